Background: an optimization exercise with open tools, aiming at small area, a short achievable clock period and few clock cycles per item. Do not read the settings as production practice. At most, simulation tests tie the RTL to the original design; equivalence was not proved. Order is by start time. A run may have started before the one above it ended, and the first run may already hold edits. Not every run is shown, and edits may drop behaviour that the tests do not exercise. Function not checked in runs 3 to 6, 11, 20 and 22: the RTL went through the layout flow alone.

==> flow/design.v <==
`timescale 1ns/1ps
module SBGCDCtrl (
  input      [31:0]   io_sb_SBaddress,
  input               io_sb_SBvalid,
  input      [31:0]   io_sb_SBwdata,
  input               io_sb_SBwrite,
  input      [3:0]    io_sb_SBsize,
  output              io_sb_SBready,
  output     [31:0]   io_sb_SBrdata,
  input               io_sel,
  output              io_irq,
  input               clk,
  input               reset
);
  wire                gcdCtrl_1_io_ready;
  wire       [31:0]   gcdCtrl_1_io_res;
  wire                busCtrl_io_ready;
  wire       [0:0]    _zz_sbDataOutputReg;
  reg        [31:0]   regA;
  reg        [31:0]   regB;
  reg        [31:0]   regResBuf;
  reg                 regValid;
  reg                 regReadyBuf;
  reg        [31:0]   sbDataOutputReg;
  wire                mmioRegLogic_read;
  wire                mmioRegLogic_write;
  wire       [7:0]    mmioRegLogic_addr;
  wire                when_SBGCDCtrl_l31;
  wire                when_SBGCDCtrl_l34;
  wire                when_SBGCDCtrl_l37;
  wire                when_SBGCDCtrl_l39;
  wire                when_SBGCDCtrl_l41;
  wire                when_SBGCDCtrl_l46;
  wire                when_SBGCDCtrl_l48;
  wire                when_SBGCDCtrl_l50;
  wire                when_SBGCDCtrl_l54;
  assign _zz_sbDataOutputReg = regReadyBuf;
  GCDTop gcdCtrl_1 (
    .io_valid (regValid              ),  
    .io_ready (gcdCtrl_1_io_ready    ),  
    .io_a     (regA[31:0]            ),  
    .io_b     (regB[31:0]            ),  
    .io_res   (gcdCtrl_1_io_res[31:0]),  
    .clk      (clk                   ),  
    .reset    (reset                 )   
  );
  SimpleBusSlaveController busCtrl (
    .io_valid  (io_sb_SBvalid   ),  
    .io_ready  (busCtrl_io_ready),  
    .io_select (io_sel          ),  
    .clk       (clk             ),  
    .reset     (reset           )   
  );
  assign mmioRegLogic_read = ((io_sb_SBvalid && io_sel) && (! io_sb_SBwrite));
  assign mmioRegLogic_write = ((io_sb_SBvalid && io_sel) && io_sb_SBwrite);
  assign mmioRegLogic_addr = io_sb_SBaddress[7 : 0];
  assign when_SBGCDCtrl_l31 = (mmioRegLogic_addr == 8'h00);
  assign when_SBGCDCtrl_l34 = (mmioRegLogic_addr == 8'h04);
  assign when_SBGCDCtrl_l37 = (mmioRegLogic_addr == 8'h08);
  assign when_SBGCDCtrl_l39 = (mmioRegLogic_addr == 8'h0c);
  assign when_SBGCDCtrl_l41 = (mmioRegLogic_addr == 8'h10);
  assign when_SBGCDCtrl_l46 = (mmioRegLogic_addr == 8'h00);
  assign when_SBGCDCtrl_l48 = (mmioRegLogic_addr == 8'h04);
  assign when_SBGCDCtrl_l50 = (mmioRegLogic_addr == 8'h08);
  assign when_SBGCDCtrl_l54 = (mmioRegLogic_addr == 8'h0c);
  assign io_sb_SBready = busCtrl_io_ready;
  assign io_sb_SBrdata = sbDataOutputReg;
  assign io_irq = regReadyBuf;
  always @(posedge clk or posedge reset) begin
    if(reset) begin
      regA <= 32'h00000000;
      regB <= 32'h00000000;
      regResBuf <= 32'h00000000;
      regValid <= 1'b0;
      regReadyBuf <= 1'b0;
      sbDataOutputReg <= 32'h00000000;
    end else begin
      if(gcdCtrl_1_io_ready) begin
        regResBuf <= gcdCtrl_1_io_res;
      end
      regValid <= 1'b0;
      if(gcdCtrl_1_io_ready) begin
        regReadyBuf <= gcdCtrl_1_io_ready;
      end
      sbDataOutputReg <= 32'h00000000;
      if(mmioRegLogic_write) begin
        if(when_SBGCDCtrl_l31) begin
          regA <= io_sb_SBwdata;
          regResBuf <= 32'h00000000;
        end else begin
          if(when_SBGCDCtrl_l34) begin
            regB <= io_sb_SBwdata;
            regResBuf <= 32'h00000000;
          end else begin
            if(!when_SBGCDCtrl_l37) begin
              if(!when_SBGCDCtrl_l39) begin
                if(when_SBGCDCtrl_l41) begin
                  regValid <= (io_sb_SBwdata == 32'h00000001);
                  regResBuf <= 32'h00000000;
                end
              end
            end
          end
        end
      end else begin
        if(mmioRegLogic_read) begin
          if(when_SBGCDCtrl_l46) begin
            sbDataOutputReg <= regA;
          end else begin
            if(when_SBGCDCtrl_l48) begin
              sbDataOutputReg <= regB;
            end else begin
              if(when_SBGCDCtrl_l50) begin
                sbDataOutputReg <= regResBuf;
                regReadyBuf <= 1'b0;
              end else begin
                if(when_SBGCDCtrl_l54) begin
                  sbDataOutputReg <= {31'd0, _zz_sbDataOutputReg};
                end
              end
            end
          end
        end
      end
    end
  end
endmodule
module SimpleBusSlaveController (
  input               io_valid,
  output              io_ready,
  input               io_select,
  input               clk,
  input               reset
);
  localparam busStateMachine_enumDef_BOOT = 2'd0;
  localparam busStateMachine_enumDef_idle = 2'd1;
  localparam busStateMachine_enumDef_handleRequest = 2'd2;
  wire                busStateMachine_wantExit;
  reg                 busStateMachine_wantStart;
  wire                busStateMachine_wantKill;
  reg                 busStateMachine_readyFlag;
  reg        [1:0]    busStateMachine_stateReg;
  reg        [1:0]    busStateMachine_stateNext;
  reg                 io_valid_regNext;
  wire                when_SimpleBusSlaveController_l22;
  assign busStateMachine_wantExit = 1'b0;
  always @(*) begin
    busStateMachine_wantStart = 1'b0;
    case(busStateMachine_stateReg)
      busStateMachine_enumDef_idle : begin
      end
      busStateMachine_enumDef_handleRequest : begin
      end
      default : begin
        busStateMachine_wantStart = 1'b1;
      end
    endcase
  end
  assign busStateMachine_wantKill = 1'b0;
  assign io_ready = busStateMachine_readyFlag;
  always @(*) begin
    busStateMachine_stateNext = busStateMachine_stateReg;
    case(busStateMachine_stateReg)
      busStateMachine_enumDef_idle : begin
        if(when_SimpleBusSlaveController_l22) begin
          busStateMachine_stateNext = busStateMachine_enumDef_handleRequest;
        end
      end
      busStateMachine_enumDef_handleRequest : begin
        busStateMachine_stateNext = busStateMachine_enumDef_idle;
      end
      default : begin
      end
    endcase
    if(busStateMachine_wantStart) begin
      busStateMachine_stateNext = busStateMachine_enumDef_idle;
    end
    if(busStateMachine_wantKill) begin
      busStateMachine_stateNext = busStateMachine_enumDef_BOOT;
    end
  end
  assign when_SimpleBusSlaveController_l22 = (io_select && (io_valid && (! io_valid_regNext)));
  always @(posedge clk or posedge reset) begin
    if(reset) begin
      busStateMachine_readyFlag <= 1'b0;
      busStateMachine_stateReg <= busStateMachine_enumDef_BOOT;
    end else begin
      busStateMachine_stateReg <= busStateMachine_stateNext;
      case(busStateMachine_stateReg)
        busStateMachine_enumDef_idle : begin
          if(when_SimpleBusSlaveController_l22) begin
            busStateMachine_readyFlag <= 1'b1;
          end
        end
        busStateMachine_enumDef_handleRequest : begin
          busStateMachine_readyFlag <= 1'b0;
        end
        default : begin
        end
      endcase
    end
  end
  always @(posedge clk) begin
    io_valid_regNext <= io_valid;
  end
endmodule
module GCDTop (
  input               io_valid,
  output              io_ready,
  input      [31:0]   io_a,
  input      [31:0]   io_b,
  output     [31:0]   io_res,
  input               clk,
  input               reset
);
  wire                gcdCtr_io_ready;
  wire                gcdCtr_io_dataCtrl_loadA;
  wire                gcdCtr_io_dataCtrl_loadB;
  wire                gcdCtr_io_dataCtrl_selL;
  wire                gcdCtr_io_dataCtrl_selR;
  wire                gcdCtr_io_dataCtrl_init;
  wire       [31:0]   gcdDat_io_res;
  wire                gcdDat_io_dataCtrl_cmpAgtB;
  wire                gcdDat_io_dataCtrl_cmpAltB;
  GCDCtrl gcdCtr (
    .io_valid            (io_valid                  ),  
    .io_ready            (gcdCtr_io_ready           ),  
    .io_dataCtrl_cmpAgtB (gcdDat_io_dataCtrl_cmpAgtB),  
    .io_dataCtrl_cmpAltB (gcdDat_io_dataCtrl_cmpAltB),  
    .io_dataCtrl_loadA   (gcdCtr_io_dataCtrl_loadA  ),  
    .io_dataCtrl_loadB   (gcdCtr_io_dataCtrl_loadB  ),  
    .io_dataCtrl_init    (gcdCtr_io_dataCtrl_init   ),  
    .io_dataCtrl_selL    (gcdCtr_io_dataCtrl_selL   ),  
    .io_dataCtrl_selR    (gcdCtr_io_dataCtrl_selR   ),  
    .clk                 (clk                       ),  
    .reset               (reset                     )   
  );
  GCDData gcdDat (
    .io_a                (io_a[31:0]                ),  
    .io_b                (io_b[31:0]                ),  
    .io_res              (gcdDat_io_res[31:0]       ),  
    .io_dataCtrl_cmpAgtB (gcdDat_io_dataCtrl_cmpAgtB),  
    .io_dataCtrl_cmpAltB (gcdDat_io_dataCtrl_cmpAltB),  
    .io_dataCtrl_loadA   (gcdCtr_io_dataCtrl_loadA  ),  
    .io_dataCtrl_loadB   (gcdCtr_io_dataCtrl_loadB  ),  
    .io_dataCtrl_init    (gcdCtr_io_dataCtrl_init   ),  
    .io_dataCtrl_selL    (gcdCtr_io_dataCtrl_selL   ),  
    .io_dataCtrl_selR    (gcdCtr_io_dataCtrl_selR   ),  
    .clk                 (clk                       ),  
    .reset               (reset                     )   
  );
  assign io_ready = gcdCtr_io_ready;
  assign io_res = gcdDat_io_res;
endmodule
module GCDData (
  input      [31:0]   io_a,
  input      [31:0]   io_b,
  output     [31:0]   io_res,
  output              io_dataCtrl_cmpAgtB,
  output              io_dataCtrl_cmpAltB,
  input               io_dataCtrl_loadA,
  input               io_dataCtrl_loadB,
  input               io_dataCtrl_init,
  input               io_dataCtrl_selL,
  input               io_dataCtrl_selR,
  input               clk,
  input               reset
);
  reg        [31:0]   regA;
  reg        [31:0]   regB;
  wire                xGTy;
  wire                xLTy;
  wire       [31:0]   chX;
  wire       [31:0]   chY;
  wire       [31:0]   subXY;
  assign xGTy = (regB < regA);
  assign xLTy = (regA < regB);
  assign chX = (io_dataCtrl_selL ? regB : regA);
  assign chY = (io_dataCtrl_selR ? regB : regA);
  assign subXY = (chX - chY);
  assign io_dataCtrl_cmpAgtB = xGTy;
  assign io_dataCtrl_cmpAltB = xLTy;
  assign io_res = regA;
  always @(posedge clk or posedge reset) begin
    if(reset) begin
      regA <= 32'h00000000;
      regB <= 32'h00000000;
    end else begin
      if(io_dataCtrl_init) begin
        regA <= io_a;
        regB <= io_b;
      end
      if(io_dataCtrl_loadA) begin
        regA <= subXY;
      end
      if(io_dataCtrl_loadB) begin
        regB <= subXY;
      end
    end
  end
endmodule
module GCDCtrl (
  input               io_valid,
  output reg          io_ready,
  input               io_dataCtrl_cmpAgtB,
  input               io_dataCtrl_cmpAltB,
  output reg          io_dataCtrl_loadA,
  output reg          io_dataCtrl_loadB,
  output reg          io_dataCtrl_init,
  output reg          io_dataCtrl_selL,
  output reg          io_dataCtrl_selR,
  input               clk,
  input               reset
);
  localparam fsm_enumDef_BOOT = 3'd0;
  localparam fsm_enumDef_idle = 3'd1;
  localparam fsm_enumDef_calculate = 3'd2;
  localparam fsm_enumDef_calcA = 3'd3;
  localparam fsm_enumDef_calcB = 3'd4;
  localparam fsm_enumDef_calcDone = 3'd5;
  wire                fsm_wantExit;
  reg                 fsm_wantStart;
  wire                fsm_wantKill;
  reg        [2:0]    fsm_stateReg;
  reg        [2:0]    fsm_stateNext;
  wire                when_GCDCtrl_l37;
  assign fsm_wantExit = 1'b0;
  always @(*) begin
    fsm_wantStart = 1'b0;
    case(fsm_stateReg)
      fsm_enumDef_idle : begin
      end
      fsm_enumDef_calculate : begin
      end
      fsm_enumDef_calcA : begin
      end
      fsm_enumDef_calcB : begin
      end
      fsm_enumDef_calcDone : begin
      end
      default : begin
        fsm_wantStart = 1'b1;
      end
    endcase
  end
  assign fsm_wantKill = 1'b0;
  always @(*) begin
    io_dataCtrl_loadA = 1'b0;
    case(fsm_stateReg)
      fsm_enumDef_idle : begin
      end
      fsm_enumDef_calculate : begin
      end
      fsm_enumDef_calcA : begin
        io_dataCtrl_loadA = 1'b1;
      end
      fsm_enumDef_calcB : begin
      end
      fsm_enumDef_calcDone : begin
      end
      default : begin
      end
    endcase
  end
  always @(*) begin
    io_dataCtrl_loadB = 1'b0;
    case(fsm_stateReg)
      fsm_enumDef_idle : begin
      end
      fsm_enumDef_calculate : begin
      end
      fsm_enumDef_calcA : begin
      end
      fsm_enumDef_calcB : begin
        io_dataCtrl_loadB = 1'b1;
      end
      fsm_enumDef_calcDone : begin
      end
      default : begin
      end
    endcase
  end
  always @(*) begin
    io_dataCtrl_init = 1'b0;
    case(fsm_stateReg)
      fsm_enumDef_idle : begin
        if(io_valid) begin
          io_dataCtrl_init = 1'b1;
        end
      end
      fsm_enumDef_calculate : begin
      end
      fsm_enumDef_calcA : begin
      end
      fsm_enumDef_calcB : begin
      end
      fsm_enumDef_calcDone : begin
      end
      default : begin
      end
    endcase
  end
  always @(*) begin
    io_dataCtrl_selL = 1'b0;
    case(fsm_stateReg)
      fsm_enumDef_idle : begin
      end
      fsm_enumDef_calculate : begin
      end
      fsm_enumDef_calcA : begin
      end
      fsm_enumDef_calcB : begin
        io_dataCtrl_selL = 1'b1;
      end
      fsm_enumDef_calcDone : begin
      end
      default : begin
      end
    endcase
  end
  always @(*) begin
    io_dataCtrl_selR = 1'b0;
    case(fsm_stateReg)
      fsm_enumDef_idle : begin
      end
      fsm_enumDef_calculate : begin
      end
      fsm_enumDef_calcA : begin
        io_dataCtrl_selR = 1'b1;
      end
      fsm_enumDef_calcB : begin
      end
      fsm_enumDef_calcDone : begin
      end
      default : begin
      end
    endcase
  end
  always @(*) begin
    io_ready = 1'b0;
    case(fsm_stateReg)
      fsm_enumDef_idle : begin
      end
      fsm_enumDef_calculate : begin
      end
      fsm_enumDef_calcA : begin
      end
      fsm_enumDef_calcB : begin
      end
      fsm_enumDef_calcDone : begin
        io_ready = 1'b1;
      end
      default : begin
      end
    endcase
  end
  always @(*) begin
    fsm_stateNext = fsm_stateReg;
    case(fsm_stateReg)
      fsm_enumDef_idle : begin
        if(io_valid) begin
          fsm_stateNext = fsm_enumDef_calculate;
        end
      end
      fsm_enumDef_calculate : begin
        if(io_dataCtrl_cmpAgtB) begin
          fsm_stateNext = fsm_enumDef_calcA;
        end else begin
          if(io_dataCtrl_cmpAltB) begin
            fsm_stateNext = fsm_enumDef_calcB;
          end else begin
            if(when_GCDCtrl_l37) begin
              fsm_stateNext = fsm_enumDef_calcDone;
            end
          end
        end
      end
      fsm_enumDef_calcA : begin
        fsm_stateNext = fsm_enumDef_calculate;
      end
      fsm_enumDef_calcB : begin
        fsm_stateNext = fsm_enumDef_calculate;
      end
      fsm_enumDef_calcDone : begin
        fsm_stateNext = fsm_enumDef_idle;
      end
      default : begin
      end
    endcase
    if(fsm_wantStart) begin
      fsm_stateNext = fsm_enumDef_idle;
    end
    if(fsm_wantKill) begin
      fsm_stateNext = fsm_enumDef_BOOT;
    end
  end
  assign when_GCDCtrl_l37 = ((! io_dataCtrl_cmpAgtB) && (! io_dataCtrl_cmpAgtB));
  always @(posedge clk or posedge reset) begin
    if(reset) begin
      fsm_stateReg <= fsm_enumDef_BOOT;
    end else begin
      fsm_stateReg <= fsm_stateNext;
    end
  end
endmodule
==> flow/run.sh <==
#!/bin/bash
# synth_recipe.tcl (not shown) runs the flow's synth.tcl, then flattens the netlist and writes it again
# the make line also repeats each setting of config.mk as NAME=value (left out here)
make -C /OpenROAD-flow-scripts/flow DESIGN_CONFIG=/design/flow/config.mk WORK_HOME=/design/flow/orfs CLKGATE_MAP_FILE= SYNTH_SCRIPT=/design/flow/synth_recipe.tcl finish
==> flow/config.mk <==
export PLATFORM = sky130hd
export DESIGN_NAME = SBGCDCtrl
export DESIGN_NICKNAME = SBGCDCtrl
export VERILOG_FILES = /design/flow/design.v
export SDC_FILE = /design/flow/constraint.sdc
export NUM_CORES = 4
export LEC_CHECK = 0
export CAP_MARGIN = 20
export CORE_MARGIN = 2
export CORE_UTILIZATION = 40
export SLEW_MARGIN = 20
==> flow/constraint.sdc <==
create_clock -name core_clock -period 10.0 [get_ports {clk}]
set_input_delay 2.0000 -clock core_clock [delete_from_list [all_inputs] [get_ports {clk}]]
set_output_delay 2.0000 -clock core_clock [all_outputs]
set_load 0.01 [all_outputs]
==> results.cfg, run 1 <==
[status]
status = timing/DRC/antenna clean

[hold_path]
hold_path.class = reg2reg
min_path_cells = 1
hold_path_end = busCtrl.busStateMachine_stateReg[0]
min_from = busCtrl.busStateMachine_stateReg[0]

[worst_setup_path]
reg2reg_slack_ps = 5330
arrival_ps = 5020
crit_path_cell_trace = inv_1, nor2_1, nand2_1, o21ai_0, ha_1, inv_1, fa_1, a211oi_2, o21ai_2, o2111a_2, o21ai_2, o21ai_2, a211oi_2, o31a_1, xor2_1, o21ai_1
critPathKind = reg2reg
critical_path_buf_inv_count = 2
crit_slowest_cell = nand2_1
crit_family = compound AO/OA/AOI/OAI gates
rr_worst_depth = 16
r2r-start = gcdCtrl_1.gcdCtr.fsm_stateReg[1]
endpoint_kind = register
crit_top_cell = o21ai_2
regToRegEndpoint = gcdCtrl_1.gcdDat.regA[24]
required_ps = 10360
cpPeakStageDelay_ps = 690
start_kind = register
cp_max_fo = 22

[synthesis]
synth_area_um2 = 11200
yosysSeqAreaShare = 0.447
synth_edf_count = 0
netlist_instances = 1219
ys_types = 56
synth_seq_cells = 201
async_reset_ff_frac = 0.995
synth_ff_type = dfrtp_1
synthesis.nets = 1356
syn_area_per_cell_um2 = 9.22
synth_warnings = 4

[clocking]
numCtsBuffers = 23
ctsHoldBuffers = 0
cts.clk_slew.worst_paths_ps = 60
clk_path_buf_depth = 3
worstSkewPairLatency_ps = 510
cts_tree = yes
cts.sinks = 201
cts_max_level = 1
cts_setup_buffers = 0
cts_root_buffer = clkbuf_16
cts_resized = 0

[cells_and_area]
nNetsFinal = 1403
area_growth_pct = 16.7
drive_gt1_frac = 0.106
final_common_cell = dfrtp_1
antennaDiodeCount = 0
fillers = 2648
layout_common_cells = dfrtp_1, nand2_1, a21oi_1, nor2_1, clkdlybuf4s50_1

[sta]
slew_headroom = 0.242
post-route-min-period_ps = 4670
worst_slew_pin_slew_ps = 1130
drv_slew = 0
rsz0062_at_grt = false
final.setup.tns_ps = 0
clock_skew_ps = 12.8
fmax_mhz = 214
hold_violations = 0
fin_crit_sh = 0.467
setup_viol = 0

[placed_design]
dpl.hpwl_um = 20400
gp_congestion = 0.869
port_buffers = 78

[global_route]
grt_pass1_vias = 8843
antenna_found_initial = 0
grt_pass1_wl_um = 48600
grt_remaining_overflow = 0
grt_util_all_layers = 0.209
grt_max_degree = 129

[die]
num_rows = 61
die_w_um = 172
initial_utilization = 0.406
die_area_um2 = 29400
io_pins = 107
core_um2 = 27700
die_y_um = 172

[route]
wl_um = 30400
dr.pass1.iters = 5
viasPerCell = 5.47
drcViolationCount = 0
vias = 9081
drt_iter0_drc = 603
wl_per_cell_um = 18.3
drtAntennaViolNets = 0

[run]
drv_cap = 0
## layer usage
metal	global-route usage	share of wire	vias to the layer above
li1	-	-	4414
met1	0.298	0.48	4421
met2	0.341	0.45	201
met3	0.0214	0.046	45
met4	0.0553	0.022	0
met5	0	0	-
## Yosys cell counts (all sizes together) (7+ instances only)
cell type / number / area share
nand4: 11 / 0.0061
nor4: 7 / 0.0039
nor2: 116 / 0.039
a21oi: 136 / 0.061
ha: 63 / 0.070
inv: 47 / 0.016
nand3: 16 / 0.0071
nor2b: 9 / 0.0050
o211ai: 9 / 0.0074
mux2i: 33 / 0.029
mux2: 64 / 0.064
clkbuf: 55 / 0.018
nor3: 12 / 0.0053
o21ai: 89 / 0.041
a21o: 13 / 0.0087
nand2: 173 / 0.058
dfrtp: 200 / 0.45
buf: 15 / 0.0057
xor2: 13 / 0.010
a22oi: 53 / 0.035
xnor2: 16 / 0.012
## stage by stage
step	instances	worst slack, ps	hold slack, ps	area, um2	utilization
floorplan	1219	2550	436	11200	-
detailed placement	1619	5330	476	12300	0.446
CTS	1660	5380	486	13100	0.473
global placement	1619	5350	457	12300	0.446
global route	1660	5020	527	13100	0.473
finish	1660	5330	484	13100	0.473
## cell type report
cell class	count	area, um2	share of cell area
clock buffer	34	667	0.0509
clock inverter	7	96.3	0.00735
inverter	47	184	0.0140
multi-input combinational	901	5780	0.441
sequential	201	5020	0.383
tap	378	473	0.0361
timing repair buffer	92	881	0.0672
## logic make-up (layout without fill, tap and decap cells)
logic type,after synthesis,in the layout,share of synthesized area
AOI/OAI and AO/OA,342,342,0.185
xor gates and xnor gates,29,29,0.0226
adders and majority gates,64,64,0.0719
buffers and inverters,117,180,0.0398
DFF,201,201,0.447
muxes,97,97,0.0936
and+or+nand+nor,369,369,0.140
## flip-flops by register name, summed over array words and instances, names as in the netlist
signal / flops
busCtrl.io_valid_regNext: 1
busCtrl.busStateMachine_stateReg: 2
sbDataOutputReg: 32
busCtrl.busStateMachine_readyFlag: 1
regResBuf: 32
gcdCtrl_1.gcdCtr.fsm_stateReg: 3
gcdCtrl_1.gcdDat.regB: 32
gcdCtrl_1.gcdDat.regA: 32
regReadyBuf: 1
regA: 32
regB: 32
regValid: 1
## how the worst max path moves through the flow
stage	start	to	cells past startpoint	slack (ps)
2_1_floorplan	reset	busCtrl.busStateMachine_readyFlag	1	2550
3_3_place_gp	io_sb_SBaddress[7]	regResBuf[19]	7	5350
3_5_place_dp	io_sb_SBaddress[7]	regResBuf[13]	7	5330
4_1_cts	gcdCtrl_1.gcdCtr.fsm_stateReg[1]	gcdCtrl_1.gcdDat.regA[24]	16	5380
5_1_grt	gcdCtrl_1.gcdCtr.fsm_stateReg[1]	gcdCtrl_1.gcdDat.regA[24]	16	5020
6_report	gcdCtrl_1.gcdCtr.fsm_stateReg[1]	gcdCtrl_1.gcdDat.regA[24]	16	5330
Testbench counts, summed over its fixed seeds: cycles 212,358, items 2,400.
Power of run 1 is not shown: the default activity estimate is doubtful for this run.
==> run 2: changes to the inputs <==
==> flow/design.v (replaced) <==
`timescale 1ns/1ps
module SBGCDCtrl (
  input      [31:0]   io_sb_SBaddress,
  input               io_sb_SBvalid,
  input      [31:0]   io_sb_SBwdata,
  input               io_sb_SBwrite,
  input      [3:0]    io_sb_SBsize,
  output              io_sb_SBready,
  output     [31:0]   io_sb_SBrdata,
  input               io_sel,
  output              io_irq,
  input               clk,
  input               reset
);
  wire        acc   = io_sb_SBvalid && io_sel;
  wire [7:0]  addr  = io_sb_SBaddress[7:0];
  wire        wr    = acc && io_sb_SBwrite;
  wire        rd    = acc && !io_sb_SBwrite;
  wire        wrA   = wr && (addr == 8'h00);
  wire        wrB   = wr && (addr == 8'h04);
  wire        wrGo  = wr && (addr == 8'h10);
  wire        start = wrGo && (io_sb_SBwdata == 32'h00000001);
  wire        rdRes = rd && (addr == 8'h08);
  reg  [31:0] regA;
  reg  [31:0] regB;
  reg         readyReg;
  reg         irqReg;
  reg         busy;      
  reg         resValid;  
  reg         reload;    
  reg         irqPrev;   
  reg         selA, selB, selR, selS;
  wire [31:0] nextA = wrA ? io_sb_SBwdata : regA;
  wire [31:0] nextB = wrB ? io_sb_SBwdata : regB;
  wire        load  = wrA || wrB || reload;
  reg  [31:0] x;
  reg  [31:0] y;
  function [4:0] ctz;
    input [31:0] v;
    integer i;
    begin
      ctz = 5'd0;
      for (i = 31; i >= 0; i = i - 1)
        if (v[i]) ctz = i;
    end
  endfunction
  wire        done  = (x == y);
  wire [31:0] xd    = x ^ y;
  wire [31:0] xy    = x | y;
  wire [31:0] low   = xy & (~xy + 32'd1);            
  wire        evenX = !(|(x & low));
  wire        evenY = !(|(y & low));
  wire [32:0] diff  = {1'b0, x} - {1'b0, y};
  wire        neg   = diff[32];
  wire [31:0] t     = evenX ? x : (evenY ? y : xd);
  wire [4:0]  kz    = ctz(t) - ctz(xy);
  wire [2:0]  k     = (kz > 5'd7) ? 3'd7 : kz[2:0];
  wire [31:0] above = ~(xd ^ (xd - 32'd1));
  wire [31:0] w     = evenX ? x : (evenY ? y : (diff[31:0] ^ ({32{neg}} & above)));
  wire [31:0] r     = w >> k;
  wire        updX  = !done && (evenX || (!evenY && !neg));
  wire        updY  = !done && !evenX && (evenY || neg);
  always @(posedge clk) begin
    if (load) begin
      x <= nextA;
      y <= nextB;
    end else begin
      if (updX) x <= r;
      if (updY) y <= r;
    end
  end
  always @(posedge clk or posedge reset) begin
    if (reset) begin
      regA     <= 32'h00000000;
      regB     <= 32'h00000000;
      readyReg <= 1'b0;
      irqReg   <= 1'b0;
      busy     <= 1'b0;
      resValid <= 1'b0;
      reload   <= 1'b1;
      irqPrev  <= 1'b0;
      selA     <= 1'b0;
      selB     <= 1'b0;
      selR     <= 1'b0;
      selS     <= 1'b0;
    end else begin
      regA     <= nextA;
      regB     <= nextB;
      reload   <= 1'b0;
      readyReg <= acc;
      irqPrev  <= irqReg;
      selA     <= rd && (addr == 8'h00);
      selB     <= rd && (addr == 8'h04);
      selR     <= rdRes && resValid;
      selS     <= rd && (addr == 8'h0c);
      if (start)
        busy <= 1'b1;
      else if (done)
        busy <= 1'b0;
      if (rdRes)
        irqReg <= 1'b0;
      else if (busy && done)
        irqReg <= 1'b1;
      if (wrA || wrB || wrGo)
        resValid <= 1'b0;
      else if (busy && done)
        resValid <= 1'b1;
    end
  end
  assign io_sb_SBready = readyReg;
  assign io_irq        = irqReg;
  assign io_sb_SBrdata = ({32{selA}} & regA) | ({32{selB}} & regB) |
                         ({32{selR}} & x) | {31'd0, selS & irqPrev};
endmodule
==> results.cfg, run 2 <==
[synthesis]
synth_top_cell_area_share = 0.137
synth_commonest_cells = nand2_1, inv_1, nor2_1, a21oi_1, clkbuf_1
synth_area_um2 = 14000
yosysTopAreaCell = edfxtp_1
synth_edf_count = 64
yosys-top-cells-area = edfxtp_1, dfrtp_1, ha_1
synth.most_common_cell = nand2_1
synthesis.nets = 1855
netlist_instances = 1712
synth_warnings = 1
yosysSeqAreaShare = 0.270
synth_ff_type = dfrtp_1
synth_seq_cells = 138
syn_area_per_cell_um2 = 8.17
async_reset_ff_frac = 0.536
ys_types = 97

[route]
wl_per_cell_um = 25.4
vias = 14800
drt_iter0_drc = 1828
wl_um = 56200
dr.pass1.iters = 6
viasPerCell = 6.66
drcViolationCount = 0
drtAntennaViolNets = 0

[global_route]
met2_usage = 0.496
grt_pass1_vias = 13700
grt_remaining_overflow = 0
use_met3 = 0.0430
grt_max_degree = 75
grt_pass1_wl_um = 84900
top_usage_layer = met2
grt_use_met1 = 0.432
grt_util_all_layers = 0.306
antenna_found_initial = 0

[hold_path]
min_from = irqReg
hold_path.class = reg2reg

[clocking]
cts_resized = 0
cts_tree = yes
numCtsBuffers = 17
clk_path_buf_depth = 2
cts.clk_slew.worst_paths_ps = 70
cts_setup_buffers = 0
ctsHoldBuffers = 0
worstSkewPairLatency_ps = 430
cts.sinks = 138
cts_max_level = 4
cts_root_buffer = clkbuf_16

[sta]
fin_crit_sh = 0.881
post-route-min-period_ps = 8810
slew_headroom = 0.324
hold_violations = 0
final.setup.tns_ps = 0
fmax_mhz = 113
worst_slew_pin_slew_ps = 1010
drv_slew = 0
clock_skew_ps = 13.9
rsz0062_at_grt = false
setup_viol = 0

[run]
drv_cap = 0

[worst_setup_path]
start_kind = register
crit_slowest_cell = or4_1
endpoint_kind = register
critPathKind = reg2reg
reg2reg_slack_ps = 1190
worstSetupStartpoint = x[20]
r2r-start = x[20]
required_ps = 10140
cp-endpoint = y[23]
regToRegEndpoint = y[23]
cpPeakStageDelay_ps = 670
cp_max_fo = 25
arrival_ps = 8950
rr_worst_depth = 28

[die]
core_um2 = 34500
die_y_um = 191
die_w_um = 191
initial_utilization = 0.406
io_pins = 107
num_rows = 68
die_area_um2 = 36500

[cells_and_area]
drive_gt1_frac = 0.113
final_common_cell = nand2_1
nNetsFinal = 1890
area_growth_pct = 13.0
antennaDiodeCount = 0
layout_common_cells = nand2_1, inv_1, nor2_1, a21oi_1, clkdlybuf4s50_1

[placed_design]
dpl.hpwl_um = 44100
port_buffers = 78
gp_congestion = 0.979

[status]
status = timing/DRC/antenna clean
[run 2: worst min path at each step]
stage	to	slack [ps]	depth (start not counted)
finish	irqPrev	480	0
floorplan	irqPrev	440	0
global placement	selR	470	1
global route	irqPrev	500	0
CTS	selR	490	1
detailed placement	selR	480	1
[run 2: kinds of logic (layout without fill, tap and decap cells)]
family,Yosys count,count (layout),share of synthesized area
AND/OR/NAND/NOR,604,604,0.223
multiplexers,117,117,0.0912
other,1,1,0.000268
AO/OA/AOI/OAI,508,508,0.262
buffers and inverters,244,292,0.0710
XOR/XNOR,30,30,0.0188
flip-flops,138,138,0.270
adder cells (fa/ha/maj),70,70,0.0637
[run 2: worst max-delay path, delay by kind of cell (launching register included)]
family | cells | cell delay (ps)
and+or+nand+nor | 10 | 3260
AOI/OAI and AO/OA | 10 | 2770
adders and majority gates | 2 | 650
DFF | 1 | 530
muxes | 2 | 520
buffers and inverters | 3 | 510
xor gates and xnor gates | 1 | 300
[run 2: final cells by class]
type                       instances  area [um2]
sequential                       138        3770
tap                              455         569
multi-input combinational       1330        9280
clock buffer                      19         464
inverter                         139         522
timing repair buffer             121        1100
fill                            3409       18700
clock inverter                    13        95.1
[run 2: layer usage]
metal  share of wire  vias to the layer above  wire [um]
met5               0                        -          0
met4           0.018                        0       1010
met3           0.086                       72       4810
met2            0.46                      768      25800
met1            0.44                     7314      24700
li1                -                     6598          -
[run 2: stage by stage]
stage	worst slack, ps	hold WS, ps	instances	util	area (um2)
2_1_floorplan	3230	435	1712	-	14000
3_3_place_gp	1480	469	2183	0.442	15200
3_5_place_dp	1470	477	2183	0.442	15200
4_1_cts	1410	490	2215	0.459	15800
5_1_grt	802	505	2215	0.459	15800
6_report	1190	479	2215	0.459	15800
Testbench counts for the RTL of run 2, summed over its fixed seeds: cycles 34,242, items 2,400.
Power of run 2 is not shown: default switching activity piles up to over one toggle a cycle in this logic, so the estimate is an artifact.
==> run 3: changes to the inputs <==
--- a/flow/design.v
+++ b/flow/design.v
@@ -37,34 +37,62 @@
   reg  [31:0] y;
-  function [4:0] ctz;
-    input [31:0] v;
-    integer i;
-    begin
-      ctz = 5'd0;
-      for (i = 31; i >= 0; i = i - 1)
-        if (v[i]) ctz = i;
+  reg  [4:0]  c;         
+  reg         fin;       
+  wire [31:0] xd = x ^ y;
+  wire        eq = ~|xd;
+  wire        ce = eq || fin;
+  wire        done = ce && (c == 5'd0);
+  wire        ex = ~x[0];
+  wire        ey = ~y[0];
+  wire [31:0] p = ~xd;
+  wire [31:0] g = x & ~y;
+  reg  [32:0] gc;
+  reg  [32:0] pc;
+  reg  [32:0] gt, pt;
+  integer i, s;
+  always @(*) begin
+    gt = {g, 1'b0};
+    pt = {p, 1'b1};
+    for (s = 1; s < 33; s = s * 2) begin
+      for (i = 32; i >= s; i = i - 1) begin
+        gt[i] = gt[i] | (pt[i] & gt[i - s]);
+        pt[i] = pt[i] & pt[i - s];
+      end
     end
-  endfunction
-  wire        done  = (x == y);
-  wire [31:0] xd    = x ^ y;
-  wire [31:0] xy    = x | y;
-  wire [31:0] low   = xy & (~xy + 32'd1);            
-  wire        evenX = !(|(x & low));
-  wire        evenY = !(|(y & low));
-  wire [32:0] diff  = {1'b0, x} - {1'b0, y};
-  wire        neg   = diff[32];
-  wire [31:0] t     = evenX ? x : (evenY ? y : xd);
-  wire [4:0]  kz    = ctz(t) - ctz(xy);
-  wire [2:0]  k     = (kz > 5'd7) ? 3'd7 : kz[2:0];
-  wire [31:0] above = ~(xd ^ (xd - 32'd1));
-  wire [31:0] w     = evenX ? x : (evenY ? y : (diff[31:0] ^ ({32{neg}} & above)));
-  wire [31:0] r     = w >> k;
-  wire        updX  = !done && (evenX || (!evenY && !neg));
-  wire        updY  = !done && !evenX && (evenY || neg);
+    gc = gt;
+    pc = pt;
+  end
+  wire [32:0] c1  = gc | pc;
+  wire        neg = ~c1[32];
+  wire [31:0] ad  = neg ? ~(p ^ gc[31:0]) : (p ^ c1[31:0]);
+  wire [31:0] t = ex ? x : (ey ? y : xd);
+  wire [2:0]  kz = t[1] ? 3'd1 : t[2] ? 3'd2 : t[3] ? 3'd3 : t[4] ? 3'd4 :
+                   t[5] ? 3'd5 : t[6] ? 3'd6 : 3'd7;
+  wire        both = ex && ey;
+  wire [2:0]  k = both ? 3'd1 : kz;
+  wire [31:0] w = ex ? x : (ey ? y : ad);
+  wire [31:0] r = w >> k;
+  wire        updX = !ce && (ex || (!ey && !neg));
+  wire        updY = !ce && !ex && (ey || neg);
+  wire        halfY = !ce && both;
+  wire        dblX = ce && (c != 5'd0);
   always @(posedge clk) begin
     if (load) begin
-      x <= nextA;
-      y <= nextB;
+      x   <= nextA;
+      y   <= nextB;
+      c   <= 5'd0;
+      fin <= 1'b0;
     end else begin
-      if (updX) x <= r;
-      if (updY) y <= r;
+      if (dblX) begin
+        x   <= {x[30:0], 1'b0};
+        c   <= c - 5'd1;
+        fin <= 1'b1;
+      end else if (updX) begin
+        x <= r;
+      end
+      if (halfY) begin
+        y <= {1'b0, y[31:1]};
+        c <= c + 5'd1;
+      end else if (updY) begin
+        y <= r;
+      end
     end
--- a/flow/config.mk
+++ b/flow/config.mk
@@ -10,2 +10,3 @@
 export CORE_UTILIZATION = 40
+export SETUP_SLACK_MARGIN = 5
 export SLEW_MARGIN = 20
==> results.cfg, run 3 <==
[synthesis]
yosysTopAreaCell = edfxtp_1
yosysSeqAreaShare = 0.315
synth_area_um2 = 12400
synth.most_common_cell = nand2_1
synth_edf_count = 64
yosys-top-cells-area = edfxtp_1, dfrtp_1, nand2_1
async_reset_ff_frac = 0.514
synth_top_cell_area_share = 0.156
ys_types = 106
netlist_instances = 1551
synth_commonest_cells = nand2_1, a21oi_1, nor2_1, o21ai_0, inv_1
syn_area_per_cell_um2 = 7.97
synth_ff_type = dfrtp_1
synth_seq_cells = 144
synthesis.nets = 1663
synth_warnings = 1

[clocking]
worstSkewPairLatency_ps = 430
cts.sinks = 144
cts_max_level = 4
cts.clk_slew.worst_paths_ps = 50
cts_tree = yes
cts_root_buffer = clkbuf_16
clk_path_buf_depth = 2
numCtsBuffers = 17

[die]
num_rows = 64
die_y_um = 180
core_um2 = 30500
io_pins = 107
die_w_um = 180
die_area_um2 = 32300
initial_utilization = 0.405

[worst_setup_path]
arrival_ps = 5060
endpoint_kind = register
start_kind = input pin
cp_max_fo = 55
required_ps = 10170
critPathKind = in2reg

[sta]
final.setup.tns_ps = 0
setup_viol = 0
worst_slew_pin_slew_ps = 1110
fin_crit_sh = 0.489
post-route-min-period_ps = 4890
rsz0062_at_grt = true
drv_slew = 0
slew_headroom = 0.259
hold_violations = 0
clock_skew_ps = 9.88
fmax_mhz = 205

[placed_design]
port_buffers = 78
dpl.hpwl_um = 33900
gp_congestion = 0.951
post-place-cells = 1934

[route]
drtAntennaViolNets = 0
wl_per_cell_um = 23.0
viasPerCell = 6.42
wl_um = 45300
vias = 12700
drcViolationCount = 0
drt_iter0_drc = 1501
dr.pass1.iters = 6

[cells_and_area]
drive_gt1_frac = 0.107
final_common_cell = nand2_1
fin_cells = 1970
layout_common_cells = nand2_1, a21oi_1, nor2_1, o21ai_0, inv_1
area_growth_pct = 12.8
antennaDiodeCount = 0
nNetsFinal = 1673

[status]
status = timing/DRC/antenna clean

[global_route]
grt_max_degree = 75
grt_pass1_vias = 11800
grt_remaining_overflow = 0
antenna_found_initial = 0
grt_util_all_layers = 0.272
grt_pass1_wl_um = 69800

[run]
drv_cap = 0

[hold_path]
hold_path.class = reg2reg
[run 3: cell count changes after synthesis, moves of 18 or more]
cell,change
ha_1,-31
inv_1,-57
o22a_1,-18
xnor2_1,-21
mux2_2,-34
nand2b_1,-18
nand2_1,+81
o21ai_0,+30
a31oi_1,-27
nand3_1,-21
a21oi_1,+37
nor4_1,-27
[run 3: cells by family after synthesis]
group                      after synthesis  share of synthesized area
AOI/OAI and AO/OA                      527                      0.294
xor gates and xnor gates                14                    0.00993
adders and majority gates               39                     0.0407
buffers and inverters                  198                     0.0689
DFF                                    144                      0.315
muxes                                   64                     0.0569
other                                    1                   0.000304
and+or+nand+nor                        564                      0.214
[run 3: critical path, cell delays in order]
cell             delay [ps]
clkdlybuf4s50_1         590
nor3_1                  120
nand2_1                  80
buf_4                   420
nand2_1                 190
nor2_4                  480
buf_6                   410
nand2_1                 350
o221a_1                 350
[run 3: timing repair]
| item | CTS | global route |
|---|---|---|
| hold buffers | 0 | 0 |
| resized for setup | 9 | 13 |
| cloned | 0 | 0 |
| pin swaps | 0 | 2 |
| setup buffers | 0 | 4 |
| endpoints found under the setup margin | 124 | 90 |
[run 3: final timing paths]
| path | startpoint | endpoint | slack, ps | cells after the start |
|---|---|---|---|---|
| setup / recovery | io_sb_SBaddress[3] | x[23] | 5110 | 9 |
| hold / removal | irqReg | irqPrev | 430 | 0 |
| setup reg to reg | y[0] | x[21] | 5220 | 18 |
| hold reg to reg | irqReg | irqPrev | 430 | 0 |
| max in group asynchronous | reset | selB | 7190 | 3 |
| min in group asynchronous | reset | regB[31] | 2170 | 3 |
[run 3: layout make-up]
cell class / instances / area (um2)
clock buffer: 26 / 489
clock inverter: 6 / 33.8
fill: 2967 / 16600
inverter: 82 / 308
multi-input combinational: 1209 / 7680
sequential: 144 / 3890
tap: 396 / 495
timing repair buffer: 107 / 1030
[run 3: per-stage QoR]
| stage | instance area [um2] | utilization | hold WS [ps] | worst slack, ps |
|---|---|---|---|---|
| 2_1_floorplan | 12400 | - | 435 | 5400 |
| 3_3_place_gp | 13300 | 0.436 | 398 | 4370 |
| 3_5_place_dp | 13300 | 0.436 | 406 | 4350 |
| 4_1_cts | 13800 | 0.454 | 422 | 4990 |
| 5_1_grt | 13900 | 0.457 | 429 | 4930 |
| 6_report | 13900 | 0.457 | 429 | 5110 |
[run 3: layer usage]
metal	routed length [um]	track usage	up-vias
li1	-	-	5789
met1	21100	0.412	6144
met2	19400	0.406	662
met3	3520	0.0286	57
met4	1250	0.0849	0
met5	0	0	-
Power of run 3 is not shown: the default activity estimate is doubtful for this run.
==> run 4: changes to the inputs <==
--- a/flow/config.mk
+++ b/flow/config.mk
@@ -10,3 +10,2 @@
 export CORE_UTILIZATION = 40
-export SETUP_SLACK_MARGIN = 5
 export SLEW_MARGIN = 20
==> results.cfg, run 4 <==
[sta]
drv_slew = 0
fin_crit_sh = 0.546
rsz0062_at_grt = false
fmax_mhz = 183
slew_headroom = 0.265
post-route-min-period_ps = 5460
clock_skew_ps = 11.8
worst_slew_pin_slew_ps = 1100
setup_viol = 0
hold_violations = 0
final.setup.tns_ps = 0

[placed_design]
port_buffers = 78
dpl.hpwl_um = 35000
gp_congestion = 0.994

[synthesis]
synthesis.nets = 1663
synth_top_cell_area_share = 0.156
synth_area_um2 = 12400
netlist_instances = 1551
synth_warnings = 1
synth_seq_cells = 144
synth_edf_count = 64
yosysSeqAreaShare = 0.315
synth_commonest_cells = nand2_1, a21oi_1, nor2_1, o21ai_0, inv_1
synth.most_common_cell = nand2_1
synth_ff_type = dfrtp_1
ys_types = 106
yosys-top-cells-area = edfxtp_1, dfrtp_1, nand2_1
yosysTopAreaCell = edfxtp_1
async_reset_ff_frac = 0.514
syn_area_per_cell_um2 = 7.97

[route]
drtAntennaViolNets = 0
viasPerCell = 6.53
drcViolationCount = 0
vias = 12800
drt_iter0_drc = 1726
wl_per_cell_um = 24.3
dr.pass1.iters = 8
wl_um = 47700

[die]
initial_utilization = 0.405
die_y_um = 180
die_area_um2 = 32300
core_um2 = 30500
num_rows = 64
die_w_um = 180
io_pins = 107

[hold_path]
hold_path.class = reg2reg
min_path_cells = 0

[worst_setup_path]
regToRegEndpoint = y[17]
reg2reg_slack_ps = 4540
crit_path_cell_trace = inv_1, buf_4, ha_1, inv_1, fa_1, nand3b_1, a21oi_2, o211a_4, o21ai_4, nand2_1, o41a_1, a32o_1, o21ai_1, o22ai_1, nor3_1, a21oi_1
arrival_ps = 5640
rr_worst_depth = 16
start_kind = register
cpPeakStageDelay_ps = 680
worstSetupStartpoint = y[0]
required_ps = 10180
crit_top_cell = inv_1
r2r-start = y[0]
cp_max_fo = 34
critPathKind = reg2reg
endpoint_kind = register
cp-endpoint = y[17]
crit_slowest_cell = o21ai_4

[clocking]
cts_max_level = 4
cts.sinks = 144
cts_tree = yes
cts_setup_buffers = 0
clk_path_buf_depth = 2
cts_resized = 0
cts.clk_slew.worst_paths_ps = 70
numCtsBuffers = 17
ctsHoldBuffers = 0
cts_root_buffer = clkbuf_16
worstSkewPairLatency_ps = 440

[run]
drv_cap = 0

[cells_and_area]
final_common_cell = nand2_1
fillers = 3017
nNetsFinal = 1668
layout_common_cells = nand2_1, a21oi_1, nor2_1, o21ai_0, inv_1
drive_gt1_frac = 0.101
antennaDiodeCount = 0
area_growth_pct = 12.4

[global_route]
grt_max_degree = 79
grt_pass1_vias = 12000
grt_remaining_overflow = 0
grt_util_all_layers = 0.288
grt_pass1_wl_um = 72800
antenna_found_initial = 0

[status]
status = timing/DRC/antenna clean
run 4: logic make-up after synthesis:
| group | Yosys count | share of synthesized area |
|---|---|---|
| AOI/OAI and AO/OA | 527 | 0.294 |
| other | 1 | 0.000304 |
| buffers and inverters | 198 | 0.0689 |
| adders and majority gates | 39 | 0.0407 |
| xor gates and xnor gates | 14 | 0.00993 |
| DFF | 144 | 0.315 |
| muxes | 64 | 0.0569 |
| and+or+nand+nor | 564 | 0.214 |
run 4: layer usage:
layer / part of all wire / vias up / GRT usage
met5: 0 / - / 0
met4: 0.035 / 0 / 0.106
met3: 0.098 / 89 / 0.0432
met2: 0.43 / 761 / 0.434
met1: 0.43 / 6199 / 0.418
li1: - / 5779 / -
run 4: final cells by class:
class	instances	area, um2	share of cell area
Timing Repair Buffer	102	961	0.0692
Multi-Input combinational cell	1209	7630	0.549
Sequential cell	144	3890	0.280
Clock inverter	10	135	0.00973
Inverter	82	308	0.0222
Clock buffer	22	465	0.0335
Tap cell	396	495	0.0357
run 4: worst min-delay path by stage:
stage	slack [ps]	startpoint	end
after floorplan	440	irqReg	irqPrev
final	430	irqReg	irqPrev
after detailed placement	410	irqReg	irqPrev
after CTS	430	irqReg	irqPrev
after global routing	460	irqReg	irqPrev
after global placement	410	irqReg	irqPrev
run 4: critical path, delay by kind of cell (launching register included):
kind	cells	cell delay, ps
buf+inv	3	420
flops	1	480
fa+ha+maj	2	600
simple gates	3	1170
compound gates	8	2530
run 4: per-stage QoR:
step	cell area [um2]	utilization	worst slack, ps	instances	hold slack [ps]
after floorplan	12400	-	4000	1551	435
after global placement	13300	0.435	4600	1933	412
after detailed placement	13300	0.435	4560	1933	407
after CTS	13900	0.455	4620	1965	433
after global routing	13900	0.455	4250	1965	459
final	13900	0.455	4540	1965	427
Power of run 4 is not shown: the default activity estimate is doubtful for this run.
==> run 5: changes to the inputs <==
==> flow/flow/run.sh (new file) <==
#!/bin/bash
set -euo pipefail
export SETUP_SLACK_MARGIN=6
bash standard.sh > standard.log 2>&1
==> flow/standard.sh (new file) <==
#!/bin/bash
# synth_recipe.tcl (not shown) runs the flow's synth.tcl, then flattens the netlist and writes it again
# the make line also repeats each setting of config.mk as NAME=value (left out here)
make -C /OpenROAD-flow-scripts/flow DESIGN_CONFIG=/design/flow/config.mk WORK_HOME=/design/flow/orfs CLKGATE_MAP_FILE= SYNTH_SCRIPT=/design/flow/synth_recipe.tcl "${@:-finish}"
removed: flow/run.sh
==> results.cfg, run 5 <==
[cells_and_area]
layout_common_cells = nand2_1, nor2_1, a21oi_1, buf_4, o21ai_0
fin_cells = 2088
area_growth_pct = 34.4
nNetsFinal = 1791
final_common_cell = nand2_1
drive_gt1_frac = 0.267
antennaDiodeCount = 0

[sta]
post-route-min-period_ps = 4060
hold_violations = 0
setup_viol = 0
slew_headroom = 0.253
clock_skew_ps = 9.70
final.setup.tns_ps = 0
rsz0062_at_grt = true
fin_crit_sh = 0.406
fmax_mhz = 247
worst_slew_pin_slew_ps = 1110
drv_slew = 0
fin_ws_ps = 5940

[synthesis]
syn_area_per_cell_um2 = 7.97
synthesis.nets = 1663
synth_ff_type = dfrtp_1
synth_area_um2 = 12400
ys_types = 106
netlist_instances = 1551
yosys-top-cells-area = edfxtp_1, dfrtp_1, nand2_1
async_reset_ff_frac = 0.514
yosysTopAreaCell = edfxtp_1
yosysSeqAreaShare = 0.315
synth_seq_cells = 144
synth_top_cell_area_share = 0.156
synth_edf_count = 64
synth_commonest_cells = nand2_1, a21oi_1, nor2_1, o21ai_0, inv_1
synth_warnings = 1
synth.most_common_cell = nand2_1

[hold_path]
hold_path.class = reg2reg
hold_path_end = irqPrev
min_from = irqReg
min_path_cells = 0

[worst_setup_path]
arrival_ps = 4240
cp_max_fo = 5
endpoint_kind = register
critPathKind = reg2reg
required_ps = 10180
r2r-start = y[0]
reg2reg_slack_ps = 5940
start_kind = register
rr_worst_depth = 19
regToRegEndpoint = y[24]

[clocking]
cts_max_level = 4
cts_root_buffer = clkbuf_16
worstSkewPairLatency_ps = 430
cts.sinks = 144
ctsHoldBuffers = 0
cts.clk_slew.worst_paths_ps = 60
clk_path_buf_depth = 2
numCtsBuffers = 17
cts_tree = yes

[placed_design]
dpl.hpwl_um = 34500
port_buffers = 78
pre_cts_ws_ps = 4450
post-place-cells = 1934
gp_congestion = 0.984

[route]
vias = 13700
drtAntennaViolNets = 0
drcViolationCount = 0
dr.pass1.iters = 10
wl_per_cell_um = 25.5
drt_iter0_drc = 1740
wl_um = 53200
viasPerCell = 6.58

[status]
status = timing/DRC/antenna clean

[die]
num_rows = 64
die_w_um = 180
die_area_um2 = 32300
die_y_um = 180
io_pins = 107
core_um2 = 30500
initial_utilization = 0.405

[global_route]
grt_util_all_layers = 0.310
grt_pass1_wl_um = 77700
grt_remaining_overflow = 0
grt_max_degree = 80
grt_pass1_vias = 12600
antenna_found_initial = 0

[run]
drv_cap = 0
run 5: final cells by class:
class                           count  area (um2)
Clock buffer                       21         450
Clock inverter                     11         210
Fill cell                        2735       13900
Inverter                           82         328
Multi-Input combinational cell   1213        8790
Sequential cell                   144        3900
Tap cell                          396         495
Timing Repair Buffer              220        2420
Timing Repair inverter              1        8.76
run 5: repair_timing:
action | 4_1_cts | 5_1_grt
hold endpoints to repair | 0 | 0
setup buffers | 56 | 49
gates cloned | 16 | 1
pin swaps | 53 | 99
resized for setup | 144 | 177
endpoints found under the setup margin | 165 | 145
run 5: how the worst max path moves through the flow:
stage / from / end / slack [ps]
final: y[0] / y[24] / 5940
after global routing: y[0] / y[24] / 5850
after CTS: y[0] / x[22] / 5930
after detailed placement: io_sb_SBvalid / x[10] / 4450
after global placement: io_sb_SBvalid / x[10] / 4480
after floorplan: y[0] / x[22] / 6000
run 5: cell families (layout without fill, tap and decap cells):
logic type | count (synthesis) | count (layout) | synth area share
buffers and inverters | 198 | 335 | 0.0689
muxes | 64 | 64 | 0.0569
adders and majority gates | 39 | 39 | 0.0407
AOI/OAI and AO/OA | 527 | 528 | 0.294
other | 1 | 1 | 0.000304
and+or+nand+nor | 564 | 567 | 0.214
xor gates and xnor gates | 14 | 14 | 0.00993
DFF | 144 | 144 | 0.315
run 5: per-stage QoR:
| stage | hold slack (ps) | area [um2] | util |
|---|---|---|---|
| after global routing | 446 | 16600 | 0.544 |
| after global placement | 411 | 13300 | 0.437 |
| after detailed placement | 409 | 13300 | 0.437 |
| final | 431 | 16600 | 0.544 |
| after floorplan | 435 | 12400 | - |
| after CTS | 420 | 15400 | 0.506 |
run 5: worst max-delay path: stages (launching register included):
cell	delay, ps
edfxtp_1	430
buf_12	170
inv_16	50
ha_4	130
inv_2	30
fa_2	350
nand3b_1	210
a21oi_2	210
o211a_4	220
o21a_4	210
nor2_4	80
buf_6	120
buf_12	130
o311a_4	310
nor3_4	220
nand2_2	80
a32o_2	300
o211ai_2	150
o21ai_2	100
o221a_1	270
run 5: routing by layer:
metal | wire, um | track usage | vias up
met1 | 21900 | 0.431 | 6736
met4 | 1930 | 0.115 | 0
met5 | 0 | 0 | -
met2 | 24200 | 0.494 | 849
met3 | 5140 | 0.0399 | 114
li1 | - | - | 6038
Power of run 5 is not shown: the default activity estimate is doubtful for this run.
==> run 6: changes to the inputs <==
==> flow/flow/run.sh (replaced) <==
#!/bin/bash
set -euo pipefail
export SETUP_SLACK_MARGIN=7
bash standard.sh > standard.log 2>&1
==> results.cfg, run 6 <==
[sta]
clock_skew_ps = 13.6
rsz0062_at_grt = true
slew_headroom = 0.487
post-route-min-period_ps = 4340
setup_viol = 0
fin_crit_sh = 0.434
drv_slew = 0
final.setup.tns_ps = 0
hold_violations = 0
worst_slew_pin_slew_ps = 751
fmax_mhz = 230

[cells_and_area]
antennaDiodeCount = 0
drive_gt1_frac = 0.416
nNetsFinal = 1919
fillers = 2491
area_growth_pct = 52.3
layout_common_cells = nand2_1, buf_4, nor2_1, a21oi_1
final_common_cell = nand2_1

[worst_setup_path]
crit_slowest_cell = edfxtp_1
rr_worst_depth = 16
cpPeakStageDelay_ps = 440
crit_path_cell_trace = bufinv_16, ha_4, inv_2, fa_2, nand3b_1, a21oi_4, o211a_4, o21ai_4, buf_6, a221o_1, nand4_1, nor3b_4, a21oi_2, a32o_2, a211oi_1, o21ai_1
regToRegEndpoint = x[27]
arrival_ps = 4510
start_kind = register
r2r-start = y[0]
crit_family = compound AO/OA/AOI/OAI gates
worstSetupStartpoint = y[0]
cp_max_fo = 5
reg2reg_slack_ps = 5660
critical_path_buf_inv_count = 3
critPathKind = reg2reg
endpoint_kind = register
required_ps = 10160

[global_route]
grt_max_degree = 75
grt_remaining_overflow = 0
grt_pass1_wl_um = 92300
grt_pass1_vias = 14100
antenna_found_initial = 0
grt_util_all_layers = 0.378

[synthesis]
synth.most_common_cell = nand2_1
yosys-top-cells-area = edfxtp_1, dfrtp_1, nand2_1
synth_area_um2 = 12400
synth_top_cell_area_share = 0.156
async_reset_ff_frac = 0.514
synthesis.nets = 1663
synth_seq_cells = 144
netlist_instances = 1551
synth_warnings = 1
ys_types = 106
syn_area_per_cell_um2 = 7.97
synth_edf_count = 64
yosysTopAreaCell = edfxtp_1
yosysSeqAreaShare = 0.315
synth_ff_type = dfrtp_1
synth_commonest_cells = nand2_1, a21oi_1, nor2_1, o21ai_0, inv_1

[hold_path]
hold_path_end = regB[30]
hold_path.class = reg2reg
min_from = regB[30]
min_path_cells = 2

[route]
wl_per_cell_um = 29.1
dr.pass1.iters = 8
drtAntennaViolNets = 0
wl_um = 64400
vias = 15000
drt_iter0_drc = 2297
drcViolationCount = 0
viasPerCell = 6.77

[clocking]
clk_path_buf_depth = 2
worstSkewPairLatency_ps = 440
cts.clk_slew.worst_paths_ps = 60
cts_max_level = 4
numCtsBuffers = 17
cts_root_buffer = clkbuf_16
cts.sinks = 144
cts_tree = yes

[placed_design]
gp_congestion = 0.950
port_buffers = 78
dpl.hpwl_um = 37500

[status]
status = timing/DRC/antenna clean

[die]
num_rows = 64
io_pins = 107
core_um2 = 30500
die_area_um2 = 32300
initial_utilization = 0.405
die_y_um = 180
die_w_um = 180

[run]
drv_cap = 0
-- run 6: changes by cell type in the layout (fill, tap and decap cells not counted), sizes merged, moves of 4 or more --
cell / before / now
buf: 131 / 293
bufbuf: 9 / 5
bufinv: 6 / 2
clkdlybuf4s15: 0 / 7
clkdlybuf4s50: 52 / 10
dlymetal6s2s: 16 / 3
-- run 6: cell families after synthesis --
kind of cell / count (synthesis) / share of synthesized area
other: 1 / 0.000304
xor gates and xnor gates: 14 / 0.00993
DFF: 144 / 0.315
and+or+nand+nor: 564 / 0.214
AOI/OAI and AO/OA: 527 / 0.294
buffers and inverters: 198 / 0.0689
muxes: 64 / 0.0569
adders and majority gates: 39 / 0.0407
-- run 6: cell type report --
type,instances,area [um2],area share
clock buffer,20,467,0.0248
clock inverter,12,105,0.00559
inverter,82,354,0.0188
multi-input combinational,1224,9930,0.528
sequential,144,3900,0.207
tap,396,495,0.0263
timing repair buffer,337,3560,0.189
timing repair inverter,1,8.76,0.000465
-- run 6: what timing repair did --
action                     4_1_cts  5_1_grt
setup endpoints to repair      239      308
cloned                          30        2
hold buffers                     0        0
pin swaps                      150      125
setup buffers                  163       59
resized for setup              564      188
-- run 6: worst max path at each step --
stage	end	slack, ps	depth (start not counted)
3_3_place_gp	x[23]	4430	9
5_1_grt	x[27]	5600	16
3_5_place_dp	x[23]	4390	9
2_1_floorplan	x[6]	6080	21
4_1_cts	y[24]	5910	16
6_report	x[27]	5660	16
-- run 6: worst register-to-register path: stages, from the launching register on --
cell	delay, ps
edfxtp_1	440
bufinv_16	230
ha_4	130
inv_2	30
fa_2	380
nand3b_1	260
a21oi_4	210
o211a_4	240
o21ai_4	130
buf_6	160
a221o_1	430
nand4_1	140
nor3b_4	320
a21oi_2	110
a32o_2	300
a211oi_1	400
o21ai_1	160
-- run 6: metrics by stage --
stage          hold slack, ps  setup WS, ps  cells  instance area (um2)   util
2_1_floorplan             435          6080   1551                12900      -
3_3_place_gp              424          4430   1930                13600  0.444
3_5_place_dp              421          4390   1930                13600  0.444
4_1_cts                   508          5910   2155                17500  0.574
5_1_grt                   525          5600   2216                18800  0.617
6_report                  505          5660   2216                18800  0.617
-- run 6: per-layer routing --
metal | up-vias | GRT usage | part of all wire | routed length [um]
met5 | - | 0 | 0 | 0
met4 | 0 | 0.204 | 0.068 | 4360
met3 | 270 | 0.0756 | 0.11 | 7340
met2 | 1112 | 0.573 | 0.43 | 27800
met1 | 7310 | 0.507 | 0.39 | 24900
li1 | 6311 | - | - | -
Power of run 6 is not shown: the default activity estimate is doubtful for this run.
==> run 7: changes to the inputs <==
--- a/flow/design.v
+++ b/flow/design.v
@@ -45,2 +45,4 @@
   wire        ey = ~y[0];
+  wire        fresh  = busy && done;
+  wire        irqNow = irqReg || fresh;
   wire [31:0] p = ~xd;
@@ -55,3 +57,9 @@
     for (s = 1; s < 33; s = s * 2) begin
-      for (i = 32; i >= s; i = i - 1) begin
+      for (i = 2 * s - 1; i < 33; i = i + 2 * s) begin
+        gt[i] = gt[i] | (pt[i] & gt[i - s]);
+        pt[i] = pt[i] & pt[i - s];
+      end
+    end
+    for (s = 16; s >= 1; s = s / 2) begin
+      for (i = 3 * s - 1; i < 33; i = i + 2 * s) begin
         gt[i] = gt[i] | (pt[i] & gt[i - s]);
@@ -118,6 +126,6 @@
       readyReg <= acc;
-      irqPrev  <= irqReg;
+      irqPrev  <= irqNow;
       selA     <= rd && (addr == 8'h00);
       selB     <= rd && (addr == 8'h04);
-      selR     <= rdRes && resValid;
+      selR     <= rdRes && (resValid || fresh);
       selS     <= rd && (addr == 8'h0c);
@@ -129,3 +137,3 @@
         irqReg <= 1'b0;
-      else if (busy && done)
+      else if (fresh)
         irqReg <= 1'b1;
@@ -133,3 +141,3 @@
         resValid <= 1'b0;
-      else if (busy && done)
+      else if (fresh)
         resValid <= 1'b1;
@@ -138,3 +146,3 @@
   assign io_sb_SBready = readyReg;
-  assign io_irq        = irqReg;
+  assign io_irq        = irqNow;
   assign io_sb_SBrdata = ({32{selA}} & regA) | ({32{selB}} & regB) |
==> flow/run.sh (new file) <==
#!/bin/bash
# synth_recipe.tcl (not shown) runs the flow's synth.tcl, then flattens the netlist and writes it again
# the make line also repeats each setting of config.mk as NAME=value (left out here)
make -C /OpenROAD-flow-scripts/flow DESIGN_CONFIG=/design/flow/config.mk WORK_HOME=/design/flow/orfs CLKGATE_MAP_FILE= SYNTH_SCRIPT=/design/flow/synth_recipe.tcl finish
--- a/flow/config.mk
+++ b/flow/config.mk
@@ -10,2 +10,3 @@
 export CORE_UTILIZATION = 40
+export SETUP_SLACK_MARGIN = 5
 export SLEW_MARGIN = 20
removed: flow/flow/run.sh
removed: flow/standard.sh
==> results.cfg, run 7 <==
[run]
drv_cap = 0

[clocking]
cts_tree = yes
cts.clk_slew.worst_paths_ps = 60
cts_max_level = 4
worstSkewPairLatency_ps = 430
cts_root_buffer = clkbuf_16
numCtsBuffers = 17
clk_path_buf_depth = 2
cts.sinks = 144

[synthesis]
synth_commonest_cells = nand2_1, a21oi_1, inv_1, nor2_1, clkbuf_1
synth_top_cell_area_share = 0.166
synth_seq_cells = 144
synth_area_um2 = 11600
yosys-top-cells-area = edfxtp_1, dfrtp_1, mux2_2
netlist_instances = 1304
yosysSeqAreaShare = 0.337
syn_area_per_cell_um2 = 8.86
yosysTopAreaCell = edfxtp_1
synthesis.nets = 1431
synth.most_common_cell = nand2_1
synth_edf_count = 64
synth_ff_type = dfrtp_1
ys_types = 88
synth_warnings = 1
async_reset_ff_frac = 0.514

[placed_design]
gp_congestion = 0.954
placed_area_um2 = 12700
dpl.hpwl_um = 30900
post-place-cells = 1705
port_buffers = 78

[route]
dr.pass1.iters = 9
drcViolationCount = 0
drtAntennaViolNets = 0
drt_iter0_drc = 1415
wl_per_cell_um = 24.8
viasPerCell = 6.49
vias = 11700
wl_um = 44600

[global_route]
grt_pass1_wl_um = 66700
grt_util_all_layers = 0.284
grt_max_degree = 75
grt_pass1_vias = 11000
antenna_found_initial = 0
grt_remaining_overflow = 0

[sta]
fin_crit_sh = 0.497
clock_skew_ps = 7.76
final.setup.tns_ps = 0
post-route-min-period_ps = 4970
worst_slew_pin_slew_ps = 1040
fmax_mhz = 201
slew_headroom = 0.292
setup_viol = 0
rsz0062_at_grt = true
drv_slew = 0
hold_violations = 0

[die]
num_rows = 62
die_y_um = 174
core_um2 = 28500
die_area_um2 = 30300
io_pins = 107
initial_utilization = 0.405
die_w_um = 174

[worst_setup_path]
endpoint_kind = primary output
arrival_ps = 2970
start_kind = register
critPathKind = reg2out
cpPeakStageDelay_ps = 430
crit_slowest_cell = or3_4
cp_max_fo = 5
crit_family = simple AND/OR/NAND/NOR gates
crit_path_cell_trace = buf_6, clkinvlp_4, buf_12, ha_4, nand3b_1, or3_4, nor3_4, nor2_4, nor2_4, a21o_1, buf_6
required_ps = 8000
critical_path_buf_inv_count = 4

[cells_and_area]
fin_cells = 1800
drive_gt1_frac = 0.225
finalInstanceArea_um2 = 14500
area_growth_pct = 25.2
nNetsFinal = 1530
layout_common_cells = nand2_1, a21oi_1, inv_1, buf_4, clkdlybuf4s50_1
antennaDiodeCount = 0
utilization = 0.507
final_common_cell = nand2_1

[hold_path]
hold_path.class = reg2reg

[status]
status = timing/DRC/antenna clean
==> run 7: layout make-up <==
| class | count | area (um2) |
|---|---|---|
| clock buffer | 19 | 433 |
| clock inverter | 13 | 193 |
| fill | 2676 | 14100 |
| inverter | 86 | 333 |
| multi-input combinational | 985 | 7520 |
| sequential | 144 | 3890 |
| tap | 384 | 480 |
| timing repair buffer | 169 | 1610 |
==> run 7: worst paths after layout <==
check / endpoint / depth (start not counted) / slack, ps / from
worst max-delay path: io_irq / 11 / 5030 / y[0]
worst min-delay path: irqPrev / 1 / 490 / irqReg
worst max register to register: y[5] / 21 / 5040 / y[0]
worst min register to register: irqPrev / 1 / 490 / irqReg
max in group asynchronous: regB[14] / 3 / 7160 / reset
min in group asynchronous: selR / 3 / 2180 / reset
==> run 7: cell families (layout without fill, tap and decap cells) <==
kind of cell             Yosys count  after routing  synth area share
AO/OA/AOI/OAI                    417            417             0.252
XOR/XNOR                          14             14            0.0106
adder cells (fa/ha/maj)           54             54            0.0695
buffers and inverters            176            287            0.0591
flip-flops                       144            144             0.337
multiplexers                     112            112             0.105
other                              1              1          0.000324
AND/OR/NAND/NOR                  386            387             0.167
==> run 7: metrics by stage <==
step	hold WS, ps	worst slack, ps
floorplan	464	5070
global route	515	4940
finish	488	5030
CTS	473	4970
global placement	449	3230
detailed placement	459	3230
==> run 7: routing by layer <==
layer | track usage | routed length (um) | vias up
met5 | 0 | 0 | -
met1 | 0.403 | 19000 | 5696
met2 | 0.428 | 19500 | 744
met4 | 0.111 | 1640 | 0
li1 | - | - | 5144
met3 | 0.0525 | 4430 | 97
==> run 7: timing repair <==
action / 4_1_cts / 5_1_grt
setup buffers: 29 / 28
hold endpoints to repair: 0 / 0
cloned: 5 / 1
resized for setup: 69 / 72
setup endpoints to repair: 135 / 93
hold buffers: 0 / 0
pin swaps: 10 / 15
==> run 7: worst reg2reg max path, cell delays in order, from the launching register on <==
cell        delay [ps]
edfxtp_1           340
buf_6              140
clkinvlp_4         110
buf_12             150
ha_1               250
a211oi_2           320
o211ai_1           230
and3_4             250
o21ai_4            180
and2_4             190
o21ai_1            100
fa_2               450
clkinv_2           170
o31ai_4            160
buf_6              200
mux2i_1            180
xnor2_1             90
a211o_1            330
a22o_1             240
o21ai_2            360
a22oi_1            160
a2bb2oi_1          180
Testbench counts for the RTL of run 7, summed over its fixed seeds: cycles 35,714, items 2,400.
Power of run 7 is not shown: the default activity estimate is doubtful for this run.
==> run 8: changes to the inputs <==
--- a/flow/config.mk
+++ b/flow/config.mk
@@ -9,3 +9,3 @@
 export CORE_MARGIN = 2
-export CORE_UTILIZATION = 40
+export CORE_UTILIZATION = 60
 export SETUP_SLACK_MARGIN = 5
==> results.cfg, run 8 <==
[status]
status = timing/DRC/antenna clean

[route]
dr.pass1.iters = 7
drcViolationCount = 0
drtAntennaViolNets = 0
wl_per_cell_um = 26.3
drt_iter0_drc = 2008
vias = 12100
viasPerCell = 7.27
wl_um = 43900

[synthesis]
synth_edf_count = 64
synth_warnings = 1
synthesis.nets = 1431
synth.most_common_cell = nand2_1
ys_types = 88
syn_area_per_cell_um2 = 8.86
netlist_instances = 1304
synth_commonest_cells = nand2_1, a21oi_1, inv_1, nor2_1, clkbuf_1
synth_top_cell_area_share = 0.166
yosysTopAreaCell = edfxtp_1
yosys-top-cells-area = edfxtp_1, dfrtp_1, mux2_2
async_reset_ff_frac = 0.514
synth_ff_type = dfrtp_1
yosysSeqAreaShare = 0.337
synth_area_um2 = 11600
synth_seq_cells = 144

[die]
die_y_um = 143
num_rows = 50
die_w_um = 143
core_um2 = 18800
io_pins = 107
die_area_um2 = 20400
initial_utilization = 0.614

[worst_setup_path]
critical_path_buf_inv_count = 2
cp_max_fo = 7
endpoint_kind = register
start_kind = register
crit_path_cell_trace = inv_1, ha_1, and4_1, a211o_2, nor2_4, inv_1, a21oi_1, o21ai_0, fa_1, nand2b_1, nor4_2, a31oi_1, a31oi_1, o21ai_0, a21boi_2, mux2_2, a221oi_1, o31ai_1
rr_worst_depth = 18
reg2reg_slack_ps = 4960
critPathKind = reg2reg
crit_family = compound AO/OA/AOI/OAI gates
required_ps = 10150
arrival_ps = 5190
crit_slowest_cell = fa_1
r2r-start = y[13]
cpPeakStageDelay_ps = 460
regToRegEndpoint = y[19]

[sta]
setup_viol = 0
hold_violations = 0
fmax_mhz = 198
final.setup.tns_ps = 0
drv_slew = 0
clock_skew_ps = 19.7
fin_crit_sh = 0.504
worst_slew_pin_slew_ps = 1060
rsz0062_at_grt = true
slew_headroom = 0.287
post-route-min-period_ps = 5040

[hold_path]
hold_path.class = reg2reg
min_from = irqReg
min_path_cells = 1
hold_path_end = irqPrev

[clocking]
numCtsBuffers = 17
cts.sinks = 144
worstSkewPairLatency_ps = 440
clk_path_buf_depth = 2
cts_tree = yes
cts_max_level = 4
cts_root_buffer = clkbuf_16
cts.clk_slew.worst_paths_ps = 70
ctsHoldBuffers = 0

[cells_and_area]
layout_common_cells = nand2_1, a21oi_1, inv_1, clkdlybuf4s50_1, nor2_1
antennaDiodeCount = 0
nNetsFinal = 1524
drive_gt1_frac = 0.210
final_common_cell = nand2_1
area_growth_pct = 22.7
fin_cells = 1670

[placed_design]
post-place-cells = 1580
port_buffers = 78
gp_congestion = 0.984
dpl.hpwl_um = 29000

[run]
drv_cap = 0

[global_route]
antenna_found_initial = 0
grt_util_all_layers = 0.431
grt_max_degree = 75
grt_remaining_overflow = 0
grt_pass1_vias = 11400
grt_pass1_wl_um = 66300
## run 8: worst max-delay path by stage
| stage | start | endpoint | slack, ps | cells after the start |
|---|---|---|---|---|
| after detailed placement | y[0] | y[24] | 3200 | 19 |
| after CTS | x[0] | y[19] | 4950 | 20 |
| after floorplan | x[0] | io_irq | 5070 | 12 |
| after global routing | y[11] | y[19] | 4870 | 18 |
| final | y[13] | y[19] | 4960 | 18 |
| after global placement | y[0] | x[21] | 3180 | 19 |
## run 8: cell type report
type	count	area, um2
timing repair buffer	162	1620
clock inverter	12	145
fill	1388	4650
tap	260	325
clock buffer	20	479
multi-input combinational	986	7380
inverter	86	329
sequential	144	3890
## run 8: what timing repair did
item                                    4_1_cts  5_1_grt
setup buffers                                28       22
gates cloned                                  6        1
pin swaps                                    11       10
endpoints found under the setup margin      135       95
resized for setup                            67       44
## run 8: metrics by stage
stage | area [um2] | hold WS [ps] | setup WS, ps | util
finish | 14200 | 492 | 4960 | 0.753
global route | 14200 | 510 | 4870 | 0.753
CTS | 13800 | 493 | 4950 | 0.734
detailed placement | 12600 | 483 | 3200 | 0.667
global placement | 12600 | 473 | 3180 | 0.667
floorplan | 11600 | 464 | 5070 | -
## run 8: cell families after synthesis
logic type      after synthesis  synth area share
compound gates              417             0.252
xor+xnor                     14            0.0106
fa+ha+maj                    54            0.0695
buf+inv                     176            0.0591
flops                       144             0.337
mux                         112             0.105
other cells                   1          0.000324
simple gates                386             0.167
## run 8: per-layer routing
metal,routed length [um],vias to the layer above,part of all wire,track usage
met3,6690,183,0.15,0.137
li1,-,5145,-,-
met5,0,-,0,0
met2,18500,1025,0.42,0.624
met4,2170,0,0.049,0.200
met1,16600,5788,0.38,0.590
Power of run 8 is not shown: the default activity estimate is doubtful for this run.
==> run 9: changes to the inputs <==
--- a/flow/design.v
+++ b/flow/design.v
@@ -57,9 +57,3 @@
     for (s = 1; s < 33; s = s * 2) begin
-      for (i = 2 * s - 1; i < 33; i = i + 2 * s) begin
-        gt[i] = gt[i] | (pt[i] & gt[i - s]);
-        pt[i] = pt[i] & pt[i - s];
-      end
-    end
-    for (s = 16; s >= 1; s = s / 2) begin
-      for (i = 3 * s - 1; i < 33; i = i + 2 * s) begin
+      for (i = 32; i >= s; i = i - 1) begin
         gt[i] = gt[i] | (pt[i] & gt[i - s]);
--- a/flow/config.mk
+++ b/flow/config.mk
@@ -9,3 +9,3 @@
 export CORE_MARGIN = 2
-export CORE_UTILIZATION = 60
+export CORE_UTILIZATION = 40
 export SETUP_SLACK_MARGIN = 5
==> results.cfg, run 9 <==
[route]
drcViolationCount = 0
viasPerCell = 6.64
vias = 13600
wl_per_cell_um = 24.9
drt_iter0_drc = 1939
wl_um = 51000
drtAntennaViolNets = 0
dr.pass1.iters = 9

[clocking]
clk_path_buf_depth = 2
ctsHoldBuffers = 0
cts.clk_slew.worst_paths_ps = 60
cts_max_level = 4
worstSkewPairLatency_ps = 420
cts_root_buffer = clkbuf_16
numCtsBuffers = 17
cts.sinks = 144
cts_tree = yes

[synthesis]
yosys-top-cells-area = edfxtp_1, dfrtp_1, nand2_1
ys_types = 92
syn_area_per_cell_um2 = 7.70
synth.most_common_cell = nand2_1
async_reset_ff_frac = 0.514
synth_warnings = 1
synth_top_cell_area_share = 0.155
synthesis.nets = 1723
synth_area_um2 = 12400
yosysSeqAreaShare = 0.314
synth_ff_type = dfrtp_1
yosysTopAreaCell = edfxtp_1
synth_seq_cells = 144
synth_commonest_cells = nand2_1, nor2_1, a21oi_1, o21ai_0, inv_1
netlist_instances = 1611
synth_edf_count = 64

[worst_setup_path]
rr_worst_depth = 18
crit_slowest_cell = edfxtp_1
regToRegEndpoint = x[23]
critPathKind = reg2out
cp_max_fo = 9
crit_family = simple AND/OR/NAND/NOR gates
reg2reg_slack_ps = 4990
start_kind = register
endpoint_kind = primary output
critical_path_buf_inv_count = 3
r2r-start = y[0]
required_ps = 8000
arrival_ps = 3070
worstSetupStartpoint = x[17]
cpPeakStageDelay_ps = 530
crit_path_cell_trace = ha_2, nand4_1, nor4_4, buf_4, a21oi_4, nor3_2, buf_4, a21o_1, clkdlybuf4s15_2
crit_top_cell = buf_4

[global_route]
grt_pass1_wl_um = 77300
grt_remaining_overflow = 0
antenna_found_initial = 0
met2_usage = 0.463
grt_use_met1 = 0.437
grt_util_all_layers = 0.305
grt_pass1_vias = 12600
top_usage_layer = met2
use_met3 = 0.0424
grt_max_degree = 75

[sta]
fin_crit_sh = 0.507
post-route-min-period_ps = 5070
clock_skew_ps = 9.07
setup_viol = 0
hold_violations = 0
worst_slew_pin_slew_ps = 1060
rsz0062_at_grt = true
drv_slew = 0
final.setup.tns_ps = 0
whs_ps = 485
slew_headroom = 0.290
fmax_mhz = 197

[cells_and_area]
fin_cells = 2047
nNetsFinal = 1750
area_growth_pct = 17.2
fillers = 3070
final_common_cell = nand2_1
antennaDiodeCount = 0
drive_gt1_frac = 0.108
utilization = 0.475
layout_common_cells = nand2_1, nor2_1, a21oi_1, o21ai_0

[hold_path]
min_from = irqReg
min_path_cells = 1
hold_path_end = irqPrev
hold_path.class = reg2reg

[die]
die_w_um = 180
die_y_um = 180
die_area_um2 = 32400
io_pins = 107
core_um2 = 30600
num_rows = 64
initial_utilization = 0.406

[placed_design]
port_buffers = 78
post-place-cells = 1991
dpl.hpwl_um = 36800
gp_congestion = 0.957

[status]
status = timing/DRC/antenna clean

[run]
drv_cap = 0
==> run 9: changes by cell type after synthesis, sizes merged, moves of 15 or more <==
cell   change
nand2    +205
nor2      +47
buf       +38
o21ai     +31
mux2      -61
mux2i     -27
a21oi     +18
fa        -15
==> run 9: worst reg2reg max path, stage by stage, from the launching register on <==
cell,delay [ps]
edfxtp_1,430
buf_12,190
clkinvlp_4,100
buf_12,180
ha_1,230
inv_1,80
fa_2,390
nand3b_1,220
a21oi_1,300
o211a_1,220
o21ai_2,80
buf_4,270
a221oi_1,450
a21oi_1,90
o211ai_1,550
o22ai_1,250
a22oi_1,310
a21boi_0,300
o221a_2,240
==> run 9: logic make-up after synthesis <==
group                    after synthesis  share of synthesized area
AND/OR/NAND/NOR                      649                      0.238
AO/OA/AOI/OAI                        544                      0.312
buffers and inverters                200                     0.0666
flip-flops                           144                      0.314
adder cells (fa/ha/maj)               39                     0.0405
multiplexers                          25                     0.0222
XOR/XNOR                               9                    0.00636
other                                  1                   0.000302
==> run 9: worst max-delay path by stage <==
stage	cells past startpoint	slack, ps	end
after global routing	11	4830	io_irq
after detailed placement	11	3620	y[12]
final	9	4930	io_irq
after global placement	11	3640	y[16]
after CTS	8	4790	io_irq
after floorplan	11	4940	io_irq
==> run 9: metal layers <==
metal | up-vias | share of wire
li1 | 6073 | -
met1 | 6556 | 0.43
met2 | 836 | 0.43
met3 | 120 | 0.10
met4 | 0 | 0.041
met5 | - | 0
==> run 9: repair_timing <==
item	in CTS	in global routing
pin swaps	4	8
resized for setup	38	34
setup endpoints to repair	128	76
setup buffers	10	11
gates cloned	3	0
==> run 9: per-stage QoR <==
stage          setup WS [ps]  cell area (um2)
5_1_grt                 4830            14500
4_1_cts                 4790            14300
6_report                4930            14500
3_5_place_dp            3620            13400
2_1_floorplan           4940            12400
3_3_place_gp            3640            13400
==> run 9: area by class of cell <==
type / instances / area (um2) / area share
clock buffer: 19 / 433 / 0.0298
clock inverter: 13 / 169 / 0.0116
inverter: 79 / 300 / 0.0207
multi-input combinational: 1267 / 7950 / 0.547
sequential: 144 / 3890 / 0.268
tap: 396 / 495 / 0.0341
timing repair buffer: 129 / 1300 / 0.0894
Testbench counts for the RTL of run 9, summed over its fixed seeds: cycles 35,714, items 2,400.
Power of run 9 is not shown: the default activity estimate is doubtful for this run.
==> run 10: changes to the inputs <==
==> flow/flow/run.sh (new file) <==
#!/bin/bash
# The standard layout (standard.sh, standard synthesis included), with
# the port buffers made from sky130_fd_sc_hd__buf_1 instead of the buffer that
# buffer_ports picks by default (a slow, large delay buffer). Every port still
# gets its own buffer.
set -euo pipefail
export BUFFER_PORTS_ARGS="-buffer_cell sky130_fd_sc_hd__buf_1"
bash standard.sh > standard.log 2>&1
==> flow/standard.sh (new file) <==
#!/bin/bash
# synth_recipe.tcl (not shown) runs the flow's synth.tcl, then flattens the netlist and writes it again
# the make line also repeats each setting of config.mk as NAME=value (left out here)
make -C /OpenROAD-flow-scripts/flow DESIGN_CONFIG=/design/flow/config.mk WORK_HOME=/design/flow/orfs CLKGATE_MAP_FILE= SYNTH_SCRIPT=/design/flow/synth_recipe.tcl "${@:-finish}"
removed: flow/run.sh
==> results.cfg, run 10 <==
[synthesis]
synth_commonest_cells = nand2_1, nor2_1, a21oi_1, o21ai_0, inv_1
synth_edf_count = 64
synth_warnings = 1
yosysTopAreaCell = edfxtp_1
synth_ff_type = dfrtp_1
yosys-top-cells-area = edfxtp_1, dfrtp_1, nand2_1
synthesis.nets = 1723
synth.most_common_cell = nand2_1
yosysSeqAreaShare = 0.314
syn_area_per_cell_um2 = 7.70
netlist_instances = 1611
ys_types = 92
synth_seq_cells = 144
synth_area_um2 = 12400
async_reset_ff_frac = 0.514
synth_top_cell_area_share = 0.155

[sta]
final.setup.tns_ps = 0
post-route-min-period_ps = 5000
fin_crit_sh = 0.500
slew_headroom = 0.354
clock_skew_ps = 4.93
whs_ps = 475
drv_slew = 0
rsz0062_at_grt = true
worst_slew_pin_slew_ps = 969
fmax_mhz = 200
hold_violations = 0
setup_viol = 0

[global_route]
grt_util_all_layers = 0.293
antenna_found_initial = 0
grt_pass1_wl_um = 74800
grt_pass1_vias = 12500
grt_max_degree = 75
grt_remaining_overflow = 0

[status]
status = timing/DRC/antenna clean

[clocking]
cts_tree = yes
cts.sinks = 144
cts_root_buffer = clkbuf_16
worstSkewPairLatency_ps = 420
clk_path_buf_depth = 2
cts.clk_slew.worst_paths_ps = 60
cts_max_level = 4
numCtsBuffers = 17

[worst_setup_path]
worstSetupStartpoint = x[12]
critPathKind = reg2out
crit_slowest_cell = ha_2
crit_family = simple AND/OR/NAND/NOR gates
r2r-start = y[0]
arrival_ps = 3000
endpoint_kind = primary output
cpPeakStageDelay_ps = 530
crit_cells = 7
cp_max_fo = 10
start_kind = register
required_ps = 8000
rr_worst_depth = 18
critical_path_buf_inv_count = 1
crit_path_cell_trace = ha_2, nand4_1, nor4_4, a21oi_4, nor3_4, a21o_1, buf_1

[hold_path]
hold_path.class = reg2reg
min_from = irqReg
min_path_cells = 1

[route]
dr.pass1.iters = 6
drtAntennaViolNets = 0
vias = 13400
drt_iter0_drc = 1681
drcViolationCount = 0
viasPerCell = 6.56
wl_per_cell_um = 24.1
wl_um = 49300

[die]
die_area_um2 = 32400
core_um2 = 30600
die_w_um = 180
num_rows = 64
die_y_um = 180
initial_utilization = 0.406
io_pins = 107

[placed_design]
dpl.hpwl_um = 35900
port_buffers = 78
gp_congestion = 0.974

[cells_and_area]
layout_common_cells = nand2_1, nor2_1, a21oi_1, o21ai_0, buf_1
fillers = 3123
utilization = 0.456
drive_gt1_frac = 0.0999
nNetsFinal = 1750
final_common_cell = nand2_1
antennaDiodeCount = 0
multi_input_area_um2 = 7900
seqCellArea_um2 = 3890
area_growth_pct = 12.5

[run]
drv_cap = 0
run 10: cell counts after synthesis:
Identical to the previous run, type by type.
run 10: area by class of cell:
type,count,share of cell area
Multi-Input combinational cell,1267,0.566
Sequential cell,144,0.279
Clock buffer,25,0.0393
Inverter,79,0.0215
Clock inverter,7,0.00475
Timing Repair Buffer,129,0.0542
Tap cell,396,0.0355
run 10: kinds of logic (layout without fill, tap and decap cells):
logic type / Yosys count / in the layout / synth area share
AOI/OAI and AO/OA: 544 / 544 / 0.312
xor gates and xnor gates: 9 / 9 / 0.00636
adders and majority gates: 39 / 39 / 0.0405
buffers and inverters: 200 / 240 / 0.0666
DFF: 144 / 144 / 0.314
muxes: 25 / 25 / 0.0222
other: 1 / 1 / 0.000302
and+or+nand+nor: 649 / 649 / 0.238
run 10: what timing repair did:
item | in CTS | in global routing
pin swaps | 4 | 7
cloned | 1 | 1
gates resized for setup | 15 | 38
hold buffers | 0 | 0
buffers inserted | 10 | 9
hold endpoints to repair | 0 | 0
setup endpoints to repair | 79 | 51
run 10: worst paths after layout:
kind	endpoint	slack [ps]
max	io_irq	5000
min	irqPrev	480
max reg2reg	x[7]	5130
min reg2reg	irqPrev	480
max in group asynchronous	regB[27]	7510
min in group asynchronous	regA[19]	1840
run 10: metal layers:
metal  vias up  global-route usage  routed length [um]  part of all wire
met3       120              0.0451                5140              0.10
met5         -                   0                   0                 0
met2       824               0.441               21100              0.43
met4         0               0.113                2230             0.045
met1      6420               0.424               20800              0.42
li1       6070                   -                   -                 -
run 10: metrics by stage:
| stage | cells | instance area (um2) | worst slack (ps) |
|---|---|---|---|
| floorplan | 1611 | 12400 | 4940 |
| global placement | 1994 | 12900 | 4040 |
| detailed placement | 1994 | 12900 | 4060 |
| CTS | 2037 | 13700 | 4950 |
| global route | 2047 | 14000 | 4910 |
| finish | 2047 | 14000 | 5000 |
Power of run 10 is not shown: the default activity estimate is doubtful for this run.
==> run 11: changes to the inputs <==
--- a/flow/design.v
+++ b/flow/design.v
@@ -45,4 +45,2 @@
   wire        ey = ~y[0];
-  wire        fresh  = busy && done;
-  wire        irqNow = irqReg || fresh;
   wire [31:0] p = ~xd;
@@ -120,6 +118,6 @@
       readyReg <= acc;
-      irqPrev  <= irqNow;
+      irqPrev  <= irqReg;
       selA     <= rd && (addr == 8'h00);
       selB     <= rd && (addr == 8'h04);
-      selR     <= rdRes && (resValid || fresh);
+      selR     <= rdRes && resValid;
       selS     <= rd && (addr == 8'h0c);
@@ -131,3 +129,3 @@
         irqReg <= 1'b0;
-      else if (fresh)
+      else if (busy && done)
         irqReg <= 1'b1;
@@ -135,3 +133,3 @@
         resValid <= 1'b0;
-      else if (fresh)
+      else if (busy && done)
         resValid <= 1'b1;
@@ -140,3 +138,3 @@
   assign io_sb_SBready = readyReg;
-  assign io_irq        = irqNow;
+  assign io_irq        = irqReg;
   assign io_sb_SBrdata = ({32{selA}} & regA) | ({32{selB}} & regB) |
==> results.cfg, run 11 <==
[sta]
slew_headroom = 0.252
worst_slew_pin_slew_ps = 1120
clock_skew_ps = 13.2
fin_ws_ps = 5160
fmax_mhz = 207
setup_viol = 0
rsz0062_at_grt = false
drv_slew = 0
hold_violations = 0
final.setup.tns_ps = 0
whs_ps = 415
fin_crit_sh = 0.484
post-route-min-period_ps = 4840

[worst_setup_path]
required_ps = 10120
endpoint_kind = register
arrival_ps = 4960
start_kind = register
critPathKind = reg2reg
cp_max_fo = 66

[synthesis]
synth.area.mux_share = 0.0569
synth_seq_cells = 144
yosysSeqAreaShare = 0.315
synth_top_family_by_area = compound AO/OA/AOI/OAI gates
yosys.area_share.simple = 0.214
syn_area_per_cell_um2 = 7.97
ys_types = 106
synth_xor_area_frac = 0.00993
netlist_instances = 1551
synth_area_um2 = 12400
synth_ff_type = dfrtp_1
yosys-top-cells-area = edfxtp_1, dfrtp_1, nand2_1
synth_edf_count = 64
async_reset_ff_frac = 0.514
yosysTopAreaCell = edfxtp_1
synth_compound_area_frac = 0.294
synth_warnings = 1
synth_commonest_cells = nand2_1, a21oi_1, nor2_1, o21ai_0, inv_1
synth.most_common_cell = nand2_1
synthesis.nets = 1663
synth_adder_area_share = 0.0407
synth_top_cell_area_share = 0.156

[global_route]
grt_pass1_wl_um = 70300
grt_remaining_overflow = 0
grt_util_all_layers = 0.275
antenna_found_initial = 0
grt_max_degree = 79
grt_pass1_vias = 11900

[hold_path]
hold_path.class = reg2reg

[clocking]
cts_root_buffer = clkbuf_16
ctsHoldBuffers = 0
cts.clk_slew.worst_paths_ps = 60
cts_tree = yes
cts.sinks = 144
worstSkewPairLatency_ps = 430
clk_path_buf_depth = 2
numCtsBuffers = 17
cts_max_level = 4

[die]
die_area_um2 = 32300
initial_utilization = 0.405
die_y_um = 180
num_rows = 64
io_pins = 107
die_w_um = 180
core_um2 = 30500

[placed_design]
pre_cts_ws_ps = 4070
dpl.hpwl_um = 33500
port_buffers = 78
placed_area_um2 = 12800
gp_congestion = 0.947

[cells_and_area]
drive_gt1_frac = 0.114
layout_common_cells = nand2_1, a21oi_1, nor2_1, o21ai_0, inv_1
nNetsFinal = 1680
fillers = 3083
finalInstanceArea_um2 = 13600
final_common_cell = nand2_1
antennaDiodeCount = 0
area_growth_pct = 10.2

[route]
viasPerCell = 6.41
wl_per_cell_um = 23.3
drtAntennaViolNets = 0
drcViolationCount = 0
drt_iter0_drc = 1364
wl_um = 46100
vias = 12700
dr.pass1.iters = 8

[run]
drv_cap = 0

[status]
status = timing/DRC/antenna clean
run 11: through the flow:
| stage | instances | utilization |
|---|---|---|
| floorplan | 1551 | - |
| global placement | 1932 | 0.419 |
| detailed placement | 1932 | 0.419 |
| CTS | 1966 | 0.439 |
| global route | 1977 | 0.446 |
| finish | 1977 | 0.446 |
run 11: final cells by class:
class	instances	area, um2	area share
multi-input cells	1210	7720	0.567
flip-flops and latches	144	3890	0.286
repair buffers	113	638	0.0469
well taps	396	495	0.0364
clock buffers	19	443	0.0325
inverters	82	317	0.0232
clock inverters	13	111	0.00818
run 11: cells by family (layout without fill, tap and decap cells):
family / Yosys count / count (layout)
and+or+nand+nor: 564 / 564
AOI/OAI and AO/OA: 527 / 528
buffers and inverters: 198 / 227
DFF: 144 / 144
muxes: 64 / 64
adders and majority gates: 39 / 39
xor gates and xnor gates: 14 / 14
other: 1 / 1
run 11: path summary, 6_finish.rpt:
check | start | to | slack (ps) | cells past startpoint
max | y[0] | y[8] | 5160 | 18
min | irqReg | irqPrev | 420 | 0
max reg2reg | y[0] | y[8] | 5160 | 18
min reg2reg | irqReg | irqPrev | 420 | 0
max in group asynchronous | reset | regB[1] | 7500 | 3
min in group asynchronous | reset | regB[30] | 1820 | 3
run 11: what timing repair did:
action                                 4_1_cts  5_1_grt
pin swaps                                    2        4
setup endpoints to repair                  124       56
endpoints found under the hold margin        0        0
gates resized for setup                      8       21
cloned                                       1        1
setup buffers                                1       10
run 11: routing by layer:
layer  wire [um]  global-route usage  part of all wire
met5           0                   0                 0
met2       20300               0.419              0.44
met3        4060              0.0361             0.088
met1       20600               0.406              0.45
met4        1070              0.0797             0.023
run 11: critical path, stage by stage (launching register included):
cell,delay (ps)
edfxtp_1,370
clkbuf_16,310
clkinvlp_4,180
buf_12,180
ha_1,230
inv_1,80
fa_2,280
nand3b_1,230
a21oi_4,90
o211a_4,280
o21a_4,260
buf_4,210
or4b_1,520
o211ai_1,150
a21oi_1,170
a22oi_1,290
mux2i_1,150
o21ai_0,390
a21oi_1,120
Power of run 11 is not shown: the default activity estimate is doubtful for this run.
==> run 12: changes to the inputs <==
--- a/flow/design.v
+++ b/flow/design.v
@@ -45,2 +45,4 @@
   wire        ey = ~y[0];
+  wire        fresh  = busy && done;
+  wire        irqNow = irqReg || fresh;
   wire [31:0] p = ~xd;
@@ -118,6 +120,6 @@
       readyReg <= acc;
-      irqPrev  <= irqReg;
+      irqPrev  <= irqNow;
       selA     <= rd && (addr == 8'h00);
       selB     <= rd && (addr == 8'h04);
-      selR     <= rdRes && resValid;
+      selR     <= rdRes && (resValid || fresh);
       selS     <= rd && (addr == 8'h0c);
@@ -129,3 +131,3 @@
         irqReg <= 1'b0;
-      else if (busy && done)
+      else if (fresh)
         irqReg <= 1'b1;
@@ -133,3 +135,3 @@
         resValid <= 1'b0;
-      else if (busy && done)
+      else if (fresh)
         resValid <= 1'b1;
@@ -138,3 +140,3 @@
   assign io_sb_SBready = readyReg;
-  assign io_irq        = irqReg;
+  assign io_irq        = irqNow;
   assign io_sb_SBrdata = ({32{selA}} & regA) | ({32{selB}} & regB) |
==> flow/flow/run.sh (replaced) <==
#!/bin/bash
# The standard layout (standard.sh, standard synthesis included), with
# the port buffers made from sky130_fd_sc_hd__buf_1 instead of the buffer that
# buffer_ports picks by default (a slow, large delay buffer), and timing repair
# aiming at 6 ns of setup slack. Every port still gets its own buffer.
set -euo pipefail
export BUFFER_PORTS_ARGS="-buffer_cell sky130_fd_sc_hd__buf_1"
export SETUP_SLACK_MARGIN=6
bash standard.sh > standard.log 2>&1
--- a/flow/config.mk
+++ b/flow/config.mk
@@ -10,3 +10,2 @@
 export CORE_UTILIZATION = 40
-export SETUP_SLACK_MARGIN = 5
 export SLEW_MARGIN = 20
==> results.cfg, run 12 <==
[status]
status = timing/DRC/antenna clean

[sta]
worst_slew_pin_slew_ps = 1030
drv_slew = 0
rsz0062_at_grt = true
hold_violations = 0
fin_crit_sh = 0.462
fmax_mhz = 216
final.setup.tns_ps = 0
setup_viol = 0
post-route-min-period_ps = 4620
clock_skew_ps = 10.4
slew_headroom = 0.312

[worst_setup_path]
start_kind = register
arrival_ps = 2620
critical_path_buf_inv_count = 3
crit_family = simple AND/OR/NAND/NOR gates
crit_path_cell_trace = inv_1, ha_4, nand4_1, nor4_4, a21oi_4, nor3_4, buf_6, a21o_1, buf_2
endpoint_kind = primary output
crit_slowest_cell = edfxtp_1
required_ps = 8000
cpPeakStageDelay_ps = 460
critPathKind = reg2out
cp_max_fo = 3

[synthesis]
yosysSeqAreaShare = 0.314
synth_commonest_cells = nand2_1, nor2_1, a21oi_1, o21ai_0, inv_1
synthesis.nets = 1723
synth_seq_cells = 144
syn_area_per_cell_um2 = 7.70
synth_area_um2 = 12400
synth.most_common_cell = nand2_1
synth_ff_type = dfrtp_1
synth_warnings = 1
async_reset_ff_frac = 0.514
synth_edf_count = 64
synth_top_cell_area_share = 0.155
yosys-top-cells-area = edfxtp_1, dfrtp_1, nand2_1
ys_types = 92
yosysTopAreaCell = edfxtp_1
netlist_instances = 1611

[global_route]
grt_pass1_vias = 13600
grt_remaining_overflow = 0
grt_max_degree = 75
antenna_found_initial = 1
grt_pass1_wl_um = 86000
grt_util_all_layers = 0.345

[route]
dr.pass1.iters = 8
drcViolationCount = 0
viasPerCell = 6.78
wl_um = 60800
vias = 15100
wl_per_cell_um = 27.4
drtAntennaViolNets = 0
drt_iter0_drc = 2468

[die]
core_um2 = 30600
initial_utilization = 0.406
die_y_um = 180
num_rows = 64
die_w_um = 180
die_area_um2 = 32400
io_pins = 107

[clocking]
cts_root_buffer = clkbuf_16
cts_max_level = 4
clk_path_buf_depth = 2
numCtsBuffers = 17
cts_tree = yes
cts.clk_slew.worst_paths_ps = 60
ctsHoldBuffers = 0
cts.sinks = 144
worstSkewPairLatency_ps = 430

[cells_and_area]
final_common_cell = nand2_1
fillers = 2743
utilization = 0.562
area_growth_pct = 38.6
layout_common_cells = nand2_1, buf_4, nor2_1, a21oi_1, buf_1
fin_cells = 2221
antennaDiodeCount = 0
drive_gt1_frac = 0.277
finalInstanceArea_um2 = 17200
nNetsFinal = 1924

[hold_path]
hold_path.class = reg2reg

[placed_design]
placed_area_um2 = 13000
dpl.hpwl_um = 37100
port_buffers = 78
post-place-cells = 1990
gp_congestion = 0.978

[run]
drv_cap = 0
## run 12: changes by cell type after synthesis, moves of 9 or more
cell and delta:
nor2b_1 +12, mux2_2 -30, o21ai_0 -13, o22ai_1 +12
and3_1 -9, mux2i_1 -9, nand3_1 -13, buf_2 +11
a21oi_1 -21, nand2_1 +72, a31oi_1 +16
## run 12: path summary, 6_finish.rpt
| kind | start | to | slack, ps | cells past startpoint |
|---|---|---|---|---|
| hold / removal | resValid | selR | 490 | 2 |
| hold reg to reg | resValid | selR | 490 | 2 |
| setup / recovery | y[31] | io_irq | 5380 | 9 |
| min in group asynchronous | reset | regA[15] | 1830 | 3 |
| setup reg to reg | x[0] | x[13] | 5400 | 17 |
| max in group asynchronous | reset | selR | 7500 | 3 |
## run 12: repair_timing
| action | in CTS | in global routing |
|---|---|---|
| gates cloned | 9 | 9 |
| setup endpoints to repair | 135 | 114 |
| gates resized for setup | 196 | 193 |
| buffers inserted | 116 | 65 |
| pin swaps | 67 | 118 |
## run 12: cells by family (layout without fill, tap and decap cells)
logic type / count (synthesis) / in the layout / share of synthesized area
fa+ha+maj: 39 / 39 / 0.0405
simple gates: 649 / 653 / 0.238
mux: 25 / 25 / 0.0222
buf+inv: 200 / 410 / 0.0666
other cells: 1 / 1 / 0.000302
xor+xnor: 9 / 9 / 0.00636
compound gates: 544 / 544 / 0.312
flops: 144 / 144 / 0.314
## run 12: cell type report
type	count	area (um2)	share of cell area
multi-input combinational	1271	9500	0.553
timing repair inverter	3	22.5	0.00131
inverter	79	345	0.0201
tap	396	495	0.0288
clock buffer	30	504	0.0293
sequential	144	3890	0.227
timing repair buffer	296	2420	0.141
clock inverter	2	10.0	0.000582
## run 12: tightest hold or removal path, stage by stage (launching register included)
cell,delay [ps]
dfrtp_1,320
a21oi_1,50
nor2_1,80
## run 12: metrics by stage
stage	setup slack (ps)	hold WS (ps)
3_5_place_dp	3980	472
4_1_cts	5410	487
3_3_place_gp	3980	459
5_1_grt	5340	512
6_report	5380	486
2_1_floorplan	5620	449
## run 12: per-layer routing
| metal | GRT usage | vias up | wire length (um) |
|---|---|---|---|
| met5 | 0 | - | 0 |
| met1 | 0.484 | 7204 | 23900 |
| met2 | 0.524 | 1197 | 26000 |
| met3 | 0.0509 | 231 | 7270 |
| li1 | - | 6428 | - |
| met4 | 0.156 | 0 | 3630 |
Testbench counts for the RTL of run 12, summed over its fixed seeds: cycles 35,714, items 2,400.
Power of run 12 is not shown: default switching activity piles up to over one toggle a cycle in this logic, so the estimate is an artifact.
==> run 13: changes to the inputs <==
--- a/flow/design.v
+++ b/flow/design.v
@@ -57,3 +57,9 @@
     for (s = 1; s < 33; s = s * 2) begin
-      for (i = 32; i >= s; i = i - 1) begin
+      for (i = 2 * s - 1; i < 33; i = i + 2 * s) begin
+        gt[i] = gt[i] | (pt[i] & gt[i - s]);
+        pt[i] = pt[i] & pt[i - s];
+      end
+    end
+    for (s = 16; s >= 1; s = s / 2) begin
+      for (i = 3 * s - 1; i < 33; i = i + 2 * s) begin
         gt[i] = gt[i] | (pt[i] & gt[i - s]);
==> flow/flow/run.sh (replaced) <==
#!/bin/bash
# The standard layout (standard.sh, standard synthesis included), with
# the port buffers made from sky130_fd_sc_hd__buf_1 instead of the buffer that
# buffer_ports picks by default (a slow, large delay buffer). Every port still
# gets its own buffer.
set -euo pipefail
export BUFFER_PORTS_ARGS="-buffer_cell sky130_fd_sc_hd__buf_1"
bash standard.sh > standard.log 2>&1
--- a/flow/config.mk
+++ b/flow/config.mk
@@ -10,2 +10,3 @@
 export CORE_UTILIZATION = 40
+export SETUP_SLACK_MARGIN = 5
 export SLEW_MARGIN = 20
==> results.cfg, run 13 <==
[synthesis]
yosysSeqAreaShare = 0.337
synth_warnings = 1
async_reset_ff_frac = 0.514
synth_edf_count = 64
yosysTopAreaCell = edfxtp_1
yosys-top-cells-area = edfxtp_1, dfrtp_1, mux2_2
synth_commonest_cells = nand2_1, a21oi_1, inv_1, nor2_1, clkbuf_1
synthesis.nets = 1431
synth_seq_cells = 144
syn_area_per_cell_um2 = 8.86
netlist_instances = 1304
ys_types = 88
synth_top_cell_area_share = 0.166
synth_ff_type = dfrtp_1
synth.most_common_cell = nand2_1
synth_area_um2 = 11600

[global_route]
grt_use_met1 = 0.408
grt_pass1_wl_um = 65800
grt_util_all_layers = 0.280
met2_usage = 0.417
grt_max_degree = 75
grt_remaining_overflow = 0
use_met3 = 0.0468
antenna_found_initial = 0
top_usage_layer = met2
grt_pass1_vias = 10800

[die]
num_rows = 62
die_w_um = 174
die_y_um = 174
core_um2 = 28500
die_area_um2 = 30300
io_pins = 107
initial_utilization = 0.405

[run]
drv_cap = 0

[sta]
fmax_mhz = 200
whs_ps = 473
rsz0062_at_grt = true
clock_skew_ps = 6.90
slew_headroom = 0.398
fin_crit_sh = 0.499
post-route-min-period_ps = 4990
hold_violations = 0
setup_viol = 0
final.setup.tns_ps = 0
drv_slew = 0
worst_slew_pin_slew_ps = 902

[cells_and_area]
fillers = 2818
utilization = 0.485
drive_gt1_frac = 0.218
nNetsFinal = 1530
seqCellArea_um2 = 3890
multi_input_area_um2 = 7470
finalInstanceArea_um2 = 13900
antennaDiodeCount = 0
layout_common_cells = nand2_1, a21oi_1, buf_4, inv_1, nor2_1
final_common_cell = nand2_1
area_growth_pct = 19.9

[hold_path]
hold_path.class = reg2reg

[worst_setup_path]
start_kind = register
arrival_ps = 2990
cp_max_fo = 6
endpoint_kind = primary output
critPathKind = reg2out
required_ps = 8000

[clocking]
cts_root_buffer = clkbuf_16
cts_tree = yes
clk_path_buf_depth = 2
worstSkewPairLatency_ps = 430
cts_max_level = 4
cts.sinks = 144
ctsHoldBuffers = 0
numCtsBuffers = 17
cts.clk_slew.worst_paths_ps = 60

[route]
dr.pass1.iters = 8
viasPerCell = 6.39
wl_per_cell_um = 24.0
vias = 11500
wl_um = 43200
drtAntennaViolNets = 0
drcViolationCount = 0
drt_iter0_drc = 1436

[placed_design]
dpl.hpwl_um = 30200
port_buffers = 78
placed_area_um2 = 12200
gp_congestion = 0.931

[status]
status = timing/DRC/antenna clean
==> run 13: cell types whose count changed after synthesis, sizes merged, moves of 9 or more <==
cell,change
a21oi,-18
nand4,-14
nand2,-205
o21ai,-31
buf,-38
mux2,+61
nor2b,-9
o211ai,-10
fa,+15
mux2i,+27
a211oi,+14
o211a,-9
nor2,-47
o21a,-13
==> run 13: routing by layer <==
metal  up-vias  share of wire  wire, um
met3        96          0.092      3980
met5         -              0         0
li1       5134              -         -
met2       658           0.44     18800
met4         0          0.034      1460
met1      5620           0.44     18900
==> run 13: worst paths after layout <==
kind	from	endpoint	slack, ps	depth (start not counted)
min reg2reg	irqReg	irqPrev	470	1
max reg2reg	x[14]	x[7]	5100	16
min in group asynchronous	reset	regB[0]	1720	3
max in group asynchronous	reset	regB[11]	7790	3
min	irqReg	irqPrev	470	1
max	x[4]	io_irq	5010	8
==> run 13: worst max-delay path: stages (launching register included) <==
cell and delay, ps:
edfxtp_1 510, ha_2 440, nand4_1 240, or3_4 470, nor3_4 330, nor2_4 80
nor2_4 180, a21o_1 170, buf_2 140
==> run 13: repair_timing <==
| action | CTS | global route |
|---|---|---|
| pin swaps | 10 | 12 |
| endpoints found under the hold margin | 0 | 0 |
| resized for setup | 61 | 55 |
| cloned | 3 | 0 |
| endpoints found under the setup margin | 99 | 64 |
| setup buffers | 27 | 32 |
==> run 13: per-stage QoR <==
stage          setup WS (ps)  std cells
2_1_floorplan           5070       1304
3_3_place_gp            3290       1706
3_5_place_dp            3290       1706
4_1_cts                 4990       1768
5_1_grt                 4930       1800
6_report                5010       1800
==> run 13: cells by family after synthesis <==
family                   synth area share
multiplexers                        0.105
AND/OR/NAND/NOR                     0.167
other                            0.000324
flip-flops                          0.337
XOR/XNOR                           0.0106
buffers and inverters              0.0591
adder cells (fa/ha/maj)            0.0695
AO/OA/AOI/OAI                       0.252
==> run 13: final cells by class <==
cell class / count / area share
Clock inverter: 10 / 0.00587
Sequential cell: 144 / 0.281
Inverter: 86 / 0.0240
Multi-Input combinational cell: 984 / 0.539
Clock buffer: 22 / 0.0350
Tap cell: 384 / 0.0347
Timing Repair Buffer: 170 / 0.0803
Testbench counts for the RTL of run 13, summed over its fixed seeds: cycles 35,714, items 2,400.
Power of run 13 is not shown: the default activity estimate is doubtful for this run.
==> run 14: changes to the inputs <==
--- a/flow/config.mk
+++ b/flow/config.mk
@@ -10,2 +10,3 @@
 export CORE_UTILIZATION = 40
+export CTS_BUF_LIST = sky130_fd_sc_hd__clkbuf_8
 export SETUP_SLACK_MARGIN = 5
==> results.cfg, run 14 <==
[sta]
fin_ws_ps = 4950
worst_slew_pin_slew_ps = 909
slew_headroom = 0.393
final.setup.tns_ps = 0
fin_crit_sh = 0.505
fmax_mhz = 198
post-route-min-period_ps = 5050
drv_slew = 0
rsz0062_at_grt = true
hold_violations = 0
clock_skew_ps = 12.4
setup_viol = 0

[placed_design]
port_buffers = 78
gp_congestion = 0.931
dpl.hpwl_um = 30200
placed_area_um2 = 12200
pre_cts_ws_ps = 3290

[worst_setup_path]
arrival_ps = 3050
r2r-start = x[2]
critPathKind = reg2out
required_ps = 8000
cp_max_fo = 5
start_kind = register
endpoint_kind = primary output
cp-endpoint = io_irq
rr_worst_depth = 17
worstSetupStartpoint = x[5]
regToRegEndpoint = x[30]
reg2reg_slack_ps = 5160

[synthesis]
syn_area_per_cell_um2 = 8.86
synth_ff_type = dfrtp_1
yosysSeqAreaShare = 0.337
synth_warnings = 1
ys_types = 88
async_reset_ff_frac = 0.514
synthesis.nets = 1431
synth_edf_count = 64
synth_top_cell_area_share = 0.166
synth.most_common_cell = nand2_1
synth_commonest_cells = nand2_1, a21oi_1, inv_1, nor2_1, clkbuf_1
yosysTopAreaCell = edfxtp_1
synth_seq_cells = 144
yosys-top-cells-area = edfxtp_1, dfrtp_1, mux2_2
netlist_instances = 1304
synth_area_um2 = 11600

[die]
num_rows = 62
io_pins = 107
initial_utilization = 0.405
core_um2 = 28500
die_area_um2 = 30300
die_y_um = 174
die_w_um = 174

[cells_and_area]
nNetsFinal = 1534
antennaDiodeCount = 0
utilization = 0.480
drive_gt1_frac = 0.223
area_growth_pct = 18.5
finalInstanceArea_um2 = 13700
layout_common_cells = nand2_1, buf_4, inv_1, a21oi_1
final_common_cell = nand2_1

[hold_path]
hold_path.class = reg2reg

[clocking]
cts.clk_slew.worst_paths_ps = 80
ctsHoldBuffers = 0
numCtsBuffers = 17
cts.sinks = 144
worstSkewPairLatency_ps = 480
cts_root_buffer = clkbuf_8
cts_tree = yes
clk_path_buf_depth = 2
cts_max_level = 4

[route]
drt_iter0_drc = 1766
dr.pass1.iters = 8
vias = 11600
wl_um = 43200
wl_per_cell_um = 24.0
viasPerCell = 6.45
drcViolationCount = 0
drtAntennaViolNets = 0

[run]
drv_cap = 0

[global_route]
grt_remaining_overflow = 0
grt_pass1_wl_um = 65900
grt_pass1_vias = 10900
antenna_found_initial = 0
grt_util_all_layers = 0.281
grt_max_degree = 75

[status]
status = timing/DRC/antenna clean
[run 14: cells by family (layout without fill, tap and decap cells)]
family | Yosys count | after routing | synth area share
AND/OR/NAND/NOR | 386 | 386 | 0.167
XOR/XNOR | 14 | 14 | 0.0106
buffers and inverters | 176 | 292 | 0.0591
other | 1 | 1 | 0.000324
multiplexers | 112 | 112 | 0.105
flip-flops | 144 | 144 | 0.337
AO/OA/AOI/OAI | 417 | 417 | 0.252
adder cells (fa/ha/maj) | 54 | 54 | 0.0695
[run 14: stage by stage]
stage,std cells,hold slack (ps)
after global placement,1706,466
after detailed placement,1706,473
after CTS,1776,489
after floorplan,1304,464
after global routing,1804,545
final,1804,530
[run 14: area by class of cell]
type                            count  area, um2
Clock buffer                       19        262
Clock inverter                     13        119
Fill cell                        2823      14900
Inverter                           86        330
Multi-Input combinational cell    984       7450
Sequential cell                   144       3890
Tap cell                          384        480
Timing Repair Buffer              174       1160
[run 14: repair_timing]
| action | 4_1_cts | 5_1_grt |
|---|---|---|
| endpoints found under the hold margin | 0 | 0 |
| cloned | 3 | 0 |
| pin swaps | 10 | 9 |
| buffers inserted | 35 | 27 |
| gates resized for setup | 64 | 48 |
| endpoints found under the setup margin | 99 | 63 |
[run 14: worst min path at each step]
stage             start        to  slack [ps]  cells past startpoint
6_report       regA[23]  regA[23]         530                      1
3_5_place_dp     irqReg   irqPrev         470                      1
2_1_floorplan  resValid      selR         460                      2
5_1_grt        regA[10]  regA[10]         540                      1
3_3_place_gp     irqReg   irqPrev         470                      1
4_1_cts          irqReg   irqPrev         490                      1
[run 14: per-layer routing]
layer	track usage	wire [um]
met5	0	0
met4	0.106	1450
met3	0.0451	4050
met2	0.420	18900
met1	0.406	18800
[run 14: worst max-delay path, cell delays in order, from the launching register on]
cell	delay [ps]
edfxtp_1	530
ha_2	450
nand4_1	210
or3_4	470
nor3_4	330
nor2_4	80
nor2_4	170
a21o_1	180
buf_2	140
Power of run 14 is not shown: the default activity estimate is doubtful for this run.
==> run 15: changes to the inputs <==
--- a/flow/design.v
+++ b/flow/design.v
@@ -81,6 +81,6 @@
   wire [31:0] r = w >> k;
-  wire        updX = !ce && (ex || (!ey && !neg));
-  wire        updY = !ce && !ex && (ey || neg);
-  wire        halfY = !ce && both;
-  wire        dblX = ce && (c != 5'd0);
+  wire        step  = !ce;
+  wire        halfY = step && both;
+  wire        dblX  = ce && (c != 5'd0);
+  wire [31:0] keep  = ex ? y : (ey ? x : (neg ? x : y));
   always @(posedge clk) begin
@@ -91,10 +91,8 @@
       fin <= 1'b0;
-    end else begin
-      if (dblX) begin
-        x   <= {x[30:0], 1'b0};
-        c   <= c - 5'd1;
-        fin <= 1'b1;
-      end else if (updX) begin
-        x <= r;
-      end
+    end else if (dblX) begin
+      x   <= {x[30:0], 1'b0};
+      c   <= c - 5'd1;
+      fin <= 1'b1;
+    end else if (step) begin
+      x <= r;
       if (halfY) begin
@@ -102,4 +100,4 @@
         c <= c + 5'd1;
-      end else if (updY) begin
-        y <= r;
+      end else begin
+        y <= keep;
       end
--- a/flow/config.mk
+++ b/flow/config.mk
@@ -10,3 +10,2 @@
 export CORE_UTILIZATION = 40
-export CTS_BUF_LIST = sky130_fd_sc_hd__clkbuf_8
 export SETUP_SLACK_MARGIN = 5
==> results.cfg, run 15 <==
[status]
status = timing/DRC/antenna clean

[sta]
slew_headroom = 0.332
post-route-min-period_ps = 4930
fmax_mhz = 203
final.setup.tns_ps = 0
worst_slew_pin_slew_ps = 1000
rsz0062_at_grt = true
fin_ws_ps = 5070
fin_crit_sh = 0.493
setup_viol = 0
drv_slew = 0
clock_skew_ps = 11.7
hold_violations = 0

[synthesis]
synth_area_um2 = 11300
yosysTopAreaCell = edfxtp_1
synth_top_cell_area_share = 0.170
synth.most_common_cell = nand2_1
async_reset_ff_frac = 0.514
synth_ff_type = dfrtp_1
syn_area_per_cell_um2 = 8.41
synth_seq_cells = 144
synthesis.nets = 1472
yosys-top-cells-area = edfxtp_1, dfrtp_1, nand2_1
netlist_instances = 1345
synth_edf_count = 64
ys_types = 96
synth_warnings = 1
synth_commonest_cells = nand2_1, nor2_1, inv_1, a21oi_1, dfrtp_1
yosysSeqAreaShare = 0.345

[clocking]
numCtsBuffers = 17
cts.sinks = 144
ctsHoldBuffers = 0
cts_tree = yes
cts_root_buffer = clkbuf_16
cts.clk_slew.worst_paths_ps = 60
clk_path_buf_depth = 2
cts_max_level = 4
worstSkewPairLatency_ps = 430

[route]
drcViolationCount = 0
wl_um = 42000
wl_per_cell_um = 22.9
dr.pass1.iters = 9
drtAntennaViolNets = 0
viasPerCell = 6.16
drt_iter0_drc = 1495
vias = 11300

[placed_design]
port_buffers = 78
pre_cts_ws_ps = 3930
dpl.hpwl_um = 28400
gp_congestion = 0.928

[worst_setup_path]
crit_path_cell_trace = ha_1, nand4_1, nor4_4, buf_4, a31oi_4, nor3_4, a21o_1, clkbuf_2
worstSetupStartpoint = x[22]
critical_path_buf_inv_count = 2
r2r-start = y[8]
start_kind = register
cp_max_fo = 5
crit_family = simple AND/OR/NAND/NOR gates
arrival_ps = 2930
endpoint_kind = primary output
crit_slowest_cell = edfxtp_1
critPathKind = reg2out
required_ps = 8000
cpPeakStageDelay_ps = 550

[global_route]
grt_pass1_wl_um = 62100
grt_max_degree = 75
antenna_found_initial = 0
grt_util_all_layers = 0.276
grt_remaining_overflow = 0
grt_pass1_vias = 10400

[die]
io_pins = 107
initial_utilization = 0.407
die_y_um = 172
core_um2 = 27800
die_w_um = 172
num_rows = 61
die_area_um2 = 29600

[cells_and_area]
layout_common_cells = nand2_1, nor2_1, inv_1, buf_1, a21oi_1
nNetsFinal = 1571
fillers = 2740
final_common_cell = nand2_1
antennaDiodeCount = 0
drive_gt1_frac = 0.159
area_growth_pct = 18.2

[hold_path]
min_from = regB[10]
hold_path.class = reg2reg

[run]
drv_cap = 0
==> run 15: changes by cell type in the layout (fill, tap and decap cells not counted), moves of 18 or more <==
cell	delta
nand2_1	+144
nor2_1	+38
mux2_2	-31
a31oi_1	+27
clkbuf_16	+22
clkbuf_8	-19
a211oi_1	-18
nor3_1	-18
==> run 15: kinds of logic (layout without fill, tap and decap cells) <==
kind of cell | after synthesis | in the layout | synth area share
xor+xnor | 18 | 18 | 0.0139
flops | 144 | 144 | 0.345
buf+inv | 162 | 274 | 0.0577
other cells | 1 | 1 | 0.000332
fa+ha+maj | 54 | 54 | 0.0710
compound gates | 381 | 381 | 0.239
simple gates | 516 | 516 | 0.208
mux | 69 | 69 | 0.0654
==> run 15: final cells by class <==
class / instances / area [um2] / share of cell area
clock buffers: 18 / 450 / 0.0337
clock inverters: 14 / 115 / 0.00861
inverters: 83 / 330 / 0.0247
multi-input cells: 1039 / 7050 / 0.528
flip-flops and latches: 144 / 3890 / 0.291
well taps: 378 / 473 / 0.0354
repair buffers: 159 / 1050 / 0.0783
==> run 15: through the flow <==
step / cells / instance area, um2 / utilization / hold WS, ps
after detailed placement: 1748 / 11900 / 0.430 / 465
after floorplan: 1345 / 11300 / - / 441
after global routing: 1835 / 13400 / 0.481 / 539
after global placement: 1748 / 11900 / 0.430 / 474
final: 1835 / 13400 / 0.481 / 509
after CTS: 1796 / 12800 / 0.461 / 481
==> run 15: routing by layer <==
metal / track usage / part of all wire / vias up
li1: - / - / 5154
met1: 0.408 / 0.43 / 5451
met2: 0.421 / 0.44 / 637
met3: 0.0332 / 0.093 / 64
met4: 0.0829 / 0.028 / 0
met5: 0 / 0 / -
==> run 15: worst paths after layout <==
check / slack (ps) / to / cells past startpoint
min reg2reg: 510 / regB[10] / 2
max: 5070 / io_irq / 8
min: 510 / regB[10] / 2
min in group asynchronous: 1830 / regA[21] / 3
max in group asynchronous: 7490 / readyReg / 3
max reg2reg: 5130 / x[17] / 18
==> run 15: timing repair <==
item | 4_1_cts | 5_1_grt
pin swaps | 8 | 13
resized for setup | 32 | 50
setup buffers | 15 | 35
endpoints found under the setup margin | 74 | 28
gates cloned | 1 | 4
==> run 15: worst min-delay path, cell delays in order (launching register included) <==
cell	delay, ps
dfrtp_1	340
nand2_1	50
nand2_1	80
Testbench counts for the RTL of run 15, summed over its fixed seeds: cycles 35,714, items 2,400.
Power of run 15 is not shown: the default activity estimate is doubtful for this run.
==> run 16: changes to the inputs <==
--- a/flow/config.mk
+++ b/flow/config.mk
@@ -7,6 +7,7 @@
 export LEC_CHECK = 0
-export CAP_MARGIN = 20
+export CAP_MARGIN = 10
 export CORE_MARGIN = 2
 export CORE_UTILIZATION = 40
+export CTS_BUF_LIST = sky130_fd_sc_hd__clkbuf_8
 export SETUP_SLACK_MARGIN = 5
-export SLEW_MARGIN = 20
+export SLEW_MARGIN = 10
==> results.cfg, run 16 <==
[cells_and_area]
seqCellArea_um2 = 3890
nNetsFinal = 1577
final_common_cell = nand2_1
area_growth_pct = 16.3
fillers = 2761
layout_common_cells = nand2_1, nor2_1, inv_1, buf_1, buf_4
finalInstanceArea_um2 = 13200
multi_input_area_um2 = 6990
antennaDiodeCount = 0
drive_gt1_frac = 0.154

[synthesis]
async_reset_ff_frac = 0.514
synth_area_um2 = 11300
netlist_instances = 1345
synth.most_common_cell = nand2_1
synth_commonest_cells = nand2_1, nor2_1, inv_1, a21oi_1, dfrtp_1
yosysTopAreaCell = edfxtp_1
synthesis.nets = 1472
yosysSeqAreaShare = 0.345
syn_area_per_cell_um2 = 8.41
synth_warnings = 1
synth_ff_type = dfrtp_1
synth_seq_cells = 144
synth_edf_count = 64
synth_top_cell_area_share = 0.170
ys_types = 96
yosys-top-cells-area = edfxtp_1, dfrtp_1, nand2_1

[route]
wl_per_cell_um = 22.7
wl_um = 41800
drcViolationCount = 0
drtAntennaViolNets = 0
dr.pass1.iters = 6
vias = 11300
drt_iter0_drc = 1386
viasPerCell = 6.14

[clocking]
clk_path_buf_depth = 2
cts_max_level = 4
worstSkewPairLatency_ps = 450
numCtsBuffers = 17
cts_root_buffer = clkbuf_8
cts_tree = yes
cts.sinks = 144
cts.clk_slew.worst_paths_ps = 100

[placed_design]
port_buffers = 78
placed_area_um2 = 11900
dpl.hpwl_um = 28400
pre_cts_ws_ps = 3930
gp_congestion = 0.928

[run]
drv_cap = 0

[sta]
slew_headroom = 0.338
post-route-min-period_ps = 4940
worst_slew_pin_slew_ps = 994
final.setup.tns_ps = 0
setup_viol = 0
drv_slew = 0
rsz0062_at_grt = true
fin_crit_sh = 0.494
hold_violations = 0
fmax_mhz = 202
fin_ws_ps = 5060
clock_skew_ps = 21.9

[hold_path]
min_path_cells = 2
hold_path_end = regB[21]
min_from = regB[21]
hold_path.class = reg2reg

[worst_setup_path]
arrival_ps = 2940
rr_worst_depth = 21
endpoint_kind = primary output
required_ps = 8000
reg2reg_slack_ps = 5080
cp_max_fo = 5
critPathKind = reg2out
regToRegEndpoint = x[10]
start_kind = register
r2r-start = y[8]

[die]
num_rows = 61
core_um2 = 27800
initial_utilization = 0.407
die_area_um2 = 29600
io_pins = 107
die_w_um = 172
die_y_um = 172

[global_route]
grt_pass1_wl_um = 61700
antenna_found_initial = 0
grt_pass1_vias = 10300
grt_remaining_overflow = 0
grt_util_all_layers = 0.274
grt_max_degree = 75

[status]
status = timing/DRC/antenna clean
==> run 16: cell counts after synthesis <==
Identical to the previous run, type by type.
==> run 16: worst max path at each step <==
stage / startpoint / endpoint / slack [ps]
global placement: y[0] / x[18] / 3970
finish: x[22] / io_irq / 5060
detailed placement: y[0] / x[23] / 3930
CTS: y[0] / io_irq / 4870
floorplan: io_sb_SBvalid / x[0] / 5020
global route: y[8] / x[10] / 4920
==> run 16: final cells by class <==
class,count,area share
repair buffers,165,0.0827
multi-input cells,1039,0.531
clock buffers,17,0.0178
flip-flops and latches,144,0.296
well taps,378,0.0360
inverters,83,0.0251
clock inverters,15,0.0110
==> run 16: per-stage QoR <==
step	hold slack (ps)	cells	utilization
after floorplan	441	1345	-
after global routing	545	1841	0.473
after detailed placement	465	1748	0.430
after global placement	474	1748	0.430
after CTS	486	1799	0.455
final	510	1841	0.473
==> run 16: metal layers <==
layer  vias up  track usage  part of all wire
met5         -            0                 0
met4         0       0.0767             0.028
met3        61       0.0316             0.092
met2       628        0.417              0.44
met1      5457        0.409              0.44
li1       5162            -                 -
==> run 16: worst max-delay path: stages (launching register included) <==
cell and delay, ps:
edfxtp_1 560, ha_1 440, nand4_1 250, nor4_4 310, buf_4 190, a31oi_4 180
nor3_4 260, a21o_1 170, clkbuf_2 140
==> run 16: kinds of logic after synthesis <==
group	count (synthesis)	synth area share
and+or+nand+nor	516	0.208
DFF	144	0.345
AOI/OAI and AO/OA	381	0.239
adders and majority gates	54	0.0710
buffers and inverters	162	0.0577
other	1	0.000332
xor gates and xnor gates	18	0.0139
muxes	69	0.0654
==> run 16: timing repair <==
| action | 4_1_cts | 5_1_grt |
|---|---|---|
| pin swaps | 7 | 12 |
| hold buffers | 0 | 0 |
| cloned | 1 | 4 |
| endpoints found under the setup margin | 69 | 28 |
| setup buffers | 18 | 38 |
| gates resized for setup | 35 | 33 |
Power of run 16 is not shown: the default activity estimate is doubtful for this run.
==> run 17: changes to the inputs <==
--- a/flow/design.v
+++ b/flow/design.v
@@ -45,3 +45,3 @@
   wire        ey = ~y[0];
-  wire        fresh  = busy && done;
+  wire        fresh  = busy && ce && (c[4:1] == 4'd0);
   wire        irqNow = irqReg || fresh;
@@ -131,3 +131,3 @@
         busy <= 1'b1;
-      else if (done)
+      else if (fresh)
         busy <= 1'b0;
==> results.cfg, run 17 <==
[worst_setup_path]
critPathKind = reg2out
crit_path_cell_trace = buf_12, clkinvlp_4, buf_12, ha_4, nand3b_1, or4_4, nor3_4, nor2_4, nor2_4, a21o_1, buf_6
required_ps = 8000
crit_family = simple AND/OR/NAND/NOR gates
cpPeakStageDelay_ps = 550
crit_slowest_cell = or4_4
start_kind = register
endpoint_kind = primary output
arrival_ps = 3110
cp_max_fo = 3
critical_path_buf_inv_count = 4

[placed_design]
dpl.hpwl_um = 31300
port_buffers = 78
gp_congestion = 0.945

[route]
drcViolationCount = 0
drt_iter0_drc = 1526
wl_um = 46000
wl_per_cell_um = 23.5
vias = 12400
viasPerCell = 6.35
dr.pass1.iters = 8
drtAntennaViolNets = 0

[die]
initial_utilization = 0.406
num_rows = 62
die_area_um2 = 30500
core_um2 = 28700
io_pins = 107
die_w_um = 175
die_y_um = 175

[sta]
rsz0062_at_grt = true
final.setup.tns_ps = 0
fmax_mhz = 196
post-route-min-period_ps = 5110
setup_viol = 0
clock_skew_ps = 15.4
fin_crit_sh = 0.511
drv_slew = 0
worst_slew_pin_slew_ps = 1020
slew_headroom = 0.321
hold_violations = 0

[synthesis]
synth.most_common_cell = nand2_1
yosysSeqAreaShare = 0.334
async_reset_ff_frac = 0.514
ys_types = 91
syn_area_per_cell_um2 = 7.89
synth_edf_count = 64
yosys-top-cells-area = edfxtp_1, dfrtp_1, nand2_1
synthesis.nets = 1607
synth_ff_type = dfrtp_1
synth_top_cell_area_share = 0.165
synth_seq_cells = 144
yosysTopAreaCell = edfxtp_1
synth_area_um2 = 11700
synth_warnings = 1
synth_commonest_cells = nand2_1, nor2_1, inv_1, clkbuf_1, dfrtp_1
netlist_instances = 1479

[status]
status = timing/DRC/antenna clean

[global_route]
grt_pass1_vias = 11600
grt_pass1_wl_um = 70100
antenna_found_initial = 0
grt_util_all_layers = 0.296
grt_max_degree = 75
grt_remaining_overflow = 0

[cells_and_area]
fillers = 2925
multi_input_area_um2 = 7340
drive_gt1_frac = 0.126
seqCellArea_um2 = 3890
antennaDiodeCount = 0
nNetsFinal = 1691
area_growth_pct = 17.5
utilization = 0.478
layout_common_cells = nand2_1, nor2_1, inv_1, buf_1, dfrtp_1
final_common_cell = nand2_1

[clocking]
worstSkewPairLatency_ps = 460
cts.clk_slew.worst_paths_ps = 90
cts_tree = yes
numCtsBuffers = 17
cts.sinks = 144
ctsHoldBuffers = 0
cts_root_buffer = clkbuf_8
cts_max_level = 4
clk_path_buf_depth = 2

[hold_path]
hold_path.class = reg2reg

[run]
drv_cap = 0
## run 17: cells by family (layout without fill, tap and decap cells)
group	Yosys count	count (layout)	synth area share
AND/OR/NAND/NOR	635	635	0.244
buffers and inverters	189	286	0.0624
flip-flops	144	144	0.334
AO/OA/AOI/OAI	417	417	0.255
multiplexers	24	24	0.0223
XOR/XNOR	14	14	0.0117
adder cells (fa/ha/maj)	55	55	0.0699
other	1	1	0.000321
## run 17: per-layer routing
metal | GRT usage | part of all wire | routed length, um | vias up
met4 | 0.111 | 0.037 | 1700 | 0
met5 | 0 | 0 | 0 | -
met3 | 0.0444 | 0.11 | 5020 | 103
met2 | 0.440 | 0.42 | 19500 | 767
li1 | - | - | - | 5600
met1 | 0.435 | 0.43 | 19800 | 5975
## run 17: per-stage QoR
step,instance area [um2],setup slack (ps),cells,hold WS (ps)
after CTS,13400,4850,1937,500
after global routing,13700,4830,1960,529
after global placement,12300,3780,1874,467
after detailed placement,12300,3730,1874,472
after floorplan,11700,5010,1479,453
final,13700,4890,1960,499
## run 17: path summary, 6_finish.rpt
| check | from | cells past startpoint | end | slack (ps) |
|---|---|---|---|---|
| min in group asynchronous | reset | 3 | regB[22] | 1810 |
| worst max register to register | x[0] | 21 | x[6] | 5050 |
| max in group asynchronous | reset | 3 | regB[5] | 7500 |
| worst max-delay path | x[0] | 11 | io_irq | 4890 |
| worst min register to register | regA[5] | 2 | regA[5] | 500 |
| worst min-delay path | regA[5] | 2 | regA[5] | 500 |
## run 17: layout make-up
cell class / count / area share
well taps: 384 / 0.0350
clock inverters: 13 / 0.0157
flip-flops and latches: 144 / 0.284
multi-input cells: 1146 / 0.536
inverters: 91 / 0.0258
repair buffers: 163 / 0.0846
clock buffers: 19 / 0.0191
## run 17: timing repair
item | 4_1_cts | 5_1_grt
endpoints found under the hold margin | 0 | 0
pin swaps | 7 | 14
gates cloned | 6 | 0
setup endpoints to repair | 61 | 31
buffers inserted | 25 | 23
gates resized for setup | 43 | 36
## run 17: worst register-to-register path, delay by kind of cell (launching register included)
| family | cells | cell delay (ps) |
|---|---|---|
| AOI/OAI and AO/OA | 9 | 2050 |
| buffers and inverters | 5 | 940 |
| and+or+nand+nor | 5 | 710 |
| adders and majority gates | 2 | 610 |
| DFF | 1 | 470 |
Testbench counts for the RTL of run 17, summed over its fixed seeds: cycles 34,963, items 2,400.
Power of run 17 is not shown: the default activity estimate is doubtful for this run.
==> run 18: changes to the inputs <==
--- a/flow/config.mk
+++ b/flow/config.mk
@@ -7,3 +7,3 @@
 export LEC_CHECK = 0
-export CAP_MARGIN = 10
+export CAP_MARGIN = 0
 export CORE_MARGIN = 2
@@ -12,2 +12,2 @@
 export SETUP_SLACK_MARGIN = 5
-export SLEW_MARGIN = 10
+export SLEW_MARGIN = 0
==> results.cfg, run 18 <==
[status]
status = timing/DRC/antenna clean

[cells_and_area]
antennaDiodeCount = 0
fin_cells = 1960
fillers = 2925
multi_input_area_um2 = 7340
drive_gt1_frac = 0.126
seqCellArea_um2 = 3890
layout_common_cells = nand2_1, nor2_1, inv_1, buf_1, dfrtp_1
final_common_cell = nand2_1
area_growth_pct = 17.5
nNetsFinal = 1691

[sta]
fin_crit_sh = 0.511
drv_slew = 0
whs_ps = 499
rsz0062_at_grt = true
worst_slew_pin_slew_ps = 1020
post-route-min-period_ps = 5110
fin_ws_ps = 4890
fmax_mhz = 196
clock_skew_ps = 15.4
final.setup.tns_ps = 0
setup_viol = 0
slew_headroom = 0.321
hold_violations = 0

[route]
wl_per_cell_um = 23.5
viasPerCell = 6.35
wl_um = 46000
vias = 12400
drtAntennaViolNets = 0
drcViolationCount = 0
dr.pass1.iters = 8
drt_iter0_drc = 1526

[worst_setup_path]
endpoint_kind = primary output
critical_path_buf_inv_count = 4
required_ps = 8000
crit_family = simple AND/OR/NAND/NOR gates
rr_worst_depth = 21
crit_path_cell_trace = buf_12, clkinvlp_4, buf_12, ha_4, nand3b_1, or4_4, nor3_4, nor2_4, nor2_4, a21o_1, buf_6
critPathKind = reg2out
reg2reg_slack_ps = 5050
crit_slowest_cell = or4_4
arrival_ps = 3110
cpPeakStageDelay_ps = 550
start_kind = register
r2r-start = x[0]
regToRegEndpoint = x[6]
cp_max_fo = 3

[placed_design]
dpl.hpwl_um = 31300
port_buffers = 78
post-place-cells = 1874
pre_cts_ws_ps = 3730
gp_congestion = 0.945

[run]
drv_cap = 0

[global_route]
grt_remaining_overflow = 0
grt_pass1_wl_um = 70100
antenna_found_initial = 0
grt_pass1_vias = 11600
grt_max_degree = 75
grt_util_all_layers = 0.296

[clocking]
cts_tree = yes
cts_max_level = 4
cts.sinks = 144
worstSkewPairLatency_ps = 460
ctsHoldBuffers = 0
numCtsBuffers = 17
clk_path_buf_depth = 2
cts_root_buffer = clkbuf_8
cts.clk_slew.worst_paths_ps = 90

[synthesis]
ys_types = 91
yosys-top-cells-area = edfxtp_1, dfrtp_1, nand2_1
syn_area_per_cell_um2 = 7.89
synth_seq_cells = 144
synth_warnings = 1
synth_area_um2 = 11700
synth_ff_type = dfrtp_1
synthesis.nets = 1607
synth_top_cell_area_share = 0.165
yosysTopAreaCell = edfxtp_1
async_reset_ff_frac = 0.514
synth_edf_count = 64
netlist_instances = 1479
synth.most_common_cell = nand2_1
yosysSeqAreaShare = 0.334
synth_commonest_cells = nand2_1, nor2_1, inv_1, clkbuf_1, dfrtp_1

[hold_path]
min_path_cells = 2
min_from = regA[5]
hold_path_end = regA[5]
hold_path.class = reg2reg

[die]
initial_utilization = 0.406
io_pins = 107
core_um2 = 28700
num_rows = 62
die_y_um = 175
die_area_um2 = 30500
die_w_um = 175
[run 18: cell counts after synthesis]
No cell type changed its count.
[run 18: stage by stage]
| stage | area (um2) | util |
|---|---|---|
| 5_1_grt | 13700 | 0.478 |
| 3_3_place_gp | 12300 | 0.430 |
| 3_5_place_dp | 12300 | 0.430 |
| 6_report | 13700 | 0.478 |
| 2_1_floorplan | 11700 | - |
| 4_1_cts | 13400 | 0.466 |
[run 18: per-layer routing]
metal,GRT usage,wire length [um]
met4,0.111,1700
met1,0.435,19800
met5,0,0
met3,0.0444,5020
met2,0.440,19500
[run 18: tightest hold or removal path: stages (launching register included)]
cell and delay (ps):
dfrtp_1 350, nand2_1 70, nand2_1 50
[run 18: cell type report]
| class | count | area share |
|---|---|---|
| clock buffer | 19 | 0.0191 |
| clock inverter | 13 | 0.0157 |
| timing repair buffer | 163 | 0.0846 |
| inverter | 91 | 0.0258 |
| tap | 384 | 0.0350 |
| sequential | 144 | 0.284 |
| multi-input combinational | 1146 | 0.536 |
[run 18: worst max-delay path by stage]
stage	depth (start not counted)	startpoint	slack, ps	endpoint
floorplan	14	y[0]	5010	io_irq
global placement	11	x[0]	3780	io_irq
detailed placement	11	x[0]	3730	io_irq
CTS	11	x[0]	4850	io_irq
global route	11	x[0]	4830	io_irq
finish	11	x[0]	4890	io_irq
[run 18: cells by family (layout without fill, tap and decap cells)]
kind of cell / after synthesis / after routing / share of synthesized area
flip-flops: 144 / 144 / 0.334
XOR/XNOR: 14 / 14 / 0.0117
other: 1 / 1 / 0.000321
AND/OR/NAND/NOR: 635 / 635 / 0.244
buffers and inverters: 189 / 286 / 0.0624
multiplexers: 24 / 24 / 0.0223
AO/OA/AOI/OAI: 417 / 417 / 0.255
adder cells (fa/ha/maj): 55 / 55 / 0.0699
[run 18: repair_timing]
action | 4_1_cts | 5_1_grt
hold endpoints to repair | 0 | 0
pin swaps | 7 | 14
gates cloned | 6 | 0
endpoints found under the setup margin | 61 | 31
setup buffers | 25 | 23
gates resized for setup | 43 | 36
Power of run 18 is not shown: the default activity estimate is doubtful for this run.
==> run 19: changes to the inputs <==
--- a/flow/config.mk
+++ b/flow/config.mk
@@ -7,7 +7,7 @@
 export LEC_CHECK = 0
-export CAP_MARGIN = 0
+export CAP_MARGIN = 10
 export CORE_MARGIN = 2
-export CORE_UTILIZATION = 40
+export CORE_UTILIZATION = 30
 export CTS_BUF_LIST = sky130_fd_sc_hd__clkbuf_8
 export SETUP_SLACK_MARGIN = 5
-export SLEW_MARGIN = 0
+export SLEW_MARGIN = 10
==> results.cfg, run 19 <==
[status]
status = timing/DRC/antenna clean

[die]
die_area_um2 = 40500
io_pins = 107
initial_utilization = 0.303
die_w_um = 201
die_y_um = 201
core_um2 = 38600
num_rows = 72

[hold_path]
min_path_cells = 2
hold_path.class = reg2reg

[sta]
setup_viol = 0
drv_slew = 0
worst_slew_pin_slew_ps = 991
final.setup.tns_ps = 0
post-route-min-period_ps = 5060
slew_headroom = 0.339
hold_violations = 0
fmax_mhz = 198
fin_crit_sh = 0.506
rsz0062_at_grt = true
clock_skew_ps = 20.1

[global_route]
grt_use_met1 = 0.312
antenna_found_initial = 0
grt_pass1_vias = 11500
top_usage_layer = met2
met2_usage = 0.337
grt_util_all_layers = 0.221
grt_max_degree = 75
grt_pass1_wl_um = 69800
grt_remaining_overflow = 0
use_met3 = 0.0340

[route]
dr.pass1.iters = 9
drcViolationCount = 0
viasPerCell = 5.95
drtAntennaViolNets = 0
drt_iter0_drc = 1484
vias = 12500
wl_per_cell_um = 22.2
wl_um = 46800

[clocking]
clk_path_buf_depth = 2
numCtsBuffers = 17
worstSkewPairLatency_ps = 460
cts_tree = yes
cts_root_buffer = clkbuf_8
cts.sinks = 144
cts_max_level = 4
ctsHoldBuffers = 0
cts.clk_slew.worst_paths_ps = 90

[worst_setup_path]
required_ps = 8000
cpPeakStageDelay_ps = 590
cp_max_fo = 4
crit_family = simple AND/OR/NAND/NOR gates
start_kind = register
critPathKind = reg2out
crit_cells = 12
rr_worst_depth = 22
critical_path_buf_inv_count = 5
arrival_ps = 3060
crit_path_cell_trace = buf_12, clkinvlp_4, buf_12, ha_4, nand3b_1, or4_4, nor3_4, buf_6, nor2_4, nor2_4, a21o_1, buf_6
crit_slowest_cell = or4_4
endpoint_kind = primary output

[synthesis]
yosysSeqAreaShare = 0.334
async_reset_ff_frac = 0.514
syn_area_per_cell_um2 = 7.89
synth_area_um2 = 11700
synth_ff_type = dfrtp_1
yosys-top-cells-area = edfxtp_1, dfrtp_1, nand2_1
synth_commonest_cells = nand2_1, nor2_1, inv_1, clkbuf_1, dfrtp_1
synth_seq_cells = 144
ys_types = 91
netlist_instances = 1479
synth_warnings = 1
synthesis.nets = 1607
synth_edf_count = 64
synth_top_cell_area_share = 0.165
synth.most_common_cell = nand2_1
yosysTopAreaCell = edfxtp_1

[placed_design]
port_buffers = 78
gp_congestion = 0.945
dpl.hpwl_um = 31900

[cells_and_area]
drive_gt1_frac = 0.135
final_common_cell = nand2_1
antennaDiodeCount = 0
nNetsFinal = 1704
layout_common_cells = nand2_1, nor2_1, inv_1, buf_4, buf_1
area_growth_pct = 20.1

[run]
drv_cap = 0
-- run 19: cell counts after synthesis --
Identical to the previous run, type by type.
-- run 19: tightest hold or removal path, delay by kind of cell (launching register included) --
kind             cells  cell delay [ps]
AND/OR/NAND/NOR      2              120
flip-flops           1              350
-- run 19: cell type report --
class | count | area (um2)
clock inverter | 13 | 218
clock buffer | 19 | 262
sequential | 144 | 3890
timing repair buffer | 176 | 1280
tap | 518 | 648
inverter | 91 | 358
multi-input combinational | 1146 | 7350
fill | 4133 | 24500
-- run 19: logic make-up (layout without fill, tap and decap cells) --
| group | count (synthesis) | in the layout | share of synthesized area |
|---|---|---|---|
| buffers and inverters | 189 | 299 | 0.0624 |
| xor gates and xnor gates | 14 | 14 | 0.0117 |
| DFF | 144 | 144 | 0.334 |
| muxes | 24 | 24 | 0.0223 |
| other | 1 | 1 | 0.000321 |
| and+or+nand+nor | 635 | 635 | 0.244 |
| AOI/OAI and AO/OA | 417 | 417 | 0.255 |
| adders and majority gates | 55 | 55 | 0.0699 |
-- run 19: routing by layer --
layer / wire (um) / up-vias
met5: 0 / -
met4: 2170 / 0
met3: 4800 / 125
met1: 19600 / 6034
met2: 20300 / 755
li1: - / 5627
-- run 19: worst paths after layout --
path / from / slack, ps / endpoint
hold / removal: regA[30] / 500 / regA[30]
setup reg to reg: y[0] / 5120 / x[4]
setup / recovery: y[0] / 4940 / io_irq
hold reg to reg: regA[30] / 500 / regA[30]
min in group asynchronous: reset / 1810 / regB[20]
max in group asynchronous: reset / 7530 / regB[4]
-- run 19: metrics by stage --
| step | util | worst slack [ps] | hold slack (ps) | cells | instance area (um2) |
|---|---|---|---|---|---|
| after floorplan | - | 5010 | 453 | 1479 | 11700 |
| after CTS | 0.352 | 4930 | 498 | 2075 | 13600 |
| after global routing | 0.363 | 4900 | 513 | 2107 | 14000 |
| after global placement | 0.325 | 4160 | 473 | 2010 | 12500 |
| after detailed placement | 0.325 | 4150 | 479 | 2010 | 12500 |
| final | 0.363 | 4940 | 500 | 2107 | 14000 |
-- run 19: what timing repair did --
item | in CTS | in global routing
cloned | 5 | 2
endpoints found under the setup margin | 62 | 30
buffers inserted | 28 | 30
pin swaps | 10 | 10
gates resized for setup | 47 | 34
Power of run 19 is not shown: the default activity estimate is doubtful for this run.
==> run 20: changes to the inputs <==
--- a/flow/design.v
+++ b/flow/design.v
@@ -45,3 +45,3 @@
   wire        ey = ~y[0];
-  wire        fresh  = busy && ce && (c[4:1] == 4'd0);
+  wire        fresh  = busy && ce && (c[4:2] == 3'd0) && !(c[1] && c[0]);
   wire        irqNow = irqReg || fresh;
@@ -78,3 +78,4 @@
   wire        both = ex && ey;
-  wire [2:0]  k = both ? 3'd1 : kz;
+  wire        both4 = both && !x[1] && !y[1];
+  wire [2:0]  k = both4 ? 3'd2 : both ? 3'd1 : kz;
   wire [31:0] w = ex ? x : (ey ? y : ad);
@@ -84,2 +85,3 @@
   wire        dblX  = ce && (c != 5'd0);
+  wire        dbl2  = c[4:1] != 4'd0;
   wire [31:0] keep  = ex ? y : (ey ? x : (neg ? x : y));
@@ -92,4 +94,4 @@
     end else if (dblX) begin
-      x   <= {x[30:0], 1'b0};
-      c   <= c - 5'd1;
+      x   <= dbl2 ? {x[29:0], 2'b00} : {x[30:0], 1'b0};
+      c   <= c - (dbl2 ? 5'd2 : 5'd1);
       fin <= 1'b1;
@@ -98,4 +100,4 @@
       if (halfY) begin
-        y <= {1'b0, y[31:1]};
-        c <= c + 5'd1;
+        y <= both4 ? {2'b00, y[31:2]} : {1'b0, y[31:1]};
+        c <= c + (both4 ? 5'd2 : 5'd1);
       end else begin
--- a/flow/config.mk
+++ b/flow/config.mk
@@ -9,3 +9,3 @@
 export CORE_MARGIN = 2
-export CORE_UTILIZATION = 30
+export CORE_UTILIZATION = 40
 export CTS_BUF_LIST = sky130_fd_sc_hd__clkbuf_8
==> results.cfg, run 20 <==
[worst_setup_path]
rr_worst_depth = 21
worstSetupStartpoint = x[0]
regToRegEndpoint = x[7]
crit_path_cell_trace = buf_12, clkinvlp_4, buf_12, ha_4, nand3b_1, nor4_4, a31oi_4, nor2_2, or2_4, clkbuf_2
critPathKind = reg2out
critical_path_buf_inv_count = 4
required_ps = 8000
crit_family = simple AND/OR/NAND/NOR gates
crit_slowest_cell = edfxtp_1
cpPeakStageDelay_ps = 470
cp_max_fo = 13
r2r-start = y[1]
reg2reg_slack_ps = 5110
start_kind = register
endpoint_kind = primary output
arrival_ps = 2950
crit_top_cell = buf_12

[global_route]
grt_max_degree = 75
grt_util_all_layers = 0.290
grt_remaining_overflow = 0
antenna_found_initial = 0
grt_pass1_vias = 11300
grt_pass1_wl_um = 69000

[clocking]
ctsHoldBuffers = 0
cts_root_buffer = clkbuf_8
numCtsBuffers = 17
worstSkewPairLatency_ps = 480
cts_tree = yes
clk_path_buf_depth = 2
cts_max_level = 4
cts.clk_slew.worst_paths_ps = 80
cts.sinks = 144

[synthesis]
ys_types = 83
yosys-top-cells-area = edfxtp_1, dfrtp_1, mux2_2
yosysTopAreaCell = edfxtp_1
synth_top_cell_area_share = 0.160
netlist_instances = 1412
synth_warnings = 1
synth_area_um2 = 12000
synth_seq_cells = 144
async_reset_ff_frac = 0.514
synth_commonest_cells = nand2_1, o21ai_0, nor2_1, inv_1
synth_edf_count = 64
synthesis.nets = 1541
yosysSeqAreaShare = 0.324
synth_ff_type = dfrtp_1
synth.most_common_cell = nand2_1
syn_area_per_cell_um2 = 8.52

[cells_and_area]
nNetsFinal = 1620
drive_gt1_frac = 0.165
area_growth_pct = 15.5
multi_input_area_um2 = 7760
fillers = 2903
final_common_cell = nand2_1
antennaDiodeCount = 0
utilization = 0.469
seqCellArea_um2 = 3890
layout_common_cells = nand2_1, o21ai_0, nor2_1, inv_1, buf_1

[route]
dr.pass1.iters = 8
drtAntennaViolNets = 0
vias = 12300
wl_um = 46800
drcViolationCount = 0
viasPerCell = 6.48
drt_iter0_drc = 1738
wl_per_cell_um = 24.7

[placed_design]
dpl.hpwl_um = 31700
port_buffers = 78
gp_congestion = 0.956

[die]
die_area_um2 = 31500
num_rows = 63
die_y_um = 177
io_pins = 107
core_um2 = 29600
initial_utilization = 0.406
die_w_um = 177

[sta]
drv_slew = 0
setup_viol = 0
hold_violations = 0
fin_crit_sh = 0.495
post-route-min-period_ps = 4950
final.setup.tns_ps = 0
clock_skew_ps = 18.9
slew_headroom = 0.213
worst_slew_pin_slew_ps = 1170
rsz0062_at_grt = true
fmax_mhz = 202

[status]
status = timing/DRC/antenna clean

[run]
drv_cap = 0

[hold_path]
hold_path.class = reg2reg
min_from = irqReg
hold_path_end = irqPrev
min_path_cells = 1
-- run 20: cell types whose count changed after synthesis, moves of 13 or more --
cell,change
a31oi_1,-32
mux2_2,+61
mux2i_1,+29
nand2_1,-157
nor2_1,-27
nor3_1,-13
o211ai_1,+27
o21ai_0,+75
or3_1,-16
-- run 20: metrics by stage --
stage	area [um2]	hold WS, ps	setup WS, ps	cells
after global placement	12700	460	3450	1813
after detailed placement	12700	471	3420	1813
after CTS	13500	499	5000	1864
final	13900	487	5050	1894
after global routing	13900	504	4910	1894
after floorplan	12000	458	5080	1412
-- run 20: cells by family (layout without fill, tap and decap cells) --
| kind of cell | after synthesis | in the layout | synth area share |
|---|---|---|---|
| DFF | 144 | 144 | 0.324 |
| xor gates and xnor gates | 18 | 18 | 0.0131 |
| adders and majority gates | 56 | 56 | 0.0688 |
| buffers and inverters | 176 | 267 | 0.0571 |
| AOI/OAI and AO/OA | 482 | 483 | 0.273 |
| and+or+nand+nor | 422 | 422 | 0.163 |
| other | 1 | 1 | 0.000312 |
| muxes | 113 | 113 | 0.101 |
-- run 20: what timing repair did --
item	4_1_cts	5_1_grt
setup endpoints to repair	100	63
pin swaps	5	7
gates resized for setup	35	33
setup buffers	18	26
cloned	1	4
-- run 20: layout make-up --
class | instances | share of cell area
Clock buffer | 18 | 0.0178
Clock inverter | 14 | 0.0143
Inverter | 81 | 0.0229
Multi-Input combinational cell | 1093 | 0.558
Sequential cell | 144 | 0.280
Tap cell | 390 | 0.0351
Timing Repair Buffer | 154 | 0.0719
-- run 20: worst max path at each step --
stage | end | slack (ps) | cells past startpoint
2_1_floorplan | x[16] | 5080 | 22
4_1_cts | io_irq | 5000 | 10
5_1_grt | x[2] | 4910 | 22
3_5_place_dp | x[27] | 3420 | 22
6_report | io_irq | 5050 | 10
3_3_place_gp | x[27] | 3450 | 22
-- run 20: per-layer routing --
metal / GRT usage / vias to the layer above / wire (um)
met2: 0.432 / 729 / 20500
li1: - / 5510 / -
met4: 0.106 / 0 / 1650
met5: 0 / - / 0
met3: 0.0641 / 107 / 5100
met1: 0.410 / 5935 / 19500
Power of run 20 is not shown: the default activity estimate is doubtful for this run.
==> run 21: changes to the inputs <==
--- a/flow/design.v
+++ b/flow/design.v
@@ -45,3 +45,3 @@
   wire        ey = ~y[0];
-  wire        fresh  = busy && ce && (c[4:2] == 3'd0) && !(c[1] && c[0]);
+  wire        fresh  = busy && done;
   wire        irqNow = irqReg || fresh;
@@ -78,4 +78,3 @@
   wire        both = ex && ey;
-  wire        both4 = both && !x[1] && !y[1];
-  wire [2:0]  k = both4 ? 3'd2 : both ? 3'd1 : kz;
+  wire [2:0]  k = both ? 3'd1 : kz;
   wire [31:0] w = ex ? x : (ey ? y : ad);
@@ -85,3 +84,2 @@
   wire        dblX  = ce && (c != 5'd0);
-  wire        dbl2  = c[4:1] != 4'd0;
   wire [31:0] keep  = ex ? y : (ey ? x : (neg ? x : y));
@@ -94,4 +92,4 @@
     end else if (dblX) begin
-      x   <= dbl2 ? {x[29:0], 2'b00} : {x[30:0], 1'b0};
-      c   <= c - (dbl2 ? 5'd2 : 5'd1);
+      x   <= {x[30:0], 1'b0};
+      c   <= c - 5'd1;
       fin <= 1'b1;
@@ -100,4 +98,4 @@
       if (halfY) begin
-        y <= both4 ? {2'b00, y[31:2]} : {1'b0, y[31:1]};
-        c <= c + (both4 ? 5'd2 : 5'd1);
+        y <= {1'b0, y[31:1]};
+        c <= c + 5'd1;
       end else begin
@@ -133,3 +131,3 @@
         busy <= 1'b1;
-      else if (fresh)
+      else if (done)
         busy <= 1'b0;
--- a/flow/config.mk
+++ b/flow/config.mk
@@ -11,2 +11,3 @@
 export CTS_BUF_LIST = sky130_fd_sc_hd__clkbuf_8
+export PLACE_DENSITY = 0.9
 export SETUP_SLACK_MARGIN = 5
==> results.cfg, run 21 <==
[synthesis]
synth_top_cell_area_share = 0.170
yosysSeqAreaShare = 0.345
ys_types = 96
synth_warnings = 1
synthesis.nets = 1472
synth_edf_count = 64
synth_area_um2 = 11300
netlist_instances = 1345
synth.most_common_cell = nand2_1
synth_seq_cells = 144
yosys-top-cells-area = edfxtp_1, dfrtp_1, nand2_1
syn_area_per_cell_um2 = 8.41
yosysTopAreaCell = edfxtp_1
synth_commonest_cells = nand2_1, nor2_1, inv_1, a21oi_1, dfrtp_1
synth_ff_type = dfrtp_1
async_reset_ff_frac = 0.514

[global_route]
grt_pass1_vias = 10800
grt_max_degree = 99
grt_remaining_overflow = 0
antenna_found_initial = 0
grt_pass1_wl_um = 58700
grt_util_all_layers = 0.254

[worst_setup_path]
cp-endpoint = io_irq
worstSetupStartpoint = x[14]
endpoint_kind = primary output
arrival_ps = 2900
required_ps = 8000
regToRegEndpoint = x[27]
critPathKind = reg2out
cp_max_fo = 5
crit_slowest_cell = edfxtp_1
r2r-start = y[8]
reg2reg_slack_ps = 5100
rr_worst_depth = 18
cpPeakStageDelay_ps = 560
start_kind = register
crit_path_cell_trace = ha_1, nand4_2, nor4_4, buf_4, a31oi_4, nor3_4, a21o_1, buf_1

[route]
drt_iter0_drc = 2329
drcViolationCount = 0
wl_um = 38400
dr.pass1.iters = 7
wl_per_cell_um = 21.2
vias = 11600
viasPerCell = 6.44
drtAntennaViolNets = 0

[die]
die_y_um = 172
die_area_um2 = 29600
initial_utilization = 0.407
num_rows = 61
die_w_um = 172
core_um2 = 27800
io_pins = 107

[sta]
drv_slew = 0
fin_crit_sh = 0.490
hold_violations = 0
worst_slew_pin_slew_ps = 1220
setup_viol = 0
slew_headroom = 0.186
clock_skew_ps = 14.3
final.setup.tns_ps = 0
post-route-min-period_ps = 4900
rsz0062_at_grt = true
fmax_mhz = 204

[placed_design]
port_buffers = 78
gp_congestion = 0.983
dpl.hpwl_um = 27100

[cells_and_area]
drive_gt1_frac = 0.135
final_common_cell = nand2_1
antennaDiodeCount = 0
area_growth_pct = 14.3
utilization = 0.465
nNetsFinal = 1544
layout_common_cells = nand2_1, nor2_1, inv_1, buf_1, a21oi_1

[clocking]
clk_path_buf_depth = 2
cts_tree = yes
numCtsBuffers = 17
cts.sinks = 144
cts_root_buffer = clkbuf_8
cts.clk_slew.worst_paths_ps = 80
cts_max_level = 4
ctsHoldBuffers = 0
worstSkewPairLatency_ps = 460

[hold_path]
min_path_cells = 1
hold_path.class = reg2reg

[status]
status = timing/DRC/antenna clean

[run]
drv_cap = 0
==> run 21: area by class of cell <==
cell class	count	area (um2)
timing repair buffer	132	793
clock inverter	13	138
sequential	144	3900
fill	2579	14900
clock buffer	19	262
inverter	83	322
tap	378	473
multi-input combinational	1039	7030
==> run 21: worst min path at each step <==
stage	startpoint	end	slack, ps
finish	irqReg	irqPrev	510
detailed placement	fin	fin	480
CTS	irqReg	irqPrev	510
global placement	irqReg	irqPrev	460
floorplan	fin	fin	440
global route	irqReg	irqPrev	530
==> run 21: critical path: cells and delay by family (launching register included) <==
family	cells	cell delay (ps)
AO/OA/AOI/OAI	2	360
adder cells (fa/ha/maj)	1	450
AND/OR/NAND/NOR	3	730
flip-flops	1	560
buffers and inverters	2	340
==> run 21: kinds of logic after synthesis <==
family	after synthesis	share of synthesized area
AND/OR/NAND/NOR	516	0.208
AO/OA/AOI/OAI	381	0.239
buffers and inverters	162	0.0577
flip-flops	144	0.345
multiplexers	69	0.0654
adder cells (fa/ha/maj)	54	0.0710
XOR/XNOR	18	0.0139
other	1	0.000332
==> run 21: timing repair <==
action                     CTS  global route
pin swaps                    8             7
gates cloned                 1             1
setup endpoints to repair   82            60
buffers inserted            14            16
resized for setup           31            43
==> run 21: metal layers <==
metal,vias to the layer above,track usage,share of wire
li1,5090,-,-
met4,0,0.105,0.041
met2,914,0.409,0.46
met5,-,0,0
met1,5514,0.337,0.38
met3,130,0.0446,0.12
==> run 21: per-stage QoR <==
stage                     std cells  area [um2]  worst slack (ps)  hold WS, ps
after detailed placement       1744       11900              4180          480
after global placement         1744       11900              4150          463
after CTS                      1791       12600              4890          508
final                          1808       12900              5100          511
after floorplan                1345       11300              5020          441
after global routing           1808       12900              4960          528
Testbench counts for the RTL of run 21, summed over its fixed seeds: cycles 35,714, items 2,400.
Power of run 21 is not shown: the default activity estimate is doubtful for this run.
==> run 22: changes to the inputs <==
--- a/flow/design.v
+++ b/flow/design.v
@@ -45,3 +45,3 @@
   wire        ey = ~y[0];
-  wire        fresh  = busy && done;
+  wire        fresh  = busy && ce && (c[4:2] == 3'd0) && !(c[1] && c[0]);
   wire        irqNow = irqReg || fresh;
@@ -78,3 +78,4 @@
   wire        both = ex && ey;
-  wire [2:0]  k = both ? 3'd1 : kz;
+  wire        both4 = both && !x[1] && !y[1];
+  wire [2:0]  k = both4 ? 3'd2 : both ? 3'd1 : kz;
   wire [31:0] w = ex ? x : (ey ? y : ad);
@@ -84,2 +85,3 @@
   wire        dblX  = ce && (c != 5'd0);
+  wire        dbl2  = c[4:1] != 4'd0;
   wire [31:0] keep  = ex ? y : (ey ? x : (neg ? x : y));
@@ -92,4 +94,4 @@
     end else if (dblX) begin
-      x   <= {x[30:0], 1'b0};
-      c   <= c - 5'd1;
+      x   <= dbl2 ? {x[29:0], 2'b00} : {x[30:0], 1'b0};
+      c   <= c - (dbl2 ? 5'd2 : 5'd1);
       fin <= 1'b1;
@@ -98,4 +100,4 @@
       if (halfY) begin
-        y <= {1'b0, y[31:1]};
-        c <= c + 5'd1;
+        y <= both4 ? {2'b00, y[31:2]} : {1'b0, y[31:1]};
+        c <= c + (both4 ? 5'd2 : 5'd1);
       end else begin
@@ -131,3 +133,3 @@
         busy <= 1'b1;
-      else if (done)
+      else if (fresh)
         busy <= 1'b0;
--- a/flow/config.mk
+++ b/flow/config.mk
@@ -11,3 +11,3 @@
 export CTS_BUF_LIST = sky130_fd_sc_hd__clkbuf_8
-export PLACE_DENSITY = 0.9
+export PLACE_DENSITY = 0.8
 export SETUP_SLACK_MARGIN = 5
==> results.cfg, run 22 <==
[status]
status = timing/DRC/antenna clean

[cells_and_area]
nNetsFinal = 1617
final_common_cell = nand2_1
area_growth_pct = 14.4
fillers = 2859
utilization = 0.465
drive_gt1_frac = 0.155
layout_common_cells = nand2_1, o21ai_0, nor2_1, inv_1, buf_1
antennaDiodeCount = 0

[sta]
fmax_mhz = 199
hold_violations = 0
final.setup.tns_ps = 0
rsz0062_at_grt = false
slew_headroom = 0.265
setup_viol = 0
worst_slew_pin_slew_ps = 1100
fin_ws_ps = 4980
clock_skew_ps = 34.0
fin_crit_sh = 0.502
post-route-min-period_ps = 5020
drv_slew = 0

[clocking]
cts_root_buffer = clkbuf_8
ctsHoldBuffers = 0
numCtsBuffers = 17
cts.sinks = 144
cts_max_level = 4
cts.clk_slew.worst_paths_ps = 80
cts_tree = yes
worstSkewPairLatency_ps = 510
clk_path_buf_depth = 2

[synthesis]
netlist_instances = 1412
synth_edf_count = 64
synth_area_um2 = 12000
synth_warnings = 1
yosysTopAreaCell = edfxtp_1
async_reset_ff_frac = 0.514
synth_top_cell_area_share = 0.160
synth.most_common_cell = nand2_1
synthesis.nets = 1541
ys_types = 83
yosysSeqAreaShare = 0.324
synth_ff_type = dfrtp_1
syn_area_per_cell_um2 = 8.52
synth_seq_cells = 144
yosys-top-cells-area = edfxtp_1, dfrtp_1, mux2_2
synth_commonest_cells = nand2_1, o21ai_0, nor2_1, inv_1

[die]
core_um2 = 29600
num_rows = 63
die_w_um = 177
initial_utilization = 0.406
io_pins = 107
die_area_um2 = 31500
die_y_um = 177

[route]
wl_per_cell_um = 24.4
drt_iter0_drc = 2180
vias = 12900
routed-wl-met2_um = 20300
viasPerCell = 6.81
wl_um = 46100
wl_met3_um = 5740
drcViolationCount = 0
wl_met1_um = 17600
dr.max_layer_used = met4
dr.pass1.iters = 8
drtAntennaViolNets = 0

[placed_design]
port_buffers = 78
dpl.hpwl_um = 30100
pre_cts_ws_ps = 3410
gp_congestion = 0.971

[worst_setup_path]
r2r-start = x[12]
cp-endpoint = x[20]
critical_path_buf_inv_count = 1
crit_slowest_cell = edfxtp_1
rr_worst_depth = 18
cp_max_fo = 9
reg2reg_slack_ps = 4980
endpoint_kind = register
crit_cells = 18
crit_family = compound AO/OA/AOI/OAI gates
critPathKind = reg2reg
required_ps = 10230
regToRegEndpoint = x[20]
cpPeakStageDelay_ps = 500
crit_path_cell_trace = ha_2, a21oi_4, o21ai_1, a22oi_1, nand3_2, a21o_1, nand2_1, nand2_1, fa_2, a31oi_4, buf_4, nand2_1, o211ai_1, a31oi_1, o21ai_0, mux2_2, nor3_1, a211o_1
crit_top_cell = nand2_1
arrival_ps = 5250
start_kind = register
worstSetupStartpoint = x[12]

[global_route]
grt_util_all_layers = 0.279
grt_pass1_wl_um = 67800
antenna_found_initial = 0
grt_pass1_vias = 12000
grt_remaining_overflow = 0
grt_max_degree = 75

[run]
drv_cap = 0

[hold_path]
hold_path.class = reg2reg
==> run 22: cell types whose count changed after synthesis, sizes merged, moves of 19 or more <==
cell    delta
a31oi     -20
clkbuf    +23
mux2      +28
nand2     -81
nor2      -19
o211ai    +27
o21ai     +79
==> run 22: worst min-delay path by stage <==
| stage | from | to | slack (ps) | cells after the start |
|---|---|---|---|---|
| 2_1_floorplan | fin | fin | 460 | 2 |
| 5_1_grt | irqReg | irqPrev | 490 | 1 |
| 4_1_cts | irqReg | irqPrev | 470 | 1 |
| 3_5_place_dp | irqReg | irqPrev | 450 | 1 |
| 6_report | irqReg | irqPrev | 470 | 1 |
| 3_3_place_gp | irqReg | irqPrev | 450 | 1 |
==> run 22: per-stage QoR <==
step	hold WS [ps]	std cells	cell area (um2)
floorplan	458	1412	12000
global placement	449	1807	12600
detailed placement	454	1807	12600
CTS	473	1857	13400
global route	487	1891	13800
finish	469	1891	13800
==> run 22: what timing repair did <==
item,4_1_cts,5_1_grt
gates cloned,3,4
setup buffers,15,30
hold endpoints to repair,0,0
pin swaps,6,10
gates resized for setup,32,24
setup endpoints to repair,105,65
==> run 22: layout make-up <==
cell class                 instances  area [um2]  area share
inverter                          81         314      0.0228
clock buffer                      17         234      0.0170
timing repair buffer             150         991      0.0720
tap                              390         488      0.0354
multi-input combinational       1094        7690       0.559
clock inverter                    15         155      0.0113
sequential                       144        3890       0.283
==> run 22: kinds of logic after synthesis <==
family                   Yosys count  synth area share
AO/OA/AOI/OAI                    482             0.273
XOR/XNOR                          18            0.0131
adder cells (fa/ha/maj)           56            0.0688
buffers and inverters            176            0.0571
flip-flops                       144             0.324
multiplexers                     113             0.101
other                              1          0.000312
AND/OR/NAND/NOR                  422             0.163
==> run 22: layer usage <==
| metal | vias to the layer above | GRT usage |
|---|---|---|
| met5 | - | 0 |
| met3 | 201 | 0.0574 |
| met4 | 0 | 0.152 |
| met2 | 1025 | 0.424 |
| li1 | 5481 | - |
| met1 | 6173 | 0.371 |
==> run 22: worst register-to-register path: stages, from the launching register on <==
cell      delay [ps]
edfxtp_1         500
ha_2             410
a21oi_4          230
o21ai_1          190
a22oi_1          340
nand3_2          180
a21o_1           230
nand2_1           70
nand2_1           70
fa_2             440
a31oi_4          390
buf_4            280
nand2_1           70
o211ai_1          90
a31oi_1          220
o21ai_0          450
mux2_2           280
nor3_1            50
a211o_1          290
Power of run 22 is not shown: the default activity estimate is doubtful for this run.
==> run 23: changes to the inputs <==
--- a/flow/design.v
+++ b/flow/design.v
@@ -45,3 +45,3 @@
   wire        ey = ~y[0];
-  wire        fresh  = busy && ce && (c[4:2] == 3'd0) && !(c[1] && c[0]);
+  wire        fresh  = busy && done;
   wire        irqNow = irqReg || fresh;
@@ -78,4 +78,3 @@
   wire        both = ex && ey;
-  wire        both4 = both && !x[1] && !y[1];
-  wire [2:0]  k = both4 ? 3'd2 : both ? 3'd1 : kz;
+  wire [2:0]  k = both ? 3'd1 : kz;
   wire [31:0] w = ex ? x : (ey ? y : ad);
@@ -85,3 +84,2 @@
   wire        dblX  = ce && (c != 5'd0);
-  wire        dbl2  = c[4:1] != 4'd0;
   wire [31:0] keep  = ex ? y : (ey ? x : (neg ? x : y));
@@ -94,4 +92,4 @@
     end else if (dblX) begin
-      x   <= dbl2 ? {x[29:0], 2'b00} : {x[30:0], 1'b0};
-      c   <= c - (dbl2 ? 5'd2 : 5'd1);
+      x   <= {x[30:0], 1'b0};
+      c   <= c - 5'd1;
       fin <= 1'b1;
@@ -100,4 +98,4 @@
       if (halfY) begin
-        y <= both4 ? {2'b00, y[31:2]} : {1'b0, y[31:1]};
-        c <= c + (both4 ? 5'd2 : 5'd1);
+        y <= {1'b0, y[31:1]};
+        c <= c + 5'd1;
       end else begin
@@ -133,3 +131,3 @@
         busy <= 1'b1;
-      else if (fresh)
+      else if (done)
         busy <= 1'b0;
==> results.cfg, run 23 <==
[status]
status = timing/DRC/antenna clean

[global_route]
grt_max_degree = 75
antenna_found_initial = 0
grt_remaining_overflow = 0
grt_pass1_vias = 10700
grt_pass1_wl_um = 58800
grt_util_all_layers = 0.254

[die]
initial_utilization = 0.407
num_rows = 61
io_pins = 107
die_area_um2 = 29600
die_y_um = 172
die_w_um = 172
core_um2 = 27800

[placed_design]
port_buffers = 78
dpl.hpwl_um = 26900
gp_congestion = 1.00

[clocking]
cts_max_level = 4
clk_path_buf_depth = 2
cts_tree = yes
cts_root_buffer = clkbuf_8
numCtsBuffers = 17
cts.clk_slew.worst_paths_ps = 90
ctsHoldBuffers = 0
worstSkewPairLatency_ps = 460
cts.sinks = 144

[worst_setup_path]
required_ps = 8000
cp_max_fo = 6
critical_path_buf_inv_count = 1
critPathKind = reg2out
start_kind = register
arrival_ps = 2970
crit_path_cell_trace = ha_1, nand4_2, nor3_4, a31oi_4, nor3_4, a21o_1, buf_1
r2r-start = y[8]
endpoint_kind = primary output
crit_family = simple AND/OR/NAND/NOR gates
crit_slowest_cell = edfxtp_1
cpPeakStageDelay_ps = 540
crit_top_cell = nor3_4
worstSetupStartpoint = x[6]

[route]
drcViolationCount = 0
wl_per_cell_um = 21.1
drtAntennaViolNets = 0
vias = 11400
viasPerCell = 6.31
wl_um = 38300
drt_iter0_drc = 1702
dr.pass1.iters = 8

[synthesis]
synth_area_um2 = 11300
netlist_instances = 1345
synth_commonest_cells = nand2_1, nor2_1, inv_1, a21oi_1, dfrtp_1
yosysTopAreaCell = edfxtp_1
async_reset_ff_frac = 0.514
synth_edf_count = 64
synth_top_cell_area_share = 0.170
synth_warnings = 1
yosys-top-cells-area = edfxtp_1, dfrtp_1, nand2_1
yosysSeqAreaShare = 0.345
syn_area_per_cell_um2 = 8.41
synth.most_common_cell = nand2_1
synth_ff_type = dfrtp_1
ys_types = 96
synth_seq_cells = 144
synthesis.nets = 1472

[cells_and_area]
layout_common_cells = nand2_1, nor2_1, inv_1, buf_1, a21oi_1
antennaDiodeCount = 0
nNetsFinal = 1548
fillers = 2652
final_common_cell = nand2_1
area_growth_pct = 13.5
drive_gt1_frac = 0.130

[hold_path]
hold_path.class = reg2reg
min_from = irqReg

[sta]
clock_skew_ps = 17.4
hold_violations = 0
post-route-min-period_ps = 4970
fmax_mhz = 201
slew_headroom = 0.354
setup_viol = 0
final.setup.tns_ps = 0
rsz0062_at_grt = true
worst_slew_pin_slew_ps = 969
fin_crit_sh = 0.497
drv_slew = 0

[run]
drv_cap = 0
==> run 23: cell types whose count changed in the layout (fill, tap and decap cells not counted), moves of 11 or more <==
cell / change
buf_4: -11
mux2i_1: -17
o21ai_0: -81
mux2_2: -28
nor2_1: +19
o211ai_1: -28
nand2_1: +81
a31oi_1: +21
==> run 23: stage by stage <==
stage | instances | hold slack, ps | utilization | worst slack [ps] | cell area, um2
final | 1812 | 503 | 0.462 | 5030 | 12800
after global routing | 1812 | 513 | 0.462 | 4950 | 12800
after floorplan | 1345 | 441 | - | 5020 | 11300
after detailed placement | 1747 | 479 | 0.430 | 4260 | 11900
after global placement | 1747 | 467 | 0.430 | 4340 | 11900
after CTS | 1795 | 499 | 0.453 | 4960 | 12600
==> run 23: worst paths after layout <==
path	endpoint	slack [ps]	depth (start not counted)
setup reg to reg	x[18]	5080	17
setup / recovery	io_irq	5030	7
max in group asynchronous	regA[1]	7550	3
hold reg to reg	irqPrev	500	1
hold / removal	irqPrev	500	1
min in group asynchronous	regB[20]	1810	3
==> run 23: metal layers <==
metal / track usage / wire length (um) / up-vias
li1: - / - / 5098
met3: 0.0483 / 4310 / 113
met4: 0.107 / 1460 / 0
met1: 0.346 / 15300 / 5407
met2: 0.397 / 17300 / 819
met5: 0 / 0 / -
==> run 23: kinds of logic (layout without fill, tap and decap cells) <==
logic type / after synthesis / in the layout / synth area share
other cells: 1 / 1 / 0.000332
mux: 69 / 69 / 0.0654
xor+xnor: 18 / 18 / 0.0139
flops: 144 / 144 / 0.345
simple gates: 516 / 516 / 0.208
fa+ha+maj: 54 / 54 / 0.0710
compound gates: 381 / 382 / 0.239
buf+inv: 162 / 250 / 0.0577
==> run 23: area by class of cell <==
| type | count | area, um2 | area share |
|---|---|---|---|
| clock buffer | 17 | 234 | 0.0182 |
| clock inverter | 15 | 194 | 0.0151 |
| inverter | 83 | 319 | 0.0249 |
| multi-input combinational | 1040 | 6970 | 0.543 |
| sequential | 144 | 3890 | 0.304 |
| tap | 378 | 473 | 0.0369 |
| timing repair buffer | 134 | 739 | 0.0576 |
| timing repair inverter | 1 | 3.75 | 0.000293 |
==> run 23: repair_timing <==
action | 4_1_cts | 5_1_grt
setup endpoints to repair | 63 | 92
buffers inserted | 14 | 17
pin swaps | 7 | 9
gates cloned | 2 | 0
gates resized for setup | 26 | 28
Testbench counts for the RTL of run 23, summed over its fixed seeds: cycles 35,714, items 2,400.
Power of run 23 is not shown: the default activity estimate is doubtful for this run.
==> run 24: changes to the inputs <==
--- a/flow/config.mk
+++ b/flow/config.mk
@@ -14 +14,2 @@
 export SLEW_MARGIN = 10
+export TNS_END_PERCENT = 0
==> results.cfg, run 24 <==
[worst_setup_path]
cpPeakStageDelay_ps = 540
required_ps = 10220
rr_worst_depth = 20
crit_path_cell_trace = ha_1, a21oi_1, o211ai_1, and2_1, a221oi_4, o21ai_2, nand3_1, nand2_1, fa_2, buf_4, xor2_1, o221ai_1, o21ai_0, o21ai_0, a21o_1, o22ai_1, and2_1, a31oi_2, a21oi_1, a21oi_1
worstSetupStartpoint = x[6]
crit_slowest_cell = edfxtp_1
cp_max_fo = 6
arrival_ps = 5230
endpoint_kind = register
reg2reg_slack_ps = 4990
crit_family = compound AO/OA/AOI/OAI gates
critical_path_buf_inv_count = 1
regToRegEndpoint = x[19]
crit_top_cell = a21oi_1
critPathKind = reg2reg
start_kind = register
r2r-start = x[6]

[cells_and_area]
nNetsFinal = 1542
antennaDiodeCount = 0
area_growth_pct = 13.3
drive_gt1_frac = 0.124
final_common_cell = nand2_1
layout_common_cells = nand2_1, nor2_1, inv_1, buf_1, a21oi_1

[global_route]
antenna_found_initial = 0
grt_max_degree = 75
grt_pass1_wl_um = 58400
grt_pass1_vias = 10500
grt_remaining_overflow = 0
grt_util_all_layers = 0.254

[route]
dr.pass1.iters = 7
wl_um = 38300
drtAntennaViolNets = 0
drcViolationCount = 0
vias = 11500
drt_iter0_drc = 1835
viasPerCell = 6.38
wl_per_cell_um = 21.2

[clocking]
cts_root_buffer = clkbuf_8
cts_tree = yes
cts.sinks = 144
worstSkewPairLatency_ps = 470
cts.clk_slew.worst_paths_ps = 90
clk_path_buf_depth = 2
ctsHoldBuffers = 0
cts_max_level = 4
numCtsBuffers = 17

[hold_path]
min_from = irqReg
min_path_cells = 1
hold_path.class = reg2reg
hold_path_end = irqPrev

[die]
die_area_um2 = 29600
core_um2 = 27800
die_w_um = 172
die_y_um = 172
io_pins = 107
initial_utilization = 0.407
num_rows = 61

[synthesis]
synth_ff_type = dfrtp_1
synth_area_um2 = 11300
async_reset_ff_frac = 0.514
synth_edf_count = 64
ys_types = 96
synth_warnings = 1
synth.most_common_cell = nand2_1
synth_seq_cells = 144
synth_top_cell_area_share = 0.170
yosysSeqAreaShare = 0.345
netlist_instances = 1345
syn_area_per_cell_um2 = 8.41
yosys-top-cells-area = edfxtp_1, dfrtp_1, nand2_1
yosysTopAreaCell = edfxtp_1
synth_commonest_cells = nand2_1, nor2_1, inv_1, a21oi_1, dfrtp_1
synthesis.nets = 1472

[sta]
final.setup.tns_ps = 0
setup_viol = 0
hold_violations = 0
fin_crit_sh = 0.501
post-route-min-period_ps = 5010
worst_slew_pin_slew_ps = 965
drv_slew = 0
slew_headroom = 0.357
clock_skew_ps = 12.9
rsz0062_at_grt = true
fmax_mhz = 200

[placed_design]
dpl.hpwl_um = 26800
gp_congestion = 0.973
port_buffers = 78

[status]
status = timing/DRC/antenna clean

[run]
drv_cap = 0
## run 24: cell counts after synthesis
No cell type changed its count.
## run 24: metrics by stage
stage                     utilization  setup WS (ps)  std cells  cell area [um2]  hold WS (ps)
after floorplan                     -           4990       1345            11300           441
after global placement          0.430           4290       1747            11900           470
after detailed placement        0.430           4220       1747            11900           485
after CTS                       0.453           4940       1792            12600           497
after global routing            0.461           4800       1806            12800           516
final                           0.461           4990       1806            12800           488
## run 24: area by class of cell
cell class / instances / area (um2)
multi-input cells: 1040 / 6980
fillers: 2659 / 15000
clock inverters: 15 / 140
flip-flops and latches: 144 / 3890
well taps: 378 / 473
clock buffers: 17 / 234
repair buffers: 129 / 762
inverters: 83 / 322
## run 24: worst max path at each step
stage | endpoint | slack, ps | depth (start not counted)
6_report | x[19] | 4990 | 20
5_1_grt | x[8] | 4800 | 19
4_1_cts | y[16] | 4940 | 10
3_5_place_dp | y[17] | 4220 | 10
3_3_place_gp | io_irq | 4290 | 9
2_1_floorplan | x[4] | 4990 | 25
## run 24: kinds of logic (layout without fill, tap and decap cells)
family	count (synthesis)	count (layout)	synth area share
xor gates and xnor gates	18	18	0.0139
and+or+nand+nor	516	516	0.208
DFF	144	144	0.345
muxes	69	69	0.0654
AOI/OAI and AO/OA	381	382	0.239
other	1	1	0.000332
buffers and inverters	162	244	0.0577
adders and majority gates	54	54	0.0710
## run 24: metal layers
layer  vias up  track usage  wire [um]
met5         -            0          0
met2       836        0.390      16900
met4         0        0.116       1840
li1       5094            -          -
met1      5467        0.352      14800
met3       130       0.0412       4750
## run 24: timing repair
| action | CTS | global route |
|---|---|---|
| endpoints found under the setup margin | 63 | 94 |
| hold endpoints to repair | 0 | 0 |
| pin swaps | 7 | 7 |
| gates cloned | 1 | 1 |
| buffers inserted | 12 | 13 |
| resized for setup | 30 | 27 |
Power of run 24 is not shown: the default activity estimate is doubtful for this run.
==> run 25: changes to the inputs <==
--- a/flow/design.v
+++ b/flow/design.v
@@ -45,3 +45,3 @@
   wire        ey = ~y[0];
-  wire        fresh  = busy && done;
+  wire        fresh  = busy && ce && (c[4:1] == 4'd0);
   wire        irqNow = irqReg || fresh;
@@ -131,3 +131,3 @@
         busy <= 1'b1;
-      else if (done)
+      else if (fresh)
         busy <= 1'b0;
--- a/flow/config.mk
+++ b/flow/config.mk
@@ -14,2 +14 @@
 export SLEW_MARGIN = 10
-export TNS_END_PERCENT = 0
==> results.cfg, run 25 <==
[status]
status = timing/DRC/antenna clean

[synthesis]
synth_edf_count = 64
synth_xor_area_frac = 0.0117
netlist_instances = 1479
synth_area_um2 = 11700
synthesis.nets = 1607
yosysTopAreaCell = edfxtp_1
synth_commonest_cells = nand2_1, nor2_1, inv_1, clkbuf_1, dfrtp_1
synth_seq_cells = 144
synth_top_cell_area_share = 0.165
synth_adder_area_share = 0.0699
yosys-top-cells-area = edfxtp_1, dfrtp_1, nand2_1
synth_top_family_by_area = compound AO/OA/AOI/OAI gates
ys_types = 91
syn_area_per_cell_um2 = 7.89
async_reset_ff_frac = 0.514
synth_compound_area_frac = 0.255
synth.most_common_cell = nand2_1
synth_ff_type = dfrtp_1
yosysSeqAreaShare = 0.334
synth_warnings = 1
synth.area.mux_share = 0.0223
yosys.area_share.simple = 0.244

[worst_setup_path]
required_ps = 8000
endpoint_kind = primary output
worstSetupStartpoint = y[0]
arrival_ps = 3060
critPathKind = reg2out
start_kind = register
cp_max_fo = 3
r2r-start = y[0]

[clocking]
clk_path_buf_depth = 2
cts.sinks = 144
numCtsBuffers = 17
cts_root_buffer = clkbuf_8
cts_max_level = 4
cts.clk_slew.worst_paths_ps = 90
worstSkewPairLatency_ps = 460
cts_tree = yes

[hold_path]
hold_path.class = reg2reg
min_from = regB[10]

[sta]
rsz0062_at_grt = true
worst_slew_pin_slew_ps = 1120
drv_slew = 0
setup_viol = 0
fin_crit_sh = 0.506
post-route-min-period_ps = 5060
fmax_mhz = 198
final.setup.tns_ps = 0
slew_headroom = 0.246
clock_skew_ps = 15.8
hold_violations = 0
fin_ws_ps = 4940

[global_route]
grt_remaining_overflow = 0
top_usage_layer = met2
grt_use_met1 = 0.369
grt_util_all_layers = 0.272
grt_pass1_wl_um = 65700
use_met3 = 0.0611
antenna_found_initial = 0
met2_usage = 0.414
grt_max_degree = 97
grt_pass1_vias = 11600

[die]
io_pins = 107
core_um2 = 28700
die_w_um = 175
num_rows = 62
die_area_um2 = 30500
initial_utilization = 0.406
die_y_um = 175

[cells_and_area]
fillers = 2765
drive_gt1_frac = 0.121
antennaDiodeCount = 0
nNetsFinal = 1689
layout_common_cells = nand2_1, nor2_1, inv_1, buf_1, dfrtp_1
seqCellArea_um2 = 3890
area_growth_pct = 15.8
final_common_cell = nand2_1
multi_input_area_um2 = 7280

[placed_design]
port_buffers = 78
pre_cts_ws_ps = 3540
gp_congestion = 0.999
dpl.hpwl_um = 29100

[route]
dr.pass1.iters = 8
wl_um = 43000
viasPerCell = 6.48
wl_per_cell_um = 22.0
drtAntennaViolNets = 0
drt_iter0_drc = 1991
vias = 12700
drcViolationCount = 0

[run]
drv_cap = 0
run 25: critical path: stages, from the launching register on:
cell,delay [ps]
edfxtp_1,440
buf_12,160
clkinvlp_4,70
buf_12,100
ha_4,190
nand3b_1,240
or4_4,590
nor3_4,280
nor2_4,70
nor2_4,160
a21o_1,160
buf_2,130
run 25: per-layer routing:
| metal | vias to the layer above | wire (um) |
|---|---|---|
| met4 | 0 | 2090 |
| met3 | 157 | 5970 |
| li1 | 5613 | - |
| met2 | 1026 | 18500 |
| met5 | - | 0 |
| met1 | 5901 | 16500 |
run 25: kinds of logic after synthesis:
kind of cell	count (synthesis)
AO/OA/AOI/OAI	417
XOR/XNOR	14
adder cells (fa/ha/maj)	55
buffers and inverters	189
flip-flops	144
multiplexers	24
other	1
AND/OR/NAND/NOR	635
run 25: final cells by class:
cell class                      count  share of cell area
Clock inverter                     14             0.00945
Timing Repair Buffer              161              0.0829
Clock buffer                       18              0.0183
Inverter                           91              0.0261
Sequential cell                   144               0.288
Multi-Input combinational cell   1146               0.539
Tap cell                          384              0.0356
run 25: final timing paths:
kind / endpoint / slack, ps / cells after the start
max: io_irq / 4940 / 11
max in group asynchronous: regB[8] / 7570 / 3
min in group asynchronous: regB[17] / 1780 / 3
max reg2reg: x[20] / 5110 / 21
min: regB[10] / 500 / 2
min reg2reg: regB[10] / 500 / 2
run 25: metrics by stage:
step | instance area (um2) | utilization | hold WS, ps | std cells
after floorplan | 11700 | - | 453 | 1479
after global placement | 12300 | 0.429 | 469 | 1870
after detailed placement | 12300 | 0.429 | 481 | 1870
after CTS | 13200 | 0.458 | 501 | 1931
after global routing | 13500 | 0.471 | 529 | 1958
final | 13500 | 0.471 | 499 | 1958
run 25: timing repair:
action	in CTS	in global routing
pin swaps	9	9
endpoints found under the hold margin	0	0
hold buffers	0	0
resized for setup	31	33
buffers inserted	24	26
gates cloned	5	1
endpoints found under the setup margin	63	32
Testbench counts for the RTL of run 25, summed over its fixed seeds: cycles 34,963, items 2,400.
Power of run 25 is not shown: the default activity estimate is doubtful for this run.
==> run 26: changes to the inputs <==
--- a/flow/design.v
+++ b/flow/design.v
@@ -45,3 +45,3 @@
   wire        ey = ~y[0];
-  wire        fresh  = busy && ce && (c[4:1] == 4'd0);
+  wire        fresh  = busy && done;
   wire        irqNow = irqReg || fresh;
@@ -131,3 +131,3 @@
         busy <= 1'b1;
-      else if (fresh)
+      else if (done)
         busy <= 1'b0;
--- a/flow/config.mk
+++ b/flow/config.mk
@@ -11,3 +11,3 @@
 export CTS_BUF_LIST = sky130_fd_sc_hd__clkbuf_8
-export PLACE_DENSITY = 0.8
+export PLACE_DENSITY = 0.7
 export SETUP_SLACK_MARGIN = 5
==> results.cfg, run 26 <==
[placed_design]
dpl.hpwl_um = 27300
gp_congestion = 0.978
placed_area_um2 = 11900
port_buffers = 78

[route]
dr.pass1.iters = 9
drcViolationCount = 0
wl_um = 39400
drtAntennaViolNets = 0
vias = 11500
viasPerCell = 6.29
drt_iter0_drc = 1579
wl_per_cell_um = 21.6

[clocking]
cts_tree = yes
cts_root_buffer = clkbuf_8
ctsHoldBuffers = 0
cts.clk_slew.worst_paths_ps = 90
clk_path_buf_depth = 2
cts_max_level = 4
numCtsBuffers = 17
cts.sinks = 144
worstSkewPairLatency_ps = 460

[sta]
hold_violations = 0
clock_skew_ps = 18.8
setup_viol = 0
worst_slew_pin_slew_ps = 1270
post-route-min-period_ps = 4930
slew_headroom = 0.156
drv_slew = 0
whs_ps = 507
fmax_mhz = 203
rsz0062_at_grt = true
final.setup.tns_ps = 0
fin_crit_sh = 0.493

[synthesis]
synthesis.nets = 1472
yosysSeqAreaShare = 0.345
synth_ff_type = dfrtp_1
syn_area_per_cell_um2 = 8.41
async_reset_ff_frac = 0.514
yosys-top-cells-area = edfxtp_1, dfrtp_1, nand2_1
synth_warnings = 1
netlist_instances = 1345
synth_area_um2 = 11300
ys_types = 96
yosysTopAreaCell = edfxtp_1
synth_edf_count = 64
synth_commonest_cells = nand2_1, nor2_1, inv_1, a21oi_1, dfrtp_1
synth_top_cell_area_share = 0.170
synth.most_common_cell = nand2_1
synth_seq_cells = 144

[worst_setup_path]
start_kind = register
endpoint_kind = primary output
crit_path_cell_trace = buf_12, clkinvlp_4, buf_12, ha_1, nand3b_4, nor3_4, a31oi_4, nor3_4, a21o_1, clkbuf_2
crit_slowest_cell = edfxtp_1
cp_max_fo = 13
arrival_ps = 2930
critPathKind = reg2out
cpPeakStageDelay_ps = 420
required_ps = 8000

[cells_and_area]
area_growth_pct = 16.2
finalInstanceArea_um2 = 13100
antennaDiodeCount = 0
drive_gt1_frac = 0.149
final_common_cell = nand2_1
layout_common_cells = nand2_1, nor2_1, inv_1, buf_1, a21oi_1
nNetsFinal = 1563
utilization = 0.473

[die]
die_y_um = 172
die_w_um = 172
num_rows = 61
initial_utilization = 0.407
io_pins = 107
die_area_um2 = 29600
core_um2 = 27800

[global_route]
grt_pass1_wl_um = 59900
grt_util_all_layers = 0.262
grt_max_degree = 75
grt_pass1_vias = 10600
antenna_found_initial = 0
grt_remaining_overflow = 0

[hold_path]
hold_path.class = reg2reg

[run]
drv_cap = 0

[status]
status = timing/DRC/antenna clean
## run 26: changes by cell type in the layout (fill, tap and decap cells not counted), sizes merged, moves of 8 or more
cell / previous run / this run
inv: 100 / 88
nor3: 38 / 22
a211oi: 25 / 13
mux2: 6 / 39
nor2: 128 / 120
or3: 21 / 13
a21oi: 65 / 80
a31oi: 60 / 49
nand2: 324 / 248
mux2i: 17 / 30
## run 26: layout make-up
class | count | area (um2)
clock buffer | 17 | 234
clock inverter | 15 | 204
fill | 2700 | 14600
inverter | 83 | 325
multi-input combinational | 1039 | 7040
sequential | 144 | 3890
tap | 378 | 473
timing repair buffer | 151 | 960
## run 26: timing repair
| item | in CTS | in global routing |
|---|---|---|
| gates resized for setup | 27 | 56 |
| buffers inserted | 13 | 33 |
| endpoints found under the setup margin | 63 | 95 |
| pin swaps | 9 | 20 |
| cloned | 1 | 2 |
## run 26: routing by layer
layer,wire [um],track usage,vias up,part of all wire
li1,-,-,5127,-
met1,15900,0.364,5523,0.40
met2,17900,0.407,740,0.46
met3,4120,0.0451,96,0.10
met4,1400,0.104,0,0.035
met5,0,0,-,0
## run 26: final timing paths
| check | startpoint | endpoint | slack (ps) | cells after the start |
|---|---|---|---|---|
| worst max-delay path | y[0] | io_irq | 5070 | 10 |
| worst min-delay path | regB[15] | regB[15] | 510 | 2 |
| worst max register to register | y[8] | x[24] | 5110 | 19 |
| worst min register to register | regB[15] | regB[15] | 510 | 2 |
| max in group asynchronous | reset | regA[3] | 7530 | 3 |
| min in group asynchronous | reset | regB[19] | 1790 | 3 |
## run 26: cell families (layout without fill, tap and decap cells)
group | after synthesis | in the layout | share of synthesized area
AOI/OAI and AO/OA | 381 | 381 | 0.239
xor gates and xnor gates | 18 | 18 | 0.0139
adders and majority gates | 54 | 54 | 0.0710
buffers and inverters | 162 | 266 | 0.0577
DFF | 144 | 144 | 0.345
muxes | 69 | 69 | 0.0654
other | 1 | 1 | 0.000332
and+or+nand+nor | 516 | 516 | 0.208
## run 26: critical path, delay by kind of cell (launching register included)
kind                     cells  cell delay (ps)
AND/OR/NAND/NOR              3              750
buffers and inverters        4              580
flip-flops                   1              420
AO/OA/AOI/OAI                2              390
adder cells (fa/ha/maj)      1              320
## run 26: stage by stage
stage,setup slack (ps),instances
after floorplan,5020,1345
after global placement,4190,1746
after detailed placement,4100,1746
after CTS,4970,1792
after global routing,4930,1827
final,5070,1827
Testbench counts for the RTL of run 26, summed over its fixed seeds: cycles 35,714, items 2,400.
Power of run 26 is not shown: the default activity estimate is doubtful for this run.
==> run 27: changes to the inputs <==
==> flow/flow/run.sh (replaced) <==
#!/bin/bash
# The standard layout (standard.sh, standard synthesis included), with
# the port buffers made from sky130_fd_sc_hd__buf_1 instead of the buffer that
# buffer_ports picks by default (a slow, large delay buffer), and timing repair
# aiming at 5.3 ns of setup slack. Every port still gets its own buffer.
set -euo pipefail
export BUFFER_PORTS_ARGS="-buffer_cell sky130_fd_sc_hd__buf_1"
export SETUP_SLACK_MARGIN=5.3
bash standard.sh > standard.log 2>&1
--- a/flow/config.mk
+++ b/flow/config.mk
@@ -11,4 +11,3 @@
 export CTS_BUF_LIST = sky130_fd_sc_hd__clkbuf_8
-export PLACE_DENSITY = 0.7
-export SETUP_SLACK_MARGIN = 5
+export PLACE_DENSITY = 0.8
 export SLEW_MARGIN = 10
==> results.cfg, run 27 <==
[status]
status = timing/DRC/antenna clean

[sta]
slew_headroom = 0.321
fin_crit_sh = 0.479
worst_slew_pin_slew_ps = 1020
drv_slew = 0
clock_skew_ps = 17.0
rsz0062_at_grt = true
setup_viol = 0
post-route-min-period_ps = 4790
hold_violations = 0
whs_ps = 507
final.setup.tns_ps = 0
fmax_mhz = 209

[synthesis]
synth_seq_cells = 144
synth_top_cell_area_share = 0.170
synth_commonest_cells = nand2_1, nor2_1, inv_1, a21oi_1, dfrtp_1
synthesis.nets = 1472
synth_ff_type = dfrtp_1
yosysTopAreaCell = edfxtp_1
synth.most_common_cell = nand2_1
syn_area_per_cell_um2 = 8.41
synth_area_um2 = 11300
yosys-top-cells-area = edfxtp_1, dfrtp_1, nand2_1
yosysSeqAreaShare = 0.345
synth_edf_count = 64
ys_types = 96
async_reset_ff_frac = 0.514
netlist_instances = 1345
synth_warnings = 1

[placed_design]
gp_congestion = 1.00
dpl.hpwl_um = 26700
placed_area_um2 = 12000
post-place-cells = 1747
port_buffers = 78

[global_route]
antenna_found_initial = 0
grt_util_all_layers = 0.259
grt_pass1_wl_um = 59700
grt_pass1_vias = 10700
grt_max_degree = 75
grt_remaining_overflow = 0

[cells_and_area]
antennaDiodeCount = 0
nNetsFinal = 1610
fin_cells = 1874
finalInstanceArea_um2 = 13900
drive_gt1_frac = 0.215
final_common_cell = nand2_1
layout_common_cells = nand2_1, nor2_1, buf_4, inv_1, buf_1
area_growth_pct = 23.2
fillers = 2454

[route]
viasPerCell = 6.42
drt_iter0_drc = 1961
drcViolationCount = 0
wl_per_cell_um = 21.7
drtAntennaViolNets = 0
wl_um = 40600
vias = 12000
dr.pass1.iters = 10

[worst_setup_path]
start_kind = register
endpoint_kind = primary output
cpPeakStageDelay_ps = 510
cp_max_fo = 4
critPathKind = reg2out
crit_path_cell_trace = inv_1, ha_2, nand4_4, nor4_4, a31oi_4, nor3_4, a21o_1, buf_2
crit_slowest_cell = edfxtp_1
arrival_ps = 2790
required_ps = 8000

[die]
initial_utilization = 0.407
die_y_um = 172
io_pins = 107
core_um2 = 27800
num_rows = 61
die_w_um = 172
die_area_um2 = 29600

[run]
drv_cap = 0

[clocking]
ctsHoldBuffers = 0
cts_root_buffer = clkbuf_8
worstSkewPairLatency_ps = 470
cts_max_level = 4
cts.clk_slew.worst_paths_ps = 80
numCtsBuffers = 17
clk_path_buf_depth = 2
cts.sinks = 144
cts_tree = yes

[hold_path]
hold_path.class = reg2reg
==> run 27: cell types whose count changed in the layout (fill, tap and decap cells not counted), moves of 4 or more <==
cell | before | now
nor2_2 | 4 | 8
o21ai_0 | 49 | 45
mux2i_1 | 26 | 20
inv_1 | 83 | 77
ha_4 | 0 | 16
a21oi_1 | 74 | 70
o21ai_1 | 4 | 8
bufinv_16 | 5 | 1
buf_4 | 64 | 106
nor2_1 | 116 | 111
ha_1 | 28 | 12
==> run 27: cell type report <==
class	instances	area, um2	share of cell area
clock inverter	14	130	0.00934
multi-input combinational	1040	7520	0.540
tap	378	473	0.0340
clock buffer	18	248	0.0178
inverter	83	340	0.0244
timing repair buffer	197	1320	0.0949
sequential	144	3890	0.280
==> run 27: final timing paths <==
path	slack (ps)	endpoint	cells after the start	from
worst min register to register	510	regB[3]	2	regB[3]
worst max-delay path	5210	io_irq	8	y[14]
worst min-delay path	510	regB[3]	2	regB[3]
worst max register to register	5250	x[4]	19	x[8]
min in group asynchronous	1770	regB[17]	3	reset
max in group asynchronous	7510	regA[1]	3	reset
==> run 27: worst max-delay path: cells and delay by family (launching register included) <==
kind,cells,cell delay [ps]
AND/OR/NAND/NOR,3,820
flip-flops,1,510
adder cells (fa/ha/maj),1,410
AO/OA/AOI/OAI,2,380
buffers and inverters,2,220
==> run 27: through the flow <==
| stage | setup WS, ps | utilization |
|---|---|---|
| 3_3_place_gp | 4280 | 0.431 |
| 5_1_grt | 5150 | 0.501 |
| 6_report | 5210 | 0.501 |
| 3_5_place_dp | 4290 | 0.431 |
| 4_1_cts | 5230 | 0.464 |
| 2_1_floorplan | 5280 | - |
==> run 27: cells by family after synthesis <==
family,share of synthesized area
buffers and inverters,0.0577
flip-flops,0.345
other,0.000332
XOR/XNOR,0.0139
AND/OR/NAND/NOR,0.208
multiplexers,0.0654
AO/OA/AOI/OAI,0.239
adder cells (fa/ha/maj),0.0710
==> run 27: metal layers <==
| layer | vias to the layer above | track usage | routed length [um] |
|---|---|---|---|
| met5 | - | 0 | 0 |
| met4 | 0 | 0.108 | 1700 |
| li1 | 5245 | - | - |
| met1 | 5703 | 0.362 | 15700 |
| met2 | 958 | 0.400 | 18200 |
| met3 | 134 | 0.0414 | 5050 |
==> run 27: repair_timing <==
item,CTS,global route
pin swaps,17,40
gates cloned,2,3
gates resized for setup,60,107
endpoints found under the setup margin,95,94
setup buffers,32,58
Power of run 27 is not shown: the default activity estimate is doubtful for this run.

==> re-timing with driven ports <==
The flow's constraints put no driver on any port. The routed layouts listed below were extracted and timed again, unchanged, in two steps. Step 1 sets driving cells, clkbuf_16 on the clock port and buf_2 on the other inputs (assumed; they add their load-dependent delay and slew). Step 2 moves the port delays by t, midway between the first and last clock arrival at a register: inputs arrive t later, outputs are due t later. That takes back most of the time a late clock gives input paths. Slacks: ideal ports / drivers / drivers and shift; pairs: ideal ports / drivers.
| run | shift t [ns] | slack for setup (ns) | slew at the worst register clock pin (ns) | worst data-port slew with drivers (ns) | cell pins on the clock port's net |
|---|---|---|---|---|---|
| run 1 | 0.551 | 5.335 / 5.335 / 5.333 | 0.07 / 0.07 | 0.04 | 1 |
| run 2 | 0.471 | 1.188 / 1.188 / 1.188 | 0.07 / 0.07 | 0.04 | 1 |
| run 3 | 0.467 | 5.110 / 5.133 / 4.666 | 0.06 / 0.06 | 0.04 | 1 |
| run 4 | 0.477 | 4.541 / 4.541 / 4.541 | 0.07 / 0.07 | 0.04 | 1 |
| run 5 | 0.472 | 5.944 / 5.914 / 5.597 | 0.06 / 0.06 | 0.04 | 1 |
| run 6 | 0.481 | 5.657 / 5.657 / 5.657 | 0.07 / 0.07 | 0.04 | 1 |
| run 7 | 0.472 | 5.031 / 4.984 / 4.764 | 0.06 / 0.06 | 0.04 | 1 |
| run 8 | 0.476 | 4.961 / 4.959 / 4.648 | 0.08 / 0.08 | 0.04 | 1 |
| run 9 | 0.462 | 4.931 / 4.885 / 4.700 | 0.06 / 0.06 | 0.05 | 1 |
| run 10 | 0.465 | 4.996 / 4.949 / 4.768 | 0.06 / 0.06 | 0.04 | 1 |
| run 11 | 0.465 | 5.163 / 5.163 / 4.980 | 0.07 / 0.07 | 0.04 | 1 |
| run 12 | 0.475 | 5.377 / 5.330 / 5.403 | 0.06 / 0.06 | 0.04 | 1 |
| run 13 | 0.475 | 5.005 / 4.959 / 4.831 | 0.06 / 0.06 | 0.04 | 1 |
| run 14 | 0.520 | 4.955 / 4.912 / 4.832 | 0.09 / 0.09 | 0.04 | 1 |
| run 15 | 0.475 | 5.070 / 5.022 / 4.719 | 0.07 / 0.07 | 0.03 | 1 |
| run 16 | 0.484 | 5.060 / 5.018 / 4.622 | 0.10 / 0.10 | 0.04 | 1 |
| run 17 | 0.489 | 4.888 / 4.848 / 4.617 | 0.09 / 0.09 | 0.03 | 1 |
| run 18 | 0.489 | 4.888 / 4.848 / 4.617 | 0.09 / 0.09 | 0.03 | 1 |
| run 19 | 0.494 | 4.944 / 4.902 / 4.728 | 0.09 / 0.09 | 0.04 | 1 |
| run 20 | 0.520 | 5.054 / 5.009 / 4.584 | 0.09 / 0.09 | 0.04 | 1 |
| run 21 | 0.494 | 5.099 / 5.061 / 4.632 | 0.09 / 0.09 | 0.03 | 1 |
| run 22 | 0.532 | 4.982 / 4.967 / 4.677 | 0.11 / 0.11 | 0.04 | 1 |
| run 23 | 0.489 | 5.033 / 4.993 / 4.670 | 0.09 / 0.09 | 0.04 | 1 |
| run 24 | 0.500 | 4.988 / 4.969 / 4.633 | 0.09 / 0.09 | 0.04 | 1 |
| run 25 | 0.489 | 4.941 / 4.904 / 4.785 | 0.09 / 0.09 | 0.03 | 1 |
| run 26 | 0.493 | 5.068 / 5.024 / 4.661 | 0.09 / 0.09 | 0.04 | 1 |
| run 27 | 0.499 | 5.209 / 5.169 / 4.895 | 0.09 / 0.09 | 0.04 | 1 |
After both steps setup and hold are still met in every run listed. The setup slack of run 20, which loses most, moves by -0.045 ns with the drivers and by -0.470 ns with both steps.
